Context: an optimization exercise on an open-source flow, tuned for small area. The choices shown serve that exercise and are no tape-out recipe. RTL that was checked went through simulation tests only; none was proved equivalent to the original. Order is by start time. A run may have started before the one above it ended, and the first run may already hold edits. Some runs may be left out. An edit can pass the tests and still lose a function that they never use. Only the layout flow was run in run 4; the RTL was not checked for function there. The clock cells of runs 11 to 16 come from the design's own scripts or RTL, not from TritonCTS. No driver is modelled on the clock port, so clock power and skew are understated where the tree is cut down; a real chip needs a root buffer or a tree.

<file path="design.v">
`timescale 1ns / 1ps
module mtm_Alu_core(
  input wire   [31:0] A,
  input wire   [31:0] B,
  output reg   [31:0] C,
  input wire   [2:0] opmode,
  output reg         carry,
  output reg         overflow,
  output wire        zero,
  output wire        negative
);
  localparam OPMODE_AND  = 3'b000;
  localparam OPMODE_OR   = 3'b001;
  localparam OPMODE_ADD  = 3'b100;
  localparam OPMODE_SUB  = 3'b101;
  wire [32:0] sum_wide;
  wire [32:0] diff_wide;
  assign sum_wide  = {1'b0, A} + {1'b0, B};
  assign diff_wide = {1'b0, A} - {1'b0, B};
  assign zero      = (C == 0);  
  assign negative  = C[31];  
  always @* begin
    case (opmode)
      OPMODE_AND: begin
        C        = A & B;
        carry    = 1'b0;
        overflow = 1'b0;
      end
      OPMODE_OR: begin
        C        = A | B;
        carry    = 1'b0;
        overflow = 1'b0;
      end
      OPMODE_SUB: begin
        C        = diff_wide[31:0];
        carry    = diff_wide[32];  
        overflow = (A[31] ^ B[31]) & (A[31] ^ diff_wide[31]);  
      end
      default: begin  
        C        = sum_wide[31:0];
        carry    = sum_wide[32];  
        overflow = ~(A[31] ^ B[31]) & (A[31] ^ sum_wide[31]);  
      end
    endcase
  end
endmodule
`timescale 1ns / 1ps
module mtm_Alu_deserializer(
  input wire        clk,
  input wire        rst,
  input wire        din,
  output reg [31:0] A_out,
  output reg [31:0] B_out,
  output reg [2:0]  OP_out,
  output reg        t_valid,
  output reg        t_err,
  output reg [2:0]  err_flags  
);
  localparam IDLE     = 3'b000;
  localparam START    = 3'b001;
  localparam DATA     = 3'b011;
  localparam CMD      = 3'b010;
  localparam CMD_READ = 3'b110;
  localparam STOP     = 3'b101;
  localparam T_START      = 3'b000;
  localparam T_WAIT       = 3'b001;
  localparam T_CHECK_ERR  = 3'b011;
  localparam T_SEND_ERR   = 3'b010;
  localparam T_END        = 3'b100;
  reg [7:0] data;
  reg [2:0] state;
  reg [3:0] crc;
  reg [2:0] opmode;
  reg [2:0] byte_cnt;
  reg [3:0] data_cnt;  
  reg       frame_cmd;
  reg       latch_flag;
  reg       latch_cmd;
  reg [7:0] B_3_pre;
  reg [7:0] B_2_pre;
  reg [7:0] B_1_pre;
  reg [7:0] B_0_pre;
  reg [7:0] A_3_pre;
  reg [7:0] A_2_pre;
  reg [7:0] A_1_pre;
  reg [7:0] A_0_pre;
  reg [2:0] OPMODE_pre;
  reg [3:0] CRC_pre;
  reg       data_correct;
  reg  crc_correct;
  wire opmode_correct;
  reg [2:0] transmit_state;
  reg  [3:0]  crc_calc;
  wire [67:0] d;
  always @(posedge clk) begin
    if (!rst) begin
      state      <= IDLE;
      data       <= 8'b0;
      byte_cnt   <= 3'b0;
      data_cnt   <= 4'b0;
      frame_cmd  <= 1'b0;
      data_correct <= 1'b0;
      latch_flag <= 1'b0;
      latch_cmd  <= 1'b0;
    end
    else begin
      latch_flag <= 1'b0;
      latch_cmd  <= 1'b0;
      if (state == IDLE) begin
        if (din)
          state <= IDLE;
        else
          state <= START;
      end
      else if (state == START) begin
        byte_cnt <= 3'b000;
        if (din) begin
          state     <= CMD;
          frame_cmd <= 1'b1;
        end
        else begin
          state     <= DATA;
          frame_cmd <= 1'b0;
        end
      end
      else if (state == DATA) begin
        case (byte_cnt)
          3'b000: data[7] <= din;  
          3'b001: data[6] <= din;
          3'b010: data[5] <= din;
          3'b011: data[4] <= din;
          3'b100: data[3] <= din;
          3'b101: data[2] <= din;
          3'b110: data[1] <= din;
          3'b111: data[0] <= din;
        endcase
        byte_cnt <= byte_cnt + 1'b1;
        if (byte_cnt == 3'b111)
          state <= STOP;
        else
          state <= DATA;
      end
      else if (state == CMD) begin
        state    <= CMD_READ;
        byte_cnt <= 3'b001;  
      end
      else if (state == CMD_READ) begin
        case (byte_cnt)
          3'b001: opmode[2] <= din;
          3'b010: opmode[1] <= din;
          3'b011: opmode[0] <= din;
          3'b100: crc[3]    <= din;
          3'b101: crc[2]    <= din;
          3'b110: crc[1]    <= din;
          3'b111: crc[0]    <= din;
          default: ;
        endcase
        byte_cnt <= byte_cnt + 1'b1;
        if (byte_cnt == 3'b111)
          state <= STOP;
        else
          state <= CMD_READ;
      end
      else if (state == STOP) begin  
        state <= IDLE;
        if (frame_cmd) begin
          latch_cmd    <= 1'b1;
          data_correct <= (data_cnt == 4'd8);
          data_cnt     <= 4'b0;
        end
        else begin
          latch_flag <= 1'b1;
        end
      end
      else
        state <= IDLE;
      if (latch_flag && data_cnt != 4'd9)
        data_cnt <= data_cnt + 1'b1;
    end  
  end  
  assign opmode_correct = (OPMODE_pre == 3'b000 || OPMODE_pre == 3'b001 || OPMODE_pre == 3'b100 || OPMODE_pre == 3'b101);
  always @(posedge clk) begin
    if (latch_flag) begin  
      case (data_cnt)
        4'd0: B_3_pre <= data;
        4'd1: B_2_pre <= data;
        4'd2: B_1_pre <= data;
        4'd3: B_0_pre <= data;
        4'd4: A_3_pre <= data;
        4'd5: A_2_pre <= data;
        4'd6: A_1_pre <= data;
        4'd7: A_0_pre <= data;
        default: ;
      endcase
    end
    if (latch_cmd) begin
      OPMODE_pre   <= opmode;
      CRC_pre      <= crc;
    end
  end
  always @(posedge clk) begin
    if (!rst) begin
      OP_out         <= 3'b000;
      t_valid        <= 1'b0;
      t_err          <= 1'b0;
      err_flags      <= 3'b000;
      transmit_state <= T_WAIT;
    end
    else if (transmit_state == T_WAIT) begin
      t_valid <= 1'b0;
      t_err   <= 1'b0;
      if (latch_cmd)
        transmit_state <= T_CHECK_ERR;
      else
        transmit_state <= T_WAIT;
    end
    else if (transmit_state == T_CHECK_ERR) begin
      if (crc_correct && opmode_correct && data_correct) begin
        transmit_state <= T_START;
      end
      else begin  
        transmit_state <= T_SEND_ERR;
        if (!data_correct)
          err_flags <= 3'b100;
        else if (!crc_correct)
          err_flags <= 3'b010;
        else
          err_flags <= 3'b001;
      end
    end
    else if (transmit_state == T_START) begin
      t_valid     <= 1'b1;
      t_err       <= 1'b0;
      OP_out <= OPMODE_pre;
      A_out  <= {A_3_pre, A_2_pre, A_1_pre, A_0_pre};
      B_out  <= {B_3_pre, B_2_pre, B_1_pre, B_0_pre};
      transmit_state <= T_END;
    end
    else if (transmit_state == T_END) begin
      t_valid <= 1'b0;
      transmit_state   <= T_WAIT;
    end
    else if (transmit_state == T_SEND_ERR) begin
      t_err          <= 1'b1;
      transmit_state <= T_WAIT;
    end
    else begin
      transmit_state <= T_WAIT;
    end
  end
    assign d[67:4] = {B_3_pre, B_2_pre, B_1_pre, B_0_pre, A_3_pre, A_2_pre, A_1_pre, A_0_pre};
    assign d[3]    = 1'b1;
    assign d[2:0]  = OPMODE_pre;
    integer i;
    reg     fb;
    always @* begin
      crc_calc = 4'b0000;
      for (i = 67; i >= 0; i = i - 1) begin
        fb       = crc_calc[3] ^ d[i];
        crc_calc = {crc_calc[2:0], 1'b0} ^ {2'b00, fb, fb};
      end
      crc_correct = (CRC_pre == crc_calc);
    end
endmodule
`timescale 1ns / 1ps
module mtm_Alu_serializer(
  input wire        clk,
  input wire        rst,
  input wire        t_valid,
  input wire        t_err,
  input wire [2:0]  err_flags,  
  input wire        carry,
  input wire        overflow,
  input wire        zero,
  input wire        negative,
  input wire [31:0] C,
  output reg        sout
);
  localparam IDLE      = 3'b000;
  localparam START     = 3'b001;
  localparam SEND_DATA = 3'b011;
  localparam SEND_CTL  = 3'b010;
  localparam STOP      = 3'b110;
  reg [2:0]      state;
  reg [31:0]     C_reg;
  reg [7:0]      CTL_reg;
  reg            send_ctl;
  reg [3:0] t_valid_d;
  reg [2:0] byte_cnt;
  reg [1:0] data_cnt;
  wire [2:0] crc;
  wire [3:0] flags;
  wire       parity;
  reg [2:0]  crc_calc;
  reg        fb;
  integer    i;
  wire [36:0] d;
  always @(posedge clk) begin
    if (!rst) begin
      t_valid_d <= 4'b0000;
    end
    else begin
      t_valid_d[0] <= t_valid;  
      t_valid_d[1] <= t_valid_d[0];  
      t_valid_d[2] <= t_valid_d[1];  
      t_valid_d[3] <= t_valid_d[2];  
    end
  end
  assign flags  = {carry, overflow, zero, negative};
  assign d      = {C, 1'b0, flags};
  always @* begin
    crc_calc = 3'b000;
    for (i = 36; i >= 0; i = i - 1) begin
      fb       = crc_calc[2] ^ d[i];
      crc_calc = {crc_calc[1:0], 1'b0} ^ {1'b0, fb, fb};
    end
  end
  assign crc    = crc_calc;
  assign parity = ~(^{err_flags, err_flags});
  always @(posedge clk) begin
    if (t_err)
      CTL_reg <= {1'b1, err_flags, err_flags, parity};
    case (t_valid_d)
      4'b0001: begin  
	C_reg[31:24] <= C[31:24];
	CTL_reg    <= {1'b0, flags, crc};
      end
      4'b0010: begin
	C_reg[23:16] <= C[23:16];
      end
      4'b0100: begin
	C_reg[15:8] <= C[15:8];
      end
      4'b1000: begin
	C_reg[7:0] <= C[7:0];
      end
    endcase
  end
  always @(posedge clk) begin
    if (!rst) begin
      state     <= IDLE;
      data_cnt  <= 2'b00;
      byte_cnt  <= 3'b000;
      send_ctl  <= 1'b0;
      sout      <= 1'b1;
    end
    else if (state == IDLE) begin
      if (t_valid_d[0]) begin  
	state    <= START;     
	byte_cnt <= 3'b000;
	sout     <= 1'b0;  
      end
      else if ((data_cnt != 2'b00) || send_ctl || t_err) begin  
	state <= START;
	sout  <= 1'b0;  
	if (t_err)
	  send_ctl <= 1'b1;  
      end
      else begin
	state <= IDLE;
	sout  <= 1'b1;
      end
    end
    else if (state == START) begin
      if (send_ctl) begin  
	state <= SEND_CTL;
	sout  <= 1'b1;
      end
      else begin
	state <= SEND_DATA;
	sout  <= 1'b0;
      end
    end
    else if (state == STOP) begin  
      sout     <= 1'b1;
      state    <= IDLE;
    end
    else if (state == SEND_DATA) begin
      byte_cnt <= byte_cnt + 1'b1;
      case (data_cnt) 
        2'b11: begin
          case (byte_cnt)
            3'b000: sout <= C_reg[7];  
            3'b001: sout <= C_reg[6];
            3'b010: sout <= C_reg[5];
            3'b011: sout <= C_reg[4];
            3'b100: sout <= C_reg[3];
            3'b101: sout <= C_reg[2];
            3'b110: sout <= C_reg[1];
            3'b111: sout <= C_reg[0];
          endcase
        end
        2'b10: begin
          case (byte_cnt)
            3'b000: sout <= C_reg[15];  
            3'b001: sout <= C_reg[14];
            3'b010: sout <= C_reg[13];
            3'b011: sout <= C_reg[12];
            3'b100: sout <= C_reg[11];
            3'b101: sout <= C_reg[10];
            3'b110: sout <= C_reg[9];
            3'b111: sout <= C_reg[8];
          endcase
        end
        2'b01: begin
          case (byte_cnt)
            3'b000: sout <= C_reg[23];  
            3'b001: sout <= C_reg[22];
            3'b010: sout <= C_reg[21];
            3'b011: sout <= C_reg[20];
            3'b100: sout <= C_reg[19];
            3'b101: sout <= C_reg[18];
            3'b110: sout <= C_reg[17];
            3'b111: sout <= C_reg[16];
          endcase
        end
        2'b00: begin
          case (byte_cnt)
            3'b000: sout <= C_reg[31];  
            3'b001: sout <= C_reg[30];
            3'b010: sout <= C_reg[29];
            3'b011: sout <= C_reg[28];
            3'b100: sout <= C_reg[27];
            3'b101: sout <= C_reg[26];
            3'b110: sout <= C_reg[25];
            3'b111: sout <= C_reg[24];
          endcase
        end
      endcase
      if (byte_cnt == 3'b111) begin  
        state <= STOP;
        data_cnt <= data_cnt + 1'b1;
	if (data_cnt == 2'b11) begin
          send_ctl <= 1'b1; 
        end
        else begin
          send_ctl <= 1'b0;
        end
      end
      else begin
	state <= SEND_DATA;
      end
    end
    else if (state == SEND_CTL) begin  
      byte_cnt <= byte_cnt + 1'b1;
      case (byte_cnt)
	3'b000: sout <= CTL_reg[7];  
	3'b001: sout <= CTL_reg[6];
	3'b010: sout <= CTL_reg[5];
	3'b011: sout <= CTL_reg[4];
	3'b100: sout <= CTL_reg[3];
	3'b101: sout <= CTL_reg[2];
	3'b110: sout <= CTL_reg[1];
	3'b111: sout <= CTL_reg[0];
      endcase
      if (byte_cnt == 3'b111) begin  
	state <= STOP;
	send_ctl <= 1'b0;
      end
      else begin
	state <= SEND_CTL;
	send_ctl <= 1'b1;
      end
    end
    else begin  
    end
  end  
endmodule
`timescale 1ns / 1ps
module mtm_Alu (
    input  wire clk,    
    input  wire rst_n,  
    input  wire sin,    
    output wire sout    
);
  wire [31:0] A;
  wire [31:0] B;
  wire [31:0] C;
  wire [2:0]  opmode;
  wire        carry;
  wire        overflow;
  wire        zero;
  wire        negative;
  wire        t_valid;
  wire        t_err;
  wire [2:0]  err_flags;
  mtm_Alu_deserializer u_mtm_Alu_deserializer(
    .clk(clk),
    .rst(rst_n),
    .din(sin),
    .A_out(A),
    .B_out(B),
    .OP_out(opmode),
    .t_valid(t_valid),
    .t_err(t_err),
    .err_flags(err_flags)
  );
  mtm_Alu_core u_mtm_Alu_core(
    .A(A),
    .B(B),
    .C(C),
    .opmode(opmode),
    .carry(carry),
    .overflow(overflow),
    .zero(zero),
    .negative(negative)
  );
  mtm_Alu_serializer u_mtm_Alu_serializer(
    .clk(clk),
    .rst(rst_n),
    .t_valid(t_valid),
    .t_err(t_err),
    .err_flags(err_flags),
    .C(C),
    .carry(carry),
    .overflow(overflow),
    .zero(zero),
    .negative(negative),
    .sout(sout)
  );
endmodule
</file>
<file path="run.sh">
#!/bin/bash
# synth_recipe.tcl (not shown) runs the flow's synth.tcl, then flattens the netlist and writes it again
# the make line also repeats each setting of config.mk as NAME=value (left out here)
make -C /OpenROAD-flow-scripts/flow DESIGN_CONFIG=/design/flow/config.mk WORK_HOME=/design/flow/orfs CLKGATE_MAP_FILE= SYNTH_SCRIPT=/design/flow/synth_recipe.tcl finish
</file>
<file path="config.mk">
export PLATFORM = sky130hd
export DESIGN_NAME = mtm_Alu
export DESIGN_NICKNAME = mtm_Alu
export VERILOG_FILES = /design/flow/design.v
export SDC_FILE = /design/flow/constraint.sdc
export NUM_CORES = 4
export LEC_CHECK = 0
export CAP_MARGIN = 20
export CORE_MARGIN = 2
export CORE_UTILIZATION = 40
export SLEW_MARGIN = 20
</file>
<file path="constraint.sdc">
create_clock -name core_clock -period 10.0 [get_ports {clk}]
set_input_delay 2.0000 -clock core_clock [delete_from_list [all_inputs] [get_ports {clk}]]
set_output_delay 2.0000 -clock core_clock [all_outputs]
set_load 0.01 [all_outputs]
</file>
==> results of run 1 <==
-- cell families (layout without fill, tap and decap cells) --
| family | count (synthesis) | count (layout) | share of synthesized area (%) |
|---|---|---|---|
| AO/OA/AOI/OAI | 405 | 405 | 17.8 |
| multiplexers | 21 | 21 | 1.45 |
| AND/OR/NAND/NOR | 381 | 381 | 12.7 |
| adder cells (fa/ha/maj) | 120 | 120 | 9.86 |
| flip-flops | 229 | 229 | 41.6 |
| buffers and inverters | 194 | 196 | 5.00 |
| XOR/XNOR | 163 | 163 | 11.6 |
-- critical path, stage by stage (launching register included) --
cell and delay (ns):
edfxtp_1 0.38, inv_1 0.12, ha_1 0.32, o21ba_1 0.14, o21bai_1 0.12, a21o_1 0.28, a2111oi_4 0.51, o21ai_1 0.26
a211oi_1 0.63, o21ai_0 0.37, xnor2_1 0.22, o211ai_1 0.15, o21ai_0 0.23, ha_1 0.23, nand3_1 0.08, nor4_1 0.21
nand2_1 0.08, or4_1 0.42, nor4_2 0.14, nand4_1 0.13, or4_4 0.47, o31ai_4 0.21, xor2_2 0.20, xnor3_1 0.42
o21ai_1 0.12
-- synth_stat cells, types with 19 or more instances --
master / n
clkbuf_1: 48
dfxtp_1: 48
ha_1: 118
nor2_1: 77
o21ai_0: 98
or3_1: 26
a21oi_1: 105
nor2b_1: 24
xor2_1: 19
nand3_1: 33
inv_1: 128
and2_1: 25
edfxtp_1: 181
xnor2_1: 115
nand2_1: 94
-- metal layers --
layer  vias up  share of wire [%]
met5         -                  0
met4         0                2.4
met3        69                5.5
met2       361                 48
met1      5494                 44
li1       5427                  -
-- how the worst max path moves through the flow --
stage / start / endpoint / slack [ns] / cells past startpoint
after floorplan: u_mtm_Alu_deserializer.B_out[1]$_DFFE_PP_ / u_mtm_Alu_serializer.CTL_reg[1]$_DFFE_PP_ / 4.46 / 24
after global placement: u_mtm_Alu_deserializer.B_out[1]$_DFFE_PP_ / u_mtm_Alu_serializer.CTL_reg[1]$_DFFE_PP_ / 3.76 / 24
after detailed placement: u_mtm_Alu_deserializer.B_out[1]$_DFFE_PP_ / u_mtm_Alu_serializer.CTL_reg[1]$_DFFE_PP_ / 3.52 / 24
after CTS: u_mtm_Alu_deserializer.B_out[1]$_DFFE_PP_ / u_mtm_Alu_serializer.CTL_reg[1]$_DFFE_PP_ / 3.51 / 24
after global routing: u_mtm_Alu_deserializer.A_out[1]$_DFFE_PP_ / u_mtm_Alu_serializer.CTL_reg[1]$_DFFE_PP_ / 2.95 / 24
final: u_mtm_Alu_deserializer.A_out[1]$_DFFE_PP_ / u_mtm_Alu_serializer.CTL_reg[1]$_DFFE_PP_ / 3.44 / 24
-- final cells by class --
class / instances / area (µm²)
clock buffer: 31 / 691
clock inverter: 19 / 196
fill: 3521 / 21000
inverter: 130 / 488
multi-input combinational: 1090 / 8240
sequential: 229 / 6400
tap: 511 / 639
timing repair buffer: 16 / 128
-- per-stage QoR --
step	hold WS, ns	cells
final	0.418	2026
after CTS	0.420	2026
after floorplan	0.400	1513
after global placement	0.401	1976
after detailed placement	0.405	1976
after global routing	0.432	2026
==> impl_metrics.csv, run 1 <==
group,metric,value,unit
critical_path,crit_fanout,6,
synth,syn_nets,1636,
synth,netlist_instances,1513,
cts,cts_resized,0,
synth,synth_edf_count,181,
timing,relSlewSlack,28.6,%
grt,grt_pass1_wl,63600,µm
cells_and_area,layout.nets,1617,
cells_and_area,final_common_cell,"edfxtp_1",
timing,setup_viol,0,
grt,globalRouteMet1Util,27.6,%
critical_path,path_class,"flop to flop",
routing,routed-via-count,11400,
cts,clk_pin_slew_worst_paths,0.06,ns
routing,dr.pass1.iters,5,
cts,clk_latency,0.56,ns
timing,tightestPinTransition,1.07,ns
hold_path,hold_depth,0,
synth,synth_top_area_share,35.3,%
cells_and_area,final_util,44.4,%
cts,cts_root_buf,"clkbuf_16",
floorplanning,die_h,200,µm
floorplanning,chipWidth,200,µm
place,io_buffers,3,
critical_path,reg2reg_to,"u_mtm_Alu_serializer.CTL_reg[1]$_DFFE_PP_",
cells_and_area,insertedDiodeCount,0,
synth,synthTopCellsByArea,"edfxtp_1, ha_1, xnor2_1, dfxtp_1, a21oi_1",
critical_path,cp-end-kind,"flop",
timing,fin_crit,6.56,ns
synth,async_reset_ff_share,0,%
timing,rsz0062_at_grt,"no",
place,dp_slack,3.52,ns
timing,finalMaxSlewViolations,0,
cts,clockBufferDepth,3,
critical_path,worstPathArrival,6.98,ns
cts,clock_sinks,229,
grt,grt_overflow,0,
hold_path,hold_path_end,"u_mtm_Alu_deserializer.OPMODE_pre[0]$_DFFE_PP_",
floorplanning,die-area,40000,µm²
timing,max_freq,152,MHz
job,drv_cap,0,
cts,post-cts-setup-buffer-count,0,
grt,antenna_found_initial,2,
critical_path,critPathRequiredTime,10.42,ns
critical_path,r2r_cells,24,
cts,cts_tree,"done",
critical_path,r2r_start,"u_mtm_Alu_deserializer.A_out[1]$_DFFE_PP_",
floorplanning,core.rowCount,71,
cells_and_area,mostFrequentLayoutCells,"edfxtp_1, inv_1, ha_1",
grt,grt_start_max_net_pins,65,
routing,wire_per_inst,20.1,µm
synth,synthDistinctLibCells,98,
grt,top_usage_layer,"met2",
cells_and_area,area_growth_syn_to_layout,9.06,%
synth,yosysSeqAreaShare,41.6,%
synth,syn_area_per_cell,10.2,µm²
place,place_congestion,0.895,
grt,met3_usage,2.16,%
routing,drc,0,
cts,cts_made_buffers,27,
cells_and_area,final_area,16800,µm²
routing,viasPerCell,5.60,
floorplanning,ios,4,
grt,use_met2,33.7,%
timing,timing.final.ws_setup,3.44,ns
synth,ys.flop_type,"edfxtp_1",
critical_path,reg2reg_slack,3.44,ns
synth,syn_area,15400,µm²
timing,finalCritPeriodShare,65.6,%
status,outcome,"complete, no violations",
synth,synth_area_leader_cell,"edfxtp_1",
routing,wl,40800,µm
synth,synth-seq-cells,229,
place,placed_area,15900,µm²
floorplanning,start_util,40.7,%
floorplanning,core,37800,µm²
critical_path,start_kind,"flop",
grt,grtUsageTotal,20.1,%
cts,h-tree-depth,1,
timing,clock_skew,0.0168,ns
cts,cts_hold_buf,0,
grt,grt_pass1_vias,10800,
hold_path,min_from,"u_mtm_Alu_deserializer.opmode[0]$_DFFE_PP_",
cells_and_area,layout-drive-gt1-share,7.19,%
hold_path,hp-class,"flop to flop",
place,hpwlAfterDp,31000,µm
timing,tns,0,ns
synth,synth-warning-count,3,
routing,drt_first_iter_violations,982,
timing,finalHoldViolations,0,
routing,detail-route-antenna-nets,0,
Power of run 1 is not shown: the default activity estimate is doubtful for this run.
==> run 2, diff against run 1 <==
==> design.v (replaced) <==
`timescale 1ns / 1ps
module mtm_Alu (
    input  wire clk,    
    input  wire rst_n,  
    input  wire sin,    
    output reg  sout    
);
  reg  [3:0]  rcnt;    
  reg         rtype;   
  reg  [3:0]  dcnt;    
  reg  [3:0]  crc4;
  reg  [2:0]  op;
  reg  [31:0] A;
  reg  [31:0] B;
  wire rpay     = (rcnt >= 4'd2);
  wire rlast    = (rcnt == 4'd9);
  wire crc_bit  = (rtype && rcnt == 4'd2) ? 1'b1 : sin;
  wire crc_fb   = crc4[3] ^ crc_bit;
  wire [3:0] crc4_nx = {crc4[2:0], 1'b0} ^ {2'b00, crc_fb, crc_fb};
  wire recv_b   = rpay && !rtype && (dcnt[3:2] == 2'b00);
  wire recv_a   = rpay && !rtype && (dcnt[3:2] == 2'b01);
  wire ctl_end  = rlast && rtype;
  reg  [3:0]  tpos;    
  reg  [2:0]  fidx;    
  reg  [1:0]  err;     
  reg         cy;
  reg         fv, fz, fn;
  reg  [2:0]  crc3;
  wire t_idle   = fidx[2] & (fidx[1] ^ fidx[0]);
  wire t_comp   = (fidx == 3'd7);
  wire t_ctl    = (fidx == 3'd4);
  wire t_pay    = !t_idle && !t_comp && (tpos >= 4'd2) && (tpos <= 4'd9);
  wire t_data   = t_pay && !fidx[2];
  wire [2:0]  dsel = tpos[2:0] + 3'd5;
  reg  [3:0]  bd;
  always @* begin
    case (dsel)
      3'd0: bd = B[3:0];
      3'd1: bd = B[7:4];
      3'd2: bd = B[11:8];
      3'd3: bd = B[15:12];
      3'd4: bd = B[19:16];
      3'd5: bd = B[23:20];
      3'd6: bd = B[27:24];
      default: bd = B[31:28];
    endcase
  end
  wire        arith = op[2];
  wire        sub   = op[0];
  wire        first = (tpos == 4'd3);
  wire [3:0]  ad    = A[3:0];
  wire [3:0]  bx    = bd ^ {4{sub}};
  wire        cin   = first ? (arith & sub) : cy;
  wire [4:0]  sum   = {1'b0, ad} + {1'b0, bx} + {4'b0, cin};
  wire [3:0]  lg    = sub ? (ad | bd) : (ad & bd);
  wire [3:0]  cd    = arith ? sum[3:0] : lg;
  wire        vd    = arith & ~(ad[3] ^ bx[3]) & (ad[3] ^ sum[3]);
  reg pbit;
  always @* begin
    if (err == 2'b00) begin
      case (tpos)
        4'd2: pbit = 1'b0;
        4'd3: pbit = arith & (cy ^ sub);
        4'd4: pbit = fv;
        4'd5: pbit = fz;
        4'd6: pbit = fn;
        default: pbit = crc3[2];
      endcase
    end
    else begin
      case (tpos)
        4'd3, 4'd6: pbit = err[1] & err[0];
        4'd4, 4'd7: pbit = err[1] & ~err[0];
        4'd5, 4'd8: pbit = ~err[1] & err[0];
        default:    pbit = 1'b1;
      endcase
    end
  end
  wire tbit = t_ctl ? pbit : A[31];
  wire crc3_fb = crc3[2] ^ tbit;
  always @(posedge clk) begin
    if (!rst_n) begin
      rcnt <= 4'd0;
      dcnt <= 4'd0;
      crc4 <= 4'd0;
      fidx <= 3'd5;
      sout <= 1'b1;
    end
    else begin
      if (rcnt == 4'd0) begin
        if (!sin) rcnt <= 4'd1;
      end
      else if (rlast)
        rcnt <= 4'd0;
      else
        rcnt <= rcnt + 4'd1;
      if (rpay)
        crc4 <= ctl_end ? 4'd0 : crc4_nx;
      if (rlast) begin
        if (rtype)
          dcnt <= 4'd0;
        else if (dcnt[3])
          dcnt[0] <= 1'b1;
        else
          dcnt <= dcnt + 4'd1;
      end
      if (t_idle && rtype && rcnt == 4'd5) begin
        fidx <= 3'd7;
        tpos <= 4'd3;
      end
      else if (!t_idle) begin
        if (tpos == 4'd10) begin
          tpos <= 4'd0;
          fidx <= (t_comp && err != 2'b00) ? 3'd4 : fidx + 3'd1;
        end
        else
          tpos <= tpos + 4'd1;
      end
      if (t_idle || t_comp || tpos == 4'd10)
        sout <= 1'b1;
      else if (tpos == 4'd0)
        sout <= 1'b0;
      else if (tpos == 4'd1)
        sout <= t_ctl;
      else
        sout <= tbit;
    end
  end
  always @(posedge clk) begin
    if (rcnt == 4'd1)
      rtype <= sin;
    if (rtype && rcnt >= 4'd3 && rcnt <= 4'd5)
      op <= {op[1:0], sin};
    if (ctl_end) begin
      if (dcnt != 4'd8)        err <= 2'b11;
      else if (crc4_nx != 0)   err <= 2'b10;
      else if (op[1])          err <= 2'b01;
      else                     err <= 2'b00;
    end
    if (recv_b)
      B <= {B[30:0], sin};
    if (t_comp)
      A <= {cd, A[31:4]};
    else if (recv_a || t_data)
      A <= {A[30:0], sin};
    if (t_comp) begin
      cy   <= sum[4];
      fv   <= vd;
      fn   <= cd[3];
      fz   <= (first | fz) & (cd == 4'd0);
      crc3 <= 3'd0;
    end
    else if (t_pay)
      crc3 <= {crc3[1:0], 1'b0} ^ {1'b0, crc3_fb, crc3_fb};
  end
endmodule
==> run 2 against run 1 <==
  * Still clean on timing, DRC and antenna
  * Count of clock-buffer cells in the layout decreased by 21
  * Non-clock buffer count decreased by 11
  * Clock skew decreased by 0.0062 ns
  * Fmax increased by 61%
  * Sequential cell count decreased by 132
  * Critical path depth decreased by 9
  * Cell area decreased by 69%
  * Utilization increased by 0.99 points
  * Hold slack improved by 0.033 ns
  * Synthesized cell count decreased by 74%
  * Global-route usage decreased by 5.4 points
  * Highest routed layer unchanged
==> impl_metrics.csv, run 2 <==
group,metric,value,unit
timing,max_freq,245,MHz
cts,clk_latency,0.35,ns
cells_and_area,fillers,1054,
cts,post-cts-setup-buffer-count,0,
cells_and_area,final_area,5230,µm²
floorplanning,core,11500,µm²
grt,globalRouteMet1Util,20.2,%
synth,syn_area_per_cell,12.0,µm²
cts,h-tree-depth,3,
synth,synthTopCellsByArea,"edfxtp_1, dfxtp_1, mux2_2, ha_1, nand2_1",
cells_and_area,mostFrequentLayoutCells,"edfxtp_1, nand2_1, mux2_2",
timing,setup_viol,0,
synth,synth_top_family_by_area,"simple AND/OR/NAND/NOR gates",
routing,viasPerCell,5.41,
synth,syn_nets,413,
critical_path,r2r_start,"tpos[1]$_SDFFCE_PP1P_",
critical_path,worstPathArrival,4.30,ns
synth,synthSimpleGateAreaFrac,14.6,%
critical_path,cp-end-kind,"flop",
critical_path,crit_path_start,"tpos[1]$_SDFFCE_PP1P_",
timing,tns,0,ns
cts,cts_resized,0,
cells_and_area,insertedDiodeCount,0,
timing,tightestPinTransition,1.03,ns
synth,netlist_instances,397,
synth,synthAdderAreaFrac,4.16,%
synth,ys.flop_type,"edfxtp_1",
grt,met3_usage,4.02,%
synth,yosysSeqAreaShare,57.0,%
cts,clockBufferDepth,2,
grt,use_met2,22.2,%
job,drv_cap,0,
routing,routed-via-count,2928,
routing,wl,8690,µm
timing,rsz0062_at_grt,"no",
cts,cts_root_buf,"clkbuf_16",
critical_path,max_stage_delay,1.03,ns
floorplanning,die-area,12800,µm²
cts,cts_hold_buf,0,
synth,synth_edf_count,78,
floorplanning,ios,4,
status,outcome,"complete, no violations",
synth,synth-seq-cells,97,
cts,cts_tree,"done",
critical_path,slowest_stage,"edfxtp_1",
timing,clock_skew,0.0106,ns
grt,grt_start_max_net_pins,51,
critical_path,start_kind,"flop",
synth,synth_xor_area_share,1.83,%
cells_and_area,area_growth_syn_to_layout,9.48,%
hold_path,hp-class,"flop to flop",
critical_path,critPathRequiredTime,10.22,ns
synth,synth_area_leader_cell,"edfxtp_1",
synth,synthDistinctLibCells,60,
critical_path,crit_chain,"inv_1, ha_1, or2_2, nand2b_1, o32ai_1, xnor2_1, fa_1, inv_1, fa_1, xnor2_1, nand2_1, o21ai_0, a31oi_1, o21a_1, and4_1",
grt,grtUsageTotal,14.7,%
grt,grt_pass1_wl,14700,µm
floorplanning,start_util,41.5,%
timing,whs,0.451,ns
synth,async_reset_ff_share,0,%
cells_and_area,layout.nets,409,
synth,synth_mux_area_share,9.22,%
cells_and_area,final_common_cell,"edfxtp_1",
cells_and_area,layout-drive-gt1-share,15.1,%
place,dp_cells,525,
floorplanning,chipWidth,113,µm
place,placed_area,4920,µm²
synth,synth_compound_area_share,10.3,%
timing,finalMaxSlewViolations,0,
floorplanning,die_h,113,µm
cts,clock_sinks,97,
synth,synth_most_common_cell,"edfxtp_1",
timing,finalCritPeriodShare,40.8,%
critical_path,path_class,"flop to flop",
grt,top_usage_layer,"met2",
place,place_congestion,0.789,
routing,drt_first_iter_violations,200,
synth,synthTopCellsByCount,"edfxtp_1, nand2_1, mux2_2",
routing,detail-route-antenna-nets,0,
cells_and_area,stdcell_count,541,
routing,wire_per_inst,16.1,µm
grt,antenna_found_initial,0,
synth,synth_top_area_share,49.0,%
hold_path,min_from,"B[17]$_DFFE_PP_",
timing,finalHoldViolations,0,
timing,relSlewSlack,31.0,%
grt,grt_overflow,0,
floorplanning,core.rowCount,39,
routing,dr.pass1.iters,4,
critical_path,crit_fanout,32,
cts,clk_pin_slew_worst_paths,0.07,ns
grt,grt_pass1_vias,2854,
routing,drc,0,
place,hpwlAfterDp,5760,µm
timing,fin_crit,4.08,ns
cts,cts_made_buffers,9,
synth,syn_area,4780,µm²
synth,synth-warning-count,1,
place,io_buffers,3,
==> run 2: area by class of cell <==
class,instances,area [µm²],share of cell area (%)
sequential,97,2720,52.0
multi-input combinational,267,1930,36.8
clock buffer,10,239,4.57
tap,143,179,3.42
clock inverter,6,70.1,1.34
inverter,13,48.8,0.933
timing repair buffer,5,45.0,0.861
==> run 2: cell families after synthesis <==
group                      count (synthesis)
muxes                                     38
xor gates and xnor gates                  10
buffers and inverters                     33
and+or+nand+nor                          130
adders and majority gates                 15
AOI/OAI and AO/OA                         74
DFF                                       97
==> run 2: worst paths after layout <==
path	to	slack (ns)	depth (start not counted)
setup / recovery	fz$_DFFE_PP_	5.92	15
hold / removal	B[18]$_DFFE_PP_	0.45	0
setup reg to reg	fz$_DFFE_PP_	5.92	15
hold reg to reg	B[18]$_DFFE_PP_	0.45	0
==> run 2: layer usage <==
metal / vias up / routed length (µm)
li1: 1458 / -
met1: 1427 / 4250
met2: 38 / 4070
met3: 5 / 288
met4: 0 / 73
met5: - / 0
==> run 2: through the flow <==
stage / setup WS [ns] / utilization, %
6_report: 5.92 / 45.4
3_5_place_dp: 5.95 / 42.7
4_1_cts: 5.92 / 45.4
5_1_grt: 5.52 / 45.4
3_3_place_gp: 6.06 / 42.7
2_1_floorplan: 5.74 / -
==> run 2: critical path, delay by kind of cell, from the launching register on <==
| kind | cells | cell delay (ns) |
|---|---|---|
| flops | 1 | 1.03 |
| xor+xnor | 2 | 0.34 |
| fa+ha+maj | 3 | 0.95 |
| buf+inv | 2 | 0.17 |
| simple gates | 4 | 0.77 |
| compound gates | 4 | 0.70 |
Power of run 2 is not shown: the default activity estimate is doubtful for this run.
==> run 3, diff against run 2 <==
--- a/config.mk
+++ b/config.mk
@@ -7,5 +7,6 @@
 export LEC_CHECK = 0
 export CAP_MARGIN = 20
 export CORE_MARGIN = 2
-export CORE_UTILIZATION = 40
+export CORE_UTILIZATION = 85
+export CTS_BUF_LIST = sky130_fd_sc_hd__clkbuf_8
 export SLEW_MARGIN = 20
==> run 3 against run 2 <==
  * Sequential share of layout area grew 2.0 points
  * Non-clock buffer count unchanged
  * Area after synthesis did not move
  * Cell count fell by 13%
  * Via count increased by 23%
  * Clock skew shrank 0.0015 ns
  * Register-to-register slack got worse by 0.50 ns
  * Global-route usage grew 28 points
  * Routed wire length rose by 47%
  * Critical path type unchanged
  * Largest cell class unchanged
==> impl_metrics.csv, run 3 <==
group,metric,value,unit
timing,tightestPinTransition,1.11,ns
critical_path,worstPathArrival,4.82,ns
cts,cts_hold_buf,0,
hold_path,hold_depth,0,
cts,post-cts-setup-buffer-count,0,
routing,routed-via-count,3606,
floorplanning,start_util,87.3,%
grt,grt_pass1_vias,3468,
cells_and_area,area_growth_syn_to_layout,5.45,%
timing,max_freq,218,MHz
critical_path,cp-end-kind,"flop",
critical_path,reg2reg_to,"fz$_DFFE_PP_",
synth,synthTopCellsByCount,"edfxtp_1, nand2_1, mux2_2",
synth,syn_area,4780,µm²
cells_and_area,mostFrequentLayoutCells,"edfxtp_1, nand2_1, mux2_2",
cts,clk_pin_slew_worst_paths,0.10,ns
timing,clock_skew,0.00909,ns
cells_and_area,final_common_cell,"edfxtp_1",
hold_path,hold_path_end,"B[26]$_DFFE_PP_",
routing,drc,0,
timing,finalHoldViolations,0,
synth,syn_area_per_cell,12.0,µm²
grt,grt_start_max_net_pins,51,
critical_path,max_stage_delay,1.10,ns
floorplanning,die_h,79.0,µm
grt,antenna_found_initial,0,
critical_path,crit_chain,"inv_1, ha_1, or2_2, nand2b_1, o32ai_1, xnor2_1, fa_1, inv_1, fa_1, xnor2_1, nand2_1, o21ai_0, a31oi_1, o21a_1, and4_1",
status,outcome,"complete, no violations",
synth,synth_area_leader_cell,"edfxtp_1",
critical_path,slowest_stage,"edfxtp_1",
timing,finalCritPeriodShare,45.8,%
cells_and_area,fillers,164,
critical_path,path_class,"flop to flop",
synth,yosysSeqAreaShare,57.0,%
cts,cts_resized,0,
grt,grt_pass1_wl,19300,µm
critical_path,start_kind,"flop",
cts,cts_root_buf,"clkbuf_8",
place,hpwlAfterDp,7490,µm
synth,synth_edf_count,78,
hold_path,hp-class,"flop to flop",
synth,synth-seq-cells,97,
timing,fin_crit,4.58,ns
critical_path,reg2reg_slack,5.42,ns
grt,grtUsageTotal,43.1,%
critical_path,crit_fanout,32,
grt,grt_overflow,0,
routing,wire_per_inst,27.1,µm
synth,ys.flop_type,"edfxtp_1",
routing,wl,12700,µm
timing,setup_viol,0,
cts,clock_sinks,97,
cts,cts_tree,"done",
synth,async_reset_ff_share,0,%
timing,rsz0062_at_grt,"no",
synth,synthTopCellsByArea,"edfxtp_1, dfxtp_1, mux2_2, ha_1, nand2_1",
cts,h-tree-depth,3,
synth,synthDistinctLibCells,60,
synth,syn_nets,413,
timing,finalMaxSlewViolations,0,
critical_path,critPathRequiredTime,10.24,ns
synth,synth_top_area_share,49.0,%
cts,clockBufferDepth,2,
job,drv_cap,0,
synth,synth_most_common_cell,"edfxtp_1",
critical_path,r2r_cells,15,
routing,dr.pass1.iters,8,
floorplanning,core,5470,µm²
floorplanning,chipWidth,79.0,µm
cts,cts_made_buffers,9,
cells_and_area,layout-drive-gt1-share,14.8,%
synth,netlist_instances,397,
hold_path,min_from,"B[25]$_DFFE_PP_",
cts,clk_latency,0.37,ns
routing,drt_first_iter_violations,619,
cells_and_area,insertedDiodeCount,0,
place,place_congestion,0.971,
routing,viasPerCell,7.67,
critical_path,r2r_start,"tpos[1]$_SDFFCE_PP1P_",
synth,synth-warning-count,1,
floorplanning,core.rowCount,27,
place,io_buffers,3,
floorplanning,die-area,6240,µm²
cells_and_area,layout.nets,409,
floorplanning,ios,4,
timing,relSlewSlack,26.1,%
routing,detail-route-antenna-nets,0,
timing,tns,0,ns
run 3: cell counts after synthesis:
Identical to the previous run, type by type.
run 3: layer usage:
metal	vias up	global-route usage, %	wire (µm)
met2	368	71.0	6170
met3	97	10.1	1510
li1	1462	-	-
met5	-	0	0
met4	0	24.7	828
met1	1679	52.5	4230
run 3: area by class of cell:
| type | count | area (µm²) | share of cell area [%] |
|---|---|---|---|
| clock buffer | 11 | 151 | 3.00 |
| clock inverter | 5 | 53.8 | 1.07 |
| timing repair buffer | 5 | 45.0 | 0.894 |
| multi-input combinational | 267 | 1930 | 38.2 |
| sequential | 97 | 2720 | 54.0 |
| inverter | 13 | 48.8 | 0.968 |
| tap | 72 | 90.1 | 1.79 |
run 3: worst max-delay path by stage:
stage                     startpoint             end  slack [ns]  depth (start not counted)
4_1_cts        tpos[1]$_SDFFCE_PP1P_    fz$_DFFE_PP_        5.59                         15
3_5_place_dp   tpos[1]$_SDFFCE_PP1P_    fz$_DFFE_PP_        5.82                         15
5_1_grt        tpos[1]$_SDFFCE_PP1P_    fz$_DFFE_PP_        5.35                         15
6_report       tpos[1]$_SDFFCE_PP1P_    fz$_DFFE_PP_        5.42                         15
2_1_floorplan   rcnt[2]$_SDFFE_PN0P_  B[0]$_DFFE_PP_        5.74                          3
3_3_place_gp   tpos[1]$_SDFFCE_PP1P_    fz$_DFFE_PP_        6.15                         15
run 3: kinds of logic (layout without fill, tap and decap cells):
logic type,after synthesis,in the layout,synth area share (%)
adders and majority gates,15,15,4.16
muxes,38,38,9.22
buffers and inverters,33,34,2.96
AOI/OAI and AO/OA,74,74,10.3
and+or+nand+nor,130,130,14.6
DFF,97,97,57.0
xor gates and xnor gates,10,10,1.83
run 3: critical path, delay by kind of cell, from the launching register on:
kind / cells / cell delay [ns]
buffers and inverters: 2 / 0.17
XOR/XNOR: 2 / 0.40
adder cells (fa/ha/maj): 3 / 1.02
flip-flops: 1 / 1.10
AO/OA/AOI/OAI: 4 / 0.88
AND/OR/NAND/NOR: 4 / 0.88
run 3: metrics by stage:
stage | hold slack (ns) | setup slack, ns | cells | util, % | cell area [µm²]
final | 0.457 | 5.42 | 470 | 92.1 | 5040
after global routing | 0.472 | 5.35 | 470 | 92.1 | 5040
after CTS | 0.463 | 5.59 | 470 | 92.1 | 5040
after detailed placement | 0.428 | 5.82 | 454 | 88.3 | 4830
after global placement | 0.430 | 6.15 | 454 | 88.3 | 4830
after floorplan | 0.418 | 5.74 | 397 | - | 4780
Power of run 3 is not shown: the default activity estimate is doubtful for this run.
==> run 4, diff against run 3 <==
==> design.v (replaced) <==
`timescale 1ns / 1ps
module mtm_Alu (
    input  wire clk,    
    input  wire rst_n,  
    input  wire sin,    
    output wire sout    
);
  reg  [3:0]  rcnt;    
  reg         rtype;   
  reg  [3:0]  dcnt;    
  reg  [3:0]  crc4;
  reg  [1:0]  op;      
  reg  [31:0] A;
  reg  [31:0] B;
  wire rpay     = (rcnt >= 4'd2);
  wire rlast    = (rcnt == 4'd9);
  wire crc_bit  = (rtype && rcnt == 4'd2) ? 1'b1 : sin;
  wire crc_fb   = crc4[3] ^ crc_bit;
  wire [3:0] crc4_nx = {crc4[2:0], 1'b0} ^ {2'b00, crc_fb, crc_fb};
  wire recv_b   = rpay && !rtype && (dcnt[3:2] == 2'b00);
  wire recv_a   = rpay && !rtype && (dcnt[3:2] == 2'b01);
  wire ctl_end  = rlast && rtype;
  reg  [3:0]  tpos;
  reg  [2:0]  fidx;
  reg  [1:0]  err;     
  reg         cy;
  reg         fv, fz, fn;
  reg  [2:0]  crc3;
  wire t_idle   = fidx[2] & (fidx[1] ^ fidx[0]);
  wire t_comp   = (fidx == 3'd7);
  wire t_ctl    = (fidx == 3'd4);
  wire t_act    = !t_idle && !t_comp;
  wire t_pay    = t_act && !tpos[3];
  wire t_data   = t_pay && !fidx[2];
  wire trigger  = t_idle && rtype && rcnt == 4'd5;
  reg  [3:0]  bd;
  always @* begin
    case (tpos[2:0])
      3'd1: bd = B[3:0];
      3'd2: bd = B[7:4];
      3'd3: bd = B[11:8];
      3'd4: bd = B[15:12];
      3'd5: bd = B[19:16];
      3'd6: bd = B[23:20];
      3'd7: bd = B[27:24];
      default: bd = B[31:28];
    endcase
  end
  wire        arith = op[1];
  wire        sub   = op[0];
  wire [3:0]  ad    = A[3:0];
  wire [3:0]  bx    = bd ^ {4{sub}};
  wire [4:0]  sum   = {1'b0, ad} + {1'b0, bx} + {4'b0, cy};
  wire [3:0]  lg    = sub ? (ad | bd) : (ad & bd);
  wire [3:0]  cd    = arith ? sum[3:0] : lg;
  wire        vd    = arith & ~(ad[3] ^ bx[3]) & (ad[3] ^ sum[3]);
  reg pbit;
  always @* begin
    if (err == 2'b00) begin
      case (tpos[2:0])
        3'd0: pbit = 1'b0;
        3'd1: pbit = arith & (cy ^ sub);
        3'd2: pbit = fv;
        3'd3: pbit = fz;
        3'd4: pbit = fn;
        default: pbit = crc3[2];
      endcase
    end
    else begin
      case (tpos[2:0])
        3'd1, 3'd4: pbit = err[1] & err[0];
        3'd2, 3'd5: pbit = err[1] & ~err[0];
        3'd3, 3'd6: pbit = ~err[1] & err[0];
        default:    pbit = 1'b1;
      endcase
    end
  end
  wire tbit    = t_ctl ? pbit : A[31];
  wire crc3_fb = crc3[2] ^ tbit;
  assign sout  = !t_act ? 1'b1 :
                 !tpos[3] ? tbit :
                 tpos[1] ? t_ctl : ~tpos[0];
  always @(posedge clk) begin
    if (!rst_n) begin
      rcnt <= 4'd0;
      dcnt <= 4'd0;
      crc4 <= 4'd0;
      fidx <= 3'd5;
    end
    else begin
      if (rcnt == 4'd0) begin
        if (!sin) rcnt <= 4'd1;
      end
      else if (rlast)
        rcnt <= 4'd0;
      else
        rcnt <= rcnt + 4'd1;
      if (rpay)
        crc4 <= ctl_end ? 4'd0 : crc4_nx;
      if (rlast) begin
        if (rtype)
          dcnt <= 4'd0;
        else if (dcnt[3])
          dcnt[0] <= 1'b1;
        else
          dcnt <= dcnt + 4'd1;
      end
      if (trigger)
        fidx <= 3'd7;
      else if (!t_idle && tpos == 4'd8)
        fidx <= (t_comp && err != 2'b00) ? 3'd4 : fidx + 3'd1;
    end
  end
  always @(posedge clk) begin
    if (trigger)
      tpos <= 4'd1;
    else if (tpos == 4'd10)
      tpos <= 4'd0;
    else
      tpos <= tpos + 4'd1;
    if (rcnt == 4'd1)
      rtype <= sin;
    if (rtype && (rcnt == 4'd3 || rcnt == 4'd5))
      op <= {op[0], sin};
    if (rtype && rcnt == 4'd4)
      err <= {1'b0, sin};
    if (ctl_end) begin
      if (dcnt != 4'd8)        err <= 2'b11;
      else if (crc4_nx != 0)   err <= 2'b10;
    end
    if (recv_b)
      B <= {B[30:0], sin};
    if (t_comp)
      A <= {cd, A[31:4]};
    else if (recv_a || t_data)
      A <= {A[30:0], sin};
    if (trigger) begin
      cy   <= op[0] & sin;
      fz   <= 1'b1;
    end
    if (t_comp) begin
      cy   <= sum[4];
      fv   <= vd;
      fn   <= cd[3];
      fz   <= fz & (cd == 4'd0);
      crc3 <= 3'd0;
    end
    else if (t_pay)
      crc3 <= {crc3[1:0], 1'b0} ^ {1'b0, crc3_fb, crc3_fb};
  end
endmodule
--- a/config.mk
+++ b/config.mk
@@ -7,6 +7,6 @@
 export LEC_CHECK = 0
 export CAP_MARGIN = 20
 export CORE_MARGIN = 2
-export CORE_UTILIZATION = 85
+export CORE_UTILIZATION = 75
 export CTS_BUF_LIST = sky130_fd_sc_hd__clkbuf_8
 export SLEW_MARGIN = 20
==> run 4 against run 3 <==
  * First-iteration DRC count is 44% lower
  * Fmax is 12% lower
  * Highest routed layer unchanged
  * Hold slack better by 0.0044 ns
  * Count of clock-buffer cells in the layout is 1 lower
  * Utilization is 10 points lower
  * Non-clock buffer count stayed put
  * Via count is 16% lower
  * Critical endpoint is now sout
  * Critical path depth is 7 lower
  * Cell count is 2.6% lower
  * Sequential share of layout area is 0.32 points lower
  * Largest cell class unchanged
  * Global-route usage is 16 points lower
==> impl_metrics.csv, run 4 <==
group,metric,value,unit
critical_path,worstPathArrival,3.17,ns
critical_path,path_class,"flop to primary output",
cts,clockBufferDepth,2,
cts,h-tree-depth,3,
routing,drt_first_iter_violations,346,
place,io_buffers,3,
routing,dr.pass1.iters,6,
grt,grtUsageTotal,27.2,%
cells_and_area,layout-drive-gt1-share,15.7,%
cells_and_area,final_area,4860,µm²
synth,async_reset_ff_share,0,%
cells_and_area,layout.nets,398,
grt,grt_pass1_wl,13500,µm
synth,synth-warning-count,1,
critical_path,start_kind,"flop",
cts,clk_pin_slew_worst_paths,0.09,ns
cts,cts_made_buffers,9,
timing,clock_skew,0.0145,ns
cts,clk_latency,0.37,ns
timing,finalHoldViolations,0,
synth,syn_nets,404,
critical_path,crit_fanout,20,
routing,detail-route-antenna-nets,0,
grt,antenna_found_initial,0,
place,placed_area,4690,µm²
cells_and_area,final_util,81.7,%
cells_and_area,mostFrequentLayoutCells,"edfxtp_1, a21oi_1, nand2_1, mux2_2, dfxtp_1",
floorplanning,chipWidth,82.7,µm
timing,finalMaxSlewViolations,0,
floorplanning,die-area,6840,µm²
place,place_congestion,0.851,
cells_and_area,insertedDiodeCount,0,
grt,grt_start_max_net_pins,51,
cts,clock_sinks,95,
routing,drc,0,
status,outcome,"complete, no violations",
critical_path,reg2reg_slack,6.00,ns
synth,synth-seq-cells,95,
cts,cts_resized,0,
place,hpwlAfterDp,5850,µm
synth,synth_top_area_share,45.9,%
routing,viasPerCell,6.60,
synth,synthTopCellsByCount,"edfxtp_1, a21oi_1, mux2_2, nand2_1, dfxtp_1",
timing,tns,0,ns
cts,cts_tree,"done",
synth,syn_area,4650,µm²
routing,wl,8560,µm
cells_and_area,final_common_cell,"edfxtp_1",
synth,synthTopCellsByArea,"edfxtp_1, dfxtp_1, mux2_2, ha_1, a21oi_1",
timing,relSlewSlack,32.3,%
floorplanning,start_util,78.0,%
routing,wire_per_inst,18.7,µm
synth,synth_edf_count,71,
cts,cts_root_buf,"clkbuf_8",
synth,synthDistinctLibCells,63,
cts,cts_hold_buf,0,
floorplanning,die_h,82.7,µm
timing,rsz0062_at_grt,"no",
grt,grt_pass1_vias,2709,
timing,max_freq,193,MHz
cells_and_area,stdcell_count,458,
synth,syn_area_per_cell,12.1,µm²
place,dp_cells,442,
cells_and_area,area_growth_syn_to_layout,4.63,%
synth,yosysSeqAreaShare,56.2,%
timing,tightestPinTransition,1.02,ns
synth,synth_area_leader_cell,"edfxtp_1",
floorplanning,ios,4,
grt,grt_overflow,0,
hold_path,hp-class,"flop to flop",
cts,post-cts-setup-buffer-count,0,
critical_path,critPathRequiredTime,8.00,ns
floorplanning,core.rowCount,28,
timing,setup_viol,0,
job,drv_cap,0,
synth,synth_most_common_cell,"edfxtp_1",
timing,finalCritPeriodShare,51.7,%
routing,routed-via-count,3024,
floorplanning,core,5960,µm²
synth,netlist_instances,384,
critical_path,cp-end-kind,"primary output",
timing,fin_crit,5.17,ns
synth,ys.flop_type,"edfxtp_1",
-- run 4: critical path, cell delays in order (launching register included) --
cell and delay, ns:
dfxtp_1 0.73, inv_1 0.29, ha_1 0.40, a211oi_1 0.24, a41o_1 0.23, a311oi_2 0.14
o21ai_0 0.19, nand3b_1 0.09, clkdlybuf4s50_1 0.48
-- run 4: cell type report --
| class | count | area, µm² |
|---|---|---|
| flip-flops and latches | 95 | 2610 |
| clock inverters | 6 | 37.5 |
| multi-input cells | 245 | 1850 |
| clock buffers | 10 | 138 |
| repair buffers | 5 | 45.0 |
| well taps | 75 | 93.8 |
| inverters | 22 | 82.6 |
| fillers | 335 | 1090 |
-- run 4: path summary, 6_finish.rpt --
path,start,to,cells past startpoint
max,tpos[2]$_SDFF_PP0_,sout,8
min,crc4[0]$_SDFFE_PN0N_,crc4[0]$_SDFFE_PN0N_,2
max reg2reg,tpos[2]$_SDFF_PP0_,A[30]$_DFFE_PP_,12
min reg2reg,crc4[0]$_SDFFE_PN0N_,crc4[0]$_SDFFE_PN0N_,2
-- run 4: logic make-up (layout without fill, tap and decap cells) --
group,after synthesis,count (layout),share of synthesized area (%)
AOI/OAI and AO/OA,89,89,14.1
buffers and inverters,44,43,4.09
xor gates and xnor gates,13,13,2.45
DFF,95,95,56.2
and+or+nand+nor,95,95,10.7
muxes,31,31,7.48
adders and majority gates,17,17,4.90
-- run 4: metrics by stage --
step                worst slack [ns]  hold WS [ns]
finish                          4.83         0.462
global route                    4.65         0.480
CTS                             4.88         0.465
detailed placement              5.26         0.442
global placement                5.41         0.434
floorplan                       5.71         0.421
-- run 4: per-layer routing --
| metal | up-vias | global-route usage [%] | wire length, µm |
|---|---|---|---|
| li1 | 1426 | - | - |
| met1 | 1464 | 36.7 | 3750 |
| met2 | 115 | 44.5 | 4230 |
| met3 | 19 | 4.67 | 416 |
| met4 | 0 | 10.2 | 167 |
| met5 | - | 0 | 0 |
Power of run 4 is not shown: the default activity estimate is doubtful for this run.
==> run 5, diff against run 4 <==
--- a/design.v
+++ b/design.v
@@ -12,9 +12,9 @@
   reg  [1:0]  op;      
   reg  [31:0] A;
   reg  [31:0] B;
-  wire rpay     = (rcnt >= 4'd2);
-  wire rlast    = (rcnt == 4'd9);
-  wire crc_bit  = (rtype && rcnt == 4'd2) ? 1'b1 : sin;
+  wire rpay     = !rcnt[3];
+  wire rlast    = (rcnt == 4'd7);
+  wire crc_bit  = (rtype && rcnt == 4'd0) ? 1'b1 : sin;
   wire crc_fb   = crc4[3] ^ crc_bit;
   wire [3:0] crc4_nx = {crc4[2:0], 1'b0} ^ {2'b00, crc_fb, crc_fb};
   wire recv_b   = rpay && !rtype && (dcnt[3:2] == 2'b00);
@@ -32,7 +32,7 @@
   wire t_act    = !t_idle && !t_comp;
   wire t_pay    = t_act && !tpos[3];
   wire t_data   = t_pay && !fidx[2];
-  wire trigger  = t_idle && rtype && rcnt == 4'd5;
+  wire trigger  = t_idle && rtype && rcnt == 4'd3;
   reg  [3:0]  bd;
   always @* begin
     case (tpos[2:0])
@@ -82,16 +82,16 @@
                  tpos[1] ? t_ctl : ~tpos[0];
   always @(posedge clk) begin
     if (!rst_n) begin
-      rcnt <= 4'd0;
+      rcnt <= 4'd8;
       dcnt <= 4'd0;
       crc4 <= 4'd0;
       fidx <= 3'd5;
     end
     else begin
-      if (rcnt == 4'd0) begin
-        if (!sin) rcnt <= 4'd1;
+      if (rcnt == 4'd8) begin
+        if (!sin) rcnt <= 4'd9;
       end
-      else if (rlast)
+      else if (rcnt == 4'd9)
         rcnt <= 4'd0;
       else
         rcnt <= rcnt + 4'd1;
@@ -118,11 +118,11 @@
       tpos <= 4'd0;
     else
       tpos <= tpos + 4'd1;
-    if (rcnt == 4'd1)
+    if (rcnt == 4'd9)
       rtype <= sin;
-    if (rtype && (rcnt == 4'd3 || rcnt == 4'd5))
+    if (rtype && (rcnt == 4'd1 || rcnt == 4'd3))
       op <= {op[0], sin};
-    if (rtype && rcnt == 4'd4)
+    if (rtype && rcnt == 4'd2)
       err <= {1'b0, sin};
     if (ctl_end) begin
       if (dcnt != 4'd8)        err <= 2'b11;
--- a/config.mk
+++ b/config.mk
@@ -7,6 +7,6 @@
 export LEC_CHECK = 0
 export CAP_MARGIN = 20
 export CORE_MARGIN = 2
-export CORE_UTILIZATION = 75
+export CORE_UTILIZATION = 70
 export CTS_BUF_LIST = sky130_fd_sc_hd__clkbuf_8
 export SLEW_MARGIN = 20
==> run 5 against run 4 <==
  * Routed wire length is 0.74% higher
  * Hold slack worse by 0.0024 ns
  * Critical path depth is the same
  * Sequential share of layout area rose by 0.79 points
  * Die area grew 4.2%
==> impl_metrics.csv, run 5 <==
group,metric,value,unit
cells_and_area,mostFrequentLayoutCells,"edfxtp_1, nand2_1, mux2_2",
synth,syn_area_per_cell,12.0,µm²
timing,finalMaxSlewViolations,0,
timing,tns,0,ns
place,hpwlAfterDp,5990,µm
synth,synthTopCellsByArea,"edfxtp_1, dfxtp_1, mux2_2, ha_1, nand2_1",
timing,finalHoldViolations,0,
synth,async_reset_ff_share,0,%
synth,synth_top_area_share,47.0,%
synth,ys.flop_type,"edfxtp_1",
floorplanning,die_h,84.5,µm
cells_and_area,layout-drive-gt1-share,13.9,%
cts,h-tree-depth,3,
synth,synth_edf_count,71,
critical_path,slowest_stage,"dfxtp_1",
cts,cts_tree,"done",
synth,synth_area_leader_cell,"edfxtp_1",
critical_path,r2r_start,"tpos[2]$_SDFF_PP0_",
timing,rsz0062_at_grt,"no",
critical_path,reg2reg_slack,5.98,ns
grt,grt_pass1_wl,14000,µm
synth,yosysSeqAreaShare,57.6,%
cts,post-cts-setup-buffer-count,0,
synth,synthTopCellsByCount,"edfxtp_1, nand2_1, mux2_2",
floorplanning,ios,4,
cts,cts_made_buffers,9,
critical_path,start_kind,"flop",
routing,viasPerCell,6.44,
critical_path,worstPathArrival,3.34,ns
cells_and_area,layout.nets,395,
hold_path,min_from,"B[5]$_DFFE_PP_",
routing,drt_first_iter_violations,249,
hold_path,hp-class,"flop to flop",
critical_path,critPathRequiredTime,8.00,ns
critical_path,max_stage_delay,0.79,ns
grt,grt_pass1_vias,2896,
synth,syn_nets,397,
timing,tightestPinTransition,1.05,ns
cts,cts_hold_buf,0,
hold_path,hold_depth,0,
floorplanning,core,6310,µm²
grt,grtUsageTotal,25.5,%
critical_path,crit_family,"flip-flops",
critical_path,crit_chain,"inv_1, ha_1, a221oi_1, nand3_1, a32oi_2, mux2i_1, or3_1, clkdlybuf4s50_1",
cts,cts_resized,0,
floorplanning,core.rowCount,29,
routing,drc,0,
job,drv_cap,0,
cells_and_area,area_growth_syn_to_layout,5.77,%
critical_path,crit_fanout,22,
synth,synth_most_common_cell,"edfxtp_1",
floorplanning,start_util,71.8,%
routing,wire_per_inst,18.9,µm
routing,detail-route-antenna-nets,0,
critical_path,cp-end-kind,"primary output",
timing,clock_skew,0.0144,ns
cts,clock_sinks,95,
synth,syn_area,4530,µm²
floorplanning,chipWidth,84.5,µm
critical_path,reg2reg_to,"fz$_SDFFCE_PN1P_",
grt,antenna_found_initial,0,
hold_path,hold_path_end,"B[6]$_DFFE_PP_",
routing,routed-via-count,2942,
cells_and_area,insertedDiodeCount,0,
critical_path,path_class,"flop to primary output",
grt,grt_overflow,0,
floorplanning,die-area,7130,µm²
timing,max_freq,187,MHz
routing,wl,8630,µm
grt,grt_start_max_net_pins,53,
cts,cts_root_buf,"clkbuf_8",
cts,clockBufferDepth,2,
timing,relSlewSlack,29.8,%
synth,synthDistinctLibCells,51,
cells_and_area,final_common_cell,"edfxtp_1",
cts,clk_latency,0.36,ns
timing,setup_viol,0,
place,place_congestion,0.873,
place,io_buffers,3,
timing,fin_crit,5.34,ns
cts,clk_pin_slew_worst_paths,0.10,ns
critical_path,worst-path-buf-inv,2,
routing,dr.pass1.iters,5,
critical_path,r2r_cells,13,
synth,synth-warning-count,1,
status,outcome,"complete, no violations",
synth,synth-seq-cells,95,
synth,netlist_instances,377,
timing,finalCritPeriodShare,53.4,%
run 5: cells by family (layout without fill, tap and decap cells):
family / after synthesis / after routing / synth area share, %
fa+ha+maj: 17 / 17 / 5.02
simple gates: 102 / 102 / 11.0
flops: 95 / 95 / 57.6
compound gates: 77 / 77 / 11.8
buf+inv: 39 / 42 / 3.48
mux: 34 / 34 / 8.28
xor+xnor: 13 / 13 / 2.82
run 5: worst reg2reg max path, cell delays in order, from the launching register on:
cell and delay [ns]:
dfxtp_1 0.79, inv_1 0.21, ha_1 0.32, a22o_1 0.22
a221oi_1 0.26, o211ai_1 0.21, nand2_1 0.12, xor2_1 0.08
fa_1 0.42, fa_1 0.51, a21oi_1 0.07, a31oi_1 0.28
nand3_1 0.12, o31ai_1 0.23
run 5: area by class of cell:
type | instances | area (µm²)
timing repair buffer | 5 | 45.0
tap | 77 | 96.3
inverter | 21 | 78.8
sequential | 95 | 2610
multi-input combinational | 243 | 1770
clock inverter | 7 | 66.3
fill | 438 | 1520
clock buffer | 9 | 124
run 5: worst max-delay path by stage:
stage                          from              to  slack, ns  cells after the start
2_1_floorplan  rcnt[3]$_SDFFE_PN1P_  B[0]$_DFFE_PP_       5.81                      2
3_3_place_gp     tpos[2]$_SDFF_PP0_            sout       5.15                      8
3_5_place_dp     tpos[2]$_SDFF_PP0_            sout       5.05                      8
4_1_cts          tpos[2]$_SDFF_PP0_            sout       4.68                      8
5_1_grt          tpos[2]$_SDFF_PP0_            sout       4.41                      8
6_report         tpos[2]$_SDFF_PP0_            sout       4.66                      8
run 5: per-layer routing:
metal | up-vias | routed length [µm] | GRT usage, %
met5 | - | 0 | 0
met4 | 0 | 228 | 10.4
met1 | 1403 | 3830 | 34.6
li1 | 1389 | - | -
met2 | 125 | 4120 | 41.3
met3 | 25 | 451 | 4.82
run 5: through the flow:
| stage | util (%) | std cells | instance area, µm² | setup slack, ns | hold slack [ns] |
|---|---|---|---|---|---|
| floorplan | - | 377 | 4530 | 5.81 | 0.418 |
| global placement | 72.9 | 441 | 4600 | 5.15 | 0.438 |
| detailed placement | 72.9 | 441 | 4600 | 5.05 | 0.437 |
| CTS | 75.9 | 457 | 4790 | 4.68 | 0.457 |
| global route | 75.9 | 457 | 4790 | 4.41 | 0.466 |
| finish | 75.9 | 457 | 4790 | 4.66 | 0.459 |
Power of run 5 is not shown: the default activity estimate is doubtful for this run.
==> run 6, diff against run 5 <==
==> flow/run.sh (new file) <==
#!/bin/bash
set -euo pipefail
cts="-sink_clustering_enable -repair_clock_nets -buf_list sky130_fd_sc_hd__clkbuf_8 -dont_use_dummy_load"
bash standard.sh "CTS_ARGS=$cts" finish > standard_flow.log 2>&1
==> standard.sh (new file) <==
#!/bin/bash
# synth_recipe.tcl (not shown) runs the flow's synth.tcl, then flattens the netlist and writes it again
# the make line also repeats each setting of config.mk as NAME=value (left out here)
make -C /OpenROAD-flow-scripts/flow DESIGN_CONFIG=/design/flow/config.mk WORK_HOME=/design/flow/orfs CLKGATE_MAP_FILE= SYNTH_SCRIPT=/design/flow/synth_recipe.tcl "${@:-finish}"
removed: run.sh
==> run 6 against run 5 <==
  * Highest routed layer unchanged
  * Count of clock-buffer cells in the layout is the same
  * Still clean
  * Hold slack got worse by 0.015 ns
  * Utilization is 1.1 points lower
  * Area after synthesis stayed put
==> impl_metrics.csv, run 6 <==
group,metric,value,unit
status,outcome,"complete, no violations",
hold_path,hold_depth,0,
hold_path,hp-class,"flop to flop",
timing,fin_crit,5.32,ns
place,place_congestion,0.873,
synth,synth-warning-count,1,
timing,clock_skew,0.0184,ns
routing,drt_first_iter_violations,252,
grt,grt_pass1_wl,13900,µm
routing,wl_met2,4080,µm
routing,dr_wl_met3,406,µm
routing,wl,8520,µm
synth,synth-seq-cells,95,
cts,cts_made_buffers,9,
place,hpwlAfterDp,5990,µm
cells_and_area,insertedDiodeCount,0,
synth,synthDistinctLibCells,51,
timing,relSlewSlack,29.3,%
cts,clock_sinks,95,
floorplanning,core,6310,µm²
synth,synth_edf_count,71,
synth,netlist_instances,377,
synth,yosysSeqAreaShare,57.6,%
cells_and_area,area_growth_syn_to_layout,4.31,%
floorplanning,die_h,84.5,µm
cells_and_area,final_common_cell,"edfxtp_1",
critical_path,path_class,"flop to primary output",
synth,synth_top_area_share,47.0,%
timing,setup_viol,0,
synth,synthTopCellsByArea,"edfxtp_1, dfxtp_1, mux2_2, ha_1, nand2_1",
timing,tightestPinTransition,1.06,ns
critical_path,crit_chain,"inv_1, ha_1, a221oi_1, nand3_1, a32oi_2, mux2i_1, or3_1, clkdlybuf4s50_1",
timing,tns,0,ns
synth,async_reset_ff_share,0,%
job,drv_cap,0,
grt,grt_pass1_vias,2902,
grt,grt_start_max_net_pins,53,
grt,antenna_found_initial,0,
timing,finalMaxSlewViolations,0,
floorplanning,die-area,7130,µm²
timing,finalCritPeriodShare,53.2,%
grt,grt_overflow,0,
critical_path,crit_fanout,22,
synth,syn_nets,397,
cells_and_area,mostFrequentLayoutCells,"edfxtp_1, nand2_1, mux2_2",
critical_path,critPathRequiredTime,8.00,ns
cts,clk_latency,0.35,ns
critical_path,crit_family,"flip-flops",
cts,h-tree-depth,3,
synth,synthTopCellsByCount,"edfxtp_1, nand2_1, mux2_2",
routing,wire_per_inst,18.9,µm
synth,synth_area_leader_cell,"edfxtp_1",
routing,drc,0,
timing,finalHoldViolations,0,
floorplanning,start_util,71.8,%
cts,cts_root_buf,"clkbuf_8",
routing,drt-met1-wl,3790,µm
grt,grtUsageTotal,25.4,%
cts,cts_tree,"done",
cells_and_area,stdcell_count,450,
critical_path,cp-end-kind,"primary output",
timing,max_freq,188,MHz
synth,synth_most_common_cell,"edfxtp_1",
critical_path,slowest_stage,"dfxtp_1",
synth,ys.flop_type,"edfxtp_1",
critical_path,max_stage_delay,0.80,ns
routing,routed-via-count,2896,
floorplanning,ios,4,
critical_path,worstPathArrival,3.32,ns
cts,post-cts-setup-buffer-count,0,
place,dp_cells,441,
cts,clockBufferDepth,2,
cells_and_area,layout.nets,395,
place,io_buffers,3,
critical_path,worst-path-stages,8,
routing,viasPerCell,6.44,
routing,highest_layer,"met4",
cts,cts_resized,0,
floorplanning,chipWidth,84.5,µm
cells_and_area,layout-drive-gt1-share,12.9,%
critical_path,worst-path-buf-inv,2,
cells_and_area,fillers,450,
routing,dr.pass1.iters,5,
timing,rsz0062_at_grt,"no",
routing,detail-route-antenna-nets,0,
synth,syn_area,4530,µm²
cts,cts_hold_buf,0,
critical_path,start_kind,"flop",
critical_path,r2r_cells,13,
synth,syn_area_per_cell,12.0,µm²
cts,clk_pin_slew_worst_paths,0.09,ns
floorplanning,core.rowCount,29,
-- run 6: cell counts after synthesis --
Identical to the previous run, type by type.
-- run 6: layout make-up --
type / instances / area, µm² / share of cell area (%)
Inverter: 21 / 78.8 / 1.67
Multi-Input combinational cell: 243 / 1770 / 37.5
Sequential cell: 95 / 2610 / 55.3
Timing Repair Buffer: 5 / 45.0 / 0.953
Tap cell: 77 / 96.3 / 2.04
Clock buffer: 9 / 124 / 2.62
-- run 6: worst reg2reg max path, cell delays in order, from the launching register on --
cell and delay [ns]:
dfxtp_1 0.80, inv_1 0.21, ha_1 0.32, a22o_1 0.22
a221oi_1 0.27, o211ai_1 0.21, nand2_1 0.12, xor2_1 0.08
fa_1 0.42, fa_1 0.51, a21oi_1 0.07, a31oi_1 0.27
nand3_1 0.12, o31ai_1 0.22
-- run 6: per-stage QoR --
step	utilization, %	cell area [µm²]	hold slack (ns)	setup WS [ns]
3_3_place_gp	72.9	4600	0.438	5.15
5_1_grt	74.9	4730	0.461	4.44
6_report	74.9	4730	0.444	4.68
3_5_place_dp	72.9	4600	0.437	5.05
2_1_floorplan	-	4530	0.418	5.81
4_1_cts	74.9	4730	0.440	4.70
-- run 6: path summary, 6_finish.rpt --
check | startpoint | end | slack, ns
setup / recovery | tpos[2]$_SDFF_PP0_ | sout | 4.68
hold reg to reg | B[5]$_DFFE_PP_ | B[6]$_DFFE_PP_ | 0.44
setup reg to reg | tpos[2]$_SDFF_PP0_ | fz$_SDFFCE_PN1P_ | 5.98
hold / removal | B[5]$_DFFE_PP_ | B[6]$_DFFE_PP_ | 0.44
-- run 6: per-layer routing --
metal,vias up,global-route usage (%)
li1,1378,-
met1,1395,34.9
met2,99,40.3
met3,24,3.93
met4,0,12.3
met5,-,0
-- run 6: kinds of logic after synthesis --
group | after synthesis | synth area share [%]
AND/OR/NAND/NOR | 102 | 11.0
XOR/XNOR | 13 | 2.82
flip-flops | 95 | 57.6
buffers and inverters | 39 | 3.48
adder cells (fa/ha/maj) | 17 | 5.02
AO/OA/AOI/OAI | 77 | 11.8
multiplexers | 34 | 8.28
Power of run 6 is not shown: the default activity estimate is doubtful for this run.
==> run 7, diff against run 6 <==
==> flow/run.sh (replaced) <==
#!/bin/bash
set -euo pipefail
cts="-sink_clustering_enable -repair_clock_nets -dont_use_dummy_load -buf_list sky130_fd_sc_hd__clkbuf_8 -sink_clustering_size 30 -sink_clustering_max_diameter 300"
bash standard.sh "CTS_ARGS=$cts" "BUFFER_PORTS_ARGS=-buffer_cell sky130_fd_sc_hd__buf_1" finish > standard_flow.log 2>&1
==> run 7 against run 6 <==
  * Cell count stayed put
  * Sequential cell count stayed put
  * Count of clock-buffer cells in the layout stayed put
  * Worst setup slack better by 0.24 ns
  * Critical path type unchanged
  * Synthesized cell count stayed put
  * Still clean
  * Die area stayed put
==> impl_metrics.csv, run 7 <==
group,metric,value,unit
routing,wl,8240,µm
synth,synth_most_common_cell,"edfxtp_1",
hold_path,hp-class,"flop to flop",
synth,synthAdderAreaFrac,5.02,%
timing,finalHoldViolations,0,
cts,clockBufferDepth,2,
cells_and_area,insertedDiodeCount,0,
hold_path,min_from,"B[1]$_DFFE_PP_",
routing,drt_first_iter_violations,234,
status,outcome,"complete, no violations",
synth,synth_mux_area_share,8.28,%
grt,grt_pass1_wl,13800,µm
floorplanning,ios,4,
synth,ys.flop_type,"edfxtp_1",
grt,grt_overflow,0,
synth,synth_top_family_by_area,"compound AO/OA/AOI/OAI gates",
critical_path,cp-end-kind,"primary output",
synth,netlist_instances,377,
routing,dr.pass1.iters,5,
timing,fin_crit,5.09,ns
critical_path,max_stage_delay,0.83,ns
synth,synthTopCellsByCount,"edfxtp_1, nand2_1, mux2_2",
cts,cts_hold_buf,0,
place,io_buffers,3,
cts,cts_root_buf,"clkbuf_8",
critical_path,path_class,"flop to primary output",
cts,cts_resized,0,
cts,cts_made_buffers,9,
critical_path,r2r_cells,13,
timing,tns,0,ns
routing,routed-via-count,2904,
floorplanning,core,6310,µm²
cells_and_area,final_area,4710,µm²
critical_path,worstPathArrival,3.09,ns
cells_and_area,mostFrequentLayoutCells,"edfxtp_1, nand2_1, mux2_2",
cts,h-tree-depth,3,
synth,syn_area_per_cell,12.0,µm²
critical_path,crit_fanout,22,
floorplanning,core.rowCount,29,
hold_path,hold_depth,0,
timing,finalCritPeriodShare,50.9,%
job,drv_cap,0,
cts,cts_tree,"done",
floorplanning,die_h,84.5,µm
timing,max_freq,197,MHz
synth,yosysSeqAreaShare,57.6,%
cells_and_area,final_common_cell,"edfxtp_1",
routing,drc,0,
place,placed_area,4580,µm²
critical_path,reg2reg_to,"fz$_SDFFCE_PN1P_",
grt,antenna_found_initial,0,
cells_and_area,area_growth_syn_to_layout,3.89,%
synth,synth_area_leader_cell,"edfxtp_1",
synth,synthSimpleGateAreaFrac,11.0,%
synth,synth-seq-cells,95,
floorplanning,start_util,71.8,%
floorplanning,die-area,7130,µm²
critical_path,reg2reg_slack,5.86,ns
critical_path,crit_chain,"inv_1, ha_1, a221oi_1, nand3_1, a32oi_2, mux2i_1, or3_1, buf_1",
grt,grt_pass1_vias,2838,
synth,syn_area,4530,µm²
timing,finalMaxSlewViolations,0,
grt,grtUsageTotal,25.2,%
synth,synth_xor_area_share,2.82,%
critical_path,start_kind,"flop",
place,hpwlAfterDp,5890,µm
timing,tightestPinTransition,1.03,ns
critical_path,critPathRequiredTime,8.00,ns
synth,synth_compound_area_share,11.8,%
cells_and_area,register_area,2610,µm²
routing,wire_per_inst,18.3,µm
cells_and_area,multiInputGateArea,1770,µm²
place,place_congestion,0.891,
synth,synth-warning-count,1,
cells_and_area,layout-drive-gt1-share,12.9,%
cts,post-cts-setup-buffer-count,0,
cells_and_area,layout.nets,395,
synth,async_reset_ff_share,0,%
timing,setup_viol,0,
cts,clk_pin_slew_worst_paths,0.08,ns
cts,clock_sinks,95,
grt,grt_start_max_net_pins,53,
timing,relSlewSlack,31.5,%
synth,synth_edf_count,71,
routing,detail-route-antenna-nets,0,
cells_and_area,fillers,428,
hold_path,hold_path_end,"B[2]$_DFFE_PP_",
floorplanning,chipWidth,84.5,µm
critical_path,r2r_start,"tpos[2]$_SDFF_PP0_",
timing,clock_skew,0.0257,ns
critical_path,slowest_stage,"dfxtp_1",
synth,synth_top_area_share,47.0,%
synth,synthTopCellsByArea,"edfxtp_1, dfxtp_1, mux2_2, ha_1, nand2_1",
routing,viasPerCell,6.45,
synth,syn_nets,397,
cts,clk_latency,0.36,ns
timing,rsz0062_at_grt,"no",
synth,synthDistinctLibCells,51,
[run 7: worst max path at each step]
stage,from,to,slack [ns],cells after the start
floorplan,rcnt[3]$_SDFFE_PN1P_,B[0]$_DFFE_PP_,5.81,2
global placement,tpos[2]$_SDFF_PP0_,sout,5.51,8
detailed placement,tpos[2]$_SDFF_PP0_,sout,5.33,8
CTS,tpos[2]$_SDFF_PP0_,sout,4.95,8
global route,tpos[2]$_SDFF_PP0_,sout,4.74,8
finish,tpos[2]$_SDFF_PP0_,sout,4.91,8
[run 7: worst max-delay path, delay by kind of cell, from the launching register on]
family | cells | cell delay [ns]
AOI/OAI and AO/OA | 2 | 0.62
adders and majority gates | 1 | 0.34
buffers and inverters | 2 | 0.38
DFF | 1 | 0.83
muxes | 1 | 0.11
and+or+nand+nor | 2 | 0.47
[run 7: logic make-up after synthesis]
kind of cell               count (synthesis)
and+or+nand+nor                          102
DFF                                       95
AOI/OAI and AO/OA                         77
buffers and inverters                     39
muxes                                     34
adders and majority gates                 17
xor gates and xnor gates                  13
[run 7: final cells by class]
type | instances | area share [%]
sequential | 95 | 55.5
multi-input combinational | 243 | 37.6
clock buffer | 9 | 2.63
tap | 77 | 2.05
inverter | 21 | 1.67
timing repair buffer | 5 | 0.558
[run 7: metal layers]
metal / track usage (%) / part of all wire [%] / vias up
met5: 0 / 0 / -
met4: 12.4 / 3.5 / 0
met1: 34.8 / 45 / 1395
met3: 5.21 / 5.3 / 24
met2: 38.5 / 46 / 101
li1: - / - / 1384
[run 7: through the flow]
stage / hold slack (ns) / util, % / cells / worst slack (ns)
2_1_floorplan: 0.418 / - / 377 / 5.81
3_3_place_gp: 0.433 / 72.6 / 441 / 5.51
3_5_place_dp: 0.439 / 72.6 / 441 / 5.33
4_1_cts: 0.450 / 74.6 / 450 / 4.95
5_1_grt: 0.463 / 74.6 / 450 / 4.74
6_report: 0.442 / 74.6 / 450 / 4.91
Power of run 7 is not shown: the default activity estimate is doubtful for this run.
==> run 8, diff against run 7 <==
==> flow/run.sh (replaced) <==
#!/bin/bash
set -euo pipefail
cts="-sink_clustering_enable -repair_clock_nets -dont_use_dummy_load -buf_list sky130_fd_sc_hd__clkbuf_16 -sink_clustering_size 40"
bash standard.sh "CTS_ARGS=$cts" "BUFFER_PORTS_ARGS=-buffer_cell sky130_fd_sc_hd__buf_1" finish > standard_flow.log 2>&1
==> run 8 against run 7 <==
  * Die area stayed put
  * Area after synthesis stayed put
  * Worst setup slack worse by 0.0080 ns
  * Register-to-register slack worse by 0.02 ns
  * Sequential cell count stayed put
  * Global-route usage is 0.24 points higher
  * Synthesized cell count stayed put
  * Sequential share of layout area is 1.2 points lower
  * Clock skew is 0.0088 ns lower
  * Routed wire length is 1.5% higher
==> impl_metrics.csv, run 8 <==
group,metric,value,unit
status,outcome,"complete, no violations",
floorplanning,die_h,84.5,µm
synth,synth_top_family_by_area,"compound AO/OA/AOI/OAI gates",
critical_path,crit_family,"flip-flops",
cells_and_area,final_common_cell,"edfxtp_1",
grt,grtUsageTotal,25.4,%
place,hpwlAfterDp,5890,µm
timing,clock_skew,0.0169,ns
critical_path,cp-end-kind,"primary output",
cts,cts_made_buffers,9,
timing,setup_viol,0,
synth,synthTopCellsByArea,"edfxtp_1, dfxtp_1, mux2_2, ha_1, nand2_1",
timing,timing.final.ws_setup,4.91,ns
critical_path,max_stage_delay,0.85,ns
grt,grt_start_max_net_pins,53,
synth,ys.flop_type,"edfxtp_1",
floorplanning,core,6310,µm²
grt,antenna_found_initial,0,
cts,cts_resized,0,
synth,syn_nets,397,
timing,finalCritPeriodShare,50.9,%
timing,tightestPinTransition,1.01,ns
routing,wl,8360,µm
critical_path,start_kind,"flop",
place,place_congestion,0.891,
critical_path,r2r_cells,13,
timing,rsz0062_at_grt,"no",
cts,clockBufferDepth,2,
grt,globalRouteMet1Util,36.0,%
synth,synth-seq-cells,95,
cells_and_area,layout.nets,395,
synth,synth_area_leader_cell,"edfxtp_1",
critical_path,reg2reg_to,"fz$_SDFFCE_PN1P_",
synth,synth-warning-count,1,
hold_path,hp-class,"flop to flop",
cts,cts_hold_buf,0,
critical_path,worst-path-buf-inv,2,
synth,synthTopCellsByCount,"edfxtp_1, nand2_1, mux2_2",
job,drv_cap,0,
routing,wire_per_inst,18.6,µm
floorplanning,core.rowCount,29,
timing,finalMaxSlewViolations,0,
synth,async_reset_ff_share,0,%
critical_path,worstPathArrival,3.09,ns
synth,synth_mux_area_share,8.28,%
critical_path,crit_path_start,"tpos[2]$_SDFF_PP0_",
cts,cts_tree,"done",
cells_and_area,layout-drive-gt1-share,12.9,%
critical_path,r2r_start,"tpos[2]$_SDFF_PP0_",
synth,synthDistinctLibCells,51,
synth,synthSimpleGateAreaFrac,11.0,%
synth,synth_compound_area_share,11.8,%
cts,clock_sinks,95,
timing,tns,0,ns
critical_path,critPathRequiredTime,8.00,ns
routing,dr.pass1.iters,5,
cells_and_area,fillers,408,
synth,yosysSeqAreaShare,57.6,%
grt,top_usage_layer,"met2",
critical_path,slowest_stage,"dfxtp_1",
synth,netlist_instances,377,
place,io_buffers,3,
synth,synthAdderAreaFrac,5.02,%
grt,met3_usage,5.51,%
floorplanning,ios,4,
floorplanning,chipWidth,84.5,µm
routing,drc,0,
grt,use_met2,38.6,%
cts,cts_root_buf,"clkbuf_16",
cells_and_area,mostFrequentLayoutCells,"edfxtp_1, nand2_1, mux2_2",
cts,post-cts-setup-buffer-count,0,
critical_path,crit_chain,"inv_1, ha_1, a221oi_1, nand3_1, a32oi_2, mux2i_1, or3_1, buf_1",
cts,clk_latency,0.34,ns
cells_and_area,insertedDiodeCount,0,
critical_path,worst-path-stages,8,
routing,routed-via-count,2898,
cts,clk_pin_slew_worst_paths,0.06,ns
hold_path,hold_depth,0,
critical_path,endpoint,"sout",
routing,drt_first_iter_violations,321,
grt,grt_pass1_vias,2820,
critical_path,reg2reg_slack,5.84,ns
cts,h-tree-depth,3,
critical_path,crit_fanout,22,
floorplanning,die-area,7130,µm²
synth,syn_area,4530,µm²
synth,synth_xor_area_share,2.82,%
synth,synth_top_area_share,47.0,%
synth,syn_area_per_cell,12.0,µm²
grt,grt_pass1_wl,13900,µm
timing,max_freq,196,MHz
synth,synth_most_common_cell,"edfxtp_1",
floorplanning,start_util,71.8,%
routing,viasPerCell,6.44,
routing,detail-route-antenna-nets,0,
place,dp_slack,5.33,ns
timing,relSlewSlack,32.4,%
critical_path,path_class,"flop to primary output",
timing,finalHoldViolations,0,
grt,grt_overflow,0,
synth,synth_edf_count,71,
cells_and_area,area_growth_syn_to_layout,6.13,%
timing,fin_crit,5.09,ns
[run 8: cell count changes in the layout (fill, tap and decap cells not counted)]
cell       change
clkbuf_8       -9
clkbuf_16      +9
[run 8: cell families (layout without fill, tap and decap cells)]
| group | after synthesis | in the layout |
|---|---|---|
| AND/OR/NAND/NOR | 102 | 102 |
| multiplexers | 34 | 34 |
| flip-flops | 95 | 95 |
| adder cells (fa/ha/maj) | 17 | 17 |
| buffers and inverters | 39 | 35 |
| AO/OA/AOI/OAI | 77 | 77 |
| XOR/XNOR | 13 | 13 |
[run 8: per-layer routing]
layer | part of all wire [%] | up-vias
li1 | - | 1385
met1 | 45 | 1408
met2 | 47 | 87
met3 | 4.6 | 18
met4 | 3.0 | 0
met5 | 0 | -
[run 8: cell type report]
cell class	instances	area [µm²]	share of cell area, %
Multi-Input combinational cell	243	1770	36.8
Inverter	21	78.8	1.64
Timing Repair Buffer	5	26.3	0.546
Tap cell	77	96.3	2.00
Clock buffer	9	225	4.68
Sequential cell	95	2610	54.3
[run 8: how the worst min path moves through the flow]
stage	endpoint	startpoint	slack (ns)
floorplan	B[29]$_DFFE_PP_	B[28]$_DFFE_PP_	0.42
global placement	crc3[2]$_SDFFE_PP0P_	crc3[1]$_SDFFE_PP0P_	0.43
detailed placement	B[16]$_DFFE_PP_	B[15]$_DFFE_PP_	0.44
CTS	B[2]$_DFFE_PP_	B[1]$_DFFE_PP_	0.45
global route	B[2]$_DFFE_PP_	B[1]$_DFFE_PP_	0.46
finish	B[2]$_DFFE_PP_	B[1]$_DFFE_PP_	0.44
[run 8: worst register-to-register path, stage by stage (launching register included)]
cell      delay, ns
dfxtp_1        0.85
inv_1          0.26
ha_1           0.35
a22o_1         0.22
a221oi_1       0.28
o211ai_1       0.26
nand2_1        0.15
xor2_1         0.08
fa_1           0.43
fa_1           0.49
a21oi_1        0.07
a31oi_1        0.26
nand3_1        0.12
o31ai_1        0.20
[run 8: per-stage QoR]
stage | utilization (%) | hold slack, ns | instances | area [µm²]
2_1_floorplan | - | 0.418 | 377 | 4530
3_3_place_gp | 72.6 | 0.433 | 441 | 4580
3_5_place_dp | 72.6 | 0.439 | 441 | 4580
4_1_cts | 76.2 | 0.449 | 450 | 4810
5_1_grt | 76.2 | 0.461 | 450 | 4810
6_report | 76.2 | 0.445 | 450 | 4810
Power of run 8 is not shown: the default activity estimate is doubtful for this run.
==> run 9, diff against run 8 <==
==> flow/run.sh (replaced) <==
#!/bin/bash
# The standard layout (standard.sh) with three changes:
#  - synthesis: ABC maps for area (flow/abc_area.script: strash; dch -f; amap)
#    instead of ORFS's delay-oriented script, and Yosys's half/full-adder
#    extraction and Kogge-Stone carry mapping are left out, so ABC sees all
#    logic. The registers are those of the standard synthesis (flip-flop
#    mapping is unchanged).
#  - clock tree synthesis: clkbuf_8 buffers and no dummy loads.
#  - port buffers: sky130_fd_sc_hd__buf_1.
# Each tool's full output goes to a log file in this folder.
set -euo pipefail
here=$(pwd)

# private copy of the ORFS scripts, with the synthesis changes
rm -rf "$here/scripts"
cp -r "$FLOW_HOME/scripts" "$here/scripts"
cp "$here/flow/abc_area.script" "$here/scripts/abc_speed.script"
sed -i 's/\[dont_use_adder_kinds\] ne "none"$/[dont_use_adder_kinds] ne "none" \&\& 0/' "$here/scripts/synth.tcl"
sed -i 's#"-extra-map $::env(FLOW_HOME)/platforms/common/lcu_kogge_stone.v"\]#""]#' "$here/scripts/synth.tcl"
grep -q 'ne "none" && 0' "$here/scripts/synth.tcl"
! grep -q 'lcu_kogge_stone' "$here/scripts/synth.tcl"

cts="-sink_clustering_enable -repair_clock_nets -dont_use_dummy_load -buf_list sky130_fd_sc_hd__clkbuf_8"
bash standard.sh "SCRIPTS_DIR=$here/scripts" "CTS_ARGS=$cts" \
  "BUFFER_PORTS_ARGS=-buffer_cell sky130_fd_sc_hd__buf_1" finish > standard_flow.log 2>&1
==> flow/abc_area.script (new file) <==
strash
dch -f
amap
topo
==> run 9 against run 8 <==
  * Routed wire length shrank 4.1%
  * Clock skew down 0.0047 ns
  * Register-to-register slack improved by 0.36 ns
  * Utilization increased by 1.2 points
  * Hold slack improved by 0.012 ns
  * Critical endpoint unchanged
  * Highest routed layer unchanged
==> impl_metrics.csv, run 9 <==
group,metric,value,unit
status,outcome,"complete, no violations",
hold_path,hold_path_end,"B[2]$_DFFE_PP_",
cts,clk_latency,0.35,ns
critical_path,worstPathArrival,2.77,ns
floorplanning,die-area,6360,µm²
floorplanning,core.rowCount,27,
timing,max_freq,210,MHz
critical_path,start_kind,"flop",
routing,drt_first_iter_violations,292,
cells_and_area,insertedDiodeCount,0,
cells_and_area,fillers,374,
floorplanning,ios,4,
synth,synth-seq-cells,95,
floorplanning,chipWidth,79.7,µm
grt,grtUsageTotal,27.2,%
routing,viasPerCell,6.49,
cells_and_area,final_common_cell,"edfxtp_1",
synth,synth_most_common_cell,"edfxtp_1",
timing,whs,0.457,ns
critical_path,path_class,"flop to primary output",
critical_path,r2r_cells,22,
synth,synth_compound_area_share,19.4,%
cts,cts_made_buffers,9,
critical_path,worst-path-buf-inv,2,
synth,synth_top_area_share,53.1,%
critical_path,crit_chain,"clkinv_1, nor3_1, nor2_1, o21ai_0, a21oi_1, o32a_1, a32oi_1, a21oi_1, buf_1",
cts,clockBufferDepth,2,
job,drv_cap,0,
place,place_congestion,0.881,
cts,cts_resized,0,
synth,ys.flop_type,"edfxtp_1",
timing,fin_crit,4.77,ns
grt,antenna_found_initial,0,
timing,tns,0,ns
synth,synth_xor_area_share,0,%
critical_path,cp-end-kind,"primary output",
timing,finalMaxSlewViolations,0,
synth,synthTopCellsByArea,"edfxtp_1, dfxtp_1, nor2_1, o22a_1, clkinv_1",
routing,wire_per_inst,18.0,µm
critical_path,reg2reg_slack,6.20,ns
synth,synth-warning-count,1,
synth,syn_area,4020,µm²
cells_and_area,layout.nets,378,
timing,relSlewSlack,47.1,%
cells_and_area,area_growth_syn_to_layout,6.73,%
synth,synthSimpleGateAreaFrac,12.2,%
timing,clock_skew,0.0122,ns
critical_path,max_stage_delay,0.57,ns
timing,tightestPinTransition,0.788,ns
critical_path,worst-path-stages,9,
cts,clock_sinks,95,
hold_path,hp-class,"flop to flop",
synth,synthAdderAreaFrac,0,%
synth,synthDistinctLibCells,31,
routing,wl,8010,µm
hold_path,hold_depth,0,
cells_and_area,layout-drive-gt1-share,4.02,%
floorplanning,start_util,72.5,%
timing,rsz0062_at_grt,"no",
cells_and_area,final_util,77.4,%
synth,syn_nets,360,
cts,h-tree-depth,3,
synth,synth_edf_count,71,
grt,grt_pass1_wl,12900,µm
synth,synth_top_family_by_area,"compound AO/OA/AOI/OAI gates",
timing,finalCritPeriodShare,47.7,%
floorplanning,die_h,79.7,µm
routing,dr.pass1.iters,7,
cts,post-cts-setup-buffer-count,0,
grt,grt_start_max_net_pins,42,
critical_path,cpMostUsedCell,"a21oi_1",
synth,synthTopCellsByCount,"edfxtp_1, nor2_1, clkinv_1",
synth,synth_mux_area_share,0,%
synth,syn_area_per_cell,11.3,µm²
timing,finalHoldViolations,0,
place,hpwlAfterDp,5500,µm
grt,grt_pass1_vias,2684,
critical_path,crit_path_start,"tpos[2]$_SDFF_PP0_",
routing,drc,0,
hold_path,min_from,"B[1]$_DFFE_PP_",
critical_path,crit_family,"compound AO/OA/AOI/OAI gates",
critical_path,crit_fanout,6,
synth,yosysSeqAreaShare,65.0,%
timing,setup_viol,0,
synth,synth_area_leader_cell,"edfxtp_1",
synth,async_reset_ff_share,0,%
routing,detail-route-antenna-nets,0,
cts,clk_pin_slew_worst_paths,0.08,ns
critical_path,critPathRequiredTime,8.00,ns
grt,grt_overflow,0,
cells_and_area,mostFrequentLayoutCells,"edfxtp_1, nor2_1, clkinv_1",
critical_path,reg2reg_to,"fz$_SDFFCE_PN1P_",
place,io_buffers,3,
routing,routed-via-count,2887,
floorplanning,core,5540,µm²
synth,netlist_instances,357,
cts,cts_hold_buf,0,
cts,cts_root_buf,"clkbuf_8",
critical_path,slowest_stage,"nor3_1",
cts,cts_tree,"done",
critical_path,r2r_start,"tpos[1]$_SDFF_PP0_",
[run 9: cell count changes in the layout (fill, tap and decap cells not counted), moves of 10 or more]
| cell | previous run | this run |
|---|---|---|
| inv_1 | 21 | 0 |
| nor3_1 | 5 | 15 |
| ha_1 | 14 | 0 |
| mux2_2 | 28 | 0 |
| o22a_1 | 0 | 23 |
| o21ai_0 | 11 | 25 |
| nor2_1 | 26 | 57 |
| clkinv_1 | 0 | 35 |
[run 9: worst register-to-register path: stages (launching register included)]
cell and delay (ns):
dfxtp_1 0.38, clkinv_1 0.15, nor2_1 0.19, clkinv_1 0.13
nor2_1 0.46, a22o_1 0.24, a221oi_1 0.06, nand2_1 0.11
o22ai_1 0.10, nor2b_1 0.17, nor2_1 0.14, nand2_1 0.08
o21ai_0 0.13, o21ai_0 0.15, nand2_1 0.09, o21ai_0 0.11
nand2_1 0.10, nand2_1 0.12, nor2_1 0.13, a21oi_1 0.05
o32ai_1 0.21, clkinv_1 0.14, o21ai_0 0.20
[run 9: routing by layer]
layer  global-route usage [%]  vias to the layer above  part of all wire (%)  wire length, µm
li1                         -                     1394                     -                -
met1                     39.8                     1362                    45             3610
met2                     41.8                      113                    46             3720
met3                     5.20                       18                   6.3              503
met4                     8.98                        0                   2.2              180
met5                        0                        -                     0                0
[run 9: area by class of cell]
cell class | instances | area (µm²) | share of cell area, %
Multi-Input combinational cell | 227 | 1280 | 29.9
Timing Repair Buffer | 7 | 48.8 | 1.14
Inverter | 35 | 131 | 3.06
Clock buffer | 9 | 124 | 2.89
Tap cell | 72 | 90.1 | 2.10
Sequential cell | 95 | 2610 | 60.9
[run 9: worst max-delay path by stage]
stage               slack [ns]        endpoint
finish                    5.23            sout
global route              5.02            sout
CTS                       5.30            sout
detailed placement        5.69            sout
global placement          5.76            sout
floorplan                 5.85  A[0]$_DFFE_PP_
[run 9: through the flow]
stage / instance area (µm²) / setup WS [ns] / instances
floorplan: 4020 / 5.85 / 357
global placement: 4150 / 5.76 / 435
detailed placement: 4150 / 5.69 / 435
CTS: 4270 / 5.30 / 444
global route: 4290 / 5.02 / 445
finish: 4290 / 5.23 / 445
[run 9: kinds of logic after synthesis]
logic type,count (synthesis)
buffers and inverters,35
DFF,95
and+or+nand+nor,116
AOI/OAI and AO/OA,111
Power of run 9 is not shown: the default activity estimate is doubtful for this run.
==> run 10, diff against run 9 <==
--- a/design.v
+++ b/design.v
@@ -76,6 +76,12 @@
     end
   end
   wire tbit    = t_ctl ? pbit : A[31];
+  wire a_sc = t_comp;
+  wire a_ss = !t_comp && (recv_a || t_data);
+  wire a_sh = !(t_comp || recv_a || t_data);
+  wire [31:0] a_nx = ({32{a_sc}} & {cd, A[31:4]}) |
+                     ({32{a_ss}} & {A[30:0], sin}) |
+                     ({32{a_sh}} & A);
   wire crc3_fb = crc3[2] ^ tbit;
   assign sout  = !t_act ? 1'b1 :
                  !tpos[3] ? tbit :
@@ -130,19 +136,12 @@
     end
     if (recv_b)
       B <= {B[30:0], sin};
-    if (t_comp)
-      A <= {cd, A[31:4]};
-    else if (recv_a || t_data)
-      A <= {A[30:0], sin};
-    if (trigger) begin
-      cy   <= op[0] & sin;
-      fz   <= 1'b1;
-    end
+    A <= a_nx;
+    cy <= (trigger & op[0] & sin) | (t_comp & sum[4]) | (!trigger & !t_comp & cy);
+    fz <= trigger | (fz & (!t_comp | (cd == 4'd0)));
     if (t_comp) begin
-      cy   <= sum[4];
       fv   <= vd;
       fn   <= cd[3];
-      fz   <= fz & (cd == 4'd0);
       crc3 <= 3'd0;
     end
     else if (t_pay)
==> run 10 against run 9 <==
  * Critical path depth rose by 1
  * First-iteration DRC count up 23%
  * Critical path type unchanged
  * Still clean on timing, DRC and antenna
  * Synthesized cell count is 8.7% higher
==> impl_metrics.csv, run 10 <==
group,metric,value,unit
status,outcome,"complete, no violations",
synth,synthDistinctLibCells,32,
cells_and_area,layout.nets,408,
synth,synth_top_area_share,30.2,%
grt,antenna_found_initial,0,
cts,cts_made_buffers,9,
place,io_buffers,3,
routing,drt_first_iter_violations,358,
cts,h-tree-depth,3,
timing,fin_crit,4.66,ns
critical_path,start_kind,"flop",
timing,finalCritPeriodShare,46.6,%
cells_and_area,area_growth_syn_to_layout,6.57,%
synth,synth_area_leader_cell,"dfxtp_1",
cells_and_area,insertedDiodeCount,0,
floorplanning,core,5200,µm²
grt,grt_pass1_vias,2871,
critical_path,crit_fanout,6,
floorplanning,die_h,78.2,µm
critical_path,worst-path-buf-inv,2,
synth,async_reset_ff_share,0,%
cts,cts_tree,"done",
critical_path,worstPathArrival,2.66,ns
grt,grt_pass1_wl,13800,µm
timing,rsz0062_at_grt,"no",
timing,finalHoldViolations,0,
place,place_congestion,0.854,
critical_path,cp-end-kind,"primary output",
cells_and_area,final_area,4100,µm²
cts,cts_root_buf,"clkbuf_8",
floorplanning,start_util,73.9,%
synth,synth_edf_count,37,
cts,cts_resized,0,
synth,synth-warning-count,1,
grt,grt_overflow,0,
timing,tightestPinTransition,0.739,ns
routing,viasPerCell,6.62,
synth,synth-seq-cells,95,
cts,clock_sinks,95,
timing,max_freq,214,MHz
synth,syn_area,3850,µm²
critical_path,crit_family,"simple AND/OR/NAND/NOR gates",
synth,synthTopCellsByCount,"clkinv_1, dfxtp_1, nor2_1",
critical_path,crit_chain,"clkinv_1, nor3_1, or3_1, o31ai_1, a21oi_1, nor3_1, nor3_1, a21oi_1, a21oi_1, buf_1",
critical_path,r2r_cells,19,
routing,wire_per_inst,17.6,µm
grt,grtUsageTotal,29.4,%
synth,synthTopCellsByArea,"dfxtp_1, edfxtp_1, a222oi_1, clkinv_1, nor2_1",
cells_and_area,layout-drive-gt1-share,3.47,%
cts,cts_hold_buf,0,
cells_and_area,final_common_cell,"clkinv_1",
timing,whs,0.450,ns
synth,synth_most_common_cell,"clkinv_1",
critical_path,max_stage_delay,0.51,ns
cts,post-cts-setup-buffer-count,0,
cts,clk_latency,0.37,ns
floorplanning,chipWidth,78.2,µm
timing,relSlewSlack,50.4,%
hold_path,min_from,"B[13]$_DFFE_PP_",
synth,syn_nets,391,
cts,clockBufferDepth,2,
routing,wl,8310,µm
hold_path,hp-class,"flop to flop",
critical_path,r2r_start,"tpos[1]$_SDFF_PP0_",
floorplanning,core.rowCount,26,
critical_path,crit_path_start,"tpos[2]$_SDFF_PP0_",
synth,netlist_instances,388,
floorplanning,die-area,6110,µm²
timing,clock_skew,0.0324,ns
critical_path,slowest_stage,"nor3_1",
cells_and_area,fillers,336,
cts,clk_pin_slew_worst_paths,0.09,ns
routing,routed-via-count,3131,
grt,grt_start_max_net_pins,36,
timing,tns,0,ns
timing,finalMaxSlewViolations,0,
critical_path,worst-path-stages,10,
synth,yosysSeqAreaShare,59.0,%
place,hpwlAfterDp,5980,µm
routing,detail-route-antenna-nets,0,
synth,syn_area_per_cell,9.92,µm²
synth,ys.flop_type,"dfxtp_1",
routing,drc,0,
timing,setup_viol,0,
hold_path,hold_depth,0,
critical_path,critPathRequiredTime,8.00,ns
routing,dr.pass1.iters,7,
place,placed_area,3980,µm²
job,drv_cap,0,
floorplanning,ios,4,
cells_and_area,mostFrequentLayoutCells,"clkinv_1, dfxtp_1, nor2_1",
critical_path,path_class,"flop to primary output",
run 10: changes by cell type after synthesis, sizes merged, moves of 3 or more:
cell,change
o22a,-23
a221oi,+3
edfxtp,-34
nand2,+4
o32ai,-3
dfxtp,+34
clkinv,+25
a222oi,+25
run 10: routing by layer:
| metal | GRT usage [%] | part of all wire [%] |
|---|---|---|
| met1 | 39.0 | 43 |
| met2 | 46.7 | 48 |
| met3 | 9.08 | 8.0 |
| met4 | 9.47 | 1.4 |
| met5 | 0 | 0 |
run 10: final cells by class:
cell class,count,area (µm²),area share [%]
Multi-Input combinational cell,233,1360,33.1
Inverter,60,225,5.49
Tap cell,70,87.6,2.14
Sequential cell,95,2270,55.4
Clock buffer,9,124,3.02
Timing Repair Buffer,6,33.8,0.824
run 10: metrics by stage:
| step | cells | setup WS, ns | util [%] |
|---|---|---|---|
| after floorplan | 388 | 6.27 | - |
| after global placement | 464 | 5.88 | 76.4 |
| after detailed placement | 464 | 5.75 | 76.4 |
| after CTS | 473 | 5.37 | 78.8 |
| after global routing | 473 | 5.15 | 78.8 |
| final | 473 | 5.34 | 78.8 |
run 10: path summary, 6_finish.rpt:
path | end | slack (ns)
worst max-delay path | sout | 5.34
worst min-delay path | B[14]$_DFFE_PP_ | 0.45
worst max register to register | A[31]$_DFF_P_ | 6.31
worst min register to register | B[14]$_DFFE_PP_ | 0.45
run 10: cells by family (layout without fill, tap and decap cells):
kind of cell	Yosys count	after routing	share of synthesized area [%]
AND/OR/NAND/NOR	118	118	13.0
buffers and inverters	60	75	5.85
AO/OA/AOI/OAI	115	115	22.1
flip-flops	95	95	59.0
Power of run 10 is not shown: the default activity estimate is doubtful for this run.
==> run 11, diff against run 10 <==
--- a/flow/run.sh
+++ b/flow/run.sh
@@ -5,7 +5,9 @@
 #    extraction and Kogge-Stone carry mapping are left out, so ABC sees all
 #    logic. The registers are those of the standard synthesis (flip-flop
 #    mapping is unchanged).
-#  - clock tree synthesis: clkbuf_8 buffers and no dummy loads.
+#  - clock tree: three clkbuf_16 buffers driven by the clock port, each
+#    driving a third of the flip-flops (split by x position), built by
+#    flow/mcts.tcl in place of TritonCTS; clock-tree timing repair as usual.
 #  - port buffers: sky130_fd_sc_hd__buf_1.
 # Each tool's full output goes to a log file in this folder.
 set -euo pipefail
@@ -20,6 +22,7 @@
 grep -q 'ne "none" && 0' "$here/scripts/synth.tcl"
 ! grep -q 'lcu_kogge_stone' "$here/scripts/synth.tcl"
 
-cts="-sink_clustering_enable -repair_clock_nets -dont_use_dummy_load -buf_list sky130_fd_sc_hd__clkbuf_8"
-bash standard.sh "SCRIPTS_DIR=$here/scripts" "CTS_ARGS=$cts" \
+sed -i "s#^log_cmd clock_tree_synthesis {\*}\$cts_args#source $here/flow/mcts.tcl; manual_cts 3 sky130_fd_sc_hd__clkbuf_16; set_propagated_clock [all_clocks]#" "$here/scripts/cts.tcl"
+grep -q "manual_cts 3" "$here/scripts/cts.tcl"
+bash standard.sh "SCRIPTS_DIR=$here/scripts" \
   "BUFFER_PORTS_ARGS=-buffer_cell sky130_fd_sc_hd__buf_1" finish > standard_flow.log 2>&1
==> flow/mcts.tcl (new file) <==
# manual clock tree: NB clkbuf cells from the clock port, sinks split by x/y
proc manual_cts { nbuf master_name } {
  set block [ord::get_db_block]
  set db [ord::get_db]
  set master [$db findMaster $master_name]
  set clk [$block findNet clk]
  set sinks {}
  foreach it [$clk getITerms] {
    lappend sinks $it
  }
  # sort sinks by x then split into nbuf groups of near-equal size
  set keyed {}
  foreach it $sinks {
    set inst [$it getInst]
    set loc [$inst getLocation]
    lappend keyed [list [lindex $loc 0] [lindex $loc 1] $it]
  }
  set keyed [lsort -integer -index 0 $keyed]
  set n [llength $keyed]
  for {set b 0} {$b < $nbuf} {incr b} {
    set lo [expr {$b * $n / $nbuf}]
    set hi [expr {($b + 1) * $n / $nbuf}]
    set buf [odb::dbInst_create $block $master "clkbuf_m$b"]
    set net [odb::dbNet_create $block "clknet_m$b"]
    $net setSigType CLOCK
    set sx 0; set sy 0
    for {set i $lo} {$i < $hi} {incr i} {
      set e [lindex $keyed $i]
      set it [lindex $e 2]
      $it disconnect
      $it connect $net
      set sx [expr {$sx + [lindex $e 0]}]
      set sy [expr {$sy + [lindex $e 1]}]
    }
    set cnt [expr {$hi - $lo}]
    [$buf findITerm A] connect $clk
    [$buf findITerm X] connect $net
    $buf setLocation [expr {$sx / $cnt}] [expr {$sy / $cnt}]
    $buf setPlacementStatus PLACED
  }
}
==> run 11 against run 10 <==
  * Cell area fell by 1.2%
  * Worst setup slack improved by 0.16 ns
  * Routed wire length fell by 2.3%
  * Critical endpoint unchanged
  * Critical path depth did not move
  * Critical path type unchanged
==> impl_metrics.csv, run 11 <==
group,metric,value,unit
status,outcome,"complete, no violations",
critical_path,cp-end-kind,"primary output",
critical_path,crit_fanout,6,
synth,netlist_instances,388,
cts,clk_latency,0.17,ns
cells_and_area,layout-drive-gt1-share,2.02,%
floorplanning,chipWidth,78.2,µm
place,place_congestion,0.854,
synth,synthTopCellsByArea,"dfxtp_1, edfxtp_1, a222oi_1, clkinv_1, nor2_1",
critical_path,crit_family,"simple AND/OR/NAND/NOR gates",
synth,syn_area_per_cell,9.92,µm²
floorplanning,die_h,78.2,µm
cts,clk_pin_slew_worst_paths,0.11,ns
critical_path,r2r_cells,20,
synth,synth_area_leader_cell,"dfxtp_1",
cells_and_area,stdcell_count,467,
critical_path,reg2reg_slack,6.27,ns
grt,grt_pass1_wl,13400,µm
floorplanning,core.rowCount,26,
synth,synth-seq-cells,95,
routing,drc,0,
timing,setup_viol,0,
synth,synth_top_area_share,30.2,%
synth,ys.flop_type,"dfxtp_1",
cells_and_area,fillers,342,
critical_path,start_kind,"flop",
grt,grtUsageTotal,27.0,%
critical_path,reg2reg_to,"A[31]$_DFF_P_",
grt,antenna_found_initial,0,
floorplanning,core,5200,µm²
timing,finalMaxSlewViolations,0,
routing,dr.pass1.iters,8,
job,drv_cap,0,
cts,post-cts-setup-buffer-count,0,
routing,routed-via-count,3102,
cts,cts_resized,0,
timing,tns,0,ns
critical_path,critPathRequiredTime,8.00,ns
floorplanning,ios,4,
synth,async_reset_ff_share,0,%
synth,syn_area,3850,µm²
cts,cts_hold_buf,0,
critical_path,endpoint,"sout",
timing,finalCritPeriodShare,45.0,%
timing,relSlewSlack,49.8,%
synth,yosysSeqAreaShare,59.0,%
place,hpwlAfterDp,5980,µm
routing,wire_per_inst,17.4,µm
synth,synth_most_common_cell,"clkinv_1",
timing,tightestPinTransition,0.749,ns
critical_path,r2r_start,"tpos[2]$_SDFF_PP0_",
critical_path,max_stage_delay,0.50,ns
timing,clock_skew,0.00742,ns
floorplanning,die-area,6110,µm²
cells_and_area,mostFrequentLayoutCells,"clkinv_1, dfxtp_1, nor2_1",
synth,synth_edf_count,37,
place,dp_cells,464,
routing,detail-route-antenna-nets,0,
timing,finalHoldViolations,0,
grt,grt_overflow,0,
routing,wl,8120,µm
cells_and_area,area_growth_syn_to_layout,5.30,%
cells_and_area,layout.nets,402,
cells_and_area,register_area,2270,µm²
routing,drt_first_iter_violations,402,
synth,synth-warning-count,1,
place,io_buffers,3,
critical_path,worst-path-buf-inv,2,
cells_and_area,multiInputGateArea,1360,µm²
critical_path,crit_path_start,"tpos[2]$_SDFF_PP0_",
timing,rsz0062_at_grt,"no",
grt,grt_pass1_vias,2799,
synth,synthTopCellsByCount,"clkinv_1, dfxtp_1, nor2_1",
cells_and_area,final_common_cell,"clkinv_1",
timing,max_freq,222,MHz
critical_path,crit_chain,"clkinv_1, nor3_1, or3_1, o31ai_1, a21oi_1, nor3_1, nor3_1, a21oi_1, a21oi_1, buf_1",
critical_path,worstPathArrival,2.50,ns
floorplanning,start_util,73.9,%
critical_path,slowest_stage,"nor3_1",
cells_and_area,insertedDiodeCount,0,
critical_path,worst-path-stages,10,
critical_path,path_class,"flop to primary output",
synth,synthDistinctLibCells,32,
synth,syn_nets,391,
hold_path,hp-class,"flop to flop",
grt,grt_start_max_net_pins,36,
timing,fin_crit,4.50,ns
routing,viasPerCell,6.64,
==> run 11: cell families after synthesis <==
| family | after synthesis | synth area share (%) |
|---|---|---|
| AO/OA/AOI/OAI | 115 | 22.1 |
| buffers and inverters | 60 | 5.85 |
| flip-flops | 95 | 59.0 |
| AND/OR/NAND/NOR | 118 | 13.0 |
==> run 11: through the flow <==
step	util (%)	setup slack, ns	area, µm²	hold slack, ns
2_1_floorplan	-	6.27	3850	0.425
3_3_place_gp	76.4	5.88	3980	0.437
3_5_place_dp	76.4	5.75	3980	0.437
4_1_cts	77.9	5.52	4050	0.464
5_1_grt	77.9	5.31	4050	0.473
6_report	77.9	5.50	4050	0.464
==> run 11: per-layer routing <==
| layer | global-route usage, % | share of wire [%] |
|---|---|---|
| met5 | 0 | 0 |
| met4 | 4.39 | 1.5 |
| met2 | 46.6 | 48 |
| met3 | 1.61 | 6.2 |
| met1 | 38.8 | 44 |
==> run 11: cell type report <==
| type | count | share of cell area [%] |
|---|---|---|
| buffer | 3 | 1.85 |
| inverter | 60 | 5.56 |
| multi-input combinational | 233 | 33.5 |
| sequential | 95 | 56.1 |
| tap | 70 | 2.16 |
| timing repair buffer | 6 | 0.834 |
==> run 11: worst min-delay path by stage <==
stage | slack (ns) | start | depth (start not counted) | endpoint
floorplan | 0.43 | B[13]$_DFFE_PP_ | 0 | B[14]$_DFFE_PP_
global placement | 0.44 | B[10]$_DFFE_PP_ | 0 | B[11]$_DFFE_PP_
detailed placement | 0.44 | B[6]$_DFFE_PP_ | 0 | B[7]$_DFFE_PP_
CTS | 0.46 | B[6]$_DFFE_PP_ | 0 | B[7]$_DFFE_PP_
global route | 0.47 | B[6]$_DFFE_PP_ | 0 | B[7]$_DFFE_PP_
finish | 0.46 | B[13]$_DFFE_PP_ | 0 | B[14]$_DFFE_PP_
Power of run 11 is not shown: the default activity estimate is doubtful for this run.
==> run 12, diff against run 11 <==
--- a/design.v
+++ b/design.v
@@ -126,11 +126,11 @@
       tpos <= tpos + 4'd1;
     if (rcnt == 4'd9)
       rtype <= sin;
-    if (rtype && (rcnt == 4'd1 || rcnt == 4'd3))
+    if (t_idle && rtype && (rcnt == 4'd1 || rcnt == 4'd3))
       op <= {op[0], sin};
-    if (rtype && rcnt == 4'd2)
+    if (t_idle && rtype && rcnt == 4'd2)
       err <= {1'b0, sin};
-    if (ctl_end) begin
+    if (ctl_end && t_comp) begin
       if (dcnt != 4'd8)        err <= 2'b11;
       else if (crc4_nx != 0)   err <= 2'b10;
     end
==> run 12 against run 11 <==
  * Still clean on timing, DRC and antenna
  * Clock skew up 0.0055 ns
  * Register-to-register slack worse by 0.38 ns
  * Fmax down 3.1%
  * Hold slack better by 0.0072 ns
  * Global-route usage down 0.68 points
  * Die area up 0.68%
  * First-iteration DRC count down 24%
  * Highest routed layer unchanged
==> impl_metrics.csv, run 12 <==
group,metric,value,unit
routing,routed-via-count,3124,
critical_path,start_kind,"flop",
cts,post-cts-setup-buffer-count,0,
synth,synth-warning-count,1,
routing,detail-route-antenna-nets,0,
critical_path,crit_chain,"clkinv_1, nor2_1, clkinv_1, nor2_1, nor2_1, o211ai_1, o21ai_0, a2111oi_0, nor3_1, a21oi_1, a21oi_1, buf_1",
hold_path,hold_depth,0,
timing,finalMaxSlewViolations,0,
critical_path,slowest_stage,"a2111oi_0",
hold_path,min_from,"B[1]$_DFFE_PP_",
cells_and_area,area_growth_syn_to_layout,5.33,%
timing,fin_crit,4.65,ns
cts,clk_latency,0.17,ns
cells_and_area,fillers,390,
synth,syn_area,3880,µm²
floorplanning,die_h,78.4,µm
routing,drt_first_iter_violations,306,
synth,async_reset_ff_share,0,%
synth,synth_area_leader_cell,"dfxtp_1",
routing,drc,0,
place,io_buffers,3,
critical_path,r2r_start,"tpos[1]$_SDFF_PP0_",
critical_path,worstPathArrival,2.65,ns
timing,timing.final.ws_setup,5.35,ns
synth,synth_top_family_by_area,"compound AO/OA/AOI/OAI gates",
critical_path,worst-path-stages,12,
critical_path,max_stage_delay,0.42,ns
floorplanning,core.rowCount,27,
place,dp_slack,5.57,ns
synth,synthTopCellsByCount,"clkinv_1, nor2_1, dfxtp_1",
grt,grt_pass1_wl,13200,µm
floorplanning,die-area,6150,µm²
timing,clock_skew,0.0129,ns
synth,synthDistinctLibCells,32,
critical_path,critPathRequiredTime,8.00,ns
place,place_congestion,0.905,
critical_path,cp-end-kind,"primary output",
cts,cts_resized,0,
routing,dr_wl_met3,449,µm
cts,clk_pin_slew_worst_paths,0.11,ns
synth,synthSimpleGateAreaFrac,12.6,%
routing,drt-met1-wl,3660,µm
timing,rsz0062_at_grt,"no",
synth,synth_xor_area_share,0.226,%
job,drv_cap,0,
routing,wl,8210,µm
place,hpwlAfterDp,5980,µm
timing,relSlewSlack,49.0,%
synth,synthAdderAreaFrac,0,%
synth,synth_compound_area_share,22.3,%
synth,synth_mux_area_share,0,%
synth,yosysSeqAreaShare,58.6,%
timing,setup_viol,0,
synth,ys.flop_type,"dfxtp_1",
synth,synthTopCellsByArea,"dfxtp_1, edfxtp_1, a222oi_1, clkinv_1, nor2_1",
critical_path,cpMostUsedCell,"nor2_1",
routing,viasPerCell,6.54,
critical_path,path_class,"flop to primary output",
cells_and_area,mostFrequentLayoutCells,"clkinv_1, nor2_1, dfxtp_1",
cells_and_area,final_util,75.1,%
critical_path,r2r_cells,24,
timing,tightestPinTransition,0.760,ns
floorplanning,ios,4,
cells_and_area,layout.nets,411,
synth,netlist_instances,397,
synth,synth_most_common_cell,"clkinv_1",
critical_path,crit_family,"compound AO/OA/AOI/OAI gates",
floorplanning,start_util,71.3,%
cells_and_area,insertedDiodeCount,0,
floorplanning,chipWidth,78.4,µm
timing,max_freq,215,MHz
floorplanning,core,5440,µm²
cells_and_area,stdcell_count,478,
routing,wire_per_inst,17.2,µm
grt,grt_start_max_net_pins,37,
grt,grt_pass1_vias,2794,
cells_and_area,layout-drive-gt1-share,1.97,%
timing,tns,0,ns
hold_path,hp-class,"flop to flop",
synth,syn_area_per_cell,9.76,µm²
routing,wl_met2,3870,µm
critical_path,worst-path-buf-inv,3,
critical_path,crit_path_start,"tpos[1]$_SDFF_PP0_",
critical_path,crit_fanout,6,
synth,synth_top_area_share,30.0,%
routing,highest_layer,"met4",
place,dp_cells,475,
timing,finalHoldViolations,0,
grt,grtUsageTotal,26.3,%
synth,syn_nets,400,
synth,synth_edf_count,37,
cells_and_area,final_common_cell,"clkinv_1",
timing,finalCritPeriodShare,46.5,%
status,outcome,"complete, no violations",
routing,dr.pass1.iters,8,
cts,cts_hold_buf,0,
synth,synth-seq-cells,95,
grt,antenna_found_initial,0,
grt,grt_overflow,0,
[run 12: final timing paths]
path                                  endpoint  slack, ns
worst min register to register  B[2]$_DFFE_PP_       0.47
worst min-delay path            B[2]$_DFFE_PP_       0.47
worst max register to register      fz$_DFF_P_       5.89
worst max-delay path                      sout       5.35
[run 12: metal layers]
metal	up-vias	track usage (%)
met1	1471	38.8
li1	1504	-
met4	0	6.49
met2	127	43.2
met3	22	1.72
met5	-	0
[run 12: logic make-up (layout without fill, tap and decap cells)]
logic type,count (synthesis),in the layout
AO/OA/AOI/OAI,119,119
AND/OR/NAND/NOR,118,118
flip-flops,95,95
buffers and inverters,64,73
XOR/XNOR,1,1
[run 12: layout make-up]
| class | count | area, µm² | area share [%] |
|---|---|---|---|
| repair buffers | 6 | 33.8 | 0.827 |
| flip-flops and latches | 95 | 2270 | 55.7 |
| well taps | 72 | 90.1 | 2.21 |
| plain buffers | 3 | 75.1 | 1.84 |
| inverters | 64 | 240 | 5.88 |
| multi-input cells | 238 | 1370 | 33.6 |
[run 12: metrics by stage]
stage                     hold WS (ns)  instance area, µm²
after detailed placement         0.443                4010
after floorplan                  0.425                3880
after CTS                        0.469                4080
final                            0.471                4080
after global routing             0.485                4080
after global placement           0.441                4010
Power of run 12 is not shown: the default activity estimate is doubtful for this run.
==> run 13, diff against run 12 <==
--- a/design.v
+++ b/design.v
@@ -24,28 +24,17 @@
   reg  [2:0]  fidx;
   reg  [1:0]  err;     
   reg         cy;
-  reg         fv, fz, fn;
+  reg         fz;
   reg  [2:0]  crc3;
-  wire t_idle   = fidx[2] & (fidx[1] ^ fidx[0]);
+  wire t_idle   = (fidx == 3'd5);
   wire t_comp   = (fidx == 3'd7);
-  wire t_ctl    = (fidx == 3'd4);
+  wire t_ctl    = fidx[2] & !fidx[0];
+  wire t_ectl   = t_ctl & fidx[1];
   wire t_act    = !t_idle && !t_comp;
   wire t_pay    = t_act && !tpos[3];
   wire t_data   = t_pay && !fidx[2];
   wire trigger  = t_idle && rtype && rcnt == 4'd3;
-  reg  [3:0]  bd;
-  always @* begin
-    case (tpos[2:0])
-      3'd1: bd = B[3:0];
-      3'd2: bd = B[7:4];
-      3'd3: bd = B[11:8];
-      3'd4: bd = B[15:12];
-      3'd5: bd = B[19:16];
-      3'd6: bd = B[23:20];
-      3'd7: bd = B[27:24];
-      default: bd = B[31:28];
-    endcase
-  end
+  wire [3:0]  bd = B[3:0];
   wire        arith = op[1];
   wire        sub   = op[0];
   wire [3:0]  ad    = A[3:0];
@@ -56,13 +45,13 @@
   wire        vd    = arith & ~(ad[3] ^ bx[3]) & (ad[3] ^ sum[3]);
   reg pbit;
   always @* begin
-    if (err == 2'b00) begin
+    if (!t_ectl) begin
       case (tpos[2:0])
         3'd0: pbit = 1'b0;
         3'd1: pbit = arith & (cy ^ sub);
-        3'd2: pbit = fv;
+        3'd2: pbit = err[1];
         3'd3: pbit = fz;
-        3'd4: pbit = fn;
+        3'd4: pbit = err[0];
         default: pbit = crc3[2];
       endcase
     end
@@ -76,6 +65,12 @@
     end
   end
   wire tbit    = t_ctl ? pbit : A[31];
+  wire b_sr = recv_b;
+  wire b_sc = t_comp && !recv_b;
+  wire b_sh = !(t_comp || recv_b);
+  wire [31:0] b_nx = ({32{b_sr}} & {B[30:0], sin}) |
+                     ({32{b_sc}} & {B[3:0], B[31:4]}) |
+                     ({32{b_sh}} & B);
   wire a_sc = t_comp;
   wire a_ss = !t_comp && (recv_a || t_data);
   wire a_sh = !(t_comp || recv_a || t_data);
@@ -114,7 +109,8 @@
       if (trigger)
         fidx <= 3'd7;
       else if (!t_idle && tpos == 4'd8)
-        fidx <= (t_comp && err != 2'b00) ? 3'd4 : fidx + 3'd1;
+        fidx <= (t_comp && err != 2'b00) ? 3'd6 :
+                (fidx == 3'd6) ? 3'd5 : fidx + 3'd1;
     end
   end
   always @(posedge clk) begin
@@ -134,16 +130,14 @@
       if (dcnt != 4'd8)        err <= 2'b11;
       else if (crc4_nx != 0)   err <= 2'b10;
     end
-    if (recv_b)
-      B <= {B[30:0], sin};
+    if (t_comp && tpos[3] && err == 2'b00)    
+      err <= {vd, cd[3]};
+    B <= b_nx;
     A <= a_nx;
     cy <= (trigger & op[0] & sin) | (t_comp & sum[4]) | (!trigger & !t_comp & cy);
     fz <= trigger | (fz & (!t_comp | (cd == 4'd0)));
-    if (t_comp) begin
-      fv   <= vd;
-      fn   <= cd[3];
+    if (t_comp)
       crc3 <= 3'd0;
-    end
     else if (t_pay)
       crc3 <= {crc3[1:0], 1'b0} ^ {1'b0, crc3_fb, crc3_fb};
   end
==> run 13 against run 12 <==
  * Register-to-register slack better by 0.59 ns
  * First-iteration DRC count up 64%
  * Still clean on timing, DRC and antenna
  * Routed wire length down 1.2%
  * Critical path depth down 2
  * Worst setup slack better by 0.18 ns
==> impl_metrics.csv, run 13 <==
group,metric,value,unit
status,outcome,"complete, no violations",
critical_path,start_kind,"flop",
critical_path,endpoint,"sout",
critical_path,slowest_stage,"dfxtp_1",
place,hpwlAfterDp,5650,µm
routing,drt-met1-wl,3450,µm
timing,finalCritPeriodShare,44.7,%
grt,grtUsageTotal,26.1,%
floorplanning,chipWidth,77.9,µm
grt,grt_pass1_vias,3021,
synth,synth_mux_area_share,0,%
grt,grt_pass1_wl,13400,µm
floorplanning,core.rowCount,26,
hold_path,min_from,"A[30]$_DFF_P_",
cells_and_area,area_growth_syn_to_layout,5.72,%
cts,cts_hold_buf,0,
place,io_buffers,3,
cells_and_area,final_common_cell,"clkinv_1",
synth,synth_compound_area_share,28.7,%
floorplanning,start_util,73.5,%
cells_and_area,multiInputGateArea,1590,µm²
synth,ys.flop_type,"dfxtp_1",
synth,synth-warning-count,1,
floorplanning,core,5200,µm²
critical_path,cpMostUsedCell,"nor2_1",
synth,syn_area,3820,µm²
hold_path,hp-class,"flop to flop",
timing,clock_skew,0.00727,ns
cts,post-cts-setup-buffer-count,0,
cts,cts_resized,0,
timing,tightestPinTransition,0.831,ns
critical_path,reg2reg_to,"A[10]$_DFF_P_",
synth,synth_top_area_share,47.1,%
grt,grt_start_max_net_pins,37,
critical_path,r2r_start,"fidx[0]$_SDFFE_PP1P_",
synth,netlist_instances,447,
timing,tns,0,ns
critical_path,r2r_cells,10,
critical_path,max_stage_delay,0.40,ns
floorplanning,ios,4,
critical_path,worstPathArrival,2.47,ns
routing,dr.pass1.iters,10,
synth,synthTopCellsByArea,"dfxtp_1, a222oi_1, clkinv_1, nor2_1, o21ai_0",
cts,clk_pin_slew_worst_paths,0.11,ns
timing,finalMaxSlewViolations,0,
synth,synth_xor_area_share,0,%
place,place_congestion,0.917,
cells_and_area,fillers,387,
synth,syn_nets,450,
routing,dr_wl_met3,448,µm
cts,clk_latency,0.17,ns
cells_and_area,layout.nets,461,
synth,async_reset_ff_share,0,%
routing,viasPerCell,6.45,
floorplanning,die-area,6070,µm²
timing,setup_viol,0,
critical_path,crit_chain,"clkinv_1, nor2_1, nor2_1, a21oi_1, nor2_1, a2111oi_0, a2111oi_0, o32ai_1, a221o_1, buf_1",
timing,finalHoldViolations,0,
timing,max_freq,224,MHz
synth,synth_area_leader_cell,"dfxtp_1",
synth,synth-seq-cells,93,
cells_and_area,insertedDiodeCount,0,
critical_path,cp-end-kind,"primary output",
cells_and_area,layout-drive-gt1-share,2.19,%
routing,wl,8110,µm
synth,synthDistinctLibCells,32,
routing,highest_layer,"met4",
critical_path,reg2reg_slack,6.48,ns
grt,antenna_found_initial,0,
routing,wire_per_inst,15.4,µm
timing,fin_crit,4.47,ns
cells_and_area,register_area,1890,µm²
routing,wl_met2,4100,µm
job,drv_cap,0,
critical_path,crit_path_start,"tpos[1]$_SDFF_PP0_",
routing,detail-route-antenna-nets,0,
synth,synth_edf_count,3,
synth,synth_most_common_cell,"clkinv_1",
timing,relSlewSlack,44.1,%
routing,routed-via-count,3394,
routing,drc,0,
floorplanning,die_h,77.9,µm
synth,synthTopCellsByCount,"clkinv_1, dfxtp_1, nor2_1",
synth,synthSimpleGateAreaFrac,12.3,%
synth,synthAdderAreaFrac,0,%
synth,syn_area_per_cell,8.56,µm²
critical_path,crit_fanout,4,
critical_path,path_class,"flop to primary output",
timing,rsz0062_at_grt,"no",
synth,synth_top_family_by_area,"compound AO/OA/AOI/OAI gates",
routing,drt_first_iter_violations,502,
critical_path,critPathRequiredTime,8.00,ns
cells_and_area,mostFrequentLayoutCells,"clkinv_1, dfxtp_1, nor2_1",
cells_and_area,final_util,77.7,%
grt,grt_overflow,0,
synth,yosysSeqAreaShare,49.5,%
[run 13: cell types whose count changed after synthesis, moves of 5 or more]
cell	delta
clkinv_1	+33
a22oi_1	-5
dfxtp_1	+32
edfxtp_1	-34
a222oi_1	+24
[run 13: how the worst min path moves through the flow]
stage | depth (start not counted) | end
2_1_floorplan | 2 | fz$_DFF_P_
3_3_place_gp | 2 | fz$_DFF_P_
3_5_place_dp | 2 | fz$_DFF_P_
4_1_cts | 2 | fz$_DFF_P_
5_1_grt | 2 | rcnt[2]$_SDFFE_PN0P_
6_report | 2 | A[26]$_DFF_P_
[run 13: per-layer routing]
layer  track usage (%)  vias to the layer above
met3              1.40                       11
li1                  -                     1686
met4              4.39                        0
met5                 0                        -
met2              47.2                      112
met1              35.3                     1585
[run 13: layout make-up]
class,instances,area share [%]
Buffer,3,1.86
Inverter,97,9.00
Multi-Input combinational cell,257,39.4
Sequential cell,93,46.8
Tap cell,70,2.17
Timing Repair Buffer,6,0.835
[run 13: through the flow]
step / setup WS [ns] / std cells / cell area, µm² / hold WS (ns)
2_1_floorplan: 5.97 / 447 / 3820 / 0.432
3_3_place_gp: 5.79 / 523 / 3960 / 0.448
3_5_place_dp: 5.74 / 523 / 3960 / 0.472
4_1_cts: 5.52 / 526 / 4030 / 0.489
5_1_grt: 5.25 / 526 / 4040 / 0.508
6_report: 5.53 / 526 / 4040 / 0.484
[run 13: kinds of logic after synthesis]
family	after synthesis
buf+inv	97
flops	93
compound gates	141
simple gates	116
[run 13: critical path, delay by kind of cell (launching register included)]
kind	cells	cell delay (ns)
compound gates	5	1.25
buf+inv	2	0.27
flops	1	0.40
simple gates	3	0.38
Power of run 13 is not shown: the default activity estimate is doubtful for this run.
==> run 14, diff against run 13 <==
--- a/design.v
+++ b/design.v
@@ -12,6 +12,7 @@
   reg  [1:0]  op;      
   reg  [31:0] A;
   reg  [31:0] B;
+  reg         pol;
   wire rpay     = !rcnt[3];
   wire rlast    = (rcnt == 4'd7);
   wire crc_bit  = (rtype && rcnt == 4'd0) ? 1'b1 : sin;
@@ -34,10 +35,10 @@
   wire t_pay    = t_act && !tpos[3];
   wire t_data   = t_pay && !fidx[2];
   wire trigger  = t_idle && rtype && rcnt == 4'd3;
-  wire [3:0]  bd = B[3:0];
+  wire [3:0]  bd = B[3:0] ^ {4{pol}};
   wire        arith = op[1];
   wire        sub   = op[0];
-  wire [3:0]  ad    = A[3:0];
+  wire [3:0]  ad    = A[3:0] ^ {4{pol}};
   wire [3:0]  bx    = bd ^ {4{sub}};
   wire [4:0]  sum   = {1'b0, ad} + {1'b0, bx} + {4'b0, cy};
   wire [3:0]  lg    = sub ? (ad | bd) : (ad & bd);
@@ -64,19 +65,20 @@
       endcase
     end
   end
-  wire tbit    = t_ctl ? pbit : A[31];
+  wire tbit    = t_ctl ? pbit : (A[31] ^ pol);
+  wire sin_p   = sin ^ pol;
   wire b_sr = recv_b;
   wire b_sc = t_comp && !recv_b;
   wire b_sh = !(t_comp || recv_b);
-  wire [31:0] b_nx = ({32{b_sr}} & {B[30:0], sin}) |
-                     ({32{b_sc}} & {B[3:0], B[31:4]}) |
-                     ({32{b_sh}} & B);
+  wire [31:0] b_nx = ~(({32{b_sr}} & {B[30:0], sin_p}) |
+                       ({32{b_sc}} & {B[3:0], B[31:4]}) |
+                       ({32{b_sh}} & B));
   wire a_sc = t_comp;
   wire a_ss = !t_comp && (recv_a || t_data);
   wire a_sh = !(t_comp || recv_a || t_data);
-  wire [31:0] a_nx = ({32{a_sc}} & {cd, A[31:4]}) |
-                     ({32{a_ss}} & {A[30:0], sin}) |
-                     ({32{a_sh}} & A);
+  wire [31:0] a_nx = ~(({32{a_sc}} & {cd ^ {4{pol}}, A[31:4]}) |
+                       ({32{a_ss}} & {A[30:0], sin_p}) |
+                       ({32{a_sh}} & A));
   wire crc3_fb = crc3[2] ^ tbit;
   assign sout  = !t_act ? 1'b1 :
                  !tpos[3] ? tbit :
@@ -132,6 +134,7 @@
     end
     if (t_comp && tpos[3] && err == 2'b00)    
       err <= {vd, cd[3]};
+    pol <= rst_n & ~pol;
     B <= b_nx;
     A <= a_nx;
     cy <= (trigger & op[0] & sin) | (t_comp & sum[4]) | (!trigger & !t_comp & cy);
==> run 14 against run 13 <==
  * Still clean
  * Critical path depth rose by 3
  * Routed wire length is 4.0% higher
  * Worst setup slack gained 0.034 ns
  * Via count down 0.21%
  * Largest cell class unchanged
  * Highest routed layer unchanged
==> impl_metrics.csv, run 14 <==
group,metric,value,unit
synth,synth_most_common_cell,"dfxtp_1",
floorplanning,ios,4,
floorplanning,start_util,73.0,%
cts,post-cts-setup-buffer-count,0,
timing,setup_viol,0,
grt,grt_overflow,0,
grt,grtUsageTotal,28.2,%
routing,routed-via-count,3387,
critical_path,r2r_cells,16,
cts,clk_pin_slew_worst_paths,0.12,ns
grt,globalRouteMet1Util,39.6,%
grt,grt_start_max_net_pins,35,
timing,clock_skew,0.0137,ns
timing,finalHoldViolations,0,
synth,syn_area_per_cell,9.25,µm²
cts,cts_resized,0,
timing,finalMaxSlewViolations,0,
floorplanning,core,5110,µm²
cells_and_area,final_common_cell,"dfxtp_1",
grt,use_met2,50.0,%
timing,tns,0,ns
routing,drc,0,
grt,grt_pass1_vias,3074,
synth,synth_area_leader_cell,"dfxtp_1",
cells_and_area,fillers,384,
synth,synthTopCellsByCount,"dfxtp_1, nor2_1, a222oi_1",
synth,async_reset_ff_share,0,%
critical_path,reg2reg_slack,6.08,ns
critical_path,endpoint,"sout",
critical_path,cp-end-kind,"primary output",
routing,viasPerCell,7.01,
timing,max_freq,225,MHz
synth,yosysSeqAreaShare,51.3,%
cells_and_area,mostFrequentLayoutCells,"dfxtp_1, nor2_1, a222oi_1",
synth,synth_top_area_share,48.9,%
grt,antenna_found_initial,0,
grt,grt_pass1_wl,14500,µm
routing,dr.pass1.iters,8,
grt,top_usage_layer,"met2",
routing,drt_first_iter_violations,446,
synth,syn_area,3730,µm²
timing,fin_crit,4.44,ns
critical_path,path_class,"flop to primary output",
synth,synth_edf_count,3,
place,hpwlAfterDp,5700,µm
floorplanning,core.rowCount,26,
status,outcome,"complete, no violations",
routing,detail-route-antenna-nets,0,
timing,rsz0062_at_grt,"no",
cells_and_area,insertedDiodeCount,0,
cts,cts_hold_buf,0,
cells_and_area,area_growth_syn_to_layout,6.08,%
timing,relSlewSlack,53.4,%
cells_and_area,layout.nets,418,
critical_path,crit_path_start,"tpos[0]$_SDFF_PP1_",
floorplanning,die-area,5920,µm²
place,io_buffers,3,
timing,whs,0.460,ns
floorplanning,die_h,77.0,µm
critical_path,reg2reg_to,"A[31]$_DFF_P_",
critical_path,critPathRequiredTime,8.00,ns
routing,wire_per_inst,17.5,µm
synth,ys.flop_type,"dfxtp_1",
grt,met3_usage,1.29,%
synth,synth-warning-count,1,
timing,tightestPinTransition,0.698,ns
critical_path,worstPathArrival,2.44,ns
cells_and_area,layout-drive-gt1-share,2.66,%
job,drv_cap,0,
synth,syn_nets,406,
hold_path,hp-class,"flop to flop",
cells_and_area,final_util,77.4,%
place,place_congestion,0.949,
routing,wl,8440,µm
synth,synthTopCellsByArea,"dfxtp_1, a222oi_1, nor2_1, clkinv_1, a21oi_1",
synth,synthDistinctLibCells,30,
floorplanning,chipWidth,77.0,µm
synth,netlist_instances,403,
synth,synth-seq-cells,94,
timing,finalCritPeriodShare,44.4,%
critical_path,start_kind,"flop",
cts,clk_latency,0.18,ns
critical_path,r2r_start,"pol$_DFF_P_",
critical_path,crit_fanout,4,
==> run 14: critical path: stages, from the launching register on <==
cell and delay [ns]:
dfxtp_1 0.42, clkinv_1 0.13, nor2_1 0.20, nor2_1 0.09, a21oi_1 0.21, nor2_1 0.08
o21ai_0 0.11, a32oi_1 0.13, o22ai_1 0.13, a21oi_1 0.09, o21ai_0 0.22, clkinv_1 0.11
o21ai_0 0.17, buf_1 0.17
==> run 14: worst min path at each step <==
stage	startpoint	end	slack, ns	cells past startpoint
5_1_grt	B[31]$_DFF_P_	B[31]$_DFF_P_	0.49	1
2_1_floorplan	B[31]$_DFF_P_	B[31]$_DFF_P_	0.42	1
4_1_cts	B[31]$_DFF_P_	B[31]$_DFF_P_	0.46	1
3_5_place_dp	B[31]$_DFF_P_	B[31]$_DFF_P_	0.44	1
6_report	B[31]$_DFF_P_	B[31]$_DFF_P_	0.46	1
3_3_place_gp	B[31]$_DFF_P_	B[31]$_DFF_P_	0.44	1
==> run 14: cell families (layout without fill, tap and decap cells) <==
logic type | Yosys count | in the layout | synth area share [%]
flops | 94 | 94 | 51.3
xor+xnor | 1 | 1 | 0.235
compound gates | 150 | 150 | 31.5
simple gates | 119 | 119 | 13.1
buf+inv | 39 | 49 | 3.93
==> run 14: metrics by stage <==
step | cells | setup WS [ns] | area, µm²
floorplan | 403 | 6.10 | 3730
global placement | 480 | 5.97 | 3870
detailed placement | 480 | 5.85 | 3870
CTS | 483 | 5.63 | 3940
global route | 483 | 5.30 | 3950
finish | 483 | 5.56 | 3950
==> run 14: layout make-up <==
class | count | area, µm² | area share (%)
multi-input combinational | 270 | 1690 | 42.8
tap | 70 | 87.6 | 2.22
buffer | 3 | 75.1 | 1.90
sequential | 94 | 1910 | 48.4
inverter | 39 | 146 | 3.70
timing repair buffer | 7 | 41.3 | 1.04
==> run 14: layer usage <==
layer	part of all wire [%]	wire, µm
met1	43	3660
met2	49	4170
met3	5.6	471
met4	1.6	139
met5	0	0
Power of run 14 is not shown: the default activity estimate is doubtful for this run.
==> run 15, diff against run 14 <==
==> config.mk (replaced) <==
export PLATFORM = sky130hd
export DESIGN_NAME = mtm_Alu
export DESIGN_NICKNAME = mtm_Alu
export VERILOG_FILES = /design/flow/design.v
export SDC_FILE = /design/flow/constraint.sdc
export NUM_CORES = 4
export LEC_CHECK = 0
export CAP_MARGIN = 0
export CORE_MARGIN = 2
export CORE_UTILIZATION = 70
export SLEW_MARGIN = 0
==> run 15 against run 14 <==
  * Sequential cell count stayed put
  * Cell area shrank 0.25%
  * Via count fell by 0.50%
  * Cell count unchanged
  * Register-to-register slack worse by 0.07 ns
  * Global-route usage stayed put
  * Critical path depth did not move
  * Utilization down 0.20 points
  * Worst setup slack improved by 0.0092 ns
  * Fmax grew 0.21%
  * Hold slack worse by 0.0028 ns
==> impl_metrics.csv, run 15 <==
group,metric,value,unit
place,place_congestion,0.949,
synth,syn_nets,406,
timing,timing.final.ws_setup,5.57,ns
timing,rsz0062_at_grt,"no",
cells_and_area,layout-drive-gt1-share,2.66,%
place,hpwlAfterDp,5700,µm
synth,async_reset_ff_share,0,%
timing,tightestPinTransition,1.20,ns
grt,grt_pass1_vias,3074,
synth,synthTopCellsByArea,"dfxtp_1, a222oi_1, nor2_1, clkinv_1, a21oi_1",
routing,drt_first_iter_violations,418,
cells_and_area,area_growth_syn_to_layout,5.81,%
routing,wl,8420,µm
cts,clk_latency,0.17,ns
timing,finalCritPeriodShare,44.3,%
critical_path,start_kind,"flop",
floorplanning,core.rowCount,26,
timing,fin_crit,4.43,ns
place,dp_slack,5.85,ns
hold_path,hp-class,"flop to flop",
synth,synth_most_common_cell,"dfxtp_1",
synth,synth-warning-count,1,
grt,antenna_found_initial,0,
cells_and_area,layout.nets,418,
grt,grt_start_max_net_pins,35,
floorplanning,die-area,5920,µm²
place,io_buffers,3,
status,outcome,"complete, no violations",
routing,drc,0,
synth,synthTopCellsByCount,"dfxtp_1, nor2_1, a222oi_1",
synth,netlist_instances,403,
critical_path,critPathRequiredTime,8.00,ns
critical_path,crit_fanout,4,
cts,cts_resized,0,
cells_and_area,final_common_cell,"dfxtp_1",
grt,grt_overflow,0,
cells_and_area,fillers,387,
cts,cts_hold_buf,0,
cells_and_area,insertedDiodeCount,0,
timing,finalMaxSlewViolations,0,
synth,synth-seq-cells,94,
cts,clk_pin_slew_worst_paths,0.12,ns
synth,synth_edf_count,3,
grt,grt_pass1_wl,14500,µm
synth,syn_area_per_cell,9.25,µm²
routing,detail-route-antenna-nets,0,
floorplanning,die_h,77.0,µm
synth,synth_top_area_share,48.9,%
floorplanning,chipWidth,77.0,µm
critical_path,path_class,"flop to primary output",
synth,yosysSeqAreaShare,51.3,%
synth,ys.flop_type,"dfxtp_1",
critical_path,cp-end-kind,"primary output",
timing,clock_skew,0.0149,ns
grt,grtUsageTotal,28.2,%
cells_and_area,mostFrequentLayoutCells,"dfxtp_1, nor2_1, a222oi_1",
synth,syn_area,3730,µm²
timing,tns,0,ns
synth,synthDistinctLibCells,30,
routing,dr.pass1.iters,9,
critical_path,worstPathArrival,2.43,ns
timing,finalHoldViolations,0,
synth,synth_area_leader_cell,"dfxtp_1",
routing,viasPerCell,6.98,
floorplanning,core,5110,µm²
cts,post-cts-setup-buffer-count,0,
floorplanning,ios,4,
routing,wire_per_inst,17.4,µm
routing,routed-via-count,3370,
floorplanning,start_util,73.0,%
timing,relSlewSlack,19.7,%
timing,max_freq,226,MHz
job,drv_cap,0,
timing,setup_viol,0,
## run 15: layout make-up
class                   count  area (µm²)  share of cell area (%)
multi-input cells         270        1680                    42.6
flip-flops and latches     94        1910                    48.5
well taps                  70        87.6                    2.22
inverters                  39         146                    3.71
plain buffers               3        75.1                    1.90
repair buffers              7        41.3                    1.05
## run 15: kinds of logic (layout without fill, tap and decap cells)
family / Yosys count / in the layout / share of synthesized area [%]
AOI/OAI and AO/OA: 150 / 150 / 31.5
xor gates and xnor gates: 1 / 1 / 0.235
buffers and inverters: 39 / 49 / 3.93
DFF: 94 / 94 / 51.3
and+or+nand+nor: 119 / 119 / 13.1
## run 15: path summary, 6_finish.rpt
check / start / endpoint / slack [ns] / depth (start not counted)
max: tpos[0]$_SDFF_PP1_ / sout / 5.57 / 13
min: B[31]$_DFF_P_ / B[31]$_DFF_P_ / 0.46 / 1
max reg2reg: pol$_DFF_P_ / A[31]$_DFF_P_ / 6.01 / 16
min reg2reg: B[31]$_DFF_P_ / B[31]$_DFF_P_ / 0.46 / 1
## run 15: routing by layer
layer / wire length (µm) / GRT usage, %
met5: 0 / 0
met4: 101 / 3.57
met3: 414 / 1.29
met2: 4180 / 50.0
met1: 3720 / 39.6
## run 15: through the flow
stage                     hold slack, ns  instance area [µm²]  util [%]  cells
after CTS                          0.460                 3940      77.2    483
final                              0.457                 3940      77.2    483
after floorplan                    0.416                 3730         -    403
after global placement             0.439                 3870      75.7    480
after detailed placement           0.441                 3870      75.7    480
after global routing               0.491                 3940      77.2    483
## run 15: worst max-delay path, stage by stage, from the launching register on
cell and delay, ns:
dfxtp_1 0.42, clkinv_1 0.13, nor2_1 0.20, nor2_1 0.08
a21oi_1 0.21, nor2_1 0.08, o21ai_0 0.11, a32oi_1 0.13
o22ai_1 0.13, a21oi_1 0.09, o21ai_0 0.22, clkinv_1 0.11
o21ai_0 0.17, buf_1 0.17
Power of run 15 is not shown: the default activity estimate is doubtful for this run.
==> run 16, diff against run 15 <==
--- a/design.v
+++ b/design.v
@@ -68,13 +68,13 @@
   wire tbit    = t_ctl ? pbit : (A[31] ^ pol);
   wire sin_p   = sin ^ pol;
   wire b_sr = recv_b;
-  wire b_sc = t_comp && !recv_b;
-  wire b_sh = !(t_comp || recv_b);
+  wire b_sc = t_comp && !tpos[3];    
+  wire b_sh = !(b_sc || recv_b);
   wire [31:0] b_nx = ~(({32{b_sr}} & {B[30:0], sin_p}) |
                        ({32{b_sc}} & {B[3:0], B[31:4]}) |
                        ({32{b_sh}} & B));
   wire a_sc = t_comp;
-  wire a_ss = !t_comp && (recv_a || t_data);
+  wire a_ss = recv_a || t_data;
   wire a_sh = !(t_comp || recv_a || t_data);
   wire [31:0] a_nx = ~(({32{a_sc}} & {cd ^ {4{pol}}, A[31:4]}) |
                        ({32{a_ss}} & {A[30:0], sin_p}) |
--- a/config.mk
+++ b/config.mk
@@ -5,7 +5,8 @@
 export SDC_FILE = /design/flow/constraint.sdc
 export NUM_CORES = 4
 export LEC_CHECK = 0
-export CAP_MARGIN = 0
+export CAP_MARGIN = 20
 export CORE_MARGIN = 2
 export CORE_UTILIZATION = 70
-export SLEW_MARGIN = 0
+export CTS_BUF_LIST = sky130_fd_sc_hd__clkbuf_8
+export SLEW_MARGIN = 20
==> run 16 against run 15 <==
  * Still clean
  * Utilization rose by 0.29 points
  * Global-route usage is 1.9 points lower
  * Routed wire length is 6.9% lower
  * Cell area rose by 0.38%
  * Critical path depth shrank 2
  * Area after synthesis shrank 0.37%
  * Via count decreased by 1.2%
  * Worst setup slack better by 0.022 ns
  * Critical path type unchanged
==> impl_metrics.csv, run 16 <==
group,metric,value,unit
cts,cts_resized,0,
synth,synth_top_area_share,49.1,%
timing,finalMaxSlewViolations,0,
cells_and_area,fillers,353,
cells_and_area,area_growth_syn_to_layout,6.60,%
cells_and_area,final_common_cell,"dfxtp_1",
critical_path,crit_fanout,4,
timing,max_freq,227,MHz
cells_and_area,mostFrequentLayoutCells,"dfxtp_1, nor2_1, a222oi_1",
floorplanning,core.rowCount,26,
cells_and_area,layout.nets,417,
timing,tns,0,ns
synth,netlist_instances,401,
synth,synthTopCellsByCount,"dfxtp_1, nor2_1, a222oi_1",
grt,grt_pass1_vias,2960,
timing,clock_skew,0.00547,ns
routing,wl,7830,µm
synth,yosysSeqAreaShare,51.5,%
place,dp_cells,479,
synth,synthTopCellsByArea,"dfxtp_1, a222oi_1, nor2_1, clkinv_1, a21oi_1",
grt,top_usage_layer,"met2",
synth,synthDistinctLibCells,29,
synth,ys.flop_type,"dfxtp_1",
critical_path,start_kind,"flop",
critical_path,path_class,"flop to primary output",
synth,syn_area,3710,µm²
synth,async_reset_ff_share,0,%
routing,routed-via-count,3329,
synth,synth_edf_count,3,
place,hpwlAfterDp,5350,µm
cells_and_area,stdcell_count,482,
cts,cts_hold_buf,0,
grt,grt_start_max_net_pins,37,
place,io_buffers,3,
critical_path,critPathRequiredTime,8.00,ns
routing,detail-route-antenna-nets,0,
status,outcome,"complete, no violations",
routing,wire_per_inst,16.3,µm
synth,synth-seq-cells,94,
cts,post-cts-setup-buffer-count,0,
cts,clk_latency,0.17,ns
timing,relSlewSlack,39.8,%
timing,rsz0062_at_grt,"no",
timing,finalCritPeriodShare,44.0,%
cells_and_area,layout-drive-gt1-share,2.91,%
floorplanning,die_h,76.8,µm
place,place_congestion,0.972,
timing,fin_crit,4.40,ns
routing,dr.pass1.iters,10,
grt,use_met2,46.1,%
job,drv_cap,0,
floorplanning,ios,4,
timing,setup_viol,0,
grt,grtUsageTotal,26.3,%
grt,grt_overflow,0,
routing,drt_first_iter_violations,465,
floorplanning,chipWidth,76.8,µm
floorplanning,core,5110,µm²
hold_path,hp-class,"flop to flop",
critical_path,worstPathArrival,2.40,ns
grt,met3_usage,1.18,%
synth,syn_nets,404,
floorplanning,die-area,5900,µm²
timing,whs,0.451,ns
cts,clk_pin_slew_worst_paths,0.11,ns
critical_path,cp-end-kind,"primary output",
cells_and_area,insertedDiodeCount,0,
timing,finalHoldViolations,0,
grt,globalRouteMet1Util,37.1,%
grt,grt_pass1_wl,13400,µm
floorplanning,start_util,72.7,%
routing,drc,0,
grt,antenna_found_initial,0,
cells_and_area,final_util,77.5,%
synth,synth_most_common_cell,"dfxtp_1",
synth,synth-warning-count,1,
synth,synth_area_leader_cell,"dfxtp_1",
routing,viasPerCell,6.91,
synth,syn_area_per_cell,9.26,µm²
timing,tightestPinTransition,0.895,ns
[run 16: cell count changes in the layout (fill, tap and decap cells not counted), moves of 2 or more]
cell      previous run  this run
a31oi_1              4         6
nor2_1              67        65
clkinv_1            39        37
a22oi_1              4         6
nor3_1              10        13
[run 16: metal layers]
layer / routed length, µm / vias up
met3: 400 / 10
met4: 72 / 0
met2: 3880 / 115
li1: - / 1638
met5: 0 / -
met1: 3480 / 1566
[run 16: path summary, 6_finish.rpt]
path | from | endpoint | slack, ns | cells past startpoint
setup / recovery | tpos[1]$_SDFF_PP0_ | sout | 5.60 | 11
hold / removal | B[31]$_DFF_P_ | B[27]$_DFF_P_ | 0.45 | 1
setup reg to reg | pol$_DFF_P_ | A[31]$_DFF_P_ | 6.32 | 16
hold reg to reg | B[31]$_DFF_P_ | B[27]$_DFF_P_ | 0.45 | 1
[run 16: layout make-up]
type	instances	area, µm²	area share, %
repair buffers	8	48.8	1.23
well taps	70	87.6	2.21
plain buffers	3	75.1	1.90
multi-input cells	270	1700	42.9
inverters	37	139	3.51
flip-flops and latches	94	1910	48.3
[run 16: per-stage QoR]
step	setup WS, ns	area [µm²]
after floorplan	5.90	3710
after global placement	6.01	3880
after detailed placement	5.88	3880
after CTS	5.67	3950
after global routing	5.31	3960
final	5.60	3960
[run 16: cell families (layout without fill, tap and decap cells)]
logic type | count (synthesis) | after routing | share of synthesized area [%]
AO/OA/AOI/OAI | 150 | 150 | 31.4
buffers and inverters | 37 | 48 | 3.74
flip-flops | 94 | 94 | 51.5
AND/OR/NAND/NOR | 120 | 120 | 13.3
[run 16: worst max-delay path, stage by stage, from the launching register on]
cell and delay (ns):
dfxtp_1 0.40, clkinv_1 0.12, nor2_1 0.22, nor2_1 0.10, a21oi_1 0.23, nor4_1 0.09, a31oi_1 0.14, o21ai_0 0.10
a22oi_1 0.18, o21ai_0 0.14, a221o_1 0.38, buf_1 0.13
Power of run 16 is not shown: the default activity estimate is doubtful for this run.
==> run 17, diff against run 16 <==
--- a/config.mk
+++ b/config.mk
@@ -7,6 +7,5 @@
 export LEC_CHECK = 0
 export CAP_MARGIN = 20
 export CORE_MARGIN = 2
-export CORE_UTILIZATION = 70
-export CTS_BUF_LIST = sky130_fd_sc_hd__clkbuf_8
+export CORE_UTILIZATION = 85
 export SLEW_MARGIN = 20
==> run 17 against run 16 <==
  * The flow now stops in 3_1_place_gp_skip_io
  * Synthesized cell count did not move
  * Area after synthesis did not move
==> impl_metrics.csv, run 17 <==
group,metric,value,unit
synth,synth_area_leader_cell,"dfxtp_1",
synth,ys.flop_type,"dfxtp_1",
synth,async_reset_ff_share,0,%
synth,synth-seq-cells,94,
synth,synth_edf_count,3,
synth,synthTopCellsByCount,"dfxtp_1, nor2_1, a222oi_1",
synth,syn_area_per_cell,9.26,µm²
synth,syn_area,3710,µm²
synth,syn_nets,404,
status,firstError,"[ERROR GPL-0301] Utilization 100.327 % exceeds 100%.",
synth,synth_most_common_cell,"dfxtp_1",
floorplanning,start_util,86.5,%
synth,yosysSeqAreaShare,51.5,%
floorplanning,core.rowCount,24,
floorplanning,chipWidth,70.1,µm
synth,synth-warning-count,1,
status,outcome,"stopped before the end",
status,lastStage,"3_1_place_gp_skip_io",
synth,synthTopCellsByArea,"dfxtp_1, a222oi_1, nor2_1, clkinv_1, a21oi_1",
synth,synthDistinctLibCells,29,
synth,netlist_instances,401,
synth,synth_top_area_share,49.1,%
floorplanning,die_h,70.1,µm
## run 17: cell counts after synthesis
Identical to the previous run, type by type.
## run 17: logic make-up after synthesis
logic type,count (synthesis),synth area share (%)
buffers and inverters,37,3.74
AOI/OAI and AO/OA,150,31.4
and+or+nand+nor,120,13.3
DFF,94,51.5

[re-timing with driven ports]
No port has a modelled driver above. Below, the same layouts with a new extraction and two added sets of constraints. Step 1, drivers: a clkbuf_16 drives clk and a buf_2 each remaining input, both assumed. Step 2 times the ports against the registers' clock, not the clock port: input delays grow and output delays shrink by t, the midpoint of the rising clock arrivals with the driver on. Slacks: no drivers / after step 1 / after step 2; pairs: no drivers / after step 1.
run	t, ns	setup WS [ns]	clock arrival spread, ns	slew at the worst register clock pin (ns)
run 1	0.607	3.440 / 3.440 / 3.440	0.017 / 0.017	0.06 / 0.06
run 2	0.383	5.921 / 5.921 / 5.921	0.012 / 0.012	0.07 / 0.07
run 3	0.398	5.423 / 5.423 / 5.423	0.009 / 0.009	0.10 / 0.10
run 4	0.388	4.825 / 4.799 / 5.186	0.015 / 0.015	0.10 / 0.10
run 5	0.384	4.656 / 4.626 / 5.010	0.014 / 0.015	0.10 / 0.10
run 6	0.373	4.677 / 4.647 / 5.021	0.018 / 0.019	0.09 / 0.09
run 7	0.380	4.914 / 4.883 / 5.263	0.026 / 0.026	0.09 / 0.09
run 8	0.365	4.906 / 4.869 / 5.235	0.017 / 0.017	0.07 / 0.07
run 9	0.375	5.230 / 5.198 / 5.573	0.012 / 0.012	0.08 / 0.08
run 10	0.388	5.338 / 5.309 / 5.697	0.032 / 0.032	0.10 / 0.10
run 11	0.225	5.496 / 5.438 / 5.663	0.008 / 0.007	0.11 / 0.11
run 12	0.225	5.351 / 5.293 / 5.518	0.014 / 0.014	0.11 / 0.11
run 13	0.227	5.530 / 5.468 / 5.695	0.008 / 0.008	0.11 / 0.11
run 14	0.228	5.565 / 5.505 / 5.733	0.014 / 0.014	0.12 / 0.12
run 15	0.227	5.574 / 5.514 / 5.741	0.015 / 0.015	0.12 / 0.12
run 16	0.224	5.596 / 5.537 / 5.761	0.007 / 0.006	0.11 / 0.11
After both steps setup and hold are still met in every run listed.
